This design comes from an exercise in tuning for small area, a short achievable clock period and few clock cycles on the open sky130 flow, not from production work.
At most, simulation tests tie the RTL to the original design; equivalence was not proved.
The runs stand in the order in which they began. Some may have run side by side, so a run need not build on the results above it, and the first need not be the original design.
Not every run is shown, and edits may drop behaviour that the tests do not exercise.
Only the layout flow was run in runs 3 to 6 and 8 to 10; the RTL was not checked for function there.
Power figures rest on the tool's default switching activity, not on a simulated workload.

==> design/flow/design.v <==
module Adder(input [31:0] operand, output reg [31:0] adder_out);
    always @ (*)
	begin
		adder_out = operand + 4;
	end
endmodule
module ALU (
    input [4:0] opcode,
    input [2:0] func3,
    input func7,
    input [31:0] operand1,
    input [31:0] operand2,
    output reg [31:0] alu_out
);
    always @(*)
    begin
        case (opcode)
            5'b01100:        
            begin
                case (func3)
                    3'b000:
                    begin
                        case (func7)
                        1'b0:alu_out = operand1 + operand2;
                        default:alu_out = operand1 - operand2;
                        endcase
                    end
                    3'b001:alu_out = operand1 << operand2[4:0];
                    3'b010:alu_out = ($signed(operand1) < $signed(operand2))?32'b1:32'b0;
                    3'b011:alu_out = (operand1 < operand2)?32'b1:32'b0;
                    3'b100:alu_out = operand1 ^ operand2;
                    3'b101:
                    begin
                        case (func7)
                        1'b0:alu_out = operand1 >> operand2[4:0];
                        default:alu_out = $signed(operand1) >>> operand2[4:0];
                        endcase
                    end
                    3'b110:alu_out = operand1 | operand2;
                    default:alu_out = operand1 & operand2;  
                endcase
            end
            5'b00100:        
            begin
                case (func3)
                    3'b000:alu_out = operand1 + operand2;
                    3'b010:alu_out = ($signed(operand1) < $signed(operand2))?32'b1:32'b0;
                    3'b011:alu_out = (operand1 < operand2)?32'b1:32'b0;
                    3'b100:alu_out = operand1 ^ operand2;
                    3'b110:alu_out = operand1 | operand2;
                    3'b111:alu_out = operand1 & operand2;
                    3'b001:alu_out = operand1 << operand2[4:0];
                    default:  
                    begin
                        case (func7)
                        1'b0:alu_out = operand1 >> operand2[4:0];
                        default:alu_out = $signed(operand1) >>> operand2[4:0];
                        endcase
                    end
                endcase
            end
            5'b01101:        
            begin
                alu_out = operand2;
            end
            5'b00101:        
            begin
                alu_out = operand1 + operand2;
            end
            5'b00000:        
            begin
                alu_out = operand1 + operand2;
            end
            5'b01000:        
            begin
                alu_out = operand1 + operand2;
            end
            5'b11011:        
            begin
                alu_out = operand1 + 4;
            end
            5'b11001:        
            begin
                alu_out = operand1 + 4;
            end
            5'b11000:        
            begin
                case (func3)
                    3'b000:alu_out = ($signed(operand1) == $signed(operand2))?32'b1:32'b0;
                    3'b001:alu_out = ($signed(operand1) != $signed(operand2))?32'b1:32'b0;
                    3'b100:alu_out = ($signed(operand1) < $signed(operand2))?32'b1:32'b0;
                    3'b101:alu_out = ($signed(operand1) >= $signed(operand2))?32'b1:32'b0;
                    3'b110:alu_out = (operand1 < operand2)?32'b1:32'b0;
                    3'b111:alu_out = (operand1 >= operand2)?32'b1:32'b0;
                    default:alu_out=32'b0;
                endcase
            end
            default:alu_out=32'b0;
        endcase
    end
endmodule
module Controller (
    input clk,
    input rst,
    input [4:0] opcode_in,
    input [2:0] func3_in,
    input [4:0] rd_index,
    input [4:0] rs1_index,
    input [4:0] rs2_index,
    input func7_in,
    input [31:0] alu_out,
    input [31:0] a0_data,
    output reg stall,
    output reg next_pc_sel,
    output reg D_rs1_data_sel,
    output reg D_rs2_data_sel,
    output reg [1:0] E_rs1_data_sel,
    output reg [1:0] E_rs2_data_sel,
    output reg E_jb_op1_sel,
    output reg E_alu_op1_sel,
    output reg E_alu_op2_sel,
    output reg [4:0] E_opcode,
    output reg [2:0] E_func3,
    output reg E_func7,
    output reg [3:0] M_dm_w_en,
    output reg W_wb_en,
    output reg [4:0] W_rd_index,
    output reg [2:0] W_func3,
    output reg W_wb_data_sel,
    output reg halt
);
    reg [4:0] E_op;
    reg [2:0] E_f3;
    reg [4:0] E_rd;
    reg [4:0] E_rs1;
    reg [4:0] E_rs2;
    reg E_f7;
    reg [31:0] E_a0_data;
    reg [4:0] M_op;
    reg [2:0] M_f3;
    reg [4:0] M_rd;
    reg [31:0] M_a0_data;
    reg [4:0] W_op;
    reg [2:0] W_f3;
    reg [4:0] W_rd;
    reg [31:0] W_a0_data;
    always @(posedge clk or posedge rst) begin
        if (rst) begin
            E_op        <= 5'b0;
            E_f3        <= 3'b0;
            E_rd        <= 5'b0;
            E_rs1       <= 5'b0;
            E_rs2       <= 5'b0;
            E_f7        <= 1'b0;
            E_a0_data   <= 32'b0;
            M_op        <= 5'b0;
            M_f3        <= 3'b0;
            M_rd        <= 5'b0;
            M_a0_data   <= 32'b0;
            W_op        <= 5'b0;
            W_f3        <= 3'b0;
            W_rd        <= 5'b0;
            W_a0_data   <= 32'b0;
        end else if (stall) begin
            E_op        <= 5'b00100;  
            E_f3        <= 3'b000;
            E_rd        <= 5'b00000;
            E_rs1       <= 5'b00000;
            E_rs2       <= 5'b00000;
            E_f7        <= 1'b0;
            E_a0_data   <= 32'b0;
            M_op        <= E_op;
            M_f3        <= E_f3;
            M_rd        <= E_rd;
            M_a0_data   <= E_a0_data;
            W_op        <= M_op;
            W_f3        <= M_f3;
            W_rd        <= M_rd;
            W_a0_data   <= M_a0_data;
        end else if (next_pc_sel) begin
            E_op        <= 5'b00100;  
            E_f3        <= 3'b000;
            E_rd        <= 5'b00000;
            E_rs1       <= 5'b00000;
            E_rs2       <= 5'b00000;
            E_f7        <= 1'b0;
            E_a0_data   <= 32'b0;
            M_op        <= E_op;
            M_f3        <= E_f3;
            M_rd        <= E_rd;
            M_a0_data   <= E_a0_data;
            W_op        <= M_op;
            W_f3        <= M_f3;
            W_rd        <= M_rd;
            W_a0_data   <= M_a0_data;
        end else begin
            E_op        <= opcode_in;
            E_f3        <= func3_in;
            E_rd        <= rd_index;
            E_rs1       <= rs1_index;
            E_rs2       <= rs2_index;
            E_f7        <= func7_in;
            E_a0_data   <= a0_data;
            M_op        <= E_op;
            M_f3        <= E_f3;
            M_rd        <= E_rd;
            M_a0_data   <= E_a0_data;
            W_op        <= M_op;
            W_f3        <= M_f3;
            W_rd        <= M_rd;
            W_a0_data   <= M_a0_data;
        end
    end
    reg is_D_use_rs1;
    reg is_D_use_rs2;
    reg is_DE_overlap;
    reg is_D_rs1_E_rd_overlap;
    reg is_D_rs2_E_rd_overlap;
    always @(*) begin
        if ((opcode_in == 5'b01101) | (opcode_in == 5'b00101) | (opcode_in == 5'b11011)) begin
            is_D_use_rs1 = 1'b0;
        end else begin
            is_D_use_rs1 = 1'b1;
        end
    end
    always @(*) begin
        if ((opcode_in == 5'b11000) | (opcode_in == 5'b01000) | (opcode_in == 5'b01100)) begin
            is_D_use_rs2 = 1'b1;
        end else begin
            is_D_use_rs2 = 1'b0;
        end
    end
    always @(*) begin
        is_D_rs1_E_rd_overlap = (is_D_use_rs1 & (rs1_index == E_rd) & (E_rd != 0));
        is_D_rs2_E_rd_overlap = (is_D_use_rs2 & (rs2_index == E_rd) & (E_rd != 0));
        is_DE_overlap = (is_D_rs1_E_rd_overlap | is_D_rs2_E_rd_overlap);
        stall = ((E_op == 5'b00000) & is_DE_overlap);
    end
    always @(*) begin
        if (E_op == 5'b11011) begin
            next_pc_sel = 1'b1;
        end else if (E_op == 5'b11001) begin
            next_pc_sel = 1'b1;
        end else if (E_op == 5'b11000) begin
            if (alu_out[0] == 1) begin
                next_pc_sel = 1'b1;
            end else begin
                next_pc_sel = 1'b0;
            end
        end else begin
            next_pc_sel = 1'b0;
        end
    end
    reg is_D_rs1_W_rd_overlap;
    reg is_D_rs2_W_rd_overlap;
    reg is_W_use_rd;
    always @(*) begin
        if ((W_op == 5'b11000) | (W_op == 5'b01000)) begin
            is_W_use_rd = 1'b0;
        end else begin
            is_W_use_rd = 1'b1;
        end
    end
    always @(*) begin
        is_D_rs1_W_rd_overlap = is_D_use_rs1 & is_W_use_rd & (rs1_index == W_rd) & (W_rd != 0);
        is_D_rs2_W_rd_overlap = is_D_use_rs2 & is_W_use_rd & (rs2_index == W_rd) & (W_rd != 0);
    end
    always @(*) begin
        if (is_D_rs1_W_rd_overlap) begin
            D_rs1_data_sel = 1'd1;
        end else begin
            D_rs1_data_sel = 1'd0;
        end
    end
    always @(*) begin
        if (is_D_rs2_W_rd_overlap) begin
            D_rs2_data_sel = 1'd1;
        end else begin
            D_rs2_data_sel = 1'd0;
        end
    end
    reg is_E_rs1_W_rd_overlap;
    reg is_E_rs1_M_rd_overlap;
    reg is_E_rs2_W_rd_overlap;
    reg is_E_rs2_M_rd_overlap;
    reg is_E_use_rs1;
    reg is_E_use_rs2;
    reg is_M_use_rd;
    always @(*) begin
        if ((E_op == 5'b01101) | (E_op == 5'b00101) | (E_op == 5'b11011)) begin
            is_E_use_rs1 = 1'b0;
        end else begin
            is_E_use_rs1 = 1'b1;
        end
    end
    always @(*) begin
        if ((E_op == 5'b11000) | (E_op == 5'b01000) | (E_op == 5'b01100)) begin
            is_E_use_rs2 = 1'b1;
        end else begin
            is_E_use_rs2 = 1'b0;
        end
    end
    always @(*) begin
        if ((M_op == 5'b11000) | (M_op == 5'b01000)) begin
            is_M_use_rd = 1'b0;
        end else begin
            is_M_use_rd = 1'b1;
        end
    end
    always @(*) begin
        is_E_rs1_W_rd_overlap = is_E_use_rs1 & is_W_use_rd & (E_rs1 == W_rd) & (W_rd != 0);
        is_E_rs1_M_rd_overlap = is_E_use_rs1 & is_M_use_rd & (E_rs1 == M_rd) & (M_rd != 0);
        is_E_rs2_W_rd_overlap = is_E_use_rs2 & is_W_use_rd & (E_rs2 == W_rd) & (W_rd != 0);
        is_E_rs2_M_rd_overlap = is_E_use_rs2 & is_M_use_rd & (E_rs2 == M_rd) & (M_rd != 0);
    end
    always @(*) begin
        if (is_E_rs1_M_rd_overlap) begin
            E_rs1_data_sel = 2'd1;
        end else begin
            if (is_E_rs1_W_rd_overlap) begin
                E_rs1_data_sel = 2'd0;
            end else begin
                E_rs1_data_sel = 2'd2;
            end
        end
    end
    always @(*) begin
        if (is_E_rs2_M_rd_overlap) begin
            E_rs2_data_sel = 2'd1;
        end else begin
            if (is_E_rs2_W_rd_overlap) begin
                E_rs2_data_sel = 2'd0;
            end else begin
                E_rs2_data_sel = 2'd2;
            end
        end
    end
    always @(*) begin
        E_opcode = E_op;
        E_func3  = E_f3;
        E_func7  = E_f7;
    end
    always @(*) begin
        E_alu_op1_sel = 1'b0;
        E_alu_op2_sel = 1'b0;
        E_jb_op1_sel  = 1'b0;
        case (E_op)
            5'b01100:
            begin
                E_alu_op1_sel = 1'b1;
                E_alu_op2_sel = 1'b1;
            end
            5'b00100:
            begin
                E_alu_op1_sel = 1'b1;
                E_alu_op2_sel = 1'b0;
            end
            5'b01101:
            begin
                E_alu_op2_sel = 1'b0;
            end
            5'b00101:
            begin
                E_alu_op1_sel = 1'b0;
                E_alu_op2_sel = 1'b0;
            end
            5'b00000:
            begin
                E_alu_op1_sel = 1'b1;
                E_alu_op2_sel = 1'b0;
            end
            5'b01000:
            begin
                E_alu_op1_sel = 1'b1;
                E_alu_op2_sel = 1'b0;
            end
            5'b11011:
            begin
                E_alu_op1_sel = 1'b0;
                E_jb_op1_sel  = 1'b0;
            end
            5'b11001:
            begin
                E_alu_op1_sel = 1'b0;
                E_jb_op1_sel  = 1'b1;
            end
            5'b11000:
            begin
                E_alu_op1_sel = 1'b1;
                E_alu_op2_sel = 1'b1;
                E_jb_op1_sel  = 1'b0;
            end
            default: begin
                E_alu_op1_sel = 1'b0;
                E_alu_op2_sel = 1'b0;
                E_jb_op1_sel  = 1'b0;
            end
        endcase
    end
    always @(*) begin
        if (M_op == 5'b01000) begin
            case (M_f3)
                3'b000:  M_dm_w_en = 4'b0001;
                3'b001:  M_dm_w_en = 4'b0011;
                3'b010:  M_dm_w_en = 4'b1111;
                default: M_dm_w_en = 4'b0000;
            endcase
        end else begin
            M_dm_w_en = 4'b0000;
        end
    end
    always @(*) begin
        W_func3 = W_f3;
        W_rd_index = W_rd;
    end
    always @(*) begin
        if (W_op == 5'b00000) begin
            W_wb_data_sel = 1'b0;
        end else begin
            W_wb_data_sel = 1'b1;
        end
    end
    always @(*) begin
        if (W_op == 5'b01000) begin
            W_wb_en = 1'b0;
        end else if (W_op == 5'b11000) begin
            W_wb_en = 1'b0;
        end else begin
            W_wb_en = 1'b1;
        end
    end
    reg halt_q;
    always @(posedge clk or posedge rst) begin
        if (rst) halt_q <= 1'b0;
        else halt_q <= halt;
    end
    always @(*) begin
        halt = halt_q | ((W_op == 5'b11100) && (a0_data == 0));
    end
endmodule
module Decoder (
    input [31:0] inst,
    output [4:0] dc_out_opcode,
    output [2:0] dc_out_func3,
    output dc_out_func7,
    output [4:0] dc_out_rs1_index,
    output [4:0] dc_out_rs2_index,
    output [4:0] dc_out_rd_index
);
    assign dc_out_opcode[4:0] = inst[6:2];
    assign dc_out_func3[2:0] = inst[14:12];
    assign dc_out_func7 = inst[30];
    assign dc_out_rs1_index[4:0] = inst[19:15];
    assign dc_out_rs2_index[4:0] = inst[24:20];
    assign dc_out_rd_index[4:0] = inst[11:7];
endmodule
module Imme_Ext (
    input [31:0] inst,
    output reg [31:0] imm_ext_out
);
    reg [4:0] opcode;
    always @(*)
    begin
	opcode[4:0] = inst[6:2];
    end
    always @(*)
    begin
        case (opcode)
            5'b01000:        
            begin
                imm_ext_out[31:0] = {{20{inst[31]}},inst[31:25],inst[11:7]};
            end
            5'b11000:        
            begin
                imm_ext_out[31:0] = {{20{inst[31]}},inst[7],inst[30:25],inst[11:8],1'b0};
            end
            5'b11011:        
            begin
                imm_ext_out[31:0] = {{12{inst[31]}},inst[19:12],inst[20],inst[30:21],1'b0};
            end
            5'b01101:        
            begin
                imm_ext_out[31:0] = {inst[31:12],12'b0};
            end
            5'b00101:        
            begin
                imm_ext_out[31:0] = {inst[31:12],12'b0};
            end
            default:         
            begin
                imm_ext_out[31:0] = {{20{inst[31]}},inst[31:20]};
            end
        endcase
    end
endmodule
module JB_Unit (
    input [31:0] operand1,
    input [31:0] operand2,
    output [31:0] jb_out
);
    assign jb_out[31:0] = (operand1[31:0] + operand2[31:0]) & (~32'd1);
endmodule
module LD_Filter (
    input [2:0] func3,
    input [31:0] ld_data,
    output reg [31:0] ld_data_f
);
    always @(*)
    begin
        case (func3)
            3'b000:      
            begin
                ld_data_f[31:0] = {{24{ld_data[7]}},ld_data[7:0]};
            end
            3'b001:      
            begin
                ld_data_f[31:0] = {{16{ld_data[15]}},ld_data[15:0]};
            end
            3'b010:      
            begin
                ld_data_f[31:0] = ld_data[31:0];
            end
            3'b100:      
            begin
                ld_data_f[31:0] = {24'b0,ld_data[7:0]};
            end
            3'b101:      
            begin
                ld_data_f[31:0] = {16'b0,ld_data[15:0]};
            end
            default:ld_data_f[31:0] = ld_data[31:0];
        endcase
    end
endmodule
module Mux2 (
    input sel,
    input [31:0] operand1,
    input [31:0] operand0,
    output reg [31:0] mux_out
);
    always @(*)
    begin
        if (sel == 1'b1)
        begin
            mux_out = operand1;
        end
        else 
        begin
            mux_out = operand0;
        end
    end
endmodule
module Mux3 (
    input [1:0] sel,
    input [31:0] operand0,
    input [31:0] operand1,
    input [31:0] operand2,
    output reg [31:0] mux_out
);
    always @(*)
    begin
        if (sel == 2'b10)
        begin
            mux_out = operand2;
        end
        else if(sel == 2'b01)
        begin
            mux_out = operand1;
        end
        else 
        begin
            mux_out = operand0;
        end
    end
endmodule
module Reg_D (
    input clk,
    input rst,
    input stall,
    input jb,
    input [31:0] next_pc,
    input [31:0] next_inst,
    output reg [31:0] current_pc,
    output reg [31:0] current_inst
);
    always @(posedge clk or posedge rst)
    begin
        if(rst)
        begin
            current_pc <= 0;
            current_inst <= 0;
        end
        else if(stall)
        begin
            current_pc <= current_pc;
            current_inst <= current_inst;
        end
        else if(jb)
        begin
            current_pc <= 0;
            current_inst <= 32'b00000000000000000000000000010011;
        end
        else
        begin
            current_pc <= next_pc;
            current_inst <= next_inst;
        end
    end
endmodule
module Reg_E (
    input clk,
    input rst,
    input stall,
    input jb,
    input [31:0] next_pc,
    input [31:0] next_rs1_data,
    input [31:0] next_rs2_data,
    input [31:0] next_sext_imm,
    output reg [31:0] current_pc,
    output reg [31:0] current_rs1_data,
    output reg [31:0] current_rs2_data,
    output reg [31:0] current_sext_imm
);
    always @(posedge clk or posedge rst)
    begin
        if(rst)
        begin
            current_pc <= 0;
            current_rs1_data <= 0;
            current_rs2_data <= 0;
            current_sext_imm <= 0;
        end
        else if(stall)
        begin
            current_pc <= 0;
            current_rs1_data <= 0;
            current_rs2_data <= 0;
            current_sext_imm <= 0;
        end
        else if(jb)
        begin
            current_pc <= 0;
            current_rs1_data <= 0;
            current_rs2_data <= 0;
            current_sext_imm <= 0;
        end
        else
        begin
            current_pc <= next_pc;
            current_rs1_data <= next_rs1_data;
            current_rs2_data <= next_rs2_data;
            current_sext_imm <= next_sext_imm;
        end
    end
endmodule
module Reg_M (
    input clk,
    input rst,
    input [31:0] next_alu_out,
    input [31:0] next_rs2_data,
    output reg [31:0] current_alu_out,
    output reg [31:0] current_rs2_data
);
    always @(posedge clk or posedge rst)
    begin
        if(rst)
        begin
            current_alu_out <= 0;
            current_rs2_data <= 0;
        end
        else
        begin
            current_alu_out <= next_alu_out;
            current_rs2_data <= next_rs2_data;
        end
    end
endmodule
module Reg_PC (
    input clk,
    input rst,
    input stall,
    input [31:0] next_pc,
    output reg [31:0] current_pc
);
    always @(posedge clk or posedge rst)
    begin
        if(rst)
            current_pc <= 0;
        else if(stall)
            current_pc <= current_pc;
        else
            current_pc <= next_pc;
    end
endmodule
module Reg_W (
    input clk,
    input rst,
    input [31:0] next_alu_out,
    input [31:0] next_ld_data,
    output reg [31:0] current_alu_out,
    output reg [31:0] current_ld_data
);
    always @(posedge clk or posedge rst)
    begin
        if(rst)
        begin
            current_alu_out <= 0;
            current_ld_data <= 0;
        end
        else
        begin
            current_alu_out <= next_alu_out;
            current_ld_data <= next_ld_data;
        end
    end
endmodule
module RegFile (
    input clk,
    input rst,
    input wb_en,
    input [31:0] wb_data,
    input [4:0] rd_index,
    input [4:0] rs1_index,
    input [4:0] rs2_index,
    output reg [31:0] rs1_data_out,
    output reg [31:0] rs2_data_out,
    output reg [31:0] a0_data
);
    reg [31:0] registers[0:31];
	wire [31:0] a1;
	assign a1 = registers[11];
    always @(*) begin
        rs1_data_out = registers[rs1_index];
        rs2_data_out = registers[rs2_index];
        a0_data = registers[10];
    end
    always @(posedge clk or posedge rst) begin
        if (rst) begin
            registers[0][31:0]  <= 32'b0;
            registers[1][31:0]  <= 32'b0;
            registers[2][31:0]  <= 32'h10000;
            registers[3][31:0]  <= 32'b0;
            registers[4][31:0]  <= 32'b0;
            registers[5][31:0]  <= 32'b0;
            registers[6][31:0]  <= 32'b0;
            registers[7][31:0]  <= 32'b0;
            registers[8][31:0]  <= 32'b0;
            registers[9][31:0]  <= 32'b0;
            registers[10][31:0] <= 32'b0;
            registers[11][31:0] <= 32'b0;
            registers[12][31:0] <= 32'b0;
            registers[13][31:0] <= 32'b0;
            registers[14][31:0] <= 32'b0;
            registers[15][31:0] <= 32'b0;
            registers[16][31:0] <= 32'b0;
            registers[17][31:0] <= 32'b0;
            registers[18][31:0] <= 32'b0;
            registers[19][31:0] <= 32'b0;
            registers[20][31:0] <= 32'b0;
            registers[21][31:0] <= 32'b0;
            registers[22][31:0] <= 32'b0;
            registers[23][31:0] <= 32'b0;
            registers[24][31:0] <= 32'b0;
            registers[25][31:0] <= 32'b0;
            registers[26][31:0] <= 32'b0;
            registers[27][31:0] <= 32'b0;
            registers[28][31:0] <= 32'b0;
            registers[29][31:0] <= 32'b0;
            registers[30][31:0] <= 32'b0;
            registers[31][31:0] <= 32'b0;
        end else begin
            if (wb_en) begin
                if (rd_index != 0) registers[rd_index][31:0] <= wb_data[31:0];
                else registers[rd_index][31:0] <= 32'b0;
            end
        end
    end
endmodule
module Top (
    input clk,
    input rst,
    output halt,
    input [31:0] M_ld_data,
    output [3:0] M_dm_w_en,
    output [15:0] M_alu_out_15_0,
    output [31:0] M_rs2_data,
    output [15:0] pc_15_0,
    input [31:0] inst
);
    wire [31:0] next_pc;
    wire [31:0] pc;
    wire [31:0] adder_out;
    wire [31:0] D_pc;
    wire [31:0] D_inst;
    wire [4:0] opcode_in;
    wire [2:0] func3_in;
    wire func7_in;
    wire [4:0] rs1_index;
    wire [4:0] rs2_index;
    wire [4:0] rd_index;
    wire [31:0] D_sext_imme;
    wire [31:0] rs1_data;
    wire [31:0] rs2_data;
    wire [31:0] a0_data;
    wire [31:0] D_rs1_data;
    wire [31:0] D_rs2_data;
    wire [31:0] E_pc;
    wire [31:0] E_rs1_data;
    wire [31:0] E_rs2_data;
    wire [31:0] E_sext_imme;
    wire [31:0] newest_rs1_data;
    wire [31:0] newest_rs2_data;
    wire [31:0] mux2_1_out;
    wire [31:0] mux2_2_out;
    wire [31:0] mux2_3_out;
    wire [31:0] E_alu_out;
    wire [31:0] jb_pc;
    wire [31:0] M_alu_out;
    wire [31:0] W_alu_out;
    wire [31:0] W_ld_data;
    wire [31:0] ld_data_f;
    wire [31:0] wb_data;
    wire stall;
    wire next_pc_sel;
    wire D_rs1_data_sel;
    wire D_rs2_data_sel;
    wire [1:0] E_rs1_data_sel;
    wire [1:0] E_rs2_data_sel;
    wire E_jb_op1_sel;
    wire E_alu_op1_sel;
    wire E_alu_op2_sel;
    wire [4:0] E_opcode;
    wire [2:0] E_func3;
    wire E_func7;
    wire W_wb_en;
    wire [4:0] W_rd_index;
    wire [2:0] W_func3;
    wire W_wb_data_sel;
    assign M_alu_out_15_0 = M_alu_out[15:0];
    assign pc_15_0 = pc[15:0];
    Reg_PC regpc (
        .clk(clk),
        .rst(rst),
        .stall(stall),
        .next_pc(next_pc),
        .current_pc(pc)
    );
    Adder adder (
        .operand  (pc),
        .adder_out(adder_out)
    );
    Mux2 mux2_0 (
        .sel(next_pc_sel),
        .operand1(jb_pc),
        .operand0(adder_out),
        .mux_out(next_pc)
    );
    Decoder decoder (
        .inst(D_inst),
        .dc_out_opcode(opcode_in),
        .dc_out_func3(func3_in),
        .dc_out_func7(func7_in),
        .dc_out_rs1_index(rs1_index),
        .dc_out_rs2_index(rs2_index),
        .dc_out_rd_index(rd_index)
    );
    Imme_Ext immext (
        .inst(D_inst),
        .imm_ext_out(D_sext_imme)
    );
    RegFile regfile (
        .clk(clk),
        .rst(rst),
        .wb_en(W_wb_en),
        .wb_data(wb_data),
        .rd_index(W_rd_index),
        .rs1_index(rs1_index),
        .rs2_index(rs2_index),
        .rs1_data_out(rs1_data),
        .rs2_data_out(rs2_data),
        .a0_data(a0_data)
    );
    Controller controller (
        .clk(clk),
        .rst(rst),
        .opcode_in(opcode_in),
        .func3_in(func3_in),
        .rd_index(rd_index),
        .rs1_index(rs1_index),
        .rs2_index(rs2_index),
        .func7_in(func7_in),
        .alu_out(E_alu_out),
        .a0_data(a0_data),
        .stall(stall),
        .next_pc_sel(next_pc_sel),
        .D_rs1_data_sel(D_rs1_data_sel),
        .D_rs2_data_sel(D_rs2_data_sel),
        .E_rs1_data_sel(E_rs1_data_sel),
        .E_rs2_data_sel(E_rs2_data_sel),
        .E_jb_op1_sel(E_jb_op1_sel),
        .E_alu_op1_sel(E_alu_op1_sel),
        .E_alu_op2_sel(E_alu_op2_sel),
        .E_opcode(E_opcode),
        .E_func3(E_func3),
        .E_func7(E_func7),
        .M_dm_w_en(M_dm_w_en),
        .W_wb_en(W_wb_en),
        .W_rd_index(W_rd_index),
        .W_func3(W_func3),
        .W_wb_data_sel(W_wb_data_sel),
        .halt(halt)
    );
    Mux2 mux2_1 (
        .sel(E_alu_op1_sel),
        .operand1(newest_rs1_data),
        .operand0(E_pc),
        .mux_out(mux2_1_out)
    );
    Mux2 mux2_2 (
        .sel(E_alu_op2_sel),
        .operand1(newest_rs2_data),
        .operand0(E_sext_imme),
        .mux_out(mux2_2_out)
    );
    Mux2 mux2_3 (
        .sel(E_jb_op1_sel),
        .operand1(newest_rs1_data),
        .operand0(E_pc),
        .mux_out(mux2_3_out)
    );
    Mux2 mux2_4 (
        .sel(W_wb_data_sel),
        .operand1(W_alu_out),
        .operand0(ld_data_f),
        .mux_out(wb_data)
    );
    Mux2 mux2_5 (
        .sel(D_rs1_data_sel),
        .operand1(wb_data),
        .operand0(rs1_data),
        .mux_out(D_rs1_data)
    );
    Mux2 mux2_6 (
        .sel(D_rs2_data_sel),
        .operand1(wb_data),
        .operand0(rs2_data),
        .mux_out(D_rs2_data)
    );
    ALU alu (
        .opcode(E_opcode),
        .func3(E_func3),
        .func7(E_func7),
        .operand1(mux2_1_out),
        .operand2(mux2_2_out),
        .alu_out(E_alu_out)
    );
    JB_Unit jbunit (
        .operand1(mux2_3_out),
        .operand2(E_sext_imme),
        .jb_out  (jb_pc)
    );
    LD_Filter ldfilter (
        .func3(W_func3),
        .ld_data(W_ld_data),
        .ld_data_f(ld_data_f)
    );
    Mux3 mux3_1 (
        .sel(E_rs1_data_sel),
        .operand0(wb_data),
        .operand1(M_alu_out),
        .operand2(E_rs1_data),
        .mux_out(newest_rs1_data)
    );
    Mux3 mux3_2 (
        .sel(E_rs2_data_sel),
        .operand0(wb_data),
        .operand1(M_alu_out),
        .operand2(E_rs2_data),
        .mux_out(newest_rs2_data)
    );
    Reg_D regd (
        .clk(clk),
        .rst(rst),
        .stall(stall),
        .jb(next_pc_sel),
        .next_pc(pc),
        .next_inst(inst),
        .current_pc(D_pc),
        .current_inst(D_inst)
    );
    Reg_E rege (
        .clk(clk),
        .rst(rst),
        .stall(stall),
        .jb(next_pc_sel),
        .next_pc(D_pc),
        .next_rs1_data(D_rs1_data),
        .next_rs2_data(D_rs2_data),
        .next_sext_imm(D_sext_imme),
        .current_pc(E_pc),
        .current_rs1_data(E_rs1_data),
        .current_rs2_data(E_rs2_data),
        .current_sext_imm(E_sext_imme)
    );
    Reg_M regm (
        .clk(clk),
        .rst(rst),
        .next_alu_out(E_alu_out),
        .next_rs2_data(newest_rs2_data),
        .current_alu_out(M_alu_out),
        .current_rs2_data(M_rs2_data)
    );
    Reg_W regw (
        .clk(clk),
        .rst(rst),
        .next_alu_out(M_alu_out),
        .next_ld_data(M_ld_data),
        .current_alu_out(W_alu_out),
        .current_ld_data(W_ld_data)
    );
endmodule
==> design/flow/run.sh <==
#!/bin/bash
# synth_recipe.tcl (not shown) runs the flow's synth.tcl, then flattens the netlist and writes it again
# the make line also repeats each setting of config.mk as NAME=value (left out here)
make -C /OpenROAD-flow-scripts/flow DESIGN_CONFIG=/design/flow/config.mk WORK_HOME=/design/flow/orfs CLKGATE_MAP_FILE= SYNTH_SCRIPT=/design/flow/synth_recipe.tcl finish
==> design/flow/config.mk <==
export PLATFORM = sky130hd
export DESIGN_NAME = Top
export DESIGN_NICKNAME = Top
export VERILOG_FILES = /design/flow/design.v
export SDC_FILE = /design/flow/constraint.sdc
export NUM_CORES = 4
export LEC_CHECK = 0
export CAP_MARGIN = 20
export CELL_PAD_IN_SITES_DETAIL_PLACEMENT = 1
export CELL_PAD_IN_SITES_GLOBAL_PLACEMENT = 1
export CORE_MARGIN = 2
export CORE_UTILIZATION = 30
export GPL_ROUTABILITY_DRIVEN = 1
export PLACE_DENSITY = 0.45
export SLEW_MARGIN = 20
==> design/flow/constraint.sdc <==
create_clock -name core_clock -period 10.0 [get_ports {clk}]
set_input_delay 2.0000 -clock core_clock [delete_from_list [all_inputs] [get_ports {clk}]]
set_output_delay 2.0000 -clock core_clock [all_outputs]
set_load 0.01 [all_outputs]
==> impl_metrics.tcl, run 1 <==
set metrics [dict create \
    p_clk_frac 0.290 \
    cp-end-kind "register" \
    clkSinkCount 1424 \
    drt_pass1_iterations 8 \
    drt-total-wl_um 493000 \
    final_hold_viol_count 0 \
    grt_first_pass_wirelength_um 668000 \
    status "no timing/DRC/antenna violations" \
    place.gp.congestion 0.929 \
    tritoncts "built" \
    drc 0 \
    fin_crit_ns 8.35 \
    p_leak_nw 37.3 \
    fin_crit_sh 0.835 \
    hp-class "reg2reg" \
    setup_viol 0 \
    numCtsBuffers 177 \
    wl_per_cell_um 41.1 \
    routed-via-count 76200 \
    rsz0062_at_grt "no" \
    start_util 0.301 \
    fin_nets 8643 \
    syn_area_per_cell_um2 8.96 \
    antenna_found_initial 25 \
    ctsResizeCount 0 \
    synthArstFlopShare 1.00 \
    maxCapViolations 0 \
    ctsRootBufferMaster "clkbuf_16" \
    track_usage 0.368 \
    p_switching_w 0.00997 \
    io_buffers 131 \
    ios 135 \
    drtIter0Drc 9378 \
    cts_setup_buffers 0 \
    grt_max_degree 151 \
    worst_slew_pin_slew_ns 1.26 \
    grt_pass1_vias 75600 \
    crit_path_max_fanout 25 \
    syn_nets 8815 \
    ys_seq_elements 1424 \
    syn2layout_area_growth_pct 15.6 \
    n_fill_cell 29200 \
    synth_edf_count 0 \
    power_per_cell_area_nw_per_um2 267 \
    holdBufCountCts 0 \
    critPathRequiredTime_ns 10.67 \
    synth_warnings 14 \
    fin_util 0.348 \
    dieWidth_um 511 \
    cts_max_level 4 \
    slew_viol_final 0 \
    worstSetupPathType "reg2reg" \
    final_cell_mix "nand2_1, dfrtp_1, o21ai_0" \
    crit_arrival_ns 9.02 \
    placed_cell_area_um2 83000 \
    seqPwrFrac 0.377 \
    design_area_um2 89200 \
    p_int_w 0.0139 \
    max-clock-path-buffers 3 \
    vias_per_cell 6.35 \
    synth_cell_type_count 112 \
    final_common_cell "nand2_1" \
    ant_nets 0 \
    clock-skew-final_ns 0.0456 \
    finalSetupTns_ns 0 \
    clk_latency_ns 0.84 \
    power_frac_comb 0.332 \
    slew_headroom 0.152 \
    dp.final_hpwl_um 316000 \
    clk_pin_slew_ns 0.06 \
    layout-drive-gt1-share 0.102 \
    seq_area_frac_synth 0.462 \
    sw_frac_of_total 0.418 \
    rows 186 \
    coreArea_um2 256000 \
    grt-ovfl-total 0 \
    max_freq_ghz 0.120 \
    critical_path.startpoint_type "register" \
    peakVddDrop_v 0.000194 \
    synthCells 8617 \
    die_area_um2 261000 \
    synth_ff_type "dfrtp_1" \
    netlist_area_um2 77200 \
    die_y_um 511 \
]
path summary, 6_finish.rpt:
kind                                              start                              endpoint  slack, ns  depth (start not counted)
hold / removal             controller.M_op[0]$_DFF_PP0_          controller.W_op[0]$_DFF_PP0_       0.38                          0
min in group asynchronous                           rst  regfile.registers[6][11]$_DFFE_PP0P_       1.70                          2
setup / recovery           controller.W_op[3]$_DFF_PP0_    regm.current_alu_out[29]$_DFF_PP0_       1.65                         24
hold reg to reg            controller.M_op[0]$_DFF_PP0_          controller.W_op[0]$_DFF_PP0_       0.38                          0
setup reg to reg           controller.W_op[3]$_DFF_PP0_    regm.current_alu_out[29]$_DFF_PP0_       1.65                         24
max in group asynchronous                           rst   regfile.registers[5][2]$_DFFE_PP0P_       6.27                          4
metal layers:
metal  global-route usage  wire, µm  up-vias
li1                     -         -    31100
met5              0.00237       160        -
met2                0.532    206000     4022
met4                0.151     23500       14
met1                0.522    221000    40100
met3               0.0877     43300     1043
final cells by class:
class                      count  area (µm²)  area share
timing repair buffer         441        3950      0.0443
clock inverter                68         985      0.0110
antenna                       19        47.5    0.000533
tap                         3384        4230      0.0475
inverter                     112         424     0.00475
multi-input combinational   6289       38700       0.434
clock buffer                 258        5200      0.0583
sequential                  1424       35600       0.399
flip-flops by register name (all words and copies together) (netlist names), 5 cells and up:
| signal | cells |
|---|---|
| controller.E_rd | 5 |
| controller.E_op | 5 |
| controller.W_rd | 5 |
| controller.E_rs1 | 5 |
| regw.current_alu_out | 32 |
| controller.M_op | 5 |
| regfile.registers | 1024 |
| regm.current_alu_out | 32 |
| controller.W_op | 5 |
| regd.current_inst | 30 |
| regpc.current_pc | 31 |
| regw.current_ld_data | 32 |
| rege.current_pc | 32 |
| regm.current_rs2_data | 32 |
| rege.current_rs1_data | 32 |
| rege.current_sext_imm | 32 |
| rege.current_rs2_data | 32 |
| regd.current_pc | 32 |
| controller.E_rs2 | 5 |
| controller.M_rd | 5 |
critical path, cell delays in order, from the launching register on:
cell,delay [ns]
dfrtp_1,0.35
buf_4,0.18
nor2_2,0.10
buf_4,0.31
and2_2,0.52
buf_4,0.46
a31oi_2,0.22
buf_4,0.24
mux2i_1,0.37
o21ai_0,0.23
mux2i_1,0.96
inv_1,0.13
ha_1,0.55
inv_1,0.18
or3_1,0.51
o31ai_1,0.27
a211oi_1,0.07
buf_4,0.20
o31ai_1,0.56
a41oi_1,0.28
a21oi_1,0.40
xnor2_1,0.17
o21ai_0,0.17
a21oi_1,0.06
or4b_1,0.63
synthesized netlist by cell type (20+ instances only):
| master | number | area [µm²] |
|---|---|---|
| a22oi_1 | 349 | 2620 |
| xor2_1 | 42 | 368 |
| mux2i_1 | 212 | 2120 |
| nor2_1 | 415 | 1560 |
| buf_1 | 44 | 165 |
| buf_2 | 39 | 195 |
| clkbuf_1 | 654 | 2450 |
| a21o_1 | 28 | 210 |
| a221oi_1 | 332 | 2910 |
| o21a_1 | 20 | 150 |
| ha_1 | 129 | 1610 |
| a31oi_1 | 42 | 263 |
| inv_1 | 101 | 379 |
| o221ai_1 | 21 | 184 |
| o211ai_1 | 47 | 353 |
| nor4_1 | 22 | 138 |
| buf_4 | 42 | 315 |
| dfrtp_1 | 1423 | 35600 |
| nand4_1 | 153 | 957 |
| o32ai_1 | 68 | 596 |
| and3_1 | 22 | 138 |
| o21ai_0 | 1276 | 6390 |
| and2_1 | 75 | 469 |
| mux2_2 | 45 | 507 |
| nand2b_1 | 25 | 156 |
| a211oi_1 | 26 | 195 |
| nor3_1 | 51 | 255 |
| or2_2 | 20 | 125 |
| nor2b_1 | 55 | 344 |
| xnor2_1 | 118 | 1030 |
| o22ai_1 | 31 | 194 |
| nand2_1 | 1545 | 5800 |
| a21oi_1 | 371 | 1860 |
| nand3_1 | 140 | 701 |
| a22o_1 | 328 | 2870 |
through the flow:
stage | hold slack [ns] | power, W | cells | setup WS, ns
final | 0.379 | 0.0239 | 12000 | 1.65
after global routing | 0.388 | 0.0249 | 12000 | 1.37
after CTS | 0.374 | 0.0237 | 12000 | 1.77
after detailed placement | 0.361 | 0.0167 | 11600 | 1.85
after global placement | 0.358 | 0.0166 | 11600 | 1.85
after floorplan | 0.346 | 0.0130 | 8617 | -11.71
cells by family after synthesis:
group / Yosys count / share of synthesized area
multiplexers: 258 / 0.0342
AND/OR/NAND/NOR: 2610 / 0.148
buffers and inverters: 904 / 0.0480
XOR/XNOR: 161 / 0.0184
adder cells (fa/ha/maj): 132 / 0.0217
AO/OA/AOI/OAI: 3127 / 0.268
flip-flops: 1424 / 0.462
other: 1 / 0.0000486
power by group through the flow:
stage / Combinational, W / Clock, W / Sequential (W)
after detailed placement: 0.00773 / 0 / 0.00902
after CTS: 0.00777 / 0.00704 / 0.00894
after global placement: 0.00761 / 0 / 0.00901
after floorplan: 0.00468 / 0 / 0.00831
after global routing: 0.00850 / 0.00726 / 0.00915
final: 0.00793 / 0.00693 / 0.00901
Testbench counts, summed over its fixed seeds: cycles 437,106.
==> inputs of run 2 (changes only) <==
==> design/flow/design.v (replaced) <==
module RegFile (
    input clk,
    input rst,
    input we,
    input [4:0] wa,
    input [31:0] wd,
    input [4:0] ra1,
    input [4:0] ra2,
    output [31:0] rd1,
    output [31:0] rd2,
    output a0_zero
);
    reg [31:0] regs [0:31];
    reg [31:0] valid;
    always @(posedge clk) begin
        if (we && wa != 5'd0) regs[wa] <= wd;
    end
    always @(posedge clk or posedge rst) begin
        if (rst) valid <= 32'b0;
        else if (we && wa != 5'd0) valid[wa] <= 1'b1;
    end
    wire v1 = valid[ra1];
    wire v2 = valid[ra2];
    assign rd1 = v1 ? regs[ra1] : {15'b0, ra1 == 5'd2, 16'b0};
    assign rd2 = v2 ? regs[ra2] : {15'b0, ra2 == 5'd2, 16'b0};
    assign a0_zero = ~valid[10] | (regs[10] == 32'b0);
endmodule
module Top (
    input clk,
    input rst,
    output halt,
    input [31:0] M_ld_data,
    output [3:0] M_dm_w_en,
    output [15:0] M_alu_out_15_0,
    output [31:0] M_rs2_data,
    output [15:0] pc_15_0,
    input [31:0] inst
);
    localparam OP_LUI   = 5'b01101;
    localparam OP_AUIPC = 5'b00101;
    localparam OP_JAL   = 5'b11011;
    localparam OP_JALR  = 5'b11001;
    localparam OP_BR    = 5'b11000;
    localparam OP_LD    = 5'b00000;
    localparam OP_ST    = 5'b01000;
    localparam OP_IMM   = 5'b00100;
    localparam OP_OP    = 5'b01100;
    localparam OP_SYS   = 5'b11100;
    reg [31:0] pc;
    reg        x_valid;
    reg        halt_q;
    reg [31:0] x_a;         
    reg [31:0] x_b;         
    reg [31:0] x_c;         
    reg [4:0]  x_rd;
    reg [2:0]  x_f3;
    reg        x_wr;        
    reg        x_ld;
    reg        x_st;
    reg        x_br;
    reg        x_jalr;
    reg        x_link;      
    reg        x_ecall;
    reg        x_pred;      
    reg        x_arith;     
    reg        x_sub;
    reg        x_sra;
    wire [31:0] sum = x_a + x_b;
    wire [32:0] diff = {1'b0, x_a} - {1'b0, x_b};
    wire ltu = diff[32];
    wire lt = (x_a[31] ^ x_b[31]) ? x_a[31] : diff[31];
    wire eq = (x_a == x_b);
    wire sh_left = ~x_f3[2];
    wire [31:0] a_rev;
    genvar gi;
    generate
        for (gi = 0; gi < 32; gi = gi + 1) begin : g_rev
            assign a_rev[gi] = x_a[31 - gi];
        end
    endgenerate
    wire [31:0] sh_in = sh_left ? a_rev : x_a;
    wire sh_fill = x_sra & x_a[31] & ~sh_left;
    wire [63:0] sh_ext = {{32{sh_fill}}, sh_in} >> x_b[4:0];
    wire [31:0] sh_r = sh_ext[31:0];
    wire [31:0] sh_out;
    generate
        for (gi = 0; gi < 32; gi = gi + 1) begin : g_rev2
            assign sh_out[gi] = sh_left ? sh_r[31 - gi] : sh_r[gi];
        end
    endgenerate
    reg [31:0] alu;
    always @(*) begin
        if (x_arith) begin
            case (x_f3)
                3'd0: alu = x_sub ? diff[31:0] : sum;
                3'd1: alu = sh_out;
                3'd2: alu = {31'b0, lt};
                3'd3: alu = {31'b0, ltu};
                3'd4: alu = x_a ^ x_b;
                3'd5: alu = sh_out;
                3'd6: alu = x_a | x_b;
                default: alu = x_a & x_b;
            endcase
        end else begin
            alu = sum;
        end
    end
    reg [31:0] ldf;
    always @(*) begin
        case (x_f3)
            3'b000: ldf = {{24{M_ld_data[7]}}, M_ld_data[7:0]};
            3'b001: ldf = {{16{M_ld_data[15]}}, M_ld_data[15:0]};
            3'b100: ldf = {24'b0, M_ld_data[7:0]};
            3'b101: ldf = {16'b0, M_ld_data[15:0]};
            default: ldf = M_ld_data;
        endcase
    end
    wire [31:0] wb = x_ld ? ldf : (x_link ? x_c : alu);
    wire wen = x_valid & x_wr;
    reg taken;
    always @(*) begin
        case (x_f3)
            3'b000: taken = eq;
            3'b001: taken = ~eq;
            3'b100: taken = lt;
            3'b101: taken = ~lt;
            3'b110: taken = ltu;
            3'b111: taken = ~ltu;
            default: taken = 1'b0;
        endcase
    end
    wire redirect = x_valid & (x_jalr | (x_br & (taken ^ x_pred)));
    wire [31:0] redirect_pc = x_jalr ? {sum[31:1], 1'b0} : x_c;
    assign M_alu_out_15_0 = sum[15:0];
    assign M_rs2_data = x_c;
    assign M_dm_w_en = (x_valid & x_st) ?
                       ((x_f3 == 3'b000) ? 4'b0001 :
                        (x_f3 == 3'b001) ? 4'b0011 :
                        (x_f3 == 3'b010) ? 4'b1111 : 4'b0000) : 4'b0000;
    wire a0_zero;
    assign halt = halt_q | (x_valid & x_ecall & a0_zero);
    assign pc_15_0 = pc[15:0];
    wire [4:0] f_op  = inst[6:2];
    wire [4:0] f_rd  = inst[11:7];
    wire [2:0] f_f3  = inst[14:12];
    wire [4:0] f_rs1 = inst[19:15];
    wire [4:0] f_rs2 = inst[24:20];
    wire f_lui   = (f_op == OP_LUI);
    wire f_auipc = (f_op == OP_AUIPC);
    wire f_jal   = (f_op == OP_JAL);
    wire f_jalr  = (f_op == OP_JALR);
    wire f_br    = (f_op == OP_BR);
    wire f_ld    = (f_op == OP_LD);
    wire f_st    = (f_op == OP_ST);
    wire f_opimm = (f_op == OP_IMM);
    wire f_opop  = (f_op == OP_OP);
    wire f_sys   = (f_op == OP_SYS);
    wire [31:0] imm_i = {{20{inst[31]}}, inst[31:20]};
    wire [31:0] imm_s = {{20{inst[31]}}, inst[31:25], inst[11:7]};
    wire [31:0] imm_b = {{20{inst[31]}}, inst[7], inst[30:25], inst[11:8], 1'b0};
    wire [31:0] imm_j = {{12{inst[31]}}, inst[19:12], inst[20], inst[30:21], 1'b0};
    wire [31:0] imm_u = {inst[31:12], 12'b0};
    wire f_pred = f_jal | (f_br & inst[31]);
    wire [31:0] f_tgt = pc + (f_jal ? imm_j : imm_b);
    wire [31:0] f_pc4 = pc + 32'd4;
    wire [31:0] f_npc = f_pred ? f_tgt : f_pc4;
    wire [31:0] rf_rd1, rf_rd2;
    RegFile regfile (
        .clk(clk),
        .rst(rst),
        .we(wen),
        .wa(x_rd),
        .wd(wb),
        .ra1(f_rs1),
        .ra2(f_rs2),
        .rd1(rf_rd1),
        .rd2(rf_rd2),
        .a0_zero(a0_zero)
    );
    wire [31:0] rs1v = (wen && x_rd == f_rs1) ? wb : rf_rd1;
    wire [31:0] rs2v = (wen && x_rd == f_rs2) ? wb : rf_rd2;
    wire [31:0] a_n = f_auipc ? pc : (f_lui ? 32'b0 : rs1v);
    wire [31:0] b_n = (f_opop | f_br) ? rs2v :
                      (f_lui | f_auipc) ? imm_u :
                      f_st ? imm_s : imm_i;
    wire [31:0] c_n = f_st ? rs2v : ((f_pred | f_jalr) ? f_pc4 : f_tgt);
    wire f_wr = ~(f_st | f_br | f_sys) & (f_rd != 5'd0);
    always @(posedge clk or posedge rst) begin
        if (rst) begin
            pc      <= 32'b0;
            x_valid <= 1'b0;
            halt_q  <= 1'b0;
        end else begin
            pc      <= redirect ? redirect_pc : f_npc;
            x_valid <= ~redirect;
            halt_q  <= halt;
        end
    end
    always @(posedge clk) begin
        x_a     <= a_n;
        x_b     <= b_n;
        x_c     <= c_n;
        x_rd    <= f_rd;
        x_f3    <= f_f3;
        x_wr    <= f_wr;
        x_ld    <= f_ld;
        x_st    <= f_st;
        x_br    <= f_br;
        x_jalr  <= f_jalr;
        x_link  <= f_jal | f_jalr;
        x_ecall <= f_sys;
        x_pred  <= f_pred;
        x_arith <= f_opimm | f_opop;
        x_sub   <= f_opop & inst[30];
        x_sra   <= inst[30];
    end
endmodule
==> run 2 against run 1 <==
Critical path type is now reg2out; fmax increased by 10%; wire length is 38% lower; utilization increased by 0.11 points; worst hold slack better by 0.10 ns; via count down 40%; register-to-register slack improved by 1.3 ns; first-iteration DRC count shrank 55%; total power decreased by 20%; design area shrank 13%.
==> impl_metrics.tcl, run 2 <==
set metrics [dict create \
    cpPeakStageDelay_ns 0.74 \
    routed-via-count 45600 \
    wirelength_met1_um 125000 \
    setup_viol 0 \
    regMostFlops "regfile.regs" \
    design_area_um2 77600 \
    wl_per_cell_um 39.4 \
    top_layer "met5" \
    crit_arrival_ns 5.57 \
    antenna_found_initial 16 \
    cts_max_level 4 \
    grt_max_degree 93 \
    final_cell_mix "edfxtp_1, mux4_2, nor2_1" \
    layout-drive-gt1-share 0.261 \
    synth_warnings 2 \
    p_leak_nw 25.8 \
    worst-r2r-cell-count 19 \
    fin_nets 4894 \
    final_common_cell "edfxtp_1" \
    yosysMostFrequentCell "edfxtp_1" \
    r2r_end "x_c[31]$_DFF_P_" \
    drt_pass1_iterations 5 \
    hold_depth 1 \
    worstSetupPathType "reg2out" \
    wl_met2_um 148000 \
    clk_latency_ns 0.83 \
    ys_seq_elements 1205 \
    place.gp.congestion 0.958 \
    ios 135 \
    clk_pin_slew_ns 0.06 \
    dieWidth_um 477 \
    die_y_um 477 \
    grt-ovfl-total 0 \
    finalSetupTns_ns 0 \
    rrSetupSlack_ns 2.93 \
    rsz0062_at_grt "no" \
    rows 173 \
    route.met3.wl_um 16100 \
    ant_nets 0 \
    ctsRootBufferMaster "clkbuf_16" \
    max_freq_ghz 0.132 \
    synthCells 4578 \
    regToRegStartpoint "x_b[2]$_DFF_P_" \
    holdBufCountCts 0 \
    final_cells 7786 \
    drc 0 \
    synth_area_leaders "edfxtp_1, mux4_2, dfxtp_1" \
    crit_path_max_fanout 35 \
    fin_crit_ns 7.57 \
    place_inst 7504 \
    register_area_um2 34700 \
    cp_common_cell "o211ai_1" \
    seq_area_frac_synth 0.517 \
    cp-end-kind "primary output" \
    worst_slew_pin_slew_ns 1.19 \
    crit_chain "buf_4 > inv_1 > ha_1 > o211ai_1 > o211ai_1 > a21boi_1 > o21ai_0 > a21oi_1 > xnor2_1 > clkdlybuf4s50_1" \
    maxCapViolations 0 \
    syn2layout_area_growth_pct 15.5 \
    largest_reg_flops 1024 \
    hold_end "regfile.valid[25]$_DFFE_PP0P_" \
    fin_crit_sh 0.757 \
    fin_util 0.349 \
    tritoncts "built" \
    syn_nets 4789 \
    dp.final_hpwl_um 209000 \
    track_usage 0.266 \
    vias_per_cell 5.86 \
    synth.largest_area_cell "edfxtp_1" \
    drt-total-wl_um 307000 \
    slew_viol_final 0 \
    hp-class "reg2reg" \
    synthTopCellsByCount "edfxtp_1, mux4_2, nor2_1, nand2_1, a21oi_1" \
    critPathRequiredTime_ns 8.00 \
    numCtsBuffers 147 \
    synth_top_area_frac 0.458 \
    min-delay-start "regfile.valid[25]$_DFFE_PP0P_" \
    slew_headroom 0.186 \
    synthArstFlopShare 0.0548 \
    synth_cell_type_count 103 \
    status "no timing/DRC/antenna violations" \
    critical_path.startpoint_type "register" \
    netlist_area_um2 67200 \
    synth_edf_count 1024 \
    clkSinkCount 1205 \
    drtIter0Drc 4256 \
    cp_slowest_cell "o21ai_0" \
    ctsResizeCount 0 \
    coreArea_um2 222000 \
    start_util 0.302 \
    die_area_um2 228000 \
    grt_first_pass_wirelength_um 418000 \
    syn_area_per_cell_um2 14.7 \
    cts_setup_buffers 0 \
    multiInputGateArea_um2 30900 \
    n_fill_cell 22700 \
    peakVddDrop_v 0.000154 \
    placed_cell_area_um2 72600 \
    io_buffers 132 \
    clock-skew-final_ns 0.0605 \
    synth_ff_type "edfxtp_1" \
    max-clock-path-buffers 3 \
    finalPower_w 0.0191 \
    power_per_cell_area_nw_per_um2 246 \
    grt_pass1_vias 48000 \
    final_hold_viol_count 0 \
]
run 2: layout make-up:
| cell class | count | share of cell area |
|---|---|---|
| flip-flops and latches | 1205 | 0.447 |
| repair buffers | 305 | 0.0369 |
| inverters | 142 | 0.00689 |
| multi-input cells | 2882 | 0.398 |
| clock buffers | 182 | 0.0502 |
| diodes | 10 | 0.000323 |
| well taps | 2975 | 0.0480 |
| clock inverters | 85 | 0.0124 |
run 2: cell families after synthesis:
group / share of synthesized area
AO/OA/AOI/OAI: 0.0890
XOR/XNOR: 0.0151
adder cells (fa/ha/maj): 0.0275
buffers and inverters: 0.0304
flip-flops: 0.517
multiplexers: 0.263
AND/OR/NAND/NOR: 0.0578
run 2: through the flow:
step | hold slack, ns | setup slack (ns)
2_1_floorplan | 0.439 | 3.93
3_3_place_gp | 0.455 | 2.76
3_5_place_dp | 0.467 | 2.79
4_1_cts | 0.480 | 2.40
5_1_grt | 0.493 | 2.14
6_report | 0.480 | 2.43
run 2: metal layers:
metal	vias to the layer above	GRT usage
met2	1519	0.438
met3	449	0.0377
met5	-	0
li1	18800	-
met1	24800	0.340
met4	8	0.139
run 2: worst max-delay path by stage:
stage	startpoint	end	slack, ns	cells after the start
floorplan	inst[23]	x_c[31]$_DFF_P_	3.93	16
global placement	x_b[2]$_DFF_P_	regfile.regs[25][31]$_DFFE_PP_	2.76	18
detailed placement	x_b[2]$_DFF_P_	regfile.regs[24][31]$_DFFE_PP_	2.79	18
CTS	x_b[4]$_DFF_P_	M_alu_out_15_0[15]	2.40	10
global route	x_b[4]$_DFF_P_	M_alu_out_15_0[15]	2.14	10
finish	x_b[4]$_DFF_P_	M_alu_out_15_0[15]	2.43	10
run 2: power by group:
group / switching, W / total (W) / internal [W]
logic: 0.00432 / 0.00643 / 0.00211
registers: 0.000664 / 0.00725 / 0.00659
clock network: 0.00234 / 0.00540 / 0.00306
run 2: worst max-delay path: cells and delay by family (launching register included):
kind	cells	cell delay (ns)
AO/OA/AOI/OAI	5	1.78
XOR/XNOR	1	0.48
adder cells (fa/ha/maj)	1	0.67
buffers and inverters	3	1.49
flip-flops	1	0.30
Testbench counts for the RTL of run 2, summed over its fixed seeds: cycles 337,112.
==> inputs of run 3 (changes only) <==
--- a/design/flow/design.v
+++ b/design/flow/design.v
@@ -10,20 +10,35 @@
     output [31:0] rd2,
     output a0_zero
 );
-    reg [31:0] regs [0:31];
-    reg [31:0] valid;
-    always @(posedge clk) begin
-        if (we && wa != 5'd0) regs[wa] <= wd;
-    end
+    reg [31:1] valid;
+    wire [31:0] q [1:31];
     always @(posedge clk or posedge rst) begin
-        if (rst) valid <= 32'b0;
+        if (rst) valid <= 31'b0;
         else if (we && wa != 5'd0) valid[wa] <= 1'b1;
     end
-    wire v1 = valid[ra1];
-    wire v2 = valid[ra2];
-    assign rd1 = v1 ? regs[ra1] : {15'b0, ra1 == 5'd2, 16'b0};
-    assign rd2 = v2 ? regs[ra2] : {15'b0, ra2 == 5'd2, 16'b0};
-    assign a0_zero = ~valid[10] | (regs[10] == 32'b0);
+    genvar r;
+    generate
+        for (r = 1; r < 32; r = r + 1) begin : g_reg
+            reg [31:0] data;
+            always @(posedge clk) begin
+                if (we && wa == r) data <= wd;
+            end
+            assign q[r] = data;
+        end
+    endgenerate
+    reg [31:0] o1, o2;
+    integer k;
+    always @(*) begin
+        o1 = {15'b0, (ra1 == 5'd2) & ~valid[2], 16'b0};
+        o2 = {15'b0, (ra2 == 5'd2) & ~valid[2], 16'b0};
+        for (k = 1; k < 32; k = k + 1) begin
+            o1 = o1 | (q[k] & {32{(ra1 == k) & valid[k]}});
+            o2 = o2 | (q[k] & {32{(ra2 == k) & valid[k]}});
+        end
+    end
+    assign rd1 = o1;
+    assign rd2 = o2;
+    assign a0_zero = ~valid[10] | (q[10] == 32'b0);
 endmodule
 module Top (
     input clk,
==> run 3 against run 2 <==
Still clean on timing, DRC and antenna; synthesized cell count up 18%; first-iteration DRC count is 110% higher; sequential cell count decreased by 33; clock skew is 0.016 ns lower; wire length increased by 34%; final cell count increased by 6.5%; sequential power fell by 2%; setup slack worse by 0.56 ns; combinational power decreased by 2%; global-route usage increased by 11 points; total power fell by 1.5%; worst hold slack better by 0.020 ns; critical endpoint is now x_b[0]$_DFF_P_; largest power group unchanged.
==> impl_metrics.tcl, run 3 <==
set metrics [dict create \
    status "no timing/DRC/antenna violations" \
    final_cell_mix "edfxtp_1, a22oi_1, nand2_1" \
    sw_frac_of_total 0.395 \
    finalSetupTns_ns 0 \
    worst_slew_pin_slew_ns 1.26 \
    final_cells 8294 \
    synth.largest_area_cell "edfxtp_1" \
    synthCells 5384 \
    drt-total-wl_um 411000 \
    seqPwrFrac 0.380 \
    ctsResizeCount 0 \
    synthArstFlopShare 0.0555 \
    synth_xor_xnor_area_share 0.0159 \
    slew_headroom 0.161 \
    use_met1 0.472 \
    synth_top_family_by_area "compound AO/OA/AOI/OAI gates" \
    placed_cell_area_um2 67400 \
    netlist_area_um2 61800 \
    clkSinkCount 1172 \
    ys_seq_elements 1172 \
    peakVddDrop_v 0.000194 \
    max_freq_ghz 0.123 \
    post_synth_fa_ha_maj_area_fraction 0.0294 \
    design_area_um2 72200 \
    die_area_um2 210000 \
    syn_nets 5593 \
    n_fill_cell 21800 \
    setup_viol 0 \
    grt-ovfl-total 0 \
    fin_nets 5682 \
    vias_per_cell 6.87 \
    final_common_cell "edfxtp_1" \
    synth_top_area_frac 0.482 \
    cpPeakStageDelay_ns 1.04 \
    worstSetupPathType "reg2reg" \
    yosys.area_share.simple 0.102 \
    crit_path_max_fanout 33 \
    hp-class "reg2reg" \
    drt_pass1_iterations 9 \
    rsz0062_at_grt "no" \
    grt_pass1_vias 55200 \
    ctsRootBufferMaster "clkbuf_16" \
    start_util 0.302 \
    critPathRequiredTime_ns 10.68 \
    coreArea_um2 205000 \
    dieWidth_um 458 \
    drtIter0Drc 9042 \
    rows 166 \
    wl_per_cell_um 49.5 \
    grt_use_met2 0.593 \
    antenna_found_initial 25 \
    regMostFlops "regfile.g.data" \
    cp_slowest_cell "a2111oi_0" \
    crit_family "compound AO/OA/AOI/OAI gates" \
    cp_common_cell "o21ai_0" \
    numCtsBuffers 141 \
    cp-end-kind "register" \
    synth_compound_area_frac 0.229 \
    synth_cell_type_count 93 \
    layout-drive-gt1-share 0.132 \
    syn2layout_area_growth_pct 16.8 \
    place.gp.congestion 0.937 \
    power_frac_comb 0.334 \
    critical_path.startpoint_type "register" \
    syn_area_per_cell_um2 11.5 \
    p_clk_frac 0.286 \
    gr-usage-met3 0.0921 \
    track_usage 0.381 \
    largest_reg_flops 992 \
    crit_arrival_ns 8.81 \
    place_inst 8015 \
    p_int_w 0.0114 \
    clk_pin_slew_ns 0.08 \
    cts_max_level 4 \
    max-clock-path-buffers 3 \
    yosysMostFrequentCell "edfxtp_1" \
    slew_viol_final 0 \
    p_leak_nw 24.6 \
    ios 135 \
    clk_latency_ns 0.85 \
    tritoncts "built" \
    synth_area_leaders "edfxtp_1, a22oi_1, a221oi_1" \
    critPathBufInv 3 \
    io_buffers 132 \
    synth_warnings 2 \
    holdBufCountCts 0 \
    drc 0 \
    synth_edf_count 992 \
    fin_crit_ns 8.13 \
    maxCapViolations 0 \
    busiest_layer "met2" \
    fin_util 0.353 \
    grt_max_degree 66 \
    synthTopCellsByCount "edfxtp_1, a22oi_1, clkbuf_1, nand2_1, nor2_1" \
    synthMuxAreaShare 0.0384 \
    routed-via-count 57000 \
    cts_setup_buffers 0 \
    clock-skew-final_ns 0.0440 \
    die_y_um 458 \
    fin_crit_sh 0.813 \
    final_hold_viol_count 0 \
    dp.final_hpwl_um 266000 \
    ant_nets 0 \
    p_switching_w 0.00741 \
    synth_ff_type "edfxtp_1" \
    power_per_cell_area_nw_per_um2 260 \
    crit_chain "buf_4 > clkinv_1 > ha_1 > nor2_1 > o211ai_1 > a21oi_1 > o21ai_0 > a2111oi_0 > o21ai_0 > o21bai_1 > a21oi_1 > fa_1 > a31o_2 > a221oi_1 > nor2_1 > a2111oi_1 > nor2_2 > buf_4 > o21ai_0 > o22ai_1" \
    grt_first_pass_wirelength_um 536000 \
    seq_area_frac_synth 0.546 \
]
## run 3: cell count changes after synthesis, sizes merged, moves of 107 or more
cell    change
a22oi     +396
a22o      +244
clkbuf    +162
mux2i     -107
a221oi    +240
mux4      -628
nand2     +111
## run 3: layout make-up
cell class                      instances  area [µm²]  share of cell area
Antenna cell                           19        47.5            0.000659
Clock buffer                          182        3810              0.0528
Clock inverter                         75         868              0.0120
Inverter                              144         542             0.00751
Multi-Input combinational cell       3609       26300               0.364
Sequential cell                      1172       33700               0.467
Tap cell                             2688        3360              0.0466
Timing Repair Buffer                  405        3520              0.0488
## run 3: kinds of logic after synthesis
group | after synthesis
and+or+nand+nor | 1293
buffers and inverters | 603
xor gates and xnor gates | 112
adders and majority gates | 143
muxes | 150
AOI/OAI and AO/OA | 1911
DFF | 1172
## run 3: final timing paths
| path | from | endpoint | slack [ns] | cells past startpoint |
|---|---|---|---|---|
| max in group asynchronous | rst | regfile.valid[5]$_DFFE_PP0P_ | 7.80 | 4 |
| max | x_b[4]$_DFF_P_ | x_b[0]$_DFF_P_ | 1.87 | 20 |
| min in group asynchronous | rst | pc[12]$_DFF_PP0_ | 1.55 | 3 |
| min reg2reg | halt_q$_DFF_PP0_ | halt_q$_DFF_PP0_ | 0.50 | 1 |
| min | halt_q$_DFF_PP0_ | halt_q$_DFF_PP0_ | 0.50 | 1 |
| max reg2reg | x_b[4]$_DFF_P_ | x_b[0]$_DFF_P_ | 1.87 | 20 |
## run 3: worst register-to-register path, stage by stage, from the launching register on
cell and delay, ns:
dfxtp_1 0.31, buf_4 0.30, clkinv_1 0.67, ha_1 0.69, nor2_1 0.30, o211ai_1 0.27
a21oi_1 0.42, o21ai_0 0.43, a2111oi_0 1.04, o21ai_0 0.35, o21bai_1 0.21, a21oi_1 0.13
fa_1 0.44, a31o_2 0.22, a221oi_1 0.24, nor2_1 0.08, a2111oi_1 0.99, nor2_2 0.17
buf_4 0.32, o21ai_0 0.28, o22ai_1 0.12
## run 3: power by group through the flow
stage	sequential, W	clock (W)	combinational [W]
global route	0.00714	0.00556	0.00653
finish	0.00714	0.00537	0.00628
detailed placement	0.00720	0	0.00611
floorplan	0.00684	0	0.00306
global placement	0.00721	0	0.00606
CTS	0.00711	0.00540	0.00612
## run 3: metrics by stage
stage,setup slack (ns),power [W],hold WS [ns]
global placement,2.15,0.0133,0.472
CTS,2.07,0.0186,0.496
detailed placement,2.15,0.0133,0.479
global route,1.63,0.0192,0.505
finish,1.87,0.0188,0.500
floorplan,4.18,0.00990,0.447
## run 3: per-layer routing
| layer | wire length (µm) | part of all wire |
|---|---|---|
| met3 | 40600 | 0.099 |
| met1 | 156000 | 0.38 |
| met4 | 31000 | 0.075 |
| met2 | 184000 | 0.45 |
| met5 | 160 | 0.00039 |
==> inputs of run 4 (changes only) <==
--- a/design/flow/config.mk
+++ b/design/flow/config.mk
@@ -12,4 +12,5 @@
 export CORE_UTILIZATION = 30
 export GPL_ROUTABILITY_DRIVEN = 1
 export PLACE_DENSITY = 0.45
+export SETUP_SLACK_MARGIN = 4.5
 export SLEW_MARGIN = 20
==> run 4 against run 3 <==
Non-clock buffer count rose by 30; combinational power is 4.3% higher; die area unchanged; sequential cell count stayed put; area after synthesis is the same; setup slack gained 2.5 ns; synthesized cell count unchanged; critical path depth shrank 8; critical path type is now in2reg.
==> impl_metrics.tcl, run 4 <==
set metrics [dict create \
    coreArea_um2 205000 \
    synth_ff_type "edfxtp_1" \
    placed_cell_area_um2 67200 \
    yosysMostFrequentCell "edfxtp_1" \
    clock-skew-final_ns 0.0397 \
    drt_pass1_iterations 7 \
    dp.final_hpwl_um 263000 \
    vias_per_cell 6.90 \
    layout-drive-gt1-share 0.158 \
    hp-class "reg2reg" \
    regMostFlops "regfile.g.data" \
    numCtsBuffers 140 \
    synth_cell_type_count 93 \
    ant_nets 0 \
    syn2layout_area_growth_pct 18.7 \
    start_util 0.302 \
    crit_path_max_fanout 18 \
    peakVddDrop_v 0.000187 \
    synth_edf_count 992 \
    hold_ws_ns 0.483 \
    dieWidth_um 458 \
    power_per_cell_area_nw_per_um2 256 \
    track_usage 0.379 \
    fin_crit_ns 5.67 \
    clkSinkCount 1172 \
    setup_viol 0 \
    slew_viol_final 0 \
    critPathRequiredTime_ns 10.64 \
    slew_headroom 0.148 \
    status "no timing/DRC/antenna violations" \
    holdBufCountCts 0 \
    syn_nets 5593 \
    wl_per_cell_um 49.4 \
    synth_area_leaders "edfxtp_1, a22oi_1, a221oi_1" \
    worstSetupPathType "in2reg" \
    ctsRootBufferMaster "clkbuf_16" \
    cp_slowest_cell "clkdlybuf4s50_1" \
    netlist_area_um2 61800 \
    worst_slew_pin_slew_ns 1.28 \
    fin_nets 5713 \
    final_cell_mix "edfxtp_1, a22oi_1, nand2_1" \
    largest_reg_flops 992 \
    grt_pass1_vias 55700 \
    final_cells 8314 \
    synthCells 5384 \
    syn_area_per_cell_um2 11.5 \
    critical_path.startpoint_type "primary input" \
    final_common_cell "edfxtp_1" \
    die_area_um2 210000 \
    drt-total-wl_um 410000 \
    clk_pin_slew_ns 0.06 \
    clk_latency_ns 0.80 \
    p_leak_nw 24.9 \
    crit_chain "clkdlybuf4s50_1 > nand2_1 > nor2_1 > and3_2 > buf_4 > buf_4 > a22oi_1 > nand4_1 > nor3_1 > a31oi_2 > o21ai_0 > nand2_1" \
    crit_family "buffers and inverters" \
    fin_crit_sh 0.567 \
    max-clock-path-buffers 3 \
    ys_seq_elements 1172 \
    synthTopCellsByCount "edfxtp_1, a22oi_1, clkbuf_1, nand2_1, nor2_1" \
    grt_first_pass_wirelength_um 535000 \
    synthArstFlopShare 0.0555 \
    routed-via-count 57400 \
    seq_area_frac_synth 0.546 \
    rows 166 \
    drc 0 \
    io_buffers 132 \
    synth_warnings 2 \
    max_freq_ghz 0.176 \
    final_hold_viol_count 0 \
    drtIter0Drc 9257 \
    crit_arrival_ns 6.31 \
    cpPeakStageDelay_ns 1.01 \
    rsz0062_at_grt "yes" \
    grt-ovfl-total 0 \
    critPathBufInv 3 \
    synth_top_area_frac 0.482 \
    finalSetupTns_ns 0 \
    place.gp.congestion 0.960 \
    cp-end-kind "register" \
    synth.largest_area_cell "edfxtp_1" \
    place_inst 7996 \
    antenna_found_initial 31 \
    ios 135 \
    die_y_um 458 \
    grt_max_degree 56 \
    cts_max_level 4 \
    maxCapViolations 0 \
    tritoncts "built" \
    design_area_um2 73300 \
]
run 4: final cells by class:
cell class              instances  area (µm²)
inverters                     144         564
fillers                     21700      131000
well taps                    2688        3360
clock buffers                 172        3700
diodes                         16        40.0
clock inverters                76         726
flip-flops and latches       1172       33800
multi-input cells            3610       27200
repair buffers                435        4000
repair inverters                1        5.00
run 4: final timing paths:
check / from / endpoint / slack (ns) / cells after the start
min: halt_q$_DFF_PP0_ / halt_q$_DFF_PP0_ / 0.48 / 1
max reg2reg: x_b[1]$_DFF_P_ / x_b[20]$_DFF_P_ / 4.49 / 15
min in group asynchronous: rst / pc[12]$_DFF_PP0_ / 1.48 / 2
max: inst[18] / x_a[8]$_DFF_P_ / 4.33 / 12
max in group asynchronous: rst / regfile.valid[10]$_DFFE_PP0P_ / 7.38 / 3
min reg2reg: halt_q$_DFF_PP0_ / halt_q$_DFF_PP0_ / 0.48 / 1
run 4: through the flow:
| stage | utilization | total power (W) | worst slack (ns) |
|---|---|---|---|
| after floorplan | - | 0.00990 | 4.52 |
| after global placement | 0.329 | 0.0132 | 2.44 |
| after detailed placement | 0.329 | 0.0132 | 2.53 |
| after CTS | 0.355 | 0.0185 | 4.27 |
| after global routing | 0.358 | 0.0193 | 4.46 |
| final | 0.358 | 0.0188 | 4.33 |
run 4: logic make-up (layout without fill, tap and decap cells):
| family | Yosys count | in the layout | share of synthesized area |
|---|---|---|---|
| AO/OA/AOI/OAI | 1911 | 1912 | 0.229 |
| multiplexers | 150 | 150 | 0.0384 |
| flip-flops | 1172 | 1172 | 0.546 |
| adder cells (fa/ha/maj) | 143 | 143 | 0.0294 |
| XOR/XNOR | 112 | 112 | 0.0159 |
| AND/OR/NAND/NOR | 1293 | 1293 | 0.102 |
| other | 0 | 16 | 0 |
| buffers and inverters | 603 | 828 | 0.0391 |
run 4: routing by layer:
layer / wire length (µm) / up-vias / track usage
met5: 76 / - / 0
met4: 30900 / 9 / 0.237
met3: 38400 / 1144 / 0.0830
met2: 187000 / 4082 / 0.606
met1: 154000 / 30200 / 0.464
li1: - / 21900 / -
run 4: power breakdown:
group | switching, W | internal [W] | leakage (nW)
registers | 0.000667 | 0.00645 | 10.7
clock network | 0.00226 | 0.00287 | 2.13
logic | 0.00449 | 0.00205 | 12.1
total | 0.00742 | 0.0114 | 24.9
run 4: what timing repair did:
| item | 4_1_cts | 5_1_grt |
|---|---|---|
| setup endpoints to repair | 297 | 141 |
| pin swaps | 25 | 24 |
| gates cloned | 3 | 3 |
| buffers inserted | 33 | 14 |
| resized for setup | 182 | 102 |
==> inputs of run 5 (changes only) <==
--- a/design/flow/config.mk
+++ b/design/flow/config.mk
@@ -12,5 +12,5 @@
 export CORE_UTILIZATION = 30
 export GPL_ROUTABILITY_DRIVEN = 1
 export PLACE_DENSITY = 0.45
-export SETUP_SLACK_MARGIN = 4.5
+export SETUP_SLACK_MARGIN = 5
 export SLEW_MARGIN = 20
==> run 5 against run 4 <==
Critical endpoint is now x_b[3]$_DFF_P_; largest power group unchanged; die area unchanged; setup slack gained 0.52 ns; critical path type unchanged; via count grew 1.2%; sequential power increased by 0.8%; utilization up 0.93 points; total power grew 4.6%; synthesized cell count did not move; register-to-register slack gained 0.46 ns; combinational power up 7.6%; clock skew grew 0.031 ns.
==> impl_metrics.tcl, run 5 <==
set metrics [dict create \
    fin_nets 5784 \
    multiInputGateArea_um2 27800 \
    rows 166 \
    dp.final_hpwl_um 263000 \
    finalSetupTns_ns 0 \
    synth_compound_area_frac 0.229 \
    grt_pass1_vias 56100 \
    ios 135 \
    p_leak_nw 25.6 \
    max_freq_ghz 0.194 \
    largest_reg_flops 992 \
    hold_depth 1 \
    final_hold_viol_count 0 \
    drt-total-wl_um 416000 \
    crit_arrival_ns 5.73 \
    yosys.area_share.simple 0.102 \
    clock-skew-final_ns 0.0710 \
    n_fill_cell 21700 \
    synthCells 5384 \
    synth_warnings 2 \
    seq_area_frac_synth 0.546 \
    clkSinkCount 1172 \
    slew_headroom 0.177 \
    synth_ff_type "edfxtp_1" \
    hp-class "reg2reg" \
    yosysMostFrequentCell "edfxtp_1" \
    syn2layout_area_growth_pct 21.8 \
    synth_top_area_frac 0.482 \
    final_cell_mix "edfxtp_1, a22oi_1, nand2_1" \
    ys_seq_elements 1172 \
    synth_edf_count 992 \
    synth.largest_area_cell "edfxtp_1" \
    routed-via-count 58100 \
    synth_area_leaders "edfxtp_1, a22oi_1, a221oi_1" \
    r2r_end "x_b[10]$_DFF_P_" \
    io_buffers 132 \
    min-delay-start "halt_q$_DFF_PP0_" \
    rrSetupSlack_ns 4.95 \
    syn_nets 5593 \
    register_area_um2 33800 \
    track_usage 0.383 \
    clk_latency_ns 0.83 \
    critical_path.startpoint_type "primary input" \
    wl_per_cell_um 49.4 \
    final_common_cell "edfxtp_1" \
    antenna_found_initial 38 \
    syn_area_per_cell_um2 11.5 \
    drt_pass1_iterations 6 \
    fin_crit_sh 0.515 \
    critPathLaunch "inst[22]" \
    synthTopCellsByCount "edfxtp_1, a22oi_1, clkbuf_1, nand2_1, nor2_1" \
    status "no timing/DRC/antenna violations" \
    crit_path_max_fanout 10 \
    grt-ovfl-total 0 \
    grt_max_degree 70 \
    rsz0062_at_grt "yes" \
    clk_pin_slew_ns 0.06 \
    fin_crit_ns 5.15 \
    netlist_area_um2 61800 \
    synth_xor_xnor_area_share 0.0159 \
    maxCapViolations 0 \
    die_y_um 458 \
    cp-end-kind "register" \
    cts_max_level 4 \
    regMostFlops "regfile.g.data" \
    ant_nets 0 \
    synthArstFlopShare 0.0555 \
    synth_top_family_by_area "compound AO/OA/AOI/OAI gates" \
    setup_viol 0 \
    ctsRootBufferMaster "clkbuf_16" \
    dieWidth_um 458 \
    worst_slew_pin_slew_ns 1.23 \
    place_inst 7986 \
    place.gp.congestion 0.942 \
    die_area_um2 210000 \
    layout-drive-gt1-share 0.193 \
    coreArea_um2 205000 \
    final_cells 8407 \
    worst-r2r-cell-count 20 \
    start_util 0.302 \
    vias_per_cell 6.91 \
    power_per_cell_area_nw_per_um2 261 \
    drtIter0Drc 9251 \
    tritoncts "built" \
    grt_first_pass_wirelength_um 540000 \
    synthMuxAreaShare 0.0384 \
    max-clock-path-buffers 3 \
    hold_end "halt_q$_DFF_PP0_" \
    regToRegStartpoint "x_b[2]$_DFF_P_" \
    synth_cell_type_count 93 \
    numCtsBuffers 144 \
    worstSetupPathType "in2reg" \
    drc 0 \
    critPathRequiredTime_ns 10.58 \
    peakVddDrop_v 0.000187 \
    post_synth_fa_ha_maj_area_fraction 0.0294 \
    slew_viol_final 0 \
]
[run 5: changes by cell type in the layout (fill, tap and decap cells not counted), moves of 9 or more]
cell	previous run	this run
clkdlybuf4s50_1	112	103
buf_12	21	32
clkinv_2	14	32
buf_2	0	9
buf_4	263	287
ha_4	13	22
dfxtp_1	90	78
diode_2	16	25
buf_6	13	34
clkinv_1	37	19
o21ai_0	184	175
[run 5: logic make-up after synthesis]
group | after synthesis
buffers and inverters | 603
adders and majority gates | 143
and+or+nand+nor | 1293
xor gates and xnor gates | 112
DFF | 1172
muxes | 150
AOI/OAI and AO/OA | 1911
[run 5: area by class of cell]
cell class	count	area share
antenna	25	0.000831
clock buffer	182	0.0509
clock inverter	83	0.0128
inverter	144	0.00795
multi-input combinational	3610	0.369
sequential	1172	0.449
tap	2688	0.0447
timing repair buffer	497	0.0640
timing repair inverter	6	0.000565
[run 5: how the worst max path moves through the flow]
stage                               to  slack (ns)  depth (start not counted)
floorplan              x_c[30]$_DFF_P_        4.94                         19
global placement      pc[31]$_DFF_PP0_        2.37                         21
detailed placement    pc[31]$_DFF_PP0_        2.34                         21
CTS                 M_alu_out_15_0[14]        4.77                         13
global route        M_alu_out_15_0[14]        4.76                         13
finish                  x_b[3]$_DFF_P_        4.85                         11
[run 5: power breakdown]
group | internal (W) | switching (W)
Sequential | 0.00644 | 0.000731
Clock | 0.00307 | 0.00237
Combinational | 0.00232 | 0.00473
[run 5: per-layer routing]
metal,up-vias,global-route usage,share of wire
met4,14,0.247,0.076
met5,-,0,0.00020
met2,4234,0.605,0.45
met1,30500,0.470,0.38
met3,1171,0.0901,0.097
li1,22100,-,-
[run 5: metrics by stage]
stage                     worst slack [ns]  area [µm²]  utilization  hold slack (ns)  total power, W
after detailed placement              2.34       67300        0.329            0.481          0.0133
after global placement                2.37       67300        0.329            0.472          0.0133
after CTS                             4.77       74200        0.363            0.489          0.0192
after floorplan                       4.94       61900            -            0.447         0.00992
final                                 4.85       75200        0.368            0.477          0.0197
after global routing                  4.76       75200        0.368            0.487          0.0201
[run 5: timing repair]
action	in CTS	in global routing
hold buffers	0	0
gates cloned	14	3
hold endpoints to repair	0	0
pin swaps	47	59
setup endpoints to repair	895	193
buffers inserted	74	37
resized for setup	391	133
[run 5: worst max-delay path, stage by stage]
cell and delay [ns]:
clkdlybuf4s15_2 0.34, nor2b_1 0.32, and3_2 0.53, buf_4 0.32, a22o_1 0.25, a221oi_1 0.25
nand4_1 0.19, nor3_2 0.66, nand2_1 0.14, o21ai_1 0.37, o22ai_1 0.31
==> inputs of run 6 (changes only) <==
--- a/design/flow/config.mk
+++ b/design/flow/config.mk
@@ -10,6 +10,7 @@
 export CELL_PAD_IN_SITES_GLOBAL_PLACEMENT = 1
 export CORE_MARGIN = 2
 export CORE_UTILIZATION = 30
+export CTS_BUF_LIST = sky130_fd_sc_hd__clkbuf_8
 export GPL_ROUTABILITY_DRIVEN = 1
 export PLACE_DENSITY = 0.45
 export SETUP_SLACK_MARGIN = 5
==> run 6 against run 5 <==
Fmax down 3.1%; register-to-register slack worse by 0.05 ns; sequential power is essentially flat; design area shrank 0.21%; area after synthesis did not move; first-iteration DRC count fell by 0.80%; clock power fell by 16%; critical path type is now reg2out; critical endpoint is now M_alu_out_15_0[14]; highest routed layer unchanged.
==> impl_metrics.tcl, run 6 <==
set metrics [dict create \
    drtIter0Drc 9177 \
    p_leak_nw 25.9 \
    synthArstFlopShare 0.0555 \
    p_clk_frac 0.242 \
    syn_area_per_cell_um2 11.5 \
    synthTopCellsByCount "edfxtp_1, a22oi_1, clkbuf_1, nand2_1, nor2_1" \
    numCtsBuffers 213 \
    route.met3.wl_um 41900 \
    antenna_found_initial 42 \
    peakVddDrop_v 0.000150 \
    crit_path_max_fanout 4 \
    die_y_um 458 \
    fin_util 0.367 \
    critPathRequiredTime_ns 8.00 \
    multiInputGateArea_um2 27900 \
    drc 0 \
    final_hold_viol_count 0 \
    synth_edf_count 992 \
    grt-ovfl-total 0 \
    dieWidth_um 458 \
    grt_first_pass_wirelength_um 545000 \
    crit_arrival_ns 3.31 \
    fin_nets 5879 \
    cp-end-kind "primary output" \
    slew_viol_final 0 \
    seq_area_frac_synth 0.546 \
    routed-via-count 58400 \
    register_area_um2 33800 \
    rsz0062_at_grt "yes" \
    crit_family "buffers and inverters" \
    synth_top_area_frac 0.482 \
    grt_max_degree 70 \
    power_per_cell_area_nw_per_um2 251 \
    max-clock-path-buffers 3 \
    cpPeakStageDelay_ns 0.36 \
    cp_slowest_cell "dfxtp_4" \
    start_util 0.302 \
    ys_seq_elements 1172 \
    tritoncts "built" \
    fin_crit_ns 5.31 \
    hp-class "reg2reg" \
    final_cells 8563 \
    yosysMostFrequentCell "edfxtp_1" \
    crit_chain "buf_12 > clkinvlp_4 > buf_12 > ha_4 > buf_6 > a211oi_4 > buf_4 > o211ai_1 > buf_4 > nand2_4 > o31ai_4 > xnor2_2 > buf_2" \
    holdBufCountCts 0 \
    max_freq_ghz 0.188 \
    finalPower_w 0.0189 \
    io_buffers 132 \
    sw_frac_of_total 0.416 \
    place.gp.congestion 0.942 \
    track_usage 0.386 \
    ant_nets 0 \
    netlist_area_um2 61800 \
    seqPwrFrac 0.381 \
    cts_max_level 4 \
    wl_per_cell_um 48.9 \
    finalSetupTns_ns 0 \
    ios 135 \
    synth_ff_type "edfxtp_1" \
    synthCells 5384 \
    wl_met2_um 187000 \
    drt-total-wl_um 418000 \
    clock-skew-final_ns 0.116 \
    synth_cell_type_count 93 \
    largest_reg_flops 992 \
    synth.largest_area_cell "edfxtp_1" \
    rows 166 \
    slew_headroom 0.162 \
    clkSinkCount 1172 \
    drt_pass1_iterations 9 \
    syn_nets 5593 \
    top_layer "met5" \
    layout-drive-gt1-share 0.205 \
    p_switching_w 0.00783 \
    wirelength_met1_um 156000 \
    critPathBufInv 7 \
    fin_crit_sh 0.531 \
    synth_area_leaders "edfxtp_1, a22oi_1, a221oi_1" \
    syn2layout_area_growth_pct 21.5 \
    worst_slew_pin_slew_ns 1.25 \
    ctsRootBufferMaster "clkbuf_8" \
    maxCapViolations 0 \
    setup_viol 0 \
    place_inst 7986 \
    worstSetupPathType "reg2out" \
    dp.final_hpwl_um 263000 \
    status "no timing/DRC/antenna violations" \
    n_fill_cell 21900 \
    power_frac_comb 0.377 \
    regMostFlops "regfile.g.data" \
    vias_per_cell 6.82 \
    critical_path.startpoint_type "register" \
    clk_pin_slew_ns 0.07 \
    hold_ws_ns 0.487 \
    final_common_cell "edfxtp_1" \
    p_int_w 0.0110 \
    clk_latency_ns 1.02 \
    synth_warnings 2 \
    grt_pass1_vias 57000 \
    coreArea_um2 205000 \
    die_area_um2 210000 \
    final_cell_mix "edfxtp_1, a22oi_1, nand2_1" \
]
run 6: timing repair:
item | 4_1_cts | 5_1_grt
setup endpoints to repair | 887 | 236
pin swaps | 55 | 66
buffers inserted | 89 | 45
gates resized for setup | 416 | 167
cloned | 19 | 0
run 6: cell families after synthesis:
logic type,Yosys count,synth area share
compound gates,1911,0.229
simple gates,1293,0.102
flops,1172,0.546
buf+inv,603,0.0391
mux,150,0.0384
fa+ha+maj,143,0.0294
xor+xnor,112,0.0159
run 6: cell type report:
type	instances	share of cell area
clock inverters	164	0.0121
repair inverters	6	0.000533
multi-input cells	3609	0.372
inverters	144	0.00812
diodes	28	0.000933
flip-flops and latches	1172	0.450
repair buffers	524	0.0697
clock buffers	228	0.0418
well taps	2688	0.0448
run 6: power groups by stage:
| stage | clock, W | sequential [W] | combinational [W] |
|---|---|---|---|
| after floorplan | 0 | 0.00684 | 0.00308 |
| after global placement | 0 | 0.00724 | 0.00603 |
| after detailed placement | 0 | 0.00723 | 0.00606 |
| after CTS | 0.00460 | 0.00714 | 0.00666 |
| after global routing | 0.00480 | 0.00718 | 0.00733 |
| final | 0.00456 | 0.00718 | 0.00711 |
run 6: worst register-to-register path: stages (launching register included):
cell	delay [ns]
dfxtp_4	0.36
buf_12	0.13
clkinvlp_4	0.11
buf_12	0.13
ha_4	0.24
buf_6	0.12
buf_6	0.12
nand2b_4	0.05
o211ai_1	0.18
a21oi_2	0.19
buf_6	0.14
o21ai_4	0.11
a2111oi_4	0.40
o21ai_2	0.13
o21bai_1	0.17
a21oi_2	0.10
fa_2	0.36
and2_4	0.15
a31oi_4	0.19
xnor2_4	0.17
nor2_2	0.08
o41a_1	0.48
a221oi_4	0.29
buf_6	0.16
buf_6	0.09
buf_12	0.15
nor2_4	0.04
a31o_2	0.21
run 6: final timing paths:
path,slack [ns],cells after the start,end,from
min in group asynchronous,1.45,3,pc[23]$_DFF_PP0_,rst
worst min-delay path,0.49,1,halt_q$_DFF_PP0_,halt_q$_DFF_PP0_
worst max-delay path,4.69,13,M_alu_out_15_0[14],x_b[2]$_DFF_P_
max in group asynchronous,7.91,4,pc[5]$_DFF_PP0_,rst
worst max register to register,4.90,27,pc[31]$_DFF_PP0_,x_b[2]$_DFF_P_
worst min register to register,0.49,1,halt_q$_DFF_PP0_,halt_q$_DFF_PP0_
run 6: through the flow:
| step | instance area [µm²] | worst slack, ns |
|---|---|---|
| global route | 75000 | 4.59 |
| detailed placement | 67300 | 2.34 |
| global placement | 67300 | 2.37 |
| finish | 75100 | 4.69 |
| floorplan | 61900 | 4.94 |
| CTS | 73900 | 4.63 |
run 6: routing by layer:
metal / vias to the layer above / global-route usage
li1: 22300 / -
met1: 30500 / 0.470
met2: 4372 / 0.608
met3: 1211 / 0.0965
met4: 22 / 0.250
met5: - / 0
==> inputs of run 7 (changes only) <==
--- a/design/flow/design.v
+++ b/design/flow/design.v
@@ -76,16 +76,15 @@
     reg        x_jalr;
     reg        x_link;      
     reg        x_ecall;
-    reg        x_pred;      
-    reg        x_arith;     
-    reg        x_sub;
+    reg [4:0]  x_sh;        
     reg        x_sra;
+    reg        r_add, r_sub, r_shl, r_shr, r_slt, r_sltu, r_xor, r_or, r_and;
+    reg        m_eq, m_ne, m_lt, m_ge, m_ltu, m_geu;
     wire [31:0] sum = x_a + x_b;
     wire [32:0] diff = {1'b0, x_a} - {1'b0, x_b};
     wire ltu = diff[32];
     wire lt = (x_a[31] ^ x_b[31]) ? x_a[31] : diff[31];
     wire eq = (x_a == x_b);
-    wire sh_left = ~x_f3[2];
     wire [31:0] a_rev;
     genvar gi;
     generate
@@ -93,33 +92,16 @@
             assign a_rev[gi] = x_a[31 - gi];
         end
     endgenerate
-    wire [31:0] sh_in = sh_left ? a_rev : x_a;
-    wire sh_fill = x_sra & x_a[31] & ~sh_left;
-    wire [63:0] sh_ext = {{32{sh_fill}}, sh_in} >> x_b[4:0];
+    wire [31:0] sh_in = r_shl ? a_rev : x_a;
+    wire sh_fill = x_sra & x_a[31] & ~r_shl;
+    wire [63:0] sh_ext = {{32{sh_fill}}, sh_in} >> x_sh;
     wire [31:0] sh_r = sh_ext[31:0];
-    wire [31:0] sh_out;
+    wire [31:0] sh_l;
     generate
         for (gi = 0; gi < 32; gi = gi + 1) begin : g_rev2
-            assign sh_out[gi] = sh_left ? sh_r[31 - gi] : sh_r[gi];
+            assign sh_l[gi] = sh_r[31 - gi];
         end
     endgenerate
-    reg [31:0] alu;
-    always @(*) begin
-        if (x_arith) begin
-            case (x_f3)
-                3'd0: alu = x_sub ? diff[31:0] : sum;
-                3'd1: alu = sh_out;
-                3'd2: alu = {31'b0, lt};
-                3'd3: alu = {31'b0, ltu};
-                3'd4: alu = x_a ^ x_b;
-                3'd5: alu = sh_out;
-                3'd6: alu = x_a | x_b;
-                default: alu = x_a & x_b;
-            endcase
-        end else begin
-            alu = sum;
-        end
-    end
     reg [31:0] ldf;
     always @(*) begin
         case (x_f3)
@@ -130,23 +112,23 @@
             default: ldf = M_ld_data;
         endcase
     end
-    wire [31:0] wb = x_ld ? ldf : (x_link ? x_c : alu);
+    wire [31:0] wb = ({32{r_add}}  & sum)
+                   | ({32{r_sub}}  & diff[31:0])
+                   | ({32{r_shl}}  & sh_l)
+                   | ({32{r_shr}}  & sh_r)
+                   | {31'b0, (r_slt & lt) | (r_sltu & ltu)}
+                   | ({32{r_xor}}  & (x_a ^ x_b))
+                   | ({32{r_or}}   & (x_a | x_b))
+                   | ({32{r_and}}  & (x_a & x_b))
+                   | ({32{x_ld}}   & ldf)
+                   | ({32{x_link}} & x_c);
     wire wen = x_valid & x_wr;
-    reg taken;
-    always @(*) begin
-        case (x_f3)
-            3'b000: taken = eq;
-            3'b001: taken = ~eq;
-            3'b100: taken = lt;
-            3'b101: taken = ~lt;
-            3'b110: taken = ltu;
-            3'b111: taken = ~ltu;
-            default: taken = 1'b0;
-        endcase
-    end
-    wire redirect = x_valid & (x_jalr | (x_br & (taken ^ x_pred)));
+    wire mispredict = (m_eq & eq) | (m_ne & ~eq) | (m_lt & lt) | (m_ge & ~lt)
+                    | (m_ltu & ltu) | (m_geu & ~ltu);
+    wire redirect = x_valid & (x_jalr | mispredict);
     wire [31:0] redirect_pc = x_jalr ? {sum[31:1], 1'b0} : x_c;
-    assign M_alu_out_15_0 = sum[15:0];
+    wire [15:0] addr = x_a[15:0] + x_b[15:0];
+    assign M_alu_out_15_0 = addr;
     assign M_rs2_data = x_c;
     assign M_dm_w_en = (x_valid & x_st) ?
                        ((x_f3 == 3'b000) ? 4'b0001 :
@@ -200,6 +182,8 @@
                       f_st ? imm_s : imm_i;
     wire [31:0] c_n = f_st ? rs2v : ((f_pred | f_jalr) ? f_pc4 : f_tgt);
     wire f_wr = ~(f_st | f_br | f_sys) & (f_rd != 5'd0);
+    wire f_arith = f_opimm | f_opop;
+    wire [2:0] f_bc = f_f3 ^ {2'b00, f_pred};
     always @(posedge clk or posedge rst) begin
         if (rst) begin
             pc      <= 32'b0;
@@ -224,9 +208,22 @@
         x_jalr  <= f_jalr;
         x_link  <= f_jal | f_jalr;
         x_ecall <= f_sys;
-        x_pred  <= f_pred;
-        x_arith <= f_opimm | f_opop;
-        x_sub   <= f_opop & inst[30];
+        x_sh    <= b_n[4:0];
         x_sra   <= inst[30];
+        r_add   <= f_lui | f_auipc | (f_arith & (f_f3 == 3'd0) & ~(f_opop & inst[30]));
+        r_sub   <= f_arith & (f_f3 == 3'd0) & f_opop & inst[30];
+        r_shl   <= f_arith & (f_f3 == 3'd1);
+        r_slt   <= f_arith & (f_f3 == 3'd2);
+        r_sltu  <= f_arith & (f_f3 == 3'd3);
+        r_xor   <= f_arith & (f_f3 == 3'd4);
+        r_shr   <= f_arith & (f_f3 == 3'd5);
+        r_or    <= f_arith & (f_f3 == 3'd6);
+        r_and   <= f_arith & (f_f3 == 3'd7);
+        m_eq    <= f_br & (f_bc == 3'b000);
+        m_ne    <= f_br & (f_bc == 3'b001);
+        m_lt    <= f_br & (f_bc == 3'b100);
+        m_ge    <= f_br & (f_bc == 3'b101);
+        m_ltu   <= f_br & (f_bc == 3'b110);
+        m_geu   <= f_br & (f_bc == 3'b111);
     end
 endmodule
--- a/design/flow/config.mk
+++ b/design/flow/config.mk
@@ -10,7 +10,6 @@
 export CELL_PAD_IN_SITES_GLOBAL_PLACEMENT = 1
 export CORE_MARGIN = 2
 export CORE_UTILIZATION = 30
-export CTS_BUF_LIST = sky130_fd_sc_hd__clkbuf_8
 export GPL_ROUTABILITY_DRIVEN = 1
 export PLACE_DENSITY = 0.45
 export SETUP_SLACK_MARGIN = 5
==> run 7 against run 6 <==
Register-to-register slack improved by 0.11 ns; design area is 2.5% lower; sequential power down 8.1%; via count down 5.3%; sequential cell count grew 11; total power shrank 7.8%; wire length fell by 5.2%; combinational power shrank 22%; sequential share of layout area up 1.4 points.
==> impl_metrics.tcl, run 7 <==
set metrics [dict create \
    finalSetupTns_ns 0 \
    layout-drive-gt1-share 0.193 \
    syn2layout_area_growth_pct 21.1 \
    dp.final_hpwl_um 250000 \
    dieWidth_um 453 \
    synth.largest_area_cell "edfxtp_1" \
    cts_max_level 4 \
    routed-via-count 55300 \
    drc 0 \
    synth_ff_type "edfxtp_1" \
    fin_crit_sh 0.519 \
    cp-end-kind "primary output" \
    power_per_cell_area_nw_per_um2 238 \
    critical_path.startpoint_type "register" \
    synthTopCellsByCount "edfxtp_1, a22oi_1, clkbuf_1, nand2_1, a221oi_1" \
    final_cells 8109 \
    final_common_cell "edfxtp_1" \
    rows 164 \
    maxCapViolations 0 \
    netlist_area_um2 60500 \
    ios 135 \
    clkSinkCount 1183 \
    coreArea_um2 200000 \
    grt_max_degree 44 \
    post_synth_fa_ha_maj_area_fraction 0.0301 \
    synthArstFlopShare 0.0549 \
    die_y_um 453 \
    synthMuxAreaShare 0.0348 \
    synth_warnings 2 \
    syn_area_per_cell_um2 11.8 \
    io_buffers 132 \
    gr-usage-met3 0.0827 \
    die_area_um2 205000 \
    hp-class "reg2reg" \
    synth_top_area_frac 0.493 \
    clock-skew-final_ns 0.0597 \
    grt-ovfl-total 0 \
    n_fill_cell 21200 \
    max_freq_ghz 0.193 \
    placed_cell_area_um2 65600 \
    slew_headroom 0.134 \
    crit_path_max_fanout 3 \
    wl_per_cell_um 48.9 \
    peakVddDrop_v 0.000197 \
    fin_nets 5533 \
    clk_latency_ns 0.84 \
    p_leak_nw 25.0 \
    clk_pin_slew_ns 0.06 \
    grt_use_met2 0.591 \
    final_cell_mix "edfxtp_1, a22oi_1, buf_4" \
    critPathLaunch "x_sh[0]$_DFF_P_" \
    grt_pass1_vias 53900 \
    ys_seq_elements 1183 \
    final_hold_viol_count 0 \
    regToRegStartpoint "x_sh[1]$_DFF_P_" \
    syn_nets 5329 \
    worstSetupPathType "reg2out" \
    rsz0062_at_grt "yes" \
    grt_first_pass_wirelength_um 517000 \
    numCtsBuffers 141 \
    seq_area_frac_synth 0.561 \
    synth_xor_xnor_area_share 0.0161 \
    place_inst 7688 \
    place.gp.congestion 0.936 \
    critPathRequiredTime_ns 8.00 \
    fin_ws_ns 4.81 \
    pre_cts_ws_ns 2.39 \
    slew_viol_final 0 \
    status "no timing/DRC/antenna violations" \
    setup_viol 0 \
    max-clock-path-buffers 3 \
    fin_crit_ns 5.19 \
    largest_reg_flops 992 \
    synth_compound_area_frac 0.227 \
    synth_area_leaders "edfxtp_1, a22oi_1, dfxtp_1" \
    worst_slew_pin_slew_ns 1.29 \
    design_area_um2 73200 \
    synth_edf_count 992 \
    drt_pass1_iterations 8 \
    synth_top_family_by_area "compound AO/OA/AOI/OAI gates" \
    regMostFlops "regfile.g.data" \
    yosys.area_share.simple 0.0911 \
    synthCells 5120 \
    use_met1 0.462 \
    antenna_found_initial 29 \
    ant_nets 0 \
    vias_per_cell 6.82 \
    drt-total-wl_um 397000 \
    drtIter0Drc 8433 \
    hold_ws_ns 0.494 \
    start_util 0.302 \
    min-delay-start "halt_q$_DFF_PP0_" \
    track_usage 0.375 \
    tritoncts "built" \
    yosysMostFrequentCell "edfxtp_1" \
    crit_arrival_ns 3.19 \
    ctsRootBufferMaster "clkbuf_16" \
    synth_cell_type_count 98 \
    busiest_layer "met2" \
]
run 7: cell types whose count changed in the layout (fill, tap and decap cells not counted), sizes merged, moves of 26 or more:
cell and delta:
clkbuf -45, nand2 -52, inv -79, mux4 -26
a22oi +33, a21oi -43, nor2 -58
run 7: where the power goes:
part	leakage, nW	internal [W]	switching, W
logic	11.9	0.00197	0.00358
registers	10.9	0.00598	0.000617
clock network	2.22	0.00295	0.00229
run 7: kinds of logic after synthesis:
logic type                 after synthesis
buffers and inverters                  587
adders and majority gates              143
AOI/OAI and AO/OA                     1826
xor gates and xnor gates               111
DFF                                   1183
muxes                                  154
and+or+nand+nor                       1116
run 7: per-layer routing:
metal,wire length (µm),up-vias
met5,125,-
met4,31500,14
met3,39100,1151
met2,178000,4034
met1,148000,29000
li1,-,21200
run 7: timing repair:
item | CTS | global route
pin swaps | 66 | 55
buffers inserted | 97 | 39
endpoints found under the setup margin | 653 | 206
hold buffers | 0 | 0
resized for setup | 391 | 108
cloned | 11 | 2
run 7: layout make-up:
type	count	area (µm²)	share of cell area
antenna	19	47.5	0.000649
clock inverter	71	758	0.0104
sequential	1183	34000	0.465
timing repair inverter	2	12.5	0.000171
tap	2656	3320	0.0454
multi-input combinational	3353	26100	0.356
clock buffer	182	3810	0.0520
inverter	140	572	0.00781
timing repair buffer	503	4600	0.0628
run 7: worst paths after layout:
| kind | endpoint | slack (ns) | cells past startpoint |
|---|---|---|---|
| setup / recovery | M_alu_out_15_0[12] | 4.81 | 10 |
| hold / removal | halt_q$_DFF_PP0_ | 0.49 | 1 |
| setup reg to reg | x_b[25]$_DFF_P_ | 5.01 | 16 |
| hold reg to reg | halt_q$_DFF_PP0_ | 0.49 | 1 |
| max in group asynchronous | regfile.valid[26]$_DFFE_PP0P_ | 7.27 | 3 |
| min in group asynchronous | pc[7]$_DFF_PP0_ | 1.59 | 2 |
run 7: critical path: stages, from the launching register on:
cell and delay [ns]:
dfxtp_4 0.37, buf_12 0.14, ha_4 0.17, fa_2 0.39
a211oi_4 0.33, o21ai_4 0.11, a21oi_4 0.23, buf_4 0.16
o21ai_1 0.11, xnor2_2 0.18, buf_2 0.17
run 7: through the flow:
| stage | power (W) | utilization |
|---|---|---|
| after global placement | 0.0115 | 0.328 |
| after CTS | 0.0172 | 0.362 |
| final | 0.0174 | 0.366 |
| after detailed placement | 0.0115 | 0.328 |
| after floorplan | 0.00896 | - |
| after global routing | 0.0179 | 0.366 |
Testbench counts for the RTL of run 7, summed over its fixed seeds: cycles 337,112.
==> inputs of run 8 (changes only) <==
--- a/design/flow/design.v
+++ b/design/flow/design.v
@@ -1,3 +1,35 @@
+module Adder #(
+    parameter W = 32
+) (
+    input  [W-1:0] a,
+    input  [W-1:0] b,
+    input          ci,
+    output [W-1:0] s,
+    output         co
+);
+    localparam L = $clog2(W);
+    wire [W-1:0] g [0:L];
+    wire [W-1:0] p [0:L];
+    wire [W-1:0] p0 = a ^ b;
+    assign g[0] = (a & b) | {{(W-1){1'b0}}, p0[0] & ci};
+    assign p[0] = p0;
+    genvar k, i;
+    generate
+        for (k = 0; k < L; k = k + 1) begin : g_lvl
+            for (i = 0; i < W; i = i + 1) begin : g_bit
+                if (i >= (1 << k)) begin : g_op
+                    assign g[k+1][i] = g[k][i] | (p[k][i] & g[k][i-(1<<k)]);
+                    assign p[k+1][i] = p[k][i] & p[k][i-(1<<k)];
+                end else begin : g_pass
+                    assign g[k+1][i] = g[k][i];
+                    assign p[k+1][i] = p[k][i];
+                end
+            end
+        end
+    endgenerate
+    assign s = p0 ^ {g[L][W-2:0], ci};
+    assign co = g[L][W-1];
+endmodule
 module RegFile (
     input clk,
     input rst,
@@ -80,9 +112,13 @@
     reg        x_sra;
     reg        r_add, r_sub, r_shl, r_shr, r_slt, r_sltu, r_xor, r_or, r_and;
     reg        m_eq, m_ne, m_lt, m_ge, m_ltu, m_geu;
-    wire [31:0] sum = x_a + x_b;
-    wire [32:0] diff = {1'b0, x_a} - {1'b0, x_b};
-    wire ltu = diff[32];
+    reg        l_lo, l_mid, l_hi, l_sb, l_sh;
+    wire [31:0] sum;
+    wire [31:0] diff;
+    wire sum_co, diff_co;
+    Adder #(.W(32)) add_sum (.a(x_a), .b(x_b), .ci(1'b0), .s(sum), .co(sum_co));
+    Adder #(.W(32)) add_diff (.a(x_a), .b(~x_b), .ci(1'b1), .s(diff), .co(diff_co));
+    wire ltu = ~diff_co;
     wire lt = (x_a[31] ^ x_b[31]) ? x_a[31] : diff[31];
     wire eq = (x_a == x_b);
     wire [31:0] a_rev;
@@ -102,32 +138,29 @@
             assign sh_l[gi] = sh_r[31 - gi];
         end
     endgenerate
-    reg [31:0] ldf;
-    always @(*) begin
-        case (x_f3)
-            3'b000: ldf = {{24{M_ld_data[7]}}, M_ld_data[7:0]};
-            3'b001: ldf = {{16{M_ld_data[15]}}, M_ld_data[15:0]};
-            3'b100: ldf = {24'b0, M_ld_data[7:0]};
-            3'b101: ldf = {16'b0, M_ld_data[15:0]};
-            default: ldf = M_ld_data;
-        endcase
-    end
+    wire [31:0] ldf;
+    assign ldf[7:0]   = {8{l_lo}} & M_ld_data[7:0];
+    assign ldf[15:8]  = ({8{l_mid}} & M_ld_data[15:8]) | {8{l_sb & M_ld_data[7]}};
+    assign ldf[31:16] = ({16{l_hi}} & M_ld_data[31:16])
+                      | {16{(l_sb & M_ld_data[7]) | (l_sh & M_ld_data[15])}};
     wire [31:0] wb = ({32{r_add}}  & sum)
-                   | ({32{r_sub}}  & diff[31:0])
+                   | ({32{r_sub}}  & diff)
                    | ({32{r_shl}}  & sh_l)
                    | ({32{r_shr}}  & sh_r)
                    | {31'b0, (r_slt & lt) | (r_sltu & ltu)}
                    | ({32{r_xor}}  & (x_a ^ x_b))
                    | ({32{r_or}}   & (x_a | x_b))
                    | ({32{r_and}}  & (x_a & x_b))
-                   | ({32{x_ld}}   & ldf)
+                   | ldf
                    | ({32{x_link}} & x_c);
     wire wen = x_valid & x_wr;
     wire mispredict = (m_eq & eq) | (m_ne & ~eq) | (m_lt & lt) | (m_ge & ~lt)
                     | (m_ltu & ltu) | (m_geu & ~ltu);
     wire redirect = x_valid & (x_jalr | mispredict);
     wire [31:0] redirect_pc = x_jalr ? {sum[31:1], 1'b0} : x_c;
-    wire [15:0] addr = x_a[15:0] + x_b[15:0];
+    wire [15:0] addr;
+    wire addr_co;
+    Adder #(.W(16)) add_addr (.a(x_a[15:0]), .b(x_b[15:0]), .ci(1'b0), .s(addr), .co(addr_co));
     assign M_alu_out_15_0 = addr;
     assign M_rs2_data = x_c;
     assign M_dm_w_en = (x_valid & x_st) ?
@@ -158,7 +191,9 @@
     wire [31:0] imm_j = {{12{inst[31]}}, inst[19:12], inst[20], inst[30:21], 1'b0};
     wire [31:0] imm_u = {inst[31:12], 12'b0};
     wire f_pred = f_jal | (f_br & inst[31]);
-    wire [31:0] f_tgt = pc + (f_jal ? imm_j : imm_b);
+    wire [31:0] f_tgt;
+    wire f_tgt_co;
+    Adder #(.W(32)) add_tgt (.a(pc), .b(f_jal ? imm_j : imm_b), .ci(1'b0), .s(f_tgt), .co(f_tgt_co));
     wire [31:0] f_pc4 = pc + 32'd4;
     wire [31:0] f_npc = f_pred ? f_tgt : f_pc4;
     wire [31:0] rf_rd1, rf_rd2;
@@ -174,13 +209,22 @@
         .rd2(rf_rd2),
         .a0_zero(a0_zero)
     );
-    wire [31:0] rs1v = (wen && x_rd == f_rs1) ? wb : rf_rd1;
-    wire [31:0] rs2v = (wen && x_rd == f_rs2) ? wb : rf_rd2;
-    wire [31:0] a_n = f_auipc ? pc : (f_lui ? 32'b0 : rs1v);
-    wire [31:0] b_n = (f_opop | f_br) ? rs2v :
-                      (f_lui | f_auipc) ? imm_u :
-                      f_st ? imm_s : imm_i;
-    wire [31:0] c_n = f_st ? rs2v : ((f_pred | f_jalr) ? f_pc4 : f_tgt);
+    wire byp1 = wen & (x_rd == f_rs1);
+    wire byp2 = wen & (x_rd == f_rs2);
+    wire a_reg = ~(f_auipc | f_lui);
+    wire b_reg = f_opop | f_br;
+    wire [31:0] imm = (f_lui | f_auipc) ? imm_u : (f_st ? imm_s : imm_i);
+    wire [31:0] pc_alt = (f_pred | f_jalr) ? f_pc4 : f_tgt;
+    wire [31:0] a_n = ({32{f_auipc}} & pc)
+                    | ({32{a_reg & byp1}} & wb)
+                    | ({32{a_reg & ~byp1}} & rf_rd1);
+    wire [31:0] b_n = ({32{~b_reg}} & imm)
+                    | ({32{b_reg & byp2}} & wb)
+                    | ({32{b_reg & ~byp2}} & rf_rd2);
+    wire [31:0] c_n = ({32{~f_st}} & pc_alt)
+                    | ({32{f_st & byp2}} & wb)
+                    | ({32{f_st & ~byp2}} & rf_rd2);
+    wire [4:0] sh_n = f_opop ? (byp2 ? wb[4:0] : rf_rd2[4:0]) : f_rs2;
     wire f_wr = ~(f_st | f_br | f_sys) & (f_rd != 5'd0);
     wire f_arith = f_opimm | f_opop;
     wire [2:0] f_bc = f_f3 ^ {2'b00, f_pred};
@@ -208,7 +252,7 @@
         x_jalr  <= f_jalr;
         x_link  <= f_jal | f_jalr;
         x_ecall <= f_sys;
-        x_sh    <= b_n[4:0];
+        x_sh    <= sh_n;
         x_sra   <= inst[30];
         r_add   <= f_lui | f_auipc | (f_arith & (f_f3 == 3'd0) & ~(f_opop & inst[30]));
         r_sub   <= f_arith & (f_f3 == 3'd0) & f_opop & inst[30];
@@ -225,5 +269,10 @@
         m_ge    <= f_br & (f_bc == 3'b101);
         m_ltu   <= f_br & (f_bc == 3'b110);
         m_geu   <= f_br & (f_bc == 3'b111);
+        l_lo    <= f_ld;
+        l_mid   <= f_ld & (f_f3[1:0] != 2'b00);
+        l_hi    <= f_ld & f_f3[1];
+        l_sb    <= f_ld & (f_f3 == 3'b000);
+        l_sh    <= f_ld & (f_f3 == 3'b001);
     end
 endmodule
--- a/design/flow/config.mk
+++ b/design/flow/config.mk
@@ -10,6 +10,8 @@
 export CELL_PAD_IN_SITES_GLOBAL_PLACEMENT = 1
 export CORE_MARGIN = 2
 export CORE_UTILIZATION = 30
+export CTS_CLUSTER_DIAMETER = 100
+export CTS_CLUSTER_SIZE = 22
 export GPL_ROUTABILITY_DRIVEN = 1
 export PLACE_DENSITY = 0.45
 export SETUP_SLACK_MARGIN = 5
==> run 8 against run 7 <==
Setup slack lost 0.23 ns; utilization shrank 1.3 points; sequential power is essentially flat; via count shrank 0.45%; clock skew grew 0.019 ns; design area shrank 2.3%; critical path depth shrank 5; count of clock-buffer cells in the layout shrank 106; critical path type unchanged; critical endpoint is now halt; highest routed layer unchanged.
==> impl_metrics.tcl, run 8 <==
set metrics [dict create \
    die_y_um 456 \
    min-delay-start "regfile.valid[24]$_DFFE_PP0P_" \
    path_depth 5 \
    post_synth_fa_ha_maj_area_fraction 0.0301 \
    drc 0 \
    max-clock-path-buffers 3 \
    maxCapViolations 0 \
    layout-drive-gt1-share 0.178 \
    tritoncts "built" \
    synth_compound_area_frac 0.226 \
    worst-r2r-cell-count 20 \
    synth_top_family_by_area "compound AO/OA/AOI/OAI gates" \
    numCtsBuffers 72 \
    drtIter0Drc 9026 \
    drt_pass1_iterations 8 \
    crit_chain "nor4_4 > nand4_1 > o21ai_4 > a31o_4 > buf_6" \
    synthCells 5168 \
    rsz0062_at_grt "yes" \
    place.gp.congestion 0.918 \
    io_buffers 132 \
    routed-via-count 55100 \
    synth.largest_area_cell "edfxtp_1" \
    critPathRequiredTime_ns 8.00 \
    synthArstFlopShare 0.0545 \
    dieWidth_um 456 \
    syn_nets 5379 \
    cp_slowest_cell "nand4_1" \
    critPathLaunch "regfile.g_reg[10].data[2]$_DFFE_PP_" \
    n_fill_cell 21500 \
    critical_path.startpoint_type "register" \
    cts_max_level 3 \
    ios 135 \
    syn2layout_area_growth_pct 16.8 \
    setup_viol 0 \
    grt_first_pass_wirelength_um 513000 \
    crit_arrival_ns 3.41 \
    hp-class "reg2reg" \
    syn_area_per_cell_um2 11.8 \
    yosysMostFrequentCell "edfxtp_1" \
    peakVddDrop_v 0.000142 \
    rows 165 \
    synth_warnings 4 \
    vias_per_cell 6.87 \
    power_per_cell_area_nw_per_um2 213 \
    yosys.area_share.simple 0.0971 \
    regToRegStartpoint "x_a[6]$_DFF_P_" \
    cpPeakStageDelay_ns 0.72 \
    cp-end-kind "primary output" \
    max_freq_ghz 0.185 \
    final_hold_viol_count 0 \
    synth_ff_type "edfxtp_1" \
    synth_top_area_frac 0.487 \
    seq_area_frac_synth 0.557 \
    antenna_found_initial 20 \
    holdBufCountCts 0 \
    ant_nets 0 \
    coreArea_um2 203000 \
    ctsRootBufferMaster "clkbuf_16" \
    fin_crit_ns 5.41 \
    finalSetupTns_ns 0 \
    fin_crit_sh 0.541 \
    crit_path_max_fanout 2 \
    synthTopCellsByCount "edfxtp_1, a22oi_1, clkbuf_1, a221oi_1, a22o_1" \
    wl_per_cell_um 49.0 \
    ys_seq_elements 1192 \
    hold_depth 1 \
    clock-skew-final_ns 0.0787 \
    slew_viol_final 0 \
    final_common_cell "edfxtp_1" \
    netlist_area_um2 61200 \
    worstSetupPathType "reg2out" \
    status "no timing/DRC/antenna violations" \
    fin_nets 5514 \
    grt_max_degree 62 \
    critPathBufInv 1 \
    crit_family "simple AND/OR/NAND/NOR gates" \
    slew_headroom 0.144 \
    synthMuxAreaShare 0.0364 \
    largest_reg_flops 992 \
    grt_pass1_vias 53500 \
    worst_slew_pin_slew_ns 1.28 \
    die_area_um2 208000 \
    grt-ovfl-total 0 \
    regMostFlops "regfile.g.data" \
    synth_cell_type_count 87 \
    clk_latency_ns 0.78 \
    track_usage 0.364 \
    dp.final_hpwl_um 251000 \
    synth_area_leaders "edfxtp_1, a22oi_1, dfxtp_1" \
    clk_pin_slew_ns 0.10 \
    finalPower_w 0.0152 \
    start_util 0.302 \
    synth_edf_count 992 \
    drt-total-wl_um 393000 \
    p_leak_nw 24.7 \
    clkSinkCount 1192 \
    fin_util 0.353 \
    final_cell_mix "edfxtp_1, a22oi_1, buf_4" \
    synth_xor_xnor_area_share 0.0150 \
]
[run 8: cell count changes after synthesis, moves of 21 or more]
| cell | change |
|---|---|
| o21bai_1 | -23 |
| a22oi_1 | -39 |
| nand3_1 | +23 |
| nor2_1 | +21 |
| clkbuf_1 | +31 |
| o21ai_0 | -28 |
| nand4_1 | -27 |
| a31oi_1 | -21 |
| and2_1 | +22 |
| buf_2 | -27 |
| o21ai_1 | -24 |
| a221o_1 | +28 |
| nand2_1 | -42 |
[run 8: repair_timing]
item                       CTS  global route
resized for setup          358           130
setup endpoints to repair  358           430
buffers inserted            78            40
cloned                       3             5
pin swaps                   50            65
[run 8: path summary, 6_finish.rpt]
kind	endpoint	slack (ns)
setup / recovery	halt	4.59
hold reg to reg	regfile.valid[24]$_DFFE_PP0P_	0.51
setup reg to reg	x_b[31]$_DFF_P_	4.90
hold / removal	regfile.valid[24]$_DFFE_PP0P_	0.51
min in group asynchronous	pc[0]$_DFFE_PP0P_	1.50
max in group asynchronous	pc[19]$_DFF_PP0_	7.35
[run 8: report_power, final]
| part | total, W | internal (W) | leakage, nW | switching [W] |
|---|---|---|---|---|
| combinational | 0.00523 | 0.00189 | 12.5 | 0.00333 |
| clock | 0.00337 | 0.00145 | 1.07 | 0.00192 |
| sequential | 0.00663 | 0.00593 | 11.1 | 0.000704 |
[run 8: layout make-up]
cell class                      instances  area, µm²  share of cell area
Clock buffer                           76       1850              0.0258
Timing Repair inverter                  2       12.5            0.000175
Antenna cell                            7       17.5            0.000245
Timing Repair Buffer                  504       4460              0.0623
Sequential cell                      1192      34200               0.478
Tap cell                             2672       3340              0.0467
Multi-Input combinational cell       3392      26800               0.374
Clock inverter                         28        339             0.00474
Inverter                              139        547             0.00764
[run 8: layer usage]
layer / wire length, µm / track usage
met1: 150000 / 0.458
met2: 176000 / 0.574
met3: 36400 / 0.0769
met4: 29300 / 0.221
met5: 59 / 0
[run 8: cell families (layout without fill, tap and decap cells)]
kind of cell,after synthesis,after routing
compound gates,1804,1805
xor+xnor,105,105
fa+ha+maj,145,145
buf+inv,586,749
flops,1192,1192
mux,151,151
other cells,0,7
simple gates,1185,1186
[run 8: through the flow]
step	hold WS, ns	setup slack, ns	instance area (µm²)	cells
finish	0.512	4.59	71500	8012
global placement	0.487	2.51	66500	7773
CTS	0.509	4.60	70600	7960
global route	0.529	4.62	71500	8006
floorplan	0.433	4.76	61300	5168
detailed placement	0.480	2.77	66600	7775
==> inputs of run 9 (changes only) <==
==> design/flow/flow/run.sh (new file) <==
#!/bin/bash
# Own flow: the standard layout (standard.sh: same synthesis, steps and
# settings) with two changes to how the layout is made: the timing-repair
# steps aim for a larger setup margin, and the buffers that ORFS puts on
# every input and output port are buf_4 cells.  make's output goes to
# standard.log; every ORFS step keeps its own log under orfs/logs.
set -uo pipefail
bash standard.sh SETUP_SLACK_MARGIN=5.5 \
    "BUFFER_PORTS_ARGS=-buffer_cell sky130_fd_sc_hd__buf_4" finish > standard.log 2>&1
==> design/flow/standard.sh (new file) <==
#!/bin/bash
# synth_recipe.tcl (not shown) runs the flow's synth.tcl, then flattens the netlist and writes it again
# the make line also repeats each setting of config.mk as NAME=value (left out here)
make -C /OpenROAD-flow-scripts/flow DESIGN_CONFIG=/design/flow/config.mk WORK_HOME=/design/flow/orfs CLKGATE_MAP_FILE= SYNTH_SCRIPT=/design/flow/synth_recipe.tcl "${@:-finish}"
removed: design/flow/run.sh
==> run 9 against run 8 <==
Die area unchanged; critical endpoint is now M_alu_out_15_0[12]; sequential power about the same; worst hold slack worse by 0.0021 ns; utilization grew 0.60 points; largest cell class unchanged.
==> impl_metrics.tcl, run 9 <==
set metrics [dict create \
    fin_crit_ns 5.20 \
    die_area_um2 208000 \
    layout-drive-gt1-share 0.226 \
    drc 0 \
    cp-end-kind "primary output" \
    maxCapViolations 0 \
    sw_frac_of_total 0.396 \
    numCtsBuffers 74 \
    power_frac_comb 0.359 \
    clk_pin_slew_ns 0.10 \
    die_y_um 456 \
    io_buffers 132 \
    tritoncts "built" \
    worstSetupPathType "reg2out" \
    syn_nets 5379 \
    final_cell_mix "edfxtp_1, buf_4, a22oi_1" \
    netlist_area_um2 61200 \
    synth.largest_area_cell "edfxtp_1" \
    dp.final_hpwl_um 248000 \
    peakVddDrop_v 0.000136 \
    synthCells 5168 \
    critPathBufInv 3 \
    holdBufCountCts 0 \
    cpPeakStageDelay_ns 0.40 \
    ios 135 \
    drtIter0Drc 9122 \
    worst_slew_pin_slew_ns 1.20 \
    synth_ff_type "edfxtp_1" \
    ys_seq_elements 1192 \
    routed-via-count 55600 \
    synth_edf_count 992 \
    finalSetupTns_ns 0 \
    final_hold_viol_count 0 \
    synth_area_leaders "edfxtp_1, a22oi_1, dfxtp_1" \
    track_usage 0.365 \
    crit_path_max_fanout 3 \
    p_leak_nw 25.3 \
    slew_headroom 0.183 \
    cts_max_level 3 \
    fin_crit_sh 0.520 \
    hp-class "reg2reg" \
    drt_pass1_iterations 8 \
    p_int_w 0.00951 \
    crit_family "compound AO/OA/AOI/OAI gates" \
    max_freq_ghz 0.192 \
    yosysMostFrequentCell "edfxtp_1" \
    grt_pass1_vias 53900 \
    setup_viol 0 \
    syn2layout_area_growth_pct 18.8 \
    seqPwrFrac 0.422 \
    start_util 0.302 \
    wl_per_cell_um 49.1 \
    seq_area_frac_synth 0.557 \
    crit_chain "ha_4 > fa_2 > a211oi_4 > o211ai_1 > buf_4 > a41oi_4 > o21bai_1 > a21oi_1 > xnor2_1 > buf_4 > buf_6" \
    clkSinkCount 1192 \
    max-clock-path-buffers 3 \
    rows 165 \
    synth_top_area_frac 0.487 \
    crit_arrival_ns 3.20 \
    pre_cts_ws_ns 3.09 \
    grt_max_degree 61 \
    power_per_cell_area_nw_per_um2 217 \
    regMostFlops "regfile.g.data" \
    finalPower_w 0.0158 \
    ant_nets 0 \
    p_switching_w 0.00625 \
    place.gp.congestion 0.954 \
    antenna_found_initial 17 \
    status "no timing/DRC/antenna violations" \
    synth_cell_type_count 87 \
    drt-total-wl_um 395000 \
    vias_per_cell 6.90 \
    coreArea_um2 203000 \
    rsz0062_at_grt "yes" \
    grt_first_pass_wirelength_um 516000 \
    p_clk_frac 0.219 \
    final_common_cell "edfxtp_1" \
    clock-skew-final_ns 0.0720 \
    cp_common_cell "buf_4" \
    synth_warnings 4 \
    syn_area_per_cell_um2 11.8 \
    fin_nets 5559 \
    clk_latency_ns 0.78 \
    critPathRequiredTime_ns 8.00 \
    grt-ovfl-total 0 \
    slew_viol_final 0 \
    synthArstFlopShare 0.0545 \
    critical_path.startpoint_type "register" \
    fin_ws_ns 4.80 \
    largest_reg_flops 992 \
    synthTopCellsByCount "edfxtp_1, a22oi_1, clkbuf_1, a221oi_1, a22o_1" \
    ctsRootBufferMaster "clkbuf_16" \
    cp_slowest_cell "fa_2" \
    dieWidth_um 456 \
]
==> run 9: cell counts after synthesis <==
No cell type changed its count.
==> run 9: worst paths after layout <==
check | start | end | cells after the start | slack (ns)
max | x_b[0]$_DFF_P_ | M_alu_out_15_0[12] | 11 | 4.80
min | regfile.valid[22]$_DFFE_PP0P_ | regfile.valid[22]$_DFFE_PP0P_ | 1 | 0.51
max reg2reg | x_a[10]$_DFF_P_ | pc[25]$_DFF_PP0_ | 23 | 5.06
min reg2reg | regfile.valid[22]$_DFFE_PP0P_ | regfile.valid[22]$_DFFE_PP0P_ | 1 | 0.51
max in group asynchronous | rst | pc[24]$_DFF_PP0_ | 3 | 7.56
min in group asynchronous | rst | pc[11]$_DFF_PP0_ | 2 | 1.28
==> run 9: cells by family (layout without fill, tap and decap cells) <==
| kind of cell | count (synthesis) | count (layout) | synth area share |
|---|---|---|---|
| AOI/OAI and AO/OA | 1804 | 1804 | 0.226 |
| xor gates and xnor gates | 105 | 105 | 0.0150 |
| adders and majority gates | 145 | 145 | 0.0301 |
| buffers and inverters | 586 | 794 | 0.0377 |
| DFF | 1192 | 1192 | 0.557 |
| muxes | 151 | 151 | 0.0364 |
| other | 0 | 3 | 0 |
| and+or+nand+nor | 1185 | 1188 | 0.0971 |
==> run 9: layer usage <==
| layer | track usage | part of all wire | vias up |
|---|---|---|---|
| met5 | 0 | 0.00035 | - |
| met4 | 0.221 | 0.075 | 16 |
| met3 | 0.0738 | 0.091 | 1082 |
| met2 | 0.579 | 0.45 | 3882 |
| met1 | 0.459 | 0.38 | 29400 |
| li1 | - | - | 21200 |
==> run 9: layout make-up <==
class	count	area, µm²
well taps	2672	3340
flip-flops and latches	1192	34200
inverters	139	544
fillers	21300	130000
multi-input cells	3393	27600
clock buffers	79	1910
diodes	3	7.51
clock inverters	28	392
repair inverters	1	7.51
repair buffers	547	4750
==> run 9: repair_timing <==
action                                  4_1_cts  5_1_grt
buffers inserted                             88       90
endpoints found under the setup margin      648      260
cloned                                        5        6
resized for setup                           374      217
pin swaps                                    62      105
==> run 9: power by group through the flow <==
stage	Combinational (W)	Clock (W)	Sequential, W
after floorplan	0.00242	0	0.00631
after global placement	0.00440	0	0.00674
after detailed placement	0.00443	0	0.00674
after CTS	0.00503	0.00347	0.00663
after global routing	0.00588	0.00364	0.00665
final	0.00566	0.00346	0.00665
==> run 9: metrics by stage <==
step / std cells / utilization / area, µm² / hold WS (ns)
CTS: 7955 / 0.351 / 71000 / 0.505
global route: 8051 / 0.359 / 72700 / 0.536
finish: 8054 / 0.359 / 72700 / 0.510
detailed placement: 7755 / 0.327 / 66200 / 0.473
floorplan: 5168 / - / 61400 / 0.433
global placement: 7753 / 0.326 / 66100 / 0.481
==> run 9: worst reg2reg max path, cell delays in order, from the launching register on <==
cell and delay [ns]:
dfxtp_2 0.33, buf_6 0.14, inv_2 0.06, ha_4 0.29, inv_1 0.09, a21oi_2 0.22, nand4b_1 0.26, o21a_4 0.32
o2111ai_4 0.36, a21oi_2 0.12, a21oi_2 0.17, o21ai_2 0.07, a221o_1 0.37, fa_2 0.37, buf_4 0.16, a211oi_2 0.19
inv_1 0.10, a211oi_2 0.23, o211ai_1 0.14, o211a_4 0.20, buf_12 0.16, buf_12 0.18, a211oi_4 0.18, a21oi_1 0.07
==> inputs of run 10 (changes only) <==
==> design/flow/run.sh (new file) <==
#!/bin/bash
# synth_recipe.tcl (not shown) runs the flow's synth.tcl, then flattens the netlist and writes it again
# the make line also repeats each setting of config.mk as NAME=value (left out here)
make -C /OpenROAD-flow-scripts/flow DESIGN_CONFIG=/design/flow/config.mk WORK_HOME=/design/flow/orfs CLKGATE_MAP_FILE= SYNTH_SCRIPT=/design/flow/synth_recipe.tcl finish
--- a/design/flow/config.mk
+++ b/design/flow/config.mk
@@ -9,10 +9,10 @@
 export CELL_PAD_IN_SITES_DETAIL_PLACEMENT = 1
 export CELL_PAD_IN_SITES_GLOBAL_PLACEMENT = 1
 export CORE_MARGIN = 2
-export CORE_UTILIZATION = 30
+export CORE_UTILIZATION = 45
 export CTS_CLUSTER_DIAMETER = 100
 export CTS_CLUSTER_SIZE = 22
 export GPL_ROUTABILITY_DRIVEN = 1
-export PLACE_DENSITY = 0.45
+export PLACE_DENSITY = 0.6
 export SETUP_SLACK_MARGIN = 5
 export SLEW_MARGIN = 20
removed: design/flow/flow/run.sh
removed: design/flow/standard.sh
==> run 10 against run 9 <==
Still clean; die area fell by 33%; fmax fell by 1.0%; clock power fell by 11%; sequential share of layout area rose by 2.2 points; count of clock-buffer cells in the layout rose by 2; largest cell class unchanged; largest power group unchanged.
==> impl_metrics.tcl, run 10 <==
set metrics [dict create \
    p_clk_frac 0.210 \
    dp.final_hpwl_um 217000 \
    fin_ws_ns 4.75 \
    final_hold_viol_count 0 \
    grt-ovfl-total 0 \
    die_area_um2 139000 \
    netlist_area_um2 61200 \
    drt-total-wl_um 352000 \
    dieWidth_um 373 \
    hold_end "regfile.valid[15]$_DFFE_PP0P_" \
    p_int_w 0.00909 \
    coreArea_um2 135000 \
    clock-skew-final_ns 0.0547 \
    regToRegStartpoint "x_a[7]$_DFF_P_" \
    vias_per_cell 8.03 \
    antenna_found_initial 18 \
    routed-via-count 56800 \
    clkSinkCount 1192 \
    worst-r2r-cell-count 20 \
    min-delay-start "regfile.valid[15]$_DFFE_PP0P_" \
    power_per_cell_area_nw_per_um2 212 \
    hp-class "reg2reg" \
    cp_slowest_cell "nor4_4" \
    rrSetupSlack_ns 4.99 \
    synth_ff_type "edfxtp_1" \
    p_leak_nw 24.3 \
    critPathBufInv 1 \
    ctsRootBufferMaster "clkbuf_16" \
    max_freq_ghz 0.190 \
    grt_max_degree 66 \
    place.gp.congestion 1.04 \
    tritoncts "built" \
    synthTopCellsByCount "edfxtp_1, a22oi_1, clkbuf_1, a221oi_1, a22o_1" \
    synth.largest_area_cell "edfxtp_1" \
    worst_slew_pin_slew_ns 1.30 \
    wl_per_cell_um 49.7 \
    grt_pass1_vias 53800 \
    finalSetupTns_ns 0 \
    slew_headroom 0.133 \
    layout-drive-gt1-share 0.170 \
    synth_cell_type_count 87 \
    io_buffers 132 \
    synth_edf_count 992 \
    ys_seq_elements 1192 \
    critical_path.startpoint_type "register" \
    track_usage 0.490 \
    pre_cts_ws_ns 2.89 \
    worstSetupPathType "reg2out" \
    holdBufCountCts 0 \
    fin_nets 5475 \
    start_util 0.452 \
    status "no timing/DRC/antenna violations" \
    setup_viol 0 \
    syn_area_per_cell_um2 11.8 \
    synth_area_leaders "edfxtp_1, a22oi_1, dfxtp_1" \
    synth_warnings 4 \
    p_switching_w 0.00567 \
    critPathRequiredTime_ns 8.00 \
    power_frac_comb 0.340 \
    synthCells 5168 \
    crit_path_max_fanout 2 \
    synth_top_area_frac 0.487 \
    maxCapViolations 0 \
    slew_viol_final 0 \
    fin_util 0.514 \
    drc 0 \
    fin_crit_sh 0.525 \
    crit_arrival_ns 3.25 \
    cpPeakStageDelay_ns 0.71 \
    hold_depth 1 \
    sw_frac_of_total 0.384 \
    peakVddDrop_v 0.000195 \
    r2r_end "x_b[31]$_DFF_P_" \
    cts_max_level 3 \
    rows 135 \
    max-clock-path-buffers 3 \
    largest_reg_flops 992 \
    numCtsBuffers 67 \
    cp-end-kind "primary output" \
    drtIter0Drc 11000 \
    fin_crit_ns 5.25 \
    ant_nets 0 \
    drt_pass1_iterations 9 \
    crit_family "simple AND/OR/NAND/NOR gates" \
    regMostFlops "regfile.g.data" \
    clk_pin_slew_ns 0.10 \
    rsz0062_at_grt "yes" \
    final_common_cell "edfxtp_1" \
    synthArstFlopShare 0.0545 \
    seq_area_frac_synth 0.557 \
    grt_first_pass_wirelength_um 467000 \
    seqPwrFrac 0.450 \
    ios 135 \
    die_y_um 373 \
    syn_nets 5379 \
    clk_latency_ns 0.75 \
    yosysMostFrequentCell "edfxtp_1" \
    crit_chain "nor4_4 > nand4_1 > o21ai_4 > a31o_4 > buf_6" \
    final_cell_mix "edfxtp_1, a22oi_1, buf_4" \
    syn2layout_area_growth_pct 13.6 \
]
## run 10: cell counts after synthesis
No cell type changed its count.
## run 10: layout make-up
cell class,count,area [µm²]
Antenna cell,8,20.0
Clock buffer,81,1770
Clock inverter,13,228
Fill cell,13900,65700
Inverter,139,529
Multi-Input combinational cell,3392,26600
Sequential cell,1192,34200
Tap cell,1781,2230
Timing Repair Buffer,472,4010
## run 10: cell families (layout without fill, tap and decap cells)
logic type | Yosys count | after routing | share of synthesized area
DFF | 1192 | 1192 | 0.557
muxes | 151 | 151 | 0.0364
adders and majority gates | 145 | 145 | 0.0301
xor gates and xnor gates | 105 | 105 | 0.0150
AOI/OAI and AO/OA | 1804 | 1805 | 0.226
and+or+nand+nor | 1185 | 1186 | 0.0971
buffers and inverters | 586 | 705 | 0.0377
other | 0 | 8 | 0
## run 10: power by group through the flow
stage	Sequential, W	Combinational [W]	Clock [W]
detailed placement	0.00671	0.00420	0
global placement	0.00671	0.00414	0
finish	0.00664	0.00502	0.00309
floorplan	0.00631	0.00237	0
global route	0.00662	0.00518	0.00323
CTS	0.00659	0.00456	0.00308
## run 10: worst max path at each step
stage | depth (start not counted) | to | startpoint | slack (ns)
2_1_floorplan | 18 | pc[30]$_DFF_PP0_ | inst[6] | 4.76
3_5_place_dp | 18 | x_a[31]$_DFF_P_ | x_a[1]$_DFF_P_ | 2.89
5_1_grt | 12 | M_alu_out_15_0[14] | x_a[0]$_DFF_P_ | 4.75
3_3_place_gp | 18 | x_a[31]$_DFF_P_ | x_a[1]$_DFF_P_ | 2.88
6_report | 5 | halt | regfile.g_reg[10].data[3]$_DFFE_PP_ | 4.75
4_1_cts | 11 | M_alu_out_15_0[14] | x_a[0]$_DFF_P_ | 4.72
## run 10: worst register-to-register path, stage by stage, from the launching register on
cell and delay, ns:
dfxtp_1 0.34, buf_6 0.19, inv_1 0.11, ha_4 0.34, inv_1 0.12, o21ai_1 0.13, nand4b_1 0.28, o21a_4 0.33
o2111ai_4 0.31, a21oi_2 0.13, a21oi_2 0.15, o21ai_1 0.09, a221o_1 0.39, fa_2 0.46, a221oi_2 0.26, nand4_1 0.13
a221oi_2 0.31, o41ai_4 0.17, buf_12 0.17, o31a_1 0.27, mux2_2 0.27
## run 10: per-layer routing
metal  up-vias  share of wire  GRT usage
met5         -        0.00086          0
met4        16           0.10      0.379
met3      1585           0.14      0.168
met2      5347           0.42      0.716
met1     28800           0.34      0.596
li1      21100              -          -
## run 10: stage by stage
step                cell area [µm²]  total power [W]  cells  hold WS [ns]
finish                        69600           0.0148   7078         0.524
global route                  69500           0.0150   7070         0.528
CTS                           68500           0.0142   7007         0.515
detailed placement            65000           0.0109   6852         0.451
global placement              64900           0.0109   6851         0.452
floorplan                     61300          0.00867   5168         0.433
## run 10: what timing repair did
item                                   in CTS  in global routing
gates cloned                                2                  2
buffers inserted                           59                 60
resized for setup                         304                139
setup endpoints to repair                 466                257
endpoints found under the hold margin       0                  0
pin swaps                                  35                 52
==> inputs of run 11 (changes only) <==
--- a/design/flow/design.v
+++ b/design/flow/design.v
@@ -1,5 +1,6 @@
 module Adder #(
-    parameter W = 32
+    parameter W = 32,
+    parameter L = 5           
 ) (
     input  [W-1:0] a,
     input  [W-1:0] b,
@@ -7,7 +8,6 @@
     output [W-1:0] s,
     output         co
 );
-    localparam L = $clog2(W);
     wire [W-1:0] g [0:L];
     wire [W-1:0] p [0:L];
     wire [W-1:0] p0 = a ^ b;
@@ -160,7 +160,7 @@
     wire [31:0] redirect_pc = x_jalr ? {sum[31:1], 1'b0} : x_c;
     wire [15:0] addr;
     wire addr_co;
-    Adder #(.W(16)) add_addr (.a(x_a[15:0]), .b(x_b[15:0]), .ci(1'b0), .s(addr), .co(addr_co));
+    Adder #(.W(16), .L(4)) add_addr (.a(x_a[15:0]), .b(x_b[15:0]), .ci(1'b0), .s(addr), .co(addr_co));
     assign M_alu_out_15_0 = addr;
     assign M_rs2_data = x_c;
     assign M_dm_w_en = (x_valid & x_st) ?
==> run 11 against run 10 <==
Wire length did not move; clock power barely moved; global-route usage did not move; area after synthesis did not move; combinational power barely moved; critical endpoint unchanged; largest cell class unchanged.
==> impl_metrics.tcl, run 11 <==
set metrics [dict create \
    seq_area_frac_synth 0.557 \
    io_buffers 132 \
    yosys.area_share.simple 0.0971 \
    drt_pass1_iterations 9 \
    grt_pass1_vias 53800 \
    fin_crit_sh 0.525 \
    worst-r2r-cell-count 20 \
    synth_warnings 4 \
    worstSetupPathType "reg2out" \
    max_freq_ghz 0.190 \
    netlist_area_um2 61200 \
    dieWidth_um 373 \
    ant_nets 0 \
    synth_top_area_frac 0.487 \
    p_leak_nw 24.3 \
    clock-skew-final_ns 0.0547 \
    clkSinkCount 1192 \
    synth_area_leaders "edfxtp_1, a22oi_1, dfxtp_1" \
    drtIter0Drc 11000 \
    p_switching_w 0.00567 \
    fin_crit_ns 5.25 \
    crit_path_max_fanout 2 \
    ctsRootBufferMaster "clkbuf_16" \
    clk_latency_ns 0.75 \
    drc 0 \
    cp-end-kind "primary output" \
    synth_edf_count 992 \
    register_area_um2 34200 \
    slew_headroom 0.133 \
    syn_nets 5379 \
    synth.largest_area_cell "edfxtp_1" \
    pre_cts_ws_ns 2.89 \
    routed-via-count 56800 \
    p_int_w 0.00909 \
    synthCells 5168 \
    rows 135 \
    final_common_cell "edfxtp_1" \
    maxCapViolations 0 \
    layout-drive-gt1-share 0.170 \
    dp.final_hpwl_um 217000 \
    synthMuxAreaShare 0.0364 \
    sw_frac_of_total 0.384 \
    n_fill_cell 13900 \
    grt-ovfl-total 0 \
    grt_max_degree 66 \
    max-clock-path-buffers 3 \
    crit_arrival_ns 3.25 \
    tritoncts "built" \
    hold_end "regfile.valid[15]$_DFFE_PP0P_" \
    regToRegStartpoint "x_a[7]$_DFF_P_" \
    antenna_found_initial 18 \
    hp-class "reg2reg" \
    fin_nets 5475 \
    peakVddDrop_v 0.000195 \
    ios 135 \
    vias_per_cell 8.03 \
    r2r_end "x_b[31]$_DFF_P_" \
    ys_seq_elements 1192 \
    worst_slew_pin_slew_ns 1.30 \
    cts_max_level 3 \
    final_hold_viol_count 0 \
    synth_cell_type_count 87 \
    place.gp.congestion 1.04 \
    min-delay-start "regfile.valid[15]$_DFFE_PP0P_" \
    power_frac_comb 0.340 \
    synthTopCellsByCount "edfxtp_1, a22oi_1, clkbuf_1, a221oi_1, a22o_1" \
    fin_util 0.514 \
    synth_ff_type "edfxtp_1" \
    drt-total-wl_um 352000 \
    synth_xor_xnor_area_share 0.0150 \
    die_y_um 373 \
    coreArea_um2 135000 \
    synthArstFlopShare 0.0545 \
    largest_reg_flops 992 \
    fin_ws_ns 4.75 \
    power_per_cell_area_nw_per_um2 212 \
    rrSetupSlack_ns 4.99 \
    hold_depth 1 \
    setup_viol 0 \
    status "no timing/DRC/antenna violations" \
    p_clk_frac 0.210 \
    slew_viol_final 0 \
    rsz0062_at_grt "yes" \
    clk_pin_slew_ns 0.10 \
    start_util 0.452 \
    post_synth_fa_ha_maj_area_fraction 0.0301 \
    wl_per_cell_um 49.7 \
    multiInputGateArea_um2 26600 \
    finalSetupTns_ns 0 \
    track_usage 0.490 \
    seqPwrFrac 0.450 \
    critPathRequiredTime_ns 8.00 \
    grt_first_pass_wirelength_um 467000 \
    critical_path.startpoint_type "register" \
    synth_compound_area_frac 0.226 \
    yosysMostFrequentCell "edfxtp_1" \
    synth_top_family_by_area "compound AO/OA/AOI/OAI gates" \
    numCtsBuffers 67 \
    die_area_um2 139000 \
    syn2layout_area_growth_pct 13.6 \
    regMostFlops "regfile.g.data" \
    syn_area_per_cell_um2 11.8 \
    final_cell_mix "edfxtp_1, a22oi_1, buf_4" \
]
==> run 11: layout make-up <==
| class | instances | share of cell area |
|---|---|---|
| flip-flops and latches | 1192 | 0.492 |
| multi-input cells | 3392 | 0.382 |
| repair buffers | 472 | 0.0576 |
| well taps | 1781 | 0.0320 |
| clock buffers | 81 | 0.0255 |
| inverters | 139 | 0.00761 |
| clock inverters | 13 | 0.00327 |
| diodes | 8 | 0.000288 |
==> run 11: worst max path at each step <==
stage	cells after the start	end	startpoint
floorplan	18	pc[30]$_DFF_PP0_	inst[6]
global placement	18	x_a[31]$_DFF_P_	x_a[1]$_DFF_P_
detailed placement	18	x_a[31]$_DFF_P_	x_a[1]$_DFF_P_
CTS	11	M_alu_out_15_0[14]	x_a[0]$_DFF_P_
global route	12	M_alu_out_15_0[14]	x_a[0]$_DFF_P_
finish	5	halt	regfile.g_reg[10].data[3]$_DFFE_PP_
==> run 11: critical path, cell delays in order, from the launching register on <==
cell	delay, ns
edfxtp_1	0.49
nor4_4	0.71
nand4_1	0.51
o21ai_4	0.47
a31o_4	0.22
buf_6	0.10
==> run 11: what timing repair did <==
item	in CTS	in global routing
pin swaps	35	52
gates cloned	2	2
setup buffers	59	60
setup endpoints to repair	466	257
hold buffers	0	0
resized for setup	304	139
endpoints found under the hold margin	0	0
==> run 11: metrics by stage <==
stage	area [µm²]	total power, W	cells	hold slack (ns)
after detailed placement	65000	0.0109	6852	0.451
after CTS	68500	0.0142	7007	0.515
after global routing	69500	0.0150	7070	0.528
final	69600	0.0148	7078	0.524
after floorplan	61300	0.00867	5168	0.433
after global placement	64900	0.0109	6851	0.452
==> run 11: cells by family after synthesis <==
group | count (synthesis)
xor+xnor | 105
compound gates | 1804
fa+ha+maj | 145
buf+inv | 586
mux | 151
simple gates | 1185
flops | 1192
==> run 11: routing by layer <==
layer	vias to the layer above	track usage	routed length, µm
li1	21100	-	-
met1	28800	0.596	120000
met2	5347	0.716	146000
met3	1585	0.168	49400
met4	16	0.379	35800
met5	-	0	303
==> run 11: power groups by stage <==
| stage | sequential (W) | clock, W | combinational (W) |
|---|---|---|---|
| 6_report | 0.00664 | 0.00309 | 0.00502 |
| 3_5_place_dp | 0.00671 | 0 | 0.00420 |
| 4_1_cts | 0.00659 | 0.00308 | 0.00456 |
| 5_1_grt | 0.00662 | 0.00323 | 0.00518 |
| 3_3_place_gp | 0.00671 | 0 | 0.00414 |
| 2_1_floorplan | 0.00631 | 0 | 0.00237 |
Testbench counts for the RTL of run 11, summed over its fixed seeds: cycles 337,112.
==> inputs of run 12 (changes only) <==
--- a/design/flow/config.mk
+++ b/design/flow/config.mk
@@ -16,3 +16,4 @@
 export PLACE_DENSITY = 0.6
 export SETUP_SLACK_MARGIN = 5
 export SLEW_MARGIN = 20
+export TNS_END_PERCENT = 5
==> run 12 against run 11 <==
Final cell count is 1.1% lower; utilization is 0.89 points lower; wire length is 2.4% lower; critical path depth is 6 higher; critical path type is now in2reg; critical endpoint is now x_b[13]$_DFF_P_; largest power group unchanged.
==> impl_metrics.tcl, run 12 <==
set metrics [dict create \
    dieWidth_um 373 \
    grt_max_degree 66 \
    p_clk_frac 0.212 \
    netlist_area_um2 61200 \
    multiInputGateArea_um2 26100 \
    drc 0 \
    synthTopCellsByCount "edfxtp_1, a22oi_1, clkbuf_1, a221oi_1, a22o_1" \
    n_fill_cell 13700 \
    syn2layout_area_growth_pct 11.7 \
    numCtsBuffers 66 \
    max-clock-path-buffers 3 \
    drtIter0Drc 10800 \
    synth_edf_count 992 \
    tritoncts "built" \
    dp.final_hpwl_um 213000 \
    final_hold_viol_count 0 \
    worstSetupPathType "in2reg" \
    maxCapViolations 0 \
    final_common_cell "edfxtp_1" \
    critPathRequiredTime_ns 10.53 \
    io_buffers 132 \
    register_area_um2 34200 \
    fin_crit_sh 0.537 \
    max_freq_ghz 0.186 \
    sw_frac_of_total 0.381 \
    fin_crit_ns 5.37 \
    regMostFlops "regfile.g.data" \
    power_frac_comb 0.325 \
    crit_arrival_ns 5.90 \
    final_cells 6998 \
    synth.largest_area_cell "edfxtp_1" \
    grt-ovfl-total 0 \
    die_area_um2 139000 \
    start_util 0.452 \
    seq_area_frac_synth 0.557 \
    drt_pass1_iterations 12 \
    layout-drive-gt1-share 0.139 \
    wl_per_cell_um 49.1 \
    critical_path.startpoint_type "primary input" \
    largest_reg_flops 992 \
    rows 135 \
    clock-skew-final_ns 0.0545 \
    cp-end-kind "register" \
    synthCells 5168 \
    hp-class "reg2reg" \
    slew_headroom 0.166 \
    vias_per_cell 7.97 \
    power_per_cell_area_nw_per_um2 209 \
    crit_path_max_fanout 13 \
    holdBufCountCts 0 \
    p_leak_nw 23.8 \
    die_y_um 373 \
    status "no timing/DRC/antenna violations" \
    grt_first_pass_wirelength_um 461000 \
    coreArea_um2 135000 \
    routed-via-count 55800 \
    syn_nets 5379 \
    clk_latency_ns 0.76 \
    track_usage 0.480 \
    synthArstFlopShare 0.0545 \
    ios 135 \
    synth_top_area_frac 0.487 \
    synth_warnings 4 \
    syn_area_per_cell_um2 11.8 \
    synth_cell_type_count 87 \
    worst_slew_pin_slew_ns 1.24 \
    ys_seq_elements 1192 \
    cts_max_level 3 \
    antenna_found_initial 14 \
    clk_pin_slew_ns 0.10 \
    rsz0062_at_grt "yes" \
    finalSetupTns_ns 0 \
    p_switching_w 0.00546 \
    grt_pass1_vias 53500 \
    slew_viol_final 0 \
    yosysMostFrequentCell "edfxtp_1" \
    clkSinkCount 1192 \
    seqPwrFrac 0.463 \
    place_inst 6844 \
    setup_viol 0 \
    place.gp.congestion 1.00 \
    drt-total-wl_um 343000 \
    fin_nets 5395 \
    ant_nets 0 \
    peakVddDrop_v 0.000134 \
    synth_ff_type "edfxtp_1" \
    final_cell_mix "edfxtp_1, a22oi_1, a221oi_1" \
    p_int_w 0.00885 \
    synth_area_leaders "edfxtp_1, a22oi_1, dfxtp_1" \
    ctsRootBufferMaster "clkbuf_16" \
]
==> run 12: cell types whose count changed in the layout (fill, tap and decap cells not counted), moves of 7 or more <==
cell and delta:
a21oi_2 -8, buf_4 -62, a21oi_1 +10, buf_6 -16, inv_2 -7, inv_1 +9
a211oi_1 +12, o21ai_0 +7, dfxtp_1 +7, nor3_1 +7, a211oi_2 -9
==> run 12: cell families (layout without fill, tap and decap cells) <==
family | after synthesis | after routing | synth area share
AOI/OAI and AO/OA | 1804 | 1804 | 0.226
xor gates and xnor gates | 105 | 105 | 0.0150
adders and majority gates | 145 | 145 | 0.0301
buffers and inverters | 586 | 624 | 0.0377
DFF | 1192 | 1192 | 0.557
muxes | 151 | 151 | 0.0364
other | 0 | 10 | 0
and+or+nand+nor | 1185 | 1186 | 0.0971
==> run 12: per-stage QoR <==
stage | setup slack [ns] | util | hold slack [ns] | power (W) | instance area [µm²]
after floorplan | 4.71 | - | 0.433 | 0.00867 | 61200
after global placement | 2.72 | 0.480 | 0.493 | 0.0108 | 64900
after detailed placement | 2.66 | 0.480 | 0.487 | 0.0108 | 64900
after CTS | 4.71 | 0.503 | 0.516 | 0.0140 | 68000
after global routing | 4.70 | 0.505 | 0.528 | 0.0146 | 68300
final | 4.63 | 0.505 | 0.509 | 0.0143 | 68400
==> run 12: power groups by stage <==
stage          sequential, W  clock [W]  combinational [W]
6_report             0.00662    0.00303            0.00465
5_1_grt              0.00660    0.00315            0.00485
4_1_cts              0.00658    0.00301            0.00442
3_5_place_dp         0.00670          0            0.00414
3_3_place_gp         0.00670          0            0.00409
2_1_floorplan        0.00631          0            0.00236
==> run 12: final cells by class <==
type | instances | area share
Timing Repair Buffer | 394 | 0.0497
Clock inverter | 12 | 0.00287
Multi-Input combinational cell | 3391 | 0.381
Antenna cell | 10 | 0.000366
Inverter | 139 | 0.00765
Sequential cell | 1192 | 0.500
Tap cell | 1781 | 0.0326
Clock buffer | 79 | 0.0252
==> run 12: repair_timing <==
| item | in CTS | in global routing |
|---|---|---|
| resized for setup | 228 | 41 |
| setup endpoints to repair | 397 | 306 |
| hold endpoints to repair | 0 | 0 |
| cloned | 2 | 0 |
| pin swaps | 31 | 21 |
| setup buffers | 37 | 13 |
==> run 12: final timing paths <==
kind                                       start                end  slack, ns  cells after the start
worst min register to register  halt_q$_DFF_PP0_   halt_q$_DFF_PP0_       0.51                      1
worst min-delay path            halt_q$_DFF_PP0_   halt_q$_DFF_PP0_       0.51                      1
worst max register to register    x_a[0]$_DFF_P_    x_b[18]$_DFF_P_       4.71                     14
max in group asynchronous                    rst   pc[24]$_DFF_PP0_       7.44                      3
worst max-delay path                    inst[22]    x_b[13]$_DFF_P_       4.63                     11
min in group asynchronous                    rst  pc[1]$_DFFE_PP0P_       1.85                      3
==> run 12: critical path: stages <==
cell             delay [ns]
clkdlybuf4s15_2        0.40
and2_0                 0.38
and4b_2                0.58
buf_4                  0.38
a22o_1                 0.28
a221oi_1               0.21
nand4_1                0.13
nor3_1                 0.73
nand2_1                0.12
o21ai_0                0.34
a21oi_1                0.27
==> run 12: layer usage <==
layer | vias up | track usage | part of all wire | wire length (µm)
li1 | 20900 | - | - | -
met1 | 28200 | 0.588 | 0.35 | 118000
met2 | 5268 | 0.711 | 0.42 | 146000
met3 | 1406 | 0.155 | 0.14 | 47800
met4 | 19 | 0.352 | 0.090 | 31000
met5 | - | 0.00524 | 0.00063 | 216
==> inputs of run 13 (changes only) <==
--- a/design/flow/config.mk
+++ b/design/flow/config.mk
@@ -13,7 +13,6 @@
 export CTS_CLUSTER_DIAMETER = 100
 export CTS_CLUSTER_SIZE = 22
 export GPL_ROUTABILITY_DRIVEN = 1
-export PLACE_DENSITY = 0.6
+export PLACE_DENSITY = 0.65
 export SETUP_SLACK_MARGIN = 5
 export SLEW_MARGIN = 20
-export TNS_END_PERCENT = 5
==> run 13 against run 12 <==
Register-to-register slack improved by 0.33 ns; fmax rose by 3.8%; die area did not move; design area rose by 1.6%; sequential cell count did not move; final cell count rose by 1.0%; setup slack improved by 0.20 ns.
==> impl_metrics.tcl, run 13 <==
set metrics [dict create \
    status "no timing/DRC/antenna violations" \
    cts_max_level 2 \
    crit_path_max_fanout 3 \
    clk_pin_slew_ns 0.10 \
    drt-total-wl_um 344000 \
    synth_top_area_frac 0.487 \
    setup_viol 0 \
    synth_cell_type_count 87 \
    multiInputGateArea_um2 26600 \
    drt_pass1_iterations 10 \
    rsz0062_at_grt "yes" \
    netlist_area_um2 61200 \
    ys_seq_elements 1192 \
    max_freq_ghz 0.193 \
    worstSetupPathType "reg2out" \
    worst_slew_pin_slew_ns 1.27 \
    coreArea_um2 135000 \
    die_y_um 373 \
    holdBufCountCts 0 \
    seq_area_frac_synth 0.557 \
    critPathRequiredTime_ns 8.00 \
    routed-via-count 57200 \
    fin_crit_ns 5.17 \
    clkSinkCount 1192 \
    slew_viol_final 0 \
    placed_cell_area_um2 64900 \
    start_util 0.452 \
    pre_cts_ws_ns 2.84 \
    tritoncts "built" \
    fin_util 0.513 \
    layout-drive-gt1-share 0.165 \
    grt_pass1_vias 54200 \
    grt_max_degree 66 \
    grt_first_pass_wirelength_um 461000 \
    syn2layout_area_growth_pct 13.4 \
    place.gp.congestion 1.09 \
    ctsRootBufferMaster "clkbuf_16" \
    yosysMostFrequentCell "edfxtp_1" \
    synth_ff_type "edfxtp_1" \
    dp.final_hpwl_um 212000 \
    synth_warnings 4 \
    fin_crit_sh 0.517 \
    fin_nets 5463 \
    clock-skew-final_ns 0.0961 \
    synthArstFlopShare 0.0545 \
    drc 0 \
    vias_per_cell 8.09 \
    power_per_cell_area_nw_per_um2 209 \
    numCtsBuffers 61 \
    max-clock-path-buffers 3 \
    final_common_cell "edfxtp_1" \
    final_cell_mix "edfxtp_1, a22oi_1, buf_4" \
    syn_area_per_cell_um2 11.8 \
    design_area_um2 69400 \
    maxCapViolations 0 \
    track_usage 0.479 \
    critical_path.startpoint_type "register" \
    ant_nets 0 \
    antenna_found_initial 29 \
    hp-class "reg2reg" \
    finalSetupTns_ns 0 \
    crit_arrival_ns 3.17 \
    dieWidth_um 373 \
    wl_per_cell_um 48.7 \
    synth_area_leaders "edfxtp_1, a22oi_1, dfxtp_1" \
    regMostFlops "regfile.g.data" \
    synthCells 5168 \
    drtIter0Drc 11600 \
    io_buffers 132 \
    n_fill_cell 13800 \
    synth_edf_count 992 \
    clk_latency_ns 0.80 \
    fin_ws_ns 4.83 \
    final_hold_viol_count 0 \
    rows 135 \
    ios 135 \
    synthTopCellsByCount "edfxtp_1, a22oi_1, clkbuf_1, a221oi_1, a22o_1" \
    cp-end-kind "primary output" \
    largest_reg_flops 992 \
    grt-ovfl-total 0 \
    register_area_um2 34200 \
    peakVddDrop_v 0.000195 \
    slew_headroom 0.153 \
    hold_ws_ns 0.476 \
    synth.largest_area_cell "edfxtp_1" \
    p_leak_nw 24.2 \
    die_area_um2 139000 \
    syn_nets 5379 \
]
[run 13: cell counts after synthesis]
Identical to the previous run, type by type.
[run 13: layer usage]
layer | global-route usage | vias up | part of all wire | wire length, µm
li1 | - | 21100 | - | -
met1 | 0.578 | 28600 | 0.34 | 116000
met2 | 0.699 | 5758 | 0.42 | 143000
met3 | 0.174 | 1735 | 0.15 | 50600
met4 | 0.361 | 36 | 0.10 | 34300
met5 | 0 | - | 0.00082 | 281
[run 13: cell type report]
type,instances,share of cell area
flip-flops and latches,1192,0.493
multi-input cells,3392,0.384
repair buffers,464,0.0580
well taps,1781,0.0321
clock buffers,78,0.0232
inverters,139,0.00771
clock inverters,8,0.00184
diodes,13,0.000469
repair inverters,2,0.000216
[run 13: what timing repair did]
action                     CTS  global route
resized for setup          337           128
setup endpoints to repair  378           232
pin swaps                   44            58
buffers inserted            80            43
gates cloned                 2             2
[run 13: stage by stage]
step	cells	total power, W
2_1_floorplan	5168	0.00867
3_3_place_gp	6843	0.0108
3_5_place_dp	6843	0.0109
4_1_cts	7011	0.0140
5_1_grt	7056	0.0148
6_report	7069	0.0145
[run 13: final timing paths]
kind,to,slack (ns),cells after the start,startpoint
setup / recovery,M_alu_out_15_0[12],4.83,11,x_b[0]$_DFF_P_
hold / removal,halt_q$_DFF_PP0_,0.48,1,halt_q$_DFF_PP0_
setup reg to reg,regfile.g_reg[23].data[31]$_DFFE_PP_,5.04,19,x_a[4]$_DFF_P_
hold reg to reg,halt_q$_DFF_PP0_,0.48,1,halt_q$_DFF_PP0_
max in group asynchronous,regfile.valid[31]$_DFFE_PP0P_,7.52,3,rst
min in group asynchronous,pc[3]$_DFF_PP0_,1.81,3,rst
[run 13: critical path: stages (launching register included)]
cell	delay (ns)
dfxtp_4	0.38
ha_4	0.17
fa_2	0.41
a211oi_4	0.28
o211ai_1	0.12
buf_4	0.19
a41oi_4	0.18
o21bai_2	0.12
a21oi_2	0.16
xnor2_1	0.13
buf_4	0.16
buf_6	0.10
[run 13: kinds of logic after synthesis]
family / share of synthesized area
xor gates and xnor gates: 0.0150
and+or+nand+nor: 0.0971
DFF: 0.557
buffers and inverters: 0.0377
AOI/OAI and AO/OA: 0.226
adders and majority gates: 0.0301
muxes: 0.0364
[run 13: where the power goes]
group          internal [W]  switching (W)
combinational       0.00184        0.00318
clock               0.00115        0.00171
sequential          0.00593       0.000715
total               0.00892        0.00560
==> inputs of run 14 (changes only) <==
--- a/design/flow/config.mk
+++ b/design/flow/config.mk
@@ -13,6 +13,6 @@
 export CTS_CLUSTER_DIAMETER = 100
 export CTS_CLUSTER_SIZE = 22
 export GPL_ROUTABILITY_DRIVEN = 1
-export PLACE_DENSITY = 0.65
+export PLACE_DENSITY = 0.7
 export SETUP_SLACK_MARGIN = 5
 export SLEW_MARGIN = 20
==> run 14 against run 13 <==
Register-to-register slack worse by 0.21 ns; design area up 0.25%; final cell count about the same; clock power up 8.7%; worst hold slack worse by 0.0050 ns; utilization up 0.13 points; clock skew down 0.027 ns; combinational power down 1%; largest cell class unchanged.
==> impl_metrics.tcl, run 14 <==
set metrics [dict create \
    status "no timing/DRC/antenna violations" \
    hold_ws_ns 0.471 \
    rsz0062_at_grt "yes" \
    critical_path.startpoint_type "register" \
    fin_nets 5452 \
    crit_arrival_ns 5.81 \
    final_common_cell "edfxtp_1" \
    placed_cell_area_um2 64900 \
    finalSetupTns_ns 0 \
    io_buffers 132 \
    synth_edf_count 992 \
    dieWidth_um 373 \
    synth_area_leaders "edfxtp_1, a22oi_1, dfxtp_1" \
    grt_pass1_vias 54700 \
    antenna_found_initial 16 \
    critPathLaunch "x_b[10]$_DFF_P_" \
    place_inst 6839 \
    maxCapViolations 0 \
    seqPwrFrac 0.451 \
    grt-ovfl-total 0 \
    slew_headroom 0.137 \
    cp_slowest_cell "fa_2" \
    critPathRequiredTime_ns 10.64 \
    n_fill_cell 13700 \
    p_switching_w 0.00557 \
    pre_cts_ws_ns 2.93 \
    rows 135 \
    layout-drive-gt1-share 0.163 \
    cpPeakStageDelay_ns 0.49 \
    yosys.area_share.simple 0.0971 \
    p_clk_frac 0.212 \
    synth_xor_xnor_area_share 0.0150 \
    crit_chain "inv_1 > ha_4 > inv_1 > a21oi_2 > nand4b_1 > o21a_4 > o2111ai_4 > a21oi_2 > a21oi_1 > o21ai_1 > a221o_1 > fa_2 > a221oi_2 > nand4_1 > a221oi_2 > o41ai_4 > or2_4 > a221o_1" \
    clock-skew-final_ns 0.0687 \
    crit_family "compound AO/OA/AOI/OAI gates" \
    numCtsBuffers 66 \
    netlist_area_um2 61200 \
    die_y_um 373 \
    regToRegStartpoint "x_b[10]$_DFF_P_" \
    die_area_um2 139000 \
    grt_max_degree 66 \
    final_hold_viol_count 0 \
    vias_per_cell 8.21 \
    ctsRootBufferMaster "clkbuf_16" \
    crit_end "x_a[31]$_DFF_P_" \
    ys_seq_elements 1192 \
    post_synth_fa_ha_maj_area_fraction 0.0301 \
    fin_crit_sh 0.517 \
    synth_ff_type "edfxtp_1" \
    design_area_um2 69600 \
    wl_per_cell_um 47.7 \
    fin_crit_ns 5.17 \
    syn_nets 5379 \
    yosysMostFrequentCell "edfxtp_1" \
    drt-total-wl_um 337000 \
    syn_area_per_cell_um2 11.8 \
    syn2layout_area_growth_pct 13.7 \
    r2r_end "x_a[31]$_DFF_P_" \
    peakVddDrop_v 0.000189 \
    worst-r2r-cell-count 18 \
    synth_cell_type_count 87 \
    synth_warnings 4 \
    synthTopCellsByCount "edfxtp_1, a22oi_1, clkbuf_1, a221oi_1, a22o_1" \
    crit_path_max_fanout 8 \
    largest_reg_flops 992 \
    start_util 0.452 \
    ios 135 \
    worst_slew_pin_slew_ns 1.29 \
    regMostFlops "regfile.g.data" \
    p_leak_nw 24.3 \
    path_depth 18 \
    place.gp.congestion 1.04 \
    rrSetupSlack_ns 4.83 \
    clk_latency_ns 0.76 \
    critPathBufInv 2 \
    sw_frac_of_total 0.379 \
    synthArstFlopShare 0.0545 \
    max_freq_ghz 0.193 \
    seq_area_frac_synth 0.557 \
    synthMuxAreaShare 0.0364 \
    routed-via-count 58000 \
    worstSetupPathType "reg2reg" \
    dp.final_hpwl_um 207000 \
    final_cell_mix "edfxtp_1, a22oi_1, buf_4" \
    hp-class "reg2reg" \
    max-clock-path-buffers 3 \
    tritoncts "built" \
    synth_top_family_by_area "compound AO/OA/AOI/OAI gates" \
    cp-end-kind "register" \
    synth.largest_area_cell "edfxtp_1" \
    grt_first_pass_wirelength_um 452000 \
    drt_pass1_iterations 10 \
    power_frac_comb 0.337 \
    synthCells 5168 \
    synth_compound_area_frac 0.226 \
    track_usage 0.466 \
    final_cells 7063 \
    coreArea_um2 135000 \
    power_per_cell_area_nw_per_um2 211 \
    fin_ws_ns 4.83 \
    drtIter0Drc 12300 \
    setup_viol 0 \
    clkSinkCount 1192 \
    clk_pin_slew_ns 0.09 \
    p_int_w 0.00911 \
    synth_top_area_frac 0.487 \
    ant_nets 0 \
    drc 0 \
    slew_viol_final 0 \
    cts_max_level 3 \
]
[run 14: cell counts after synthesis]
No cell type changed its count.
[run 14: area by class of cell]
class | instances | area, µm² | area share
sequential | 1192 | 34200 | 0.491
multi-input combinational | 3393 | 26700 | 0.383
timing repair buffer | 449 | 3930 | 0.0564
tap | 1781 | 2230 | 0.0320
clock buffer | 78 | 1750 | 0.0251
inverter | 139 | 533 | 0.00766
clock inverter | 13 | 256 | 0.00369
antenna | 18 | 45.0 | 0.000647
[run 14: repair_timing]
item | in CTS | in global routing
pin swaps | 41 | 51
hold buffers | 0 | 0
gates cloned | 1 | 2
setup endpoints to repair | 468 | 258
setup buffers | 59 | 53
gates resized for setup | 306 | 151
[run 14: how the worst min path moves through the flow]
| stage | startpoint | end | slack (ns) | cells after the start |
|---|---|---|---|---|
| global route | halt_q$_DFF_PP0_ | halt_q$_DFF_PP0_ | 0.49 | 1 |
| detailed placement | halt_q$_DFF_PP0_ | halt_q$_DFF_PP0_ | 0.45 | 1 |
| global placement | halt_q$_DFF_PP0_ | halt_q$_DFF_PP0_ | 0.45 | 1 |
| floorplan | regfile.valid[14]$_DFFE_PP0P_ | regfile.valid[14]$_DFFE_PP0P_ | 0.43 | 1 |
| finish | halt_q$_DFF_PP0_ | halt_q$_DFF_PP0_ | 0.47 | 1 |
| CTS | halt_q$_DFF_PP0_ | halt_q$_DFF_PP0_ | 0.47 | 1 |
[run 14: through the flow]
step / power, W / util
after detailed placement: 0.0108 / 0.480
after global placement: 0.0107 / 0.480
after CTS: 0.0141 / 0.506
final: 0.0147 / 0.514
after floorplan: 0.00867 / -
after global routing: 0.0149 / 0.514
[run 14: power groups by stage]
stage               Sequential [W]  Clock [W]  Combinational (W)
floorplan                  0.00631          0            0.00237
global placement           0.00665          0            0.00402
detailed placement         0.00666          0            0.00411
CTS                        0.00656    0.00309            0.00445
global route               0.00660    0.00324            0.00510
finish                     0.00661    0.00311            0.00495
[run 14: metal layers]
| layer | share of wire | global-route usage | up-vias |
|---|---|---|---|
| met5 | 0.00051 | 0.000699 | - |
| met4 | 0.11 | 0.391 | 12 |
| met3 | 0.16 | 0.174 | 1975 |
| met2 | 0.41 | 0.663 | 6212 |
| met1 | 0.33 | 0.559 | 28700 |
| li1 | - | - | 21100 |
[run 14: cell families (layout without fill, tap and decap cells)]
group                    Yosys count  count (layout)
buffers and inverters            586             679
AO/OA/AOI/OAI                   1804            1805
AND/OR/NAND/NOR                 1185            1187
other                              0              18
multiplexers                     151             151
adder cells (fa/ha/maj)          145             145
flip-flops                      1192            1192
XOR/XNOR                         105             105

==> re-timing with driven ports <==
In the flow no input, the clock included, has a driving cell. The finished layouts below were timed again as built, in two steps. Step 1 sets driving cells, clkbuf_16 on the clock port and buf_2 on the other inputs (assumed; they add their load-dependent delay and slew). Step 2 also shifts input and output timing later by t, the mid clock arrival at the registers, as if the neighbouring blocks saw the same clock. a / b / c = ideal / step 1 / step 2; a / b = the first two.
| run | shift t [ns] | setup WS [ns] | slew at the worst register clock pin (ns) | cell pins on the clock port's net |
|---|---|---|---|---|
| run 1 | 0.938 | 1.652 / 1.652 / 1.652 | 0.07 / 0.07 | 1 |
| run 2 | 0.888 | 2.432 / 2.345 / 2.689 | 0.07 / 0.07 | 1 |
| run 3 | 0.911 | 1.871 / 1.871 / 1.871 | 0.08 / 0.08 | 1 |
| run 4 | 0.870 | 4.333 / 4.364 / 3.512 | 0.07 / 0.07 | 1 |
| run 5 | 0.899 | 4.854 / 4.759 / 4.032 | 0.07 / 0.07 | 1 |
| run 6 | 1.050 | 4.689 / 4.606 / 3.901 | 0.08 / 0.08 | 1 |
| run 7 | 0.894 | 4.814 / 4.726 / 4.041 | 0.07 / 0.07 | 1 |
| run 8 | 0.825 | 4.588 / 4.501 / 4.125 | 0.11 / 0.11 | 1 |
| run 9 | 0.845 | 4.799 / 4.701 / 4.493 | 0.10 / 0.10 | 1 |
| run 10 | 0.803 | 4.746 / 4.663 / 4.130 | 0.10 / 0.10 | 1 |
| run 11 | 0.803 | 4.746 / 4.663 / 4.130 | 0.10 / 0.10 | 1 |
| run 12 | 0.822 | 4.633 / 4.655 / 3.875 | 0.10 / 0.10 | 1 |
| run 13 | 0.834 | 4.828 / 4.747 / 4.074 | 0.11 / 0.11 | 1 |
| run 14 | 0.799 | 4.828 / 4.773 / 4.141 | 0.11 / 0.11 | 1 |
After both steps every run listed still meets setup and hold. The setup slack of run 5, which loses most, moves by -0.095 ns with the drivers and by -0.822 ns with both steps.
